From an optimization exercise on the open Yosys and OpenROAD flow, aimed at small area, a short achievable clock period and few clock cycles per item; shortcuts taken in it are not production practice. Only simulation tests tie the RTL to the original design; equivalence was not proved. Runs are listed by start time; runs that overlapped did not see each other's results, and the first one shown may already differ from the original design. The series may have gaps, and a smaller design here may also do less where the tests do not look.

==> design/flow/run.sh <==
#!/bin/bash
# synth_recipe.tcl (not shown) runs the flow's synth.tcl, then flattens the netlist and writes it again
# the make line also repeats each setting of config.mk as NAME=value (left out here)
make -C /OpenROAD-flow-scripts/flow DESIGN_CONFIG=/design/flow/config.mk WORK_HOME=/design/flow/orfs CLKGATE_MAP_FILE= SYNTH_SCRIPT=/design/flow/synth_recipe.tcl finish
==> design/flow/config.mk <==
export PLATFORM = sky130hd
export DESIGN_NAME = avalon_accel
export DESIGN_NICKNAME = avalon_accel
export VERILOG_FILES = /design/flow/design.v
export SDC_FILE = /design/flow/constraint.sdc
export NUM_CORES = 4
export LEC_CHECK = 0
export CAP_MARGIN = 20
export CORE_MARGIN = 2
export CORE_UTILIZATION = 40
export PLACE_DENSITY = 0.6
export SLEW_MARGIN = 20
==> design/flow/constraint.sdc <==
create_clock -name core_clock -period 7.0 [get_ports {clk}]
set_input_delay 1.4000 -clock core_clock [delete_from_list [all_inputs] [get_ports {clk}]]
set_output_delay 1.4000 -clock core_clock [all_outputs]
set_load 0.01 [all_outputs]
==> design/flow/design.v <==
package present_pkg;
localparam N_ROUNDS = 32;
localparam ROUNDS_PER_CYCLE = 2;
endpackage
import present_pkg::*;
module present_dp (
                    clk,
                    nrst,
                    ld,
                    plaintext,
                    key,
                    round,
                    ciphertext
                  );
input  clk;
input  nrst;
input  ld;
input  [63:0] plaintext;
input  [127:0] key;
input  [4:0]  round ;
output logic [63:0] ciphertext;
function [63:0] P (input [63:0] D);
    P = {
             D[63],D[59],D[55],D[51],D[47],D[43],D[39],D[35],D[31],D[27],D[23],D[19],D[15],D[11],D[ 7],D[ 3],
             D[62],D[58],D[54],D[50],D[46],D[42],D[38],D[34],D[30],D[26],D[22],D[18],D[14],D[10],D[ 6],D[ 2],
             D[61],D[57],D[53],D[49],D[45],D[41],D[37],D[33],D[29],D[25],D[21],D[17],D[13],D[ 9],D[ 5],D[ 1],
             D[60],D[56],D[52],D[48],D[44],D[40],D[36],D[32],D[28],D[24],D[20],D[16],D[12],D[ 8],D[ 4],D[ 0]
           };
endfunction
function [127:0] SK (input [127:0] K);
    SK = { K[66:0] , K[127:67] };
endfunction
function [3:0] fSBox ( input [3:0] i );
case (i)
  4'h0: fSBox = 4'hC ; 4'h1: fSBox = 4'h5 ; 4'h2: fSBox = 4'h6 ; 4'h3: fSBox = 4'hB ;
  4'h4: fSBox = 4'h9 ; 4'h5: fSBox = 4'h0 ; 4'h6: fSBox = 4'hA ; 4'h7: fSBox = 4'hD ;
  4'h8: fSBox = 4'h3 ; 4'h9: fSBox = 4'hE ; 4'hA: fSBox = 4'hF ; 4'hB: fSBox = 4'h8 ;
  4'hC: fSBox = 4'h4 ; 4'hD: fSBox = 4'h7 ; 4'hE: fSBox = 4'h1 ; 4'hF: fSBox = 4'h2 ;
endcase
endfunction
logic [63:0] Dreg,Dnext;
logic [127:0] Kreg,Knext;
always_ff @(posedge clk or negedge nrst)
if(!nrst)
begin
    Dreg <= '0;
    Kreg <= '0;
end
else
begin
    Dreg <= Dnext;
    Kreg <= Knext;
end
always_comb
begin: combi
int sb;
int rd;
logic [63:0]  D;
logic [128:0] K;
logic [63:0] DxorK;
logic [4:0] un_round, KxorR_66_62;
logic [3:0] Ksbox127_124, Ksbox123_120;
   D = Dreg;
   K = Kreg;
   for (rd=0; rd<ROUNDS_PER_CYCLE; rd++)
   begin
      un_round = ((round-1)*ROUNDS_PER_CYCLE + (rd+1));
      DxorK  =  D ^ K[127-:64];
      for (sb=0; sb< 16; sb++)
         D[3+4*sb-:4] = fSBox(DxorK[3+4*sb-:4]);
      D = P(D);
      K = SK(K);
      KxorR_66_62 = K[66-:5] ^ un_round;
      Ksbox127_124 = fSBox(K[127-:4]);
      Ksbox123_120 = fSBox(K[123-:4]);
      K = {Ksbox127_124,Ksbox123_120,K[119:67],KxorR_66_62,K[61:0]};
   end
   if (ld)
   begin
      Dnext = plaintext;
      Knext = key ;
   end
   else
   begin
      Dnext = D;
      Knext = K;
   end
   ciphertext = DxorK;
end
endmodule
import present_pkg::N_ROUNDS;
import present_pkg::ROUNDS_PER_CYCLE;
module present_ctrl  (
                       clk,
                       nrst,
                       start,
                       eoc,
                       round 
                      );
input        clk;
input        nrst;
input        start;
output       eoc;
output [4:0] round ;
logic [4:0] round ;
logic eoc;
logic computing;
always_ff @(posedge clk or negedge nrst)
if(!nrst)
begin
    round <= 5'd1;;
    eoc <= 1'b0;
    computing <= 1'b0;
end
else
begin
  eoc <= 1'b0;
  if (start)
  begin
    round <= 5'b1;
    computing <= 1'b1;
  end
  if(computing)
  begin
    round <= round + 1'b1;
    if(round == N_ROUNDS/ROUNDS_PER_CYCLE -1)
    begin
      eoc <= 1'b1;
      computing <= 1'b0;
    end
  end
end
endmodule
module present(
                 clk,
                 nrst,
                 start,
                 eoc,
                 plaintext,
                 key,
                 ciphertext
                );
input  clk;
input  nrst;
input  start;
output eoc;
input  [63:0] plaintext;
input  [127:0] key;
output [63:0] ciphertext;
wire   [4:0] round;
wire ld = start;
present_dp dp_i(
                    .clk(clk),
                    .nrst(nrst),
                    .ld(ld),
                    .plaintext(plaintext),
                    .key(key),
                    .round(round),
                    .ciphertext(ciphertext)
                  );
present_ctrl  ctrl_i (
                       .clk(clk),
                       .nrst(nrst),
                       .start(start),
                       .eoc(eoc),
                       .round(round ) 
                      );
endmodule
module avalon_accel(
  input  clk,
  input  reset_n,
  input         avs_write,
  input  [31:0] avs_writedata,
  output [31:0] avs_readdata,
  input  [4:0]  avs_address,
  output logic avm_write,
  output logic avm_read,
  input         avm_waitrequest,
  output logic [31:0] avm_writedata,
  input  [31:0] avm_readdata,
  output logic [31:0] avm_address,
  output logic irq
);
logic[31:0] R[0:7];
wire[3:0][31:0] key_reg  = {R[3],R[2],R[1],R[0]};
wire[31:0]      src_addr_reg = R[4];
wire[31:0]     dest_addr_reg = R[5];
wire[31:0]       num_blk_reg = R[6];
wire[31:0]          ctrl_reg = R[7];
wire start_dma = ctrl_reg;
always_ff@(posedge clk or negedge reset_n)
  if(!reset_n)
    for(int i=0; i<8; i++)
      R[i] <= '0;
  else
    if(avs_write) 
      R[avs_address[4:2]] <= avs_writedata;
enum logic [3:0] {wait_for_crtl, read_frst_word, read_scd_word, start_encr, wait_end_encry, write_frst_word, write_scd_word, gen_irq} state; 
assign avs_readdata = (avs_address == 5'h1c) ? !(state == wait_for_crtl) : R[avs_address[4:2]];
logic [63:0] ct;
logic [63:0] ct_sauv;
logic [63:0] pt;
logic eoc;
logic[31:0] read_addr_reg;
logic[31:0] write_addr_reg;
logic[31:0] blk_reg;
always_ff@(posedge clk or negedge reset_n)
  if(!reset_n)begin
    read_addr_reg <= '0;
  end
  else
  begin
     if (state == read_frst_word && !avm_waitrequest) begin
          read_addr_reg <= read_addr_reg + 4;
          pt[63:32] <= avm_readdata;
     end
     if (state == read_scd_word  && !avm_waitrequest) begin 
        read_addr_reg <= read_addr_reg + 4;
        pt[31:0] <= avm_readdata;
      end
    if (state == write_frst_word && !avm_waitrequest) begin
      write_addr_reg <= write_addr_reg + 4;
     end
     if (state == write_scd_word  && !avm_waitrequest) begin
      write_addr_reg <= write_addr_reg + 4;
     end
     if (state == wait_for_crtl) begin 
        write_addr_reg <= dest_addr_reg;
        read_addr_reg <= src_addr_reg;
      end
  end
always_comb begin
  avm_read      = (state == read_frst_word)  || (state == read_scd_word);
  avm_write     = (state == write_frst_word) || (state == write_scd_word);
  avm_address   = avm_write ? write_addr_reg : read_addr_reg;
  avm_writedata = (state == write_frst_word) ? ct_sauv[63:32] : ct_sauv[31:0];
end
always_ff@(posedge clk or negedge reset_n)
  if(!reset_n)
    blk_reg <= '0;
  else
    begin
      if (state == start_encr) blk_reg <= blk_reg - 1;
      if (state == wait_for_crtl)  blk_reg <= num_blk_reg;
    end
wire start_present = (state == start_encr);
always_ff@(posedge clk or negedge reset_n)
  if(!reset_n)
    state <= wait_for_crtl;
  else
    case(state)
      wait_for_crtl :
        if(start_dma) state <= read_frst_word;
      read_frst_word :
	      if(!avm_waitrequest) state <= read_scd_word;
      read_scd_word :
	      if(!avm_waitrequest) state <= start_encr;
      start_encr :
      	state <= wait_end_encry;
      wait_end_encry :
	      if (eoc)begin
          state <= write_frst_word;
          ct_sauv <= ct;
        end
      write_frst_word :
        if(!avm_waitrequest) begin 
          state <= write_scd_word;
        end
      write_scd_word :
        if(!avm_waitrequest) if(blk_reg) state <= read_frst_word;
                              else state <= gen_irq;
      gen_irq :
      	if (!start_dma) state <= wait_for_crtl;
    endcase 
always_ff @(posedge clk or negedge reset_n)
  if(!reset_n)
    irq <= 0;
  else begin
    if(state == gen_irq) irq <= 1;
    else if(irq)  irq <= 0;
  end
present my_inst (
                 .clk(clk),
                 .nrst(reset_n),
                 .start(start_present),
                 .eoc(eoc),
                 .plaintext(pt),
                 .key(key_reg),
                 .ciphertext(ct)
                );
endmodule
==> summary.txt, run 1 <==
Placement
  • Post-place setup slack: 1370 ps
  • IO Port Bufs: 171
  • DP Area: around 40000 µm²
  • Routability congestion estimate: between 0.9 and 1
  • Hpwl dp: around 83000 µm

Job
  • Max Cap Viol: 0

Status
  • Status: no timing/DRC/antenna violations

Global route
  • Total GRT Usage: a little under a quarter
  • First-pass GRT wire length: between 150000 and 200000 µm
  • Initial antenna violation count: 3
  • Number of global-route vias before repair: ~25000
  • Remaining Overflow, GRT: 0
  • Largest net degree at the start of global routing: 160

Layout
  • Net count, final: 3643
  • Syn-to-layout area delta: 14.8%
  • Share of cells above drive strength 1: 18.7%
  • Top reg by flops: R
  • Design area: ~42000 µm²
  • Commonest non-fill, non-tap cell in the layout: dfrtp_1
  • Most frequent cells in the layout: dfrtp_1, nand2_1, mux2_2
  • Largest register FFs: approximately 260
  • Top Registers: R: 256 flops, my_inst.dp_i.Kreg: 128 flops

STA
  • Final TNS setup: 0 ps
  • Clock skew: roughly 34 ps
  • Setup repair after global routing missed its margin: false
  • Hold_ws: 446 ps
  • Max Slew Vio Count: 0
  • Final Hold Viols: 0
  • Setup slack after layout: 1380 ps
  • Post-layout min period: approximately 5600 ps
  • Worst Max-Slew Pin Slew: roughly 1100 ps
  • Period utilisation layout: about four fifths
  • Fmax: 178 MHz
  • Final Setup Violations: 0
  • Max transition margin: 29.2%

Synthesis
  • Commonest register cell after synthesis: dfrtp_1
  • Synth unique cells: 76
  • Post-Syn Instances: around 3300
  • Seq/Total Area, Yosys: approximately half
  • Mapped Area: about 37000 µm²
  • Async set-reset flop share out of synthesis: between 70% and 80%
  • Synth warn: 4
  • Mean Syn Cell Area: approximately 11 µm²
  • Synth Register Bits: 683
  • Number of synthesized flops with an enable pin: 160

Floorplanning
  • Die extent in y: between 300 and 400 µm
  • Die width: approximately 310 µm
  • Die area: 94700 µm²
  • Ports: 172
  • FP Rows: between 100 and 150
  • Core ar.: around 92000 µm²
  • Initial core utilization: between 40% and 50%

CTS
  • Clock slew seen by the registers of the worst setup and hold paths: roughly 60 ps
  • Root Buffer: clkbuf_16
  • CTS Buf Count: 76
  • Longest Clk Path Bufs: 3
  • # hold bufs at CTS: 0
  • Worst skew pair latency: around 630 ps
  • Post-CTS Setup Inserts: 0
  • CTS sink cnt: 683
  • CTS tree: built
  • H-Tree Level Count: 3
  • Post-cts sizing count: 0

Routing
  • Total Wirelength: about 110000 µm
  • Vias: about 26000
  • Initial DRC count: about 2100
  • DRC viols: 0
  • Drt via density: between 5 and 6
  • Per-cell routed wire length: 24.2 µm
  • Initial DRT Pass Iterations: 5
  • Antenna viol nets, final: 0

Worst setup path
  • Crit path kind: input pin to primary output
  • Worst EP required: approximately 5600 ps
  • Worst setup SP type: input pin
  • Arr. time, crit path: about 4200 ps
  • Crit end category: primary output
  • Critical path fanouts, max: 41

Min path
  • HP Class: flip-flop to flip-flop
-- final cells by class --
cell class	count	area [µm²]
Multi-Input combinational cell	2263	17800
Antenna cell	1	2.50
Clock inverter	29	320
Clock buffer	109	2160
Fill cell	8369	49200
Timing Repair Buffer	205	2020
Sequential cell	683	17900
Inverter	173	649
Tap cell	1186	1480
-- metrics by stage --
step,util [%],instances
5_1_grt,46.3,4648
2_1_floorplan,-,3274
3_3_place_gp,43.5,4509
4_1_cts,46.2,4647
6_report,46.3,4649
3_5_place_dp,43.5,4509
-- critical path: stages --
cell	delay, ps
buf_4	520
inv_1	390
nor2_1	440
nand2_1	100
o21ai_0	90
a221oi_1	140
nor3_1	490
clkdlybuf4s50_1	640
-- per-layer routing --
metal / track usage [%] / wire [µm]
met5: 0 / 13
met4: 8.61 / 4070
met3: 3.19 / 6380
met2: 36.5 / 50800
met1: 34.4 / 51200
-- cell usage after synthesis (15+ instances only) --
library cell	number	area [µm²]
o22a_1	18	158
o21ai_0	129	646
clkbuf_1	104	390
a31oi_1	20	125
edfxtp_1	160	4800
ha_1	168	2100
nor2_1	227	852
mux2i_1	89	891
nand3_1	45	225
nor3_1	46	230
inv_1	171	642
mux4_2	105	2360
xor2_2	17	277
nand2_1	517	1940
dfrtp_1	522	13100
xor2_1	104	911
buf_1	33	124
a21oi_1	121	606
a211oi_1	25	188
xnor2_1	96	841
xnor2_2	15	244
mux2_2	327	3680
-- path summary, 6_finish.rpt --
kind | slack (ps) | endpoint | start | cells past startpoint
min in group asynchronous | 690 | R[0][7] | reset_n | 1
setup reg to reg | 3080 | my_inst.dp_i.Dreg[6] | my_inst.dp_i.Dreg[44] | 9
hold / removal | 450 | my_inst.dp_i.Dreg[11] | pt[11] | 1
max in group asynchronous | 4300 | R[7][20] | reset_n | 3
hold reg to reg | 450 | my_inst.dp_i.Dreg[11] | pt[11] | 1
setup / recovery | 1380 | avs_readdata[6] | avs_address[2] | 8
-- kinds of logic after synthesis --
group | count (synthesis) | synth area share, %
muxes | 524 | 19.0
adders and majority gates | 168 | 5.70
xor gates and xnor gates | 232 | 6.16
buffers and inverters | 328 | 3.49
AOI/OAI and AO/OA | 405 | 6.61
DFF | 683 | 48.5
and+or+nand+nor | 934 | 10.6
Testbench counts, summed over its fixed seeds: cycles 42,283, blocks 1,681.
Power of run 1 is not shown: default switching activity piles up to over one toggle a cycle in this logic, so the estimate is an artifact.
==> run 2: changes to the inputs <==
==> design/flow/design.v (replaced) <==
package present_pkg;
localparam N_ROUNDS = 32;
localparam ROUNDS_PER_CYCLE = 4;
localparam N_CYCLES = N_ROUNDS / ROUNDS_PER_CYCLE;
endpackage
import present_pkg::*;
module present_dp (
  input  [63:0]  d,
  input  [127:0] k,
  input  [2:0]   cyc,
  output logic [63:0]  d_next,
  output logic [127:0] k_next,
  output logic [63:0]  ct
);
function [3:0] fSBox (input [3:0] i);
case (i)
  4'h0: fSBox = 4'hC ; 4'h1: fSBox = 4'h5 ; 4'h2: fSBox = 4'h6 ; 4'h3: fSBox = 4'hB ;
  4'h4: fSBox = 4'h9 ; 4'h5: fSBox = 4'h0 ; 4'h6: fSBox = 4'hA ; 4'h7: fSBox = 4'hD ;
  4'h8: fSBox = 4'h3 ; 4'h9: fSBox = 4'hE ; 4'hA: fSBox = 4'hF ; 4'hB: fSBox = 4'h8 ;
  4'hC: fSBox = 4'h4 ; 4'hD: fSBox = 4'h7 ; 4'hE: fSBox = 4'h1 ; 4'hF: fSBox = 4'h2 ;
endcase
endfunction
function [63:0] P (input [63:0] x);
integer b;
begin
  for (b = 0; b < 63; b = b + 1)
    P[(16*b) % 63] = x[b];
  P[63] = x[63];
end
endfunction
always_comb begin : rounds
  integer j, sb;
  logic [63:0]  dd, ax;
  logic [127:0] kk;
  logic [4:0]   rc;
  dd = d;
  kk = k;
  ax = '0;
  for (j = 0; j < ROUNDS_PER_CYCLE; j = j + 1) begin
    rc = 5'({cyc, 2'b00} + j + 1);
    ax = dd ^ kk[127:64];
    for (sb = 0; sb < 16; sb = sb + 1)
      dd[4*sb+3 -: 4] = fSBox(ax[4*sb+3 -: 4]);
    dd = P(dd);
    kk = {kk[66:0], kk[127:67]};
    kk = {fSBox(kk[127:124]), fSBox(kk[123:120]), kk[119:67], kk[66:62] ^ rc, kk[61:0]};
  end
  d_next = dd;
  k_next = kk;
  ct = ax;
end
endmodule
import present_pkg::*;
module present_ctrl (
  input            clk,
  input            nrst,
  input            ld,      
  input            run,     
  output           last,    
  output logic [2:0] cyc
);
assign last = (cyc == 3'(N_CYCLES-1));
always_ff @(posedge clk)
  if (ld)
    cyc <= 3'd0;
  else if (run && !last)
    cyc <= cyc + 3'd1;
endmodule
import present_pkg::*;
module present (
  input          clk,
  input          nrst,
  input          ld,
  input          busy,       
  input  [63:0]  plaintext,
  input  [127:0] key,
  output         ready,      
  output [63:0]  ciphertext
);
logic [63:0]  dreg;
logic [127:0] kreg;
wire  [63:0]  d_next;
wire  [127:0] k_next;
wire  [2:0]   cyc;
wire          last;
present_ctrl ctrl_i (
  .clk (clk),
  .nrst(nrst),
  .ld  (ld),
  .run (busy),
  .last(last),
  .cyc (cyc)
);
present_dp dp_i (
  .d     (dreg),
  .k     (kreg),
  .cyc   (cyc),
  .d_next(d_next),
  .k_next(k_next),
  .ct    (ciphertext)
);
always_ff @(posedge clk)
  if (ld) begin
    dreg <= plaintext;
    kreg <= key;
  end else if (!last) begin
    dreg <= d_next;
    kreg <= k_next;
  end
assign ready = !busy || last;
endmodule
module avalon_accel(
  input  clk,
  input  reset_n,
  input         avs_write,
  input  [31:0] avs_writedata,
  output [31:0] avs_readdata,
  input  [4:0]  avs_address,
  output logic avm_write,
  output logic avm_read,
  input         avm_waitrequest,
  output logic [31:0] avm_writedata,
  input  [31:0] avm_readdata,
  output logic [31:0] avm_address,
  output logic irq
);
logic [31:0] R [0:7];
wire [127:0] key_reg = {R[3], R[2], R[1], R[0]};
always_ff @(posedge clk or negedge reset_n)
  if (!reset_n)
    for (int i = 0; i < 8; i++)
      R[i] <= '0;
  else if (avs_write)
    R[avs_address[4:2]] <= avs_writedata;
logic act;
wire  run = act && !irq;
assign avs_readdata = (avs_address == 5'h1c) ? {31'b0, act} : R[avs_address[4:2]];
wire ctrl_wr = avs_write && (avs_address[4:2] == 3'd7);
localparam [1:0] WH = 2'd0, WL = 2'd1, RH = 2'd2, RL = 2'd3;
logic [1:0]  ph;
logic        breq;           
logic        bpt;            
logic        comp;           
logic [63:0] buff;           
logic [31:3] rd_ptr, wr_ptr;
logic [31:0] rem;            
wire acc    = breq && !avm_waitrequest;
wire more   = (rem != 32'd0);
wire bdone  = (acc && (ph == RL || (ph == WL && !more))) || (run && !breq);
wire finish = acc && ph == WL && !more && !comp;
wire        ready;
wire [63:0] ct;
wire        swap = run && bdone && ready && !finish;
wire        newpt = (acc && ph == RL) || bpt;
wire [63:0] pt = {buff[63:32], breq ? avm_readdata : buff[31:0]};
assign avm_read      = breq && ph[1];
assign avm_write     = breq && !ph[1];
assign avm_address   = {ph[1] ? rd_ptr : wr_ptr, ph[0], 2'b00};
assign avm_writedata = ph[0] ? buff[31:0] : buff[63:32];
always_ff @(posedge clk or negedge reset_n)
  if (!reset_n) begin
    act  <= 1'b0;
    irq  <= 1'b0;
    breq <= 1'b0;
    bpt  <= 1'b0;
    comp <= 1'b0;
    ph   <= RH;
  end else begin
    if (!act) begin
      if (ctrl_wr && avs_writedata[0]) begin
        act  <= 1'b1;
        breq <= 1'b1;
        ph   <= RH;
        bpt  <= 1'b0;
        comp <= 1'b0;
      end
    end else if (irq) begin
      if (ctrl_wr && !avs_writedata[0]) begin
        act <= 1'b0;
        irq <= 1'b0;
      end
    end else begin
      if (finish) begin
        irq  <= 1'b1;
        breq <= 1'b0;
      end else if (swap) begin
        comp <= newpt;
        bpt  <= 1'b0;
        breq <= comp || more;
        ph   <= comp ? WH : RH;
      end else if (acc) begin
        case (ph)
          WH: ph <= WL;
          WL: if (more) ph <= RH; else breq <= 1'b0;
          RH: ph <= RL;
          RL: begin breq <= 1'b0; bpt <= 1'b1; end
        endcase
      end
    end
  end
always_ff @(posedge clk) begin
  if (!act) begin
    rd_ptr <= R[4][31:3];
    wr_ptr <= R[5][31:3];
    rem    <= R[6];
  end else begin
    if (acc && ph == RH) rem <= rem - 32'd1;
    if (acc && ph == RL) rd_ptr <= rd_ptr + 29'd1;
    if (acc && ph == WL) wr_ptr <= wr_ptr + 29'd1;
  end
  if (swap)
    buff <= ct;
  else if (acc && ph == RH)
    buff[63:32] <= avm_readdata;
  else if (acc && ph == RL)
    buff[31:0] <= avm_readdata;
end
present core (
  .clk       (clk),
  .nrst      (reset_n),
  .ld        (swap),
  .busy      (comp),
  .plaintext (pt),
  .key       (key_reg),
  .ready     (ready),
  .ciphertext(ct)
);
endmodule
==> run 2 against run 1 <==
Sequential share of layout area shrank 9.3 points. Count of clock-buffer cells in the layout shrank 12. Highest routed layer unchanged. Worst hold slack better by 28 ps. Still clean. Die area is 24% higher. Clock skew about the same. Setup slack worse by 1000 ps. Area after synthesis rose by 24%. Critical path depth increased by 10. Synthesized cell count is 39% higher. Routed wire length up 49%. Core utilization shrank 0.50 points. First-iteration DRC count rose by 87%.
==> summary.txt, run 2 <==
STA
  • Fmax: 150 MHz (-16%)
  • Final TNS setup: 0 ps (unchanged)
  • Clock skew: 33.3 ps (-0.336 ps)
  • Worst Max-Slew Pin Slew: 1150 ps (+91.2 ps)
  • Final Setup Violations: 0 (unchanged)
  • Max Slew Vio Count: 0 (unchanged)
  • Setup repair after global routing missed its margin: false
  • Final Hold Viols: 0 (unchanged)
  • Post-layout min period: 6660 ps (+1040 ps)
  • Period utilisation layout: 95.1% (+15 points)
  • Max transition margin: 23.1% (-6.1 points)

CTS
  • CTS tree: built
  • CTS Buf Count: 75 (-1.3%)
  • Clock slew seen by the registers of the worst setup and hold paths: 60 ps (about the same)
  • Worst skew pair latency: 670 ps (+40 ps)
  • # hold bufs at CTS: 0 (unchanged)
  • H-Tree Level Count: 3 (unchanged)
  • CTS sink cnt: 620 (-9.2%)
  • Root Buffer: clkbuf_16
  • Longest Clk Path Bufs: 3 (unchanged)

Routing
  • Initial DRT Pass Iterations: 5 (unchanged)
  • Initial DRC count: 3944 (+87%)
  • Drt via density: 5.79 (+4.7%)
  • DRC viols: 0 (unchanged)
  • Total Wirelength: 168000 µm (+49%)
  • Vias: 36400 (+42%)
  • Per-cell routed wire length: 26.7 µm (+10%)
  • Antenna viol nets, final: 0 (unchanged)

Synthesis
  • Mean Syn Cell Area: 10.1 µm² (-11%)
  • Async set-reset flop share out of synthesis: 42.4% (-34 points)
  • Yosys top cell by area: edfxtp_1
  • Count leader, synth: nand2_1
  • Post-synth top area share: 22.6% (-13 points)
  • Post-Syn Instances: 4561 (+39%)
  • Top post-synthesis cells by area: edfxtp_1, dfrtp_1, ha_1
  • Mapped Area: 45900 µm² (+24%)
  • Number of synthesized flops with an enable pin: 346 (+120%)
  • Synth unique cells: 103 (+36%)
  • Synth Register Bits: 620 (-9.2%)
  • Seq/Total Area, Yosys: 37.4% (-11 points)
  • Commonest register cell after synthesis: edfxtp_1
  • Synth warn: 5 (+1)
  • Top post-synthesis cells by count: nand2_1, edfxtp_1, mux2_2

Worst setup path
  • Crit end category: flip-flop
  • Critical path fanouts, max: 6 (-85%)
  • Worst EP required: 7310 ps (+1710 ps)
  • Worst setup SP type: flip-flop
  • R2R Path Start: core.dreg[52]
  • Reg2reg path depth: 18 (+9)
  • Crit path kind: flip-flop to flip-flop
  • Arr. time, crit path: 6970 ps (+2750 ps)
  • Setup crit start: core.dreg[52]

Layout
  • Net count, final: 5136 (+41%)
  • Register area: 17200 µm² (-3.9%)
  • Syn-to-layout area delta: 13.8%
  • Share of cells above drive strength 1: 15.7% (-3.0 points)
  • Multi-input gate area: 27000 µm² (+52%)
  • Most frequent cells in the layout: nand2_1, edfxtp_1, mux2_2
  • Top Registers: R: 256 flops, core.kreg: 128 flops
  • Top reg by flops: R
  • FILL cells: 10900 (+30%)
  • Commonest non-fill, non-tap cell in the layout: nand2_1
  • Largest register FFs: 256 (unchanged)

Min path
  • HP Class: flip-flop to flip-flop
  • Hold Crit Start: R[7][23]
  • Hold Path Depth: 2 (+1)

Global route
  • First-pass GRT wire length: 241000 µm (+43%)
  • Remaining Overflow, GRT: 0 (unchanged)
  • Number of global-route vias before repair: 34500 (+37%)
  • Initial antenna violation count: 5 (+2)
  • Met3 usage in global routing: 4.02% (+0.84 points)
  • GR peak layer: met2
  • GR Layer Usage met2: 44.4% (+7.9 points)
  • Largest net degree at the start of global routing: 167 (+4.4%)
  • Met1 usage: 37.6% (+3.2 points)
  • Total GRT Usage: 28.1% (+4.3 points)

Floorplanning
  • Ports: 172 (unchanged)
  • Die extent in y: 343 µm (+11%)
  • Initial core utilization: 40.2% (-0.099 points)
  • FP Rows: 124 (+12%)
  • Core ar.: 114000 µm² (+25%)
  • Die width: 343 µm (+11%)
  • Die area: 118000 µm² (+24%)

Placement
  • IO Port Bufs: 169 (-1.2%)
  • Routability congestion estimate: 1.01 (+9.3%)
  • Hpwl dp: 131000 µm (+57%)

Job
  • Max Cap Viol: 0 (unchanged)

Status
  • Status: no timing/DRC/antenna violations
[run 2: cell types whose count changed after synthesis, moves of 36 or more]
cell      delta
nand2_1    +103
dfrtp_1    -260
inv_1       +95
xor2_1      +54
mux2i_1    +175
nand3_1     +36
o21ai_0     +67
a21oi_1     +73
xnor2_1    +109
nor2_1     +112
edfxtp_1   +186
clkbuf_1    +48
o22ai_1     +37
ha_1       +168
[run 2: logic make-up (layout without fill, tap and decap cells)]
group,Yosys count,count (layout),synth area share [%]
simple gates,1303,1303,12.4
compound gates,728,728,10.0
mux,682,682,17.8
flops,620,620,37.4
buf+inv,469,692,4.01
xor+xnor,422,422,9.20
fa+ha+maj,336,336,9.15
other cells,1,3,0.00816
[run 2: what timing repair did]
action / 4_1_cts / 5_1_grt
setup buffers: 0 / 0
setup endpoints to repair: 1 / 1
gates resized for setup: 1 / 3
[run 2: critical path, stage by stage (launching register included)]
cell,delay [ps]
edfxtp_1,640
xor2_1,390
inv_1,130
ha_1,220
mux4_2,500
xnor2_1,400
inv_1,160
ha_1,360
xor2_1,170
mux2i_1,670
xor2_2,460
o21ai_0,170
o22ai_1,220
xor2_2,430
inv_1,170
ha_1,340
and2_1,150
o32a_1,330
o21ai_0,410
[run 2: final cells by class]
type	count	share of cell area, %
Timing Repair Buffer	282	5.13
Inverter	275	1.97
Sequential cell	620	32.9
Multi-Input combinational cell	3473	51.7
Antenna cell	1	0.00479
Clock buffer	97	3.93
Clock inverter	38	0.742
Tap cell	1512	3.62
[run 2: final timing paths]
check	slack [ps]	end
hold reg to reg	470	R[7][23]
max in group asynchronous	4770	R[3][1]
hold / removal	470	R[7][23]
min in group asynchronous	760	R[5][29]
setup reg to reg	340	core.dreg[4]
setup / recovery	340	core.dreg[4]
[run 2: stage by stage]
stage | util (%) | std cells | setup WS, ps | instance area, µm² | hold slack, ps
floorplan | - | 4562 | 966 | 45900 | 440
global placement | 43.6 | 6160 | -84.2 | 49700 | 453
detailed placement | 43.6 | 6161 | -7.25 | 49800 | 458
CTS | 45.7 | 6296 | 155 | 52200 | 473
global route | 45.8 | 6298 | 50.3 | 52300 | 485
finish | 45.8 | 6298 | 343 | 52300 | 474
[run 2: metal layers]
layer / up-vias / share of wire (%)
met2: 1491 / 46
met3: 280 / 7.3
li1: 16500 / -
met4: 2 / 5.5
met1: 18200 / 42
met5: - / 0.0077
Testbench counts for the RTL of run 2, summed over its fixed seeds: cycles 15,956, blocks 1,681.
Power of run 2 is left out for the same reason.
==> run 3: changes to the inputs <==
--- a/design/flow/design.v
+++ b/design/flow/design.v
@@ -3,3 +3,5 @@
 localparam ROUNDS_PER_CYCLE = 4;
-localparam N_CYCLES = N_ROUNDS / ROUNDS_PER_CYCLE;
+localparam N_CYCLES = (N_ROUNDS + ROUNDS_PER_CYCLE - 1) / ROUNDS_PER_CYCLE;
+localparam CT_STAGE = N_ROUNDS - (N_CYCLES - 1) * ROUNDS_PER_CYCLE - 1;
+localparam CW = (N_CYCLES <= 2) ? 1 : (N_CYCLES <= 4) ? 2 : (N_CYCLES <= 8) ? 3 : (N_CYCLES <= 16) ? 4 : 5;
 endpackage
@@ -9,3 +11,3 @@
   input  [127:0] k,
-  input  [2:0]   cyc,
+  input  [CW-1:0] cyc,
   output logic [63:0]  d_next,
@@ -14,9 +16,10 @@
 );
-function [3:0] fSBox (input [3:0] i);
-case (i)
-  4'h0: fSBox = 4'hC ; 4'h1: fSBox = 4'h5 ; 4'h2: fSBox = 4'h6 ; 4'h3: fSBox = 4'hB ;
-  4'h4: fSBox = 4'h9 ; 4'h5: fSBox = 4'h0 ; 4'h6: fSBox = 4'hA ; 4'h7: fSBox = 4'hD ;
-  4'h8: fSBox = 4'h3 ; 4'h9: fSBox = 4'hE ; 4'hA: fSBox = 4'hF ; 4'hB: fSBox = 4'h8 ;
-  4'hC: fSBox = 4'h4 ; 4'hD: fSBox = 4'h7 ; 4'hE: fSBox = 4'h1 ; 4'hF: fSBox = 4'h2 ;
-endcase
+function [3:0] fSBox (input [3:0] x);
+  fSBox[0] = (x[1]&x[2]) ^ x[2] ^ x[3] ^ x[0];
+  fSBox[1] = (x[1]&x[3]) ^ (x[0]&x[1]&x[2]) ^ (x[0]&x[2]&x[3]) ^ (x[2]&x[3]) ^
+             (x[0]&x[1]&x[3]) ^ x[3] ^ x[1];
+  fSBox[2] = ~((x[0]&x[3]) ^ (x[0]&x[1]) ^ (x[0]&x[2]&x[3]) ^ (x[1]&x[3]) ^
+               (x[0]&x[1]&x[3]) ^ x[3] ^ x[2]);
+  fSBox[3] = ~((x[0]&x[1]&x[3]) ^ (x[1]&x[2]) ^ (x[0]&x[1]&x[2]) ^ (x[0]&x[2]&x[3]) ^
+               x[3] ^ x[1] ^ x[0]);
 endfunction
@@ -38,5 +41,7 @@
   ax = '0;
+  ct = '0;
   for (j = 0; j < ROUNDS_PER_CYCLE; j = j + 1) begin
-    rc = 5'({cyc, 2'b00} + j + 1);
+    rc = 5'(cyc * ROUNDS_PER_CYCLE + j + 1);
     ax = dd ^ kk[127:64];
+    if (j == CT_STAGE) ct = ax;
     for (sb = 0; sb < 16; sb = sb + 1)
@@ -49,3 +54,2 @@
   k_next = kk;
-  ct = ax;
 end
@@ -59,10 +63,10 @@
   output           last,    
-  output logic [2:0] cyc
-);
-assign last = (cyc == 3'(N_CYCLES-1));
+  output logic [CW-1:0] cyc
+);
+assign last = (cyc == CW'(N_CYCLES-1));
 always_ff @(posedge clk)
   if (ld)
-    cyc <= 3'd0;
+    cyc <= '0;
   else if (run && !last)
-    cyc <= cyc + 3'd1;
+    cyc <= cyc + 1'b1;
 endmodule
@@ -83,3 +87,3 @@
 wire  [127:0] k_next;
-wire  [2:0]   cyc;
+wire  [CW-1:0] cyc;
 wire          last;
@@ -146,4 +150,4 @@
 logic [31:0] rem;            
+logic        more;           
 wire acc    = breq && !avm_waitrequest;
-wire more   = (rem != 32'd0);
 wire bdone  = (acc && (ph == RL || (ph == WL && !more))) || (run && !breq);
@@ -205,4 +209,8 @@
     rem    <= R[6];
+    more   <= 1'b1;
   end else begin
-    if (acc && ph == RH) rem <= rem - 32'd1;
+    if (acc && ph == RH) begin
+      rem  <= rem - 32'd1;
+      more <= (rem != 32'd1);
+    end
     if (acc && ph == RL) rd_ptr <= rd_ptr + 29'd1;
==> run 3 against run 2 <==
Core utilization is 0.075 points lower. Non-clock buffer count is 50 lower. Synthesized cell count is 8.9% lower. Count of clock-buffer cells in the layout stayed put. Global-route usage is 2.5 points higher. Sequential cell count is 7 lower. Largest cell class unchanged. Maximum frequency is 16% higher. Area after synthesis is 11% lower. Worst hold slack worse by 3.0 ps. Final cell count is 9.8% lower.
==> summary.txt, run 3 <==
Status
  • Status: no timing/DRC/antenna violations

CTS
  • Longest Clk Path Bufs: 3 (unchanged)
  • H-Tree Level Count: 3 (unchanged)
  • CTS tree: built
  • Post-cts sizing count: 0 (-1)
  • CTS sink cnt: 613 (-1.1%)
  • Root Buffer: clkbuf_16
  • Worst skew pair latency: 650 ps (-20 ps)
  • CTS Buf Count: 69 (-8.0%)
  • Clock slew seen by the registers of the worst setup and hold paths: 60 ps (about the same)
  • Post-CTS Setup Inserts: 0 (unchanged)
  • # hold bufs at CTS: 0 (unchanged)

Floorplanning
  • FP Rows: 117 (-5.6%)
  • Ports: 172 (unchanged)
  • Core ar.: 101000 µm² (-11%)
  • Die area: 105000 µm² (-11%)
  • Initial core utilization: 40.2% (about the same)
  • Die width: 323 µm (-5.7%)
  • Die extent in y: 323 µm (-5.7%)

Worst setup path
  • Crit path kind: flip-flop to flip-flop
  • Critical path fanouts, max: 9 (+3)
  • Most common cell on crit path: xor2_1
  • Worst EP required: 7390 ps (+80 ps)
  • Worst path max stage delay: 790 ps (+120 ps)
  • Critical Path, Cell by Cell: xor2_1 -> nor3_1 -> o32ai_2 -> xnor2_1 -> xnor3_1 -> a221oi_1 -> xnor2_1 -> xnor3_1 -> a221oi_1 -> xor2_1 -> nand2_1 -> xor2_1 -> a21oi_1
  • Crit end category: flip-flop
  • Slowest cell on crit path: xor2_1
  • Arr. time, crit path: 6140 ps (-830 ps)
  • Worst setup SP type: flip-flop

Layout
  • Most frequent cells in the layout: nand2_1, nor2_1, edfxtp_1
  • Top Registers: R: 256 flops, core.kreg: 128 flops
  • Non-Filler Instances: 5679 (-9.8%)
  • Largest register FFs: 256 (unchanged)
  • Commonest non-fill, non-tap cell in the layout: nand2_1
  • Syn-to-layout area delta: 13.6%
  • Net count, final: 4335 (-16%)
  • Top reg by flops: R
  • Post-layout util: 45.7% (-0.075 points)
  • FILL cells: 9570 (-12%)
  • Share of cells above drive strength 1: 13.9% (-1.8 points)

Synthesis
  • Seq/Total Area, Yosys: 41.8% (+4.3 points)
  • Top post-synthesis cells by count: nand2_1, nor2_1, edfxtp_1
  • Synth unique cells: 110 (+6.8%)
  • Simple-gate area share of the yosys netlist: 16.9% (+4.5 points)
  • Top post-synthesis cells by area: edfxtp_1, dfrtp_1, mux2_2
  • Mapped Area: 40800 µm² (-11%)
  • Mean Syn Cell Area: 9.82 µm² (-2.5%)
  • Async set-reset flop share out of synthesis: 42.9% (+0.48 points)
  • Synth Register Bits: 613 (-1.1%)
  • Post-synthesis xor/xnor area fraction: 13.9% (+4.7 points)
  • Largest family of logic cells by synthesized area: simple AND/OR/NAND/NOR gates
  • Synth warn: 5 (unchanged)
  • Yosys top cell by area: edfxtp_1
  • Compound-cell area share of the yosys netlist: 13.8% (+3.8 points)
  • Post-synthesis mux area share: 10.8% (-7.0 points)
  • Count leader, synth: nand2_1
  • Post-synthesis adder-cell area fraction: 0.306% (-8.8 points)
  • Post-Syn Instances: 4157 (-8.9%)
  • Commonest register cell after synthesis: edfxtp_1
  • Number of synthesized flops with an enable pin: 346 (unchanged)
  • Post-synth top area share: 25.4% (+2.8 points)

Placement
  • Hpwl dp: 125000 µm (-4.9%)
  • IO Port Bufs: 169 (unchanged)
  • Routability congestion estimate: 1.04 (+2.4%)
  • Post-place setup slack: 1390 ps (+1390 ps)
  • Dpl cells: 5547 (-10%)

Global route
  • Remaining Overflow, GRT: 0 (unchanged)
  • Total GRT Usage: 30.5% (+2.5 points)
  • GR Layer Usage met2: 44.8% (+0.40 points)
  • First-pass GRT wire length: 229000 µm (-5.0%)
  • Met1 usage: 43.6% (+5.9 points)
  • Initial antenna violation count: 8 (+3)
  • Met3 usage in global routing: 5.82% (+1.8 points)
  • Largest net degree at the start of global routing: 162 (-3.0%)
  • GR peak layer: met2
  • Number of global-route vias before repair: 31200 (-9.6%)

Routing
  • Per-cell routed wire length: 28.6 µm (+7.2%)
  • Total Wirelength: 162000 µm (-3.3%)
  • Initial DRT Pass Iterations: 6 (+1)
  • Initial DRC count: 4954 (+26%)
  • Drt via density: 6.11 (+5.6%)
  • Vias: 34700 (-4.8%)
  • DRC viols: 0 (unchanged)
  • Antenna viol nets, final: 0 (unchanged)

STA
  • Setup repair after global routing missed its margin: false
  • Post-layout min period: 5750 ps (-906 ps)
  • Worst Max-Slew Pin Slew: 1270 ps (+124 ps)
  • Clock skew: 24.4 ps (-8.87 ps)
  • Max transition margin: 14.9% (-8.2 points)
  • Max Slew Vio Count: 0 (unchanged)
  • Final TNS setup: 0 ps (unchanged)
  • Setup slack after layout: 1250 ps (+906 ps)
  • Fmax: 174 MHz (+16%)
  • Period utilisation layout: 82.2% (-13 points)
  • Final Setup Violations: 0 (unchanged)
  • Final Hold Viols: 0 (unchanged)

Job
  • Max Cap Viol: 0 (unchanged)

Min path
  • HP Class: flip-flop to flip-flop
-- run 3: changes by cell type after synthesis, moves of 51 or more --
cell	change
xnor2_1	+57
a21oi_1	+74
mux4_2	-51
mux2i_1	-201
inv_1	-228
ha_1	-326
nor2_1	+61
-- run 3: final cells by class --
class | instances | area, µm² | area share (%)
Sequential cell | 613 | 17100 | 36.8
Multi-Input combinational cell | 3298 | 22900 | 49.4
Clock buffer | 97 | 2030 | 4.37
Clock inverter | 29 | 259 | 0.559
Timing Repair Buffer | 232 | 2250 | 4.86
Antenna cell | 4 | 10.0 | 0.0216
Tap cell | 1368 | 1710 | 3.69
Inverter | 38 | 143 | 0.308
-- run 3: metal layers --
layer / routed length [µm] / up-vias
met2: 69700 / 1862
met4: 7720 / 2
met1: 68900 / 17200
met5: 13 / -
met3: 16000 / 298
li1: - / 15300
-- run 3: final timing paths --
check                           depth (start not counted)  slack (ps)             to     startpoint
worst min-delay path                                    2         470       R[7][29]       R[7][29]
min in group asynchronous                               1         770       R[4][20]        reset_n
max in group asynchronous                               2        4750       R[3][27]        reset_n
worst min register to register                          2         470       R[7][29]       R[7][29]
worst max-delay path                                   13        1250  core.dreg[13]  core.dreg[15]
worst max register to register                         13        1250  core.dreg[13]  core.dreg[15]
-- run 3: kinds of logic (layout without fill, tap and decap cells) --
| logic type | Yosys count | count (layout) |
|---|---|---|
| AOI/OAI and AO/OA | 856 | 856 |
| xor gates and xnor gates | 543 | 543 |
| adders and majority gates | 10 | 10 |
| buffers and inverters | 247 | 396 |
| DFF | 613 | 613 |
| muxes | 380 | 380 |
| other | 1 | 6 |
| and+or+nand+nor | 1507 | 1507 |
-- run 3: stage by stage --
stage                     cell area, µm²  hold WS [ps]
after detailed placement           44000           457
after CTS                          46300           472
after global routing               46400           486
final                              46400           471
after floorplan                    40800           440
after global placement             44000           452
-- run 3: worst max-delay path, delay by kind of cell, from the launching register on --
family | cells | cell delay, ps
AO/OA/AOI/OAI | 4 | 1690
XOR/XNOR | 7 | 2900
flip-flops | 1 | 610
AND/OR/NAND/NOR | 2 | 300
Testbench counts for the RTL of run 3, summed over its fixed seeds: cycles 15,956, blocks 1,681.
Power of run 3 is left out for the same reason.
==> run 4: changes to the inputs <==
--- a/design/flow/design.v
+++ b/design/flow/design.v
@@ -2,3 +2,3 @@
 localparam N_ROUNDS = 32;
-localparam ROUNDS_PER_CYCLE = 4;
+localparam ROUNDS_PER_CYCLE = 3;
 localparam N_CYCLES = (N_ROUNDS + ROUNDS_PER_CYCLE - 1) / ROUNDS_PER_CYCLE;
==> run 4 against run 3 <==
Area after synthesis decreased by 5.9%. Die area decreased by 5.8%. Sequential cell count increased by 1. Clock skew increased by 13 ps. Critical path type is now input pin to primary output. Via count decreased by 13%. Design area decreased by 5.5%. Synthesized cell count decreased by 10%. Maximum frequency about the same. Non-clock buffer count decreased by 22. Still clean. First-iteration DRC count decreased by 34%.
==> summary.txt, run 4 <==
Global route
  • Met3 usage in global routing: 3.75% (-2.1 points)
  • GR Layer Usage met2: 40.3% (-4.5 points)
  • Initial antenna violation count: 3 (-5)
  • Remaining Overflow, GRT: 0 (unchanged)
  • Largest net degree at the start of global routing: 148 (-8.6%)
  • GR peak layer: met2
  • Total GRT Usage: 26.6% (-3.9 points)
  • Number of global-route vias before repair: 27800 (-11%)
  • First-pass GRT wire length: 193000 µm (-16%)
  • Met1 usage: 37.7% (-5.9 points)

CTS
  • CTS sink cnt: 614 (+0.16%)
  • Clock slew seen by the registers of the worst setup and hold paths: 60 ps (about the same)
  • CTS Buf Count: 72 (+4.3%)
  • Longest Clk Path Bufs: 3 (unchanged)
  • Post-CTS Setup Inserts: 0 (unchanged)
  • H-Tree Level Count: 3 (unchanged)
  • Worst skew pair latency: 660 ps (about the same)
  • Root Buffer: clkbuf_16
  • Post-cts sizing count: 0 (unchanged)
  • CTS tree: built
  • # hold bufs at CTS: 0 (unchanged)

Layout
  • Net count, final: 3908 (-9.9%)
  • Largest register FFs: 256 (unchanged)
  • Share of cells above drive strength 1: 16.4% (+2.5 points)
  • Non-Filler Instances: 5142 (-9.5%)
  • Ant diodes: 0 (-4)
  • Syn-to-layout area delta: 14.0%
  • Top Registers: R: 256 flops, core.kreg: 128 flops
  • Top reg by flops: R
  • FILL cells: 8947 (-6.5%)
  • Multi-input gate area: 20500 µm² (-10%)
  • Register area: 17100 µm² (+0.12%)
  • Most frequent cells in the layout: nand2_1, edfxtp_1, nor2_1
  • Commonest non-fill, non-tap cell in the layout: nand2_1

Worst setup path
  • Crit path kind: input pin to primary output
  • Crit end category: primary output
  • Critical path fanouts, max: 44 (+35)
  • Worst setup SP type: input pin
  • Worst EP required: 5600 ps (-1790 ps)
  • Arr. time, crit path: 4350 ps (-1790 ps)

Job
  • Max Cap Viol: 0 (unchanged)

Floorplanning
  • FP Rows: 113 (-3.4%)
  • Ports: 172 (unchanged)
  • Core ar.: 95200 µm² (-6.2%)
  • Initial core utilization: 40.4% (+0.15 points)
  • Die extent in y: 314 µm (-2.9%)
  • Die width: 314 µm (-2.9%)
  • Die area: 98600 µm² (-5.8%)

STA
  • Max transition margin: 22.2% (+7.3 points)
  • Post-layout min period: 5750 ps (+2.61 ps)
  • Clock skew: 37.1 ps (+12.8 ps)
  • Max Slew Vio Count: 0 (unchanged)
  • Period utilisation layout: 82.2% (about the same)
  • Fmax: 174 MHz (about the same)
  • Final Setup Violations: 0 (unchanged)
  • Final TNS setup: 0 ps (unchanged)
  • Worst Max-Slew Pin Slew: 1170 ps (-107 ps)
  • Setup repair after global routing missed its margin: false
  • Final Hold Viols: 0 (unchanged)

Synthesis
  • Synth Register Bits: 614 (+0.16%)
  • Number of synthesized flops with an enable pin: 346 (unchanged)
  • Mapped Area: 38400 µm² (-5.9%)
  • Synth unique cells: 106 (-3.6%)
  • Count leader, synth: nand2_1
  • Top post-synthesis cells by area: edfxtp_1, dfrtp_1, mux2_2
  • Yosys top cell by area: edfxtp_1
  • Seq/Total Area, Yosys: 44.4% (+2.7 points)
  • Top post-synthesis cells by count: nand2_1, edfxtp_1, nor2_1
  • Synth warn: 5 (unchanged)
  • Post-Syn Instances: 3721 (-10%)
  • Async set-reset flop share out of synthesis: 42.8% (-0.070 points)
  • Commonest register cell after synthesis: edfxtp_1
  • Mean Syn Cell Area: 10.3 µm² (+5.2%)
  • Post-synth top area share: 27.0% (+1.6 points)

Routing
  • Antenna viol nets, final: 0 (unchanged)
  • Initial DRT Pass Iterations: 7 (+1)
  • Vias: 30100 (-13%)
  • Per-cell routed wire length: 25.8 µm (-9.6%)
  • Drt via density: 5.86 (-4.1%)
  • Initial DRC count: 3287 (-34%)
  • Total Wirelength: 133000 µm (-18%)
  • DRC viols: 0 (unchanged)

Placement
  • Hpwl dp: 102000 µm (-18%)
  • IO Port Bufs: 169 (unchanged)
  • Dpl cells: 5009 (-9.7%)
  • Routability congestion estimate: 0.992 (-4.4%)

Min path
  • HP Class: flip-flop to flip-flop

Status
  • Status: no timing/DRC/antenna violations
==> run 4: cell types whose count changed after synthesis, moves of 11 or more <==
cell / delta
nor4_1: -17
nor2_1: -66
a211oi_1: -35
xor2_2: +15
mux2_2: +33
xnor2_1: -66
a221oi_1: -14
o21ai_0: -19
nand2_1: -118
xnor3_1: -11
nor2b_1: -11
xor2_1: -40
mux2i_1: -12
==> run 4: cells by family (layout without fill, tap and decap cells) <==
family	Yosys count	in the layout	synth area share [%]
XOR/XNOR	455	455	13.1
AO/OA/AOI/OAI	751	751	12.7
buffers and inverters	233	388	2.39
adder cells (fa/ha/maj)	16	16	0.540
AND/OR/NAND/NOR	1249	1249	14.6
other	1	2	0.00976
flip-flops	614	614	44.4
multiplexers	402	402	12.2
==> run 4: worst max-delay path: stages <==
cell             delay, ps
buf_2                  660
buf_4                  540
mux2_2                 240
a221oi_1                90
nor2_1                 130
nor2_1                  50
a211oi_1               560
clkdlybuf4s50_1        660
==> run 4: layout make-up <==
type                    instances  area share (%)
repair buffers                210            4.66
clock inverters                39           0.974
clock buffers                  93            4.55
inverters                      46           0.394
multi-input cells            2875            46.8
flip-flops and latches        614            39.0
well taps                    1265            3.61
==> run 4: final timing paths <==
kind                                startpoint                to  slack [ps]  depth (start not counted)
worst max-delay path            avs_address[3]  avs_readdata[28]        1250                          8
worst min-delay path                   R[5][0]           R[5][0]         490                          2
worst max register to register           ph[1]     core.kreg[60]        1870                         10
worst min register to register         R[5][0]           R[5][0]         490                          2
max in group asynchronous              reset_n               act        5020                          2
min in group asynchronous              reset_n          R[5][25]         690                          1
==> run 4: per-layer routing <==
metal  part of all wire (%)  wire, µm
met5                  0.023        30
met4                    5.1      6820
met3                    7.6     10100
met2                     44     58800
met1                     43     57200
==> run 4: metrics by stage <==
| step | hold slack (ps) | utilization [%] | area (µm²) | setup slack [ps] |
|---|---|---|---|---|
| after detailed placement | 479 | 43.5 | 41400 | 1290 |
| after global placement | 464 | 43.5 | 41400 | 1320 |
| after floorplan | 445 | - | 38400 | 520 |
| after global routing | 512 | 46.1 | 43800 | 1130 |
| after CTS | 492 | 46.0 | 43800 | 1270 |
| final | 490 | 46.1 | 43800 | 1250 |
Testbench counts for the RTL of run 4, summed over its fixed seeds: cycles 20,158, blocks 1,681.
Power of run 4 is left out for the same reason.
==> run 5: changes to the inputs <==
--- a/design/flow/design.v
+++ b/design/flow/design.v
@@ -2,3 +2,3 @@
 localparam N_ROUNDS = 32;
-localparam ROUNDS_PER_CYCLE = 3;
+localparam ROUNDS_PER_CYCLE = 4;
 localparam N_CYCLES = (N_ROUNDS + ROUNDS_PER_CYCLE - 1) / ROUNDS_PER_CYCLE;
--- a/design/flow/config.mk
+++ b/design/flow/config.mk
@@ -11,2 +11,3 @@
 export PLACE_DENSITY = 0.6
+export SETUP_SLACK_MARGIN = 1.5
 export SLEW_MARGIN = 20
==> run 5 against run 4 <==
Register-to-register slack worse by 390 ps. Non-clock buffer count rose by 24. Setup slack gained 230 ps. Synthesized cell count is 12% higher. Critical endpoint is now core.dreg[13].
==> summary.txt, run 5 <==
Status
  • Status: no timing/DRC/antenna violations

Floorplanning
  • Initial core utilization: 40.2% (-0.15 points)
  • Core ar.: 101000 µm² (+6.6%)
  • FP Rows: 117 (+3.5%)
  • Die width: 323 µm (+3.0%)
  • Die area: 105000 µm² (+6.1%)
  • Ports: 172 (unchanged)
  • Die extent in y: 323 µm (+3.0%)

STA
  • Period utilisation layout: 78.9% (-3.3 points)
  • Post-layout min period: 5520 ps (-231 ps)
  • Final Setup Violations: 0 (unchanged)
  • Fmax: 181 MHz (+4.2%)
  • Final Hold Viols: 0 (unchanged)
  • Setup repair after global routing missed its margin: true
  • Max transition margin: 15.6% (-6.6 points)
  • Final TNS setup: 0 ps (unchanged)
  • Worst Max-Slew Pin Slew: 1260 ps (+95.8 ps)
  • Clock skew: 25.2 ps (-11.9 ps)
  • Max Slew Vio Count: 0 (unchanged)

Layout
  • Net count, final: 4337 (+11%)
  • Top reg by flops: R
  • Top Registers: R: 256 flops, core.kreg: 128 flops
  • FILL cells: 9571 (+7.0%)
  • Syn-to-layout area delta: 13.7%
  • Most frequent cells in the layout: nand2_1, nor2_1, edfxtp_1
  • Non-Filler Instances: 5680 (+10%)
  • Commonest non-fill, non-tap cell in the layout: nand2_1
  • Largest register FFs: 256 (unchanged)
  • Share of cells above drive strength 1: 14.2% (-2.3 points)

Placement
  • Routability congestion estimate: 1.04 (+4.6%)
  • Hpwl dp: 125000 µm (+22%)
  • IO Port Bufs: 169 (unchanged)
  • Dpl cells: 5547 (+11%)

Routing
  • Drt via density: 6.10 (+4.2%)
  • Antenna viol nets, final: 0 (unchanged)
  • Initial DRC count: 4772 (+45%)
  • Total Wirelength: 162000 µm (+22%)
  • Initial DRT Pass Iterations: 6 (-1)
  • Per-cell routed wire length: 28.6 µm (+10%)
  • Vias: 34700 (+15%)
  • DRC viols: 0 (unchanged)

Worst setup path
  • Worst EP required: 7390 ps (+1790 ps)
  • Crit path kind: flip-flop to flip-flop
  • Critical path fanouts, max: 8 (-82%)
  • Arr. time, crit path: 5910 ps (+1560 ps)
  • Critical Path, Cell by Cell: xnor2_1 -> xnor2_1 -> xnor3_1 -> xnor2_1 -> o221ai_1 -> xor2_1 -> or3b_2 -> a31oi_1 -> xnor2_1 -> xnor2_1 -> xor2_1 -> a21oi_1
  • Crit end category: flip-flop
  • Slowest cell on crit path: xnor2_1
  • Worst setup SP type: flip-flop
  • Most common cell on crit path: xnor2_1
  • Worst path max stage delay: 980 ps (+320 ps)

Synthesis
  • Top post-synthesis cells by count: nand2_1, nor2_1, edfxtp_1
  • Yosys top cell by area: edfxtp_1
  • Top post-synthesis cells by area: edfxtp_1, dfrtp_1, mux2_2
  • Synth Register Bits: 613 (-0.16%)
  • Mapped Area: 40800 µm² (+6.2%)
  • Synth warn: 5 (unchanged)
  • Seq/Total Area, Yosys: 41.8% (-2.7 points)
  • Synth unique cells: 110 (+3.8%)
  • Post-synth top area share: 25.4% (-1.6 points)
  • Async set-reset flop share out of synthesis: 42.9% (+0.070 points)
  • Number of synthesized flops with an enable pin: 346 (unchanged)
  • Mean Syn Cell Area: 9.82 µm² (-4.9%)
  • Commonest register cell after synthesis: edfxtp_1
  • Count leader, synth: nand2_1
  • Post-Syn Instances: 4157 (+12%)

CTS
  • H-Tree Level Count: 3 (unchanged)
  • Longest Clk Path Bufs: 3 (unchanged)
  • CTS sink cnt: 613 (-0.16%)
  • CTS Buf Count: 69 (-4.2%)
  • Worst skew pair latency: 650 ps (about the same)
  • # hold bufs at CTS: 0 (unchanged)
  • Root Buffer: clkbuf_16
  • CTS tree: built
  • Clock slew seen by the registers of the worst setup and hold paths: 70 ps (about the same)

Global route
  • Remaining Overflow, GRT: 0 (unchanged)
  • Largest net degree at the start of global routing: 162 (+9.5%)
  • First-pass GRT wire length: 229000 µm (+19%)
  • Initial antenna violation count: 8 (+5)
  • Total GRT Usage: 30.5% (+4.0 points)
  • Number of global-route vias before repair: 31200 (+12%)

Job
  • Max Cap Viol: 0 (unchanged)

Min path
  • HP Class: flip-flop to flip-flop
[run 5: repair_timing]
| action | in CTS | in global routing |
|---|---|---|
| cloned | 0 | 0 |
| endpoints found under the hold margin | 0 | 0 |
| pin swaps | 0 | 2 |
| gates resized for setup | 2 | 8 |
| setup buffers | 0 | 3 |
| setup endpoints to repair | 9 | 30 |
[run 5: layout make-up]
type	instances	area, µm²	share of cell area (%)
Antenna cell	3	7.51	0.0162
Clock buffer	97	2030	4.37
Clock inverter	29	259	0.558
Inverter	38	143	0.307
Multi-Input combinational cell	3298	23000	49.5
Sequential cell	613	17100	36.7
Tap cell	1368	1710	3.69
Timing Repair Buffer	234	2260	4.86
[run 5: final timing paths]
path / slack (ps) / from / cells after the start / to
max: 1480 / core.kreg[83] / 12 / core.dreg[13]
min: 470 / R[7][8] / 2 / R[7][8]
max reg2reg: 1480 / core.kreg[83] / 12 / core.dreg[13]
min reg2reg: 470 / R[7][8] / 2 / R[7][8]
max in group asynchronous: 4760 / reset_n / 2 / R[2][26]
min in group asynchronous: 770 / reset_n / 1 / R[4][20]
[run 5: critical path: cells and delay by family (launching register included)]
kind	cells	cell delay, ps
xor gates and xnor gates	8	3630
and+or+nand+nor	1	230
DFF	1	550
AOI/OAI and AO/OA	3	820
[run 5: kinds of logic (layout without fill, tap and decap cells)]
group | after synthesis | count (layout) | share of synthesized area [%]
DFF | 613 | 613 | 41.8
muxes | 380 | 380 | 10.8
adders and majority gates | 10 | 10 | 0.306
other | 1 | 5 | 0.00919
buffers and inverters | 247 | 398 | 2.51
xor gates and xnor gates | 543 | 543 | 13.9
AOI/OAI and AO/OA | 856 | 856 | 13.8
and+or+nand+nor | 1507 | 1507 | 16.9
[run 5: through the flow]
step | hold WS [ps] | setup slack (ps) | instance area [µm²] | util [%]
6_report | 470 | 1480 | 46400 | 45.8
2_1_floorplan | 440 | 1650 | 40800 | -
4_1_cts | 472 | 1500 | 46300 | 45.6
3_3_place_gp | 452 | 1390 | 44000 | 43.3
3_5_place_dp | 457 | 1390 | 44000 | 43.4
5_1_grt | 486 | 1490 | 46400 | 45.8
[run 5: routing by layer]
| layer | vias up | part of all wire [%] | GRT usage (%) |
|---|---|---|---|
| met4 | 2 | 4.9 | 13.7 |
| met3 | 300 | 9.8 | 5.94 |
| met5 | - | 0.0080 | 0 |
| met1 | 17200 | 42 | 43.5 |
| met2 | 1826 | 43 | 44.8 |
| li1 | 15300 | - | - |
Testbench counts for the RTL of run 5, summed over its fixed seeds: cycles 15,956, blocks 1,681.
Power of run 5 is left out for the same reason.
==> run 6: changes to the inputs <==
--- a/design/flow/config.mk
+++ b/design/flow/config.mk
@@ -11,3 +11,3 @@
 export PLACE_DENSITY = 0.6
-export SETUP_SLACK_MARGIN = 1.5
+export SETUP_SLACK_MARGIN = 2.5
 export SLEW_MARGIN = 20
==> run 6 against run 5 <==
Via count increased by 3.9%. Setup slack improved by 970 ps. Sequential cell count unchanged. Count of clock-buffer cells in the layout decreased by 3. Still clean on timing, DRC and antenna. Design area increased by 10%. Clock skew decreased by 2.3 ps. Worst hold slack improved by 2.7 ps.
==> summary.txt, run 6 <==
Routing
  • Per-cell routed wire length: 28.8 µm (+1.0%)
  • Total Wirelength: 170000 µm (+4.7%)
  • DRC viols: 0 (unchanged)
  • Initial DRC count: 4842 (+1.5%)
  • Antenna viol nets, final: 0 (unchanged)
  • Vias: 36000 (+3.9%)
  • Drt via density: 6.12 (+0.23%)
  • Initial DRT Pass Iterations: 10 (+4)

STA
  • Setup repair after global routing missed its margin: true
  • Post-layout min period: 4550 ps (-971 ps)
  • Worst Max-Slew Pin Slew: 1180 ps (-86.7 ps)
  • Hold_ws: 473 ps (+2.73 ps)
  • Final TNS setup: 0 ps (unchanged)
  • Period utilisation layout: 65.0% (-14 points)
  • Max Slew Vio Count: 0 (unchanged)
  • Clock skew: 22.9 ps (-2.32 ps)
  • Final Hold Viols: 0 (unchanged)
  • Final Setup Violations: 0 (unchanged)
  • Max transition margin: 21.0% (+5.4 points)
  • Fmax: 220 MHz (+21%)

Floorplanning
  • Ports: 172 (unchanged)
  • Die area: 105000 µm² (unchanged)
  • FP Rows: 117 (unchanged)
  • Core ar.: 101000 µm² (unchanged)
  • Initial core utilization: 40.2% (unchanged)
  • Die extent in y: 323 µm (unchanged)
  • Die width: 323 µm (unchanged)

CTS
  • H-Tree Level Count: 3 (unchanged)
  • CTS tree: built
  • Root Buffer: clkbuf_16
  • Worst skew pair latency: 650 ps (about the same)
  • # hold bufs at CTS: 0 (unchanged)
  • CTS Buf Count: 70 (+1.4%)
  • Longest Clk Path Bufs: 3 (unchanged)
  • CTS sink cnt: 613 (unchanged)
  • Clock slew seen by the registers of the worst setup and hold paths: 60 ps (about the same)

Min path
  • Hold Crit Start: R[7][28]
  • HP Class: flip-flop to flip-flop

Layout
  • Design area: 51200 µm² (+10%)
  • Share of cells above drive strength 1: 25.4% (+11 points)
  • FILL cells: 9212 (-3.8%)
  • Largest register FFs: 256 (unchanged)
  • Most frequent cells in the layout: nand2_1, nor2_1, edfxtp_1
  • Syn-to-layout area delta: 25.5%
  • Top reg by flops: R
  • Commonest non-fill, non-tap cell in the layout: nand2_1
  • Top Registers: R: 256 flops, core.kreg: 128 flops
  • Net count, final: 4543 (+4.7%)
  • Non-Filler Instances: 5886 (+3.6%)

Synthesis
  • Post-Syn Instances: 4157 (unchanged)
  • Seq/Total Area, Yosys: 41.8% (unchanged)
  • Mean Syn Cell Area: 9.82 µm² (unchanged)
  • Post-synth top area share: 25.4% (unchanged)
  • Commonest register cell after synthesis: edfxtp_1
  • Number of synthesized flops with an enable pin: 346 (unchanged)
  • Count leader, synth: nand2_1
  • Top post-synthesis cells by count: nand2_1, nor2_1, edfxtp_1
  • Mapped Area: 40800 µm² (unchanged)
  • Async set-reset flop share out of synthesis: 42.9% (unchanged)
  • Top post-synthesis cells by area: edfxtp_1, dfrtp_1, mux2_2
  • Synth unique cells: 110 (unchanged)
  • Synth warn: 5 (unchanged)
  • Yosys top cell by area: edfxtp_1
  • Synth Register Bits: 613 (unchanged)

Worst setup path
  • Worst setup SP type: input pin
  • Crit path kind: input pin to primary output
  • Critical path fanouts, max: 19 (+11)
  • RR Endpoint: core.dreg[4]
  • Reg2reg path depth: 15 (+3)
  • Setup crit start: avs_address[3]
  • Worst EP required: 5600 ps (-1790 ps)
  • Critical Path End: avs_readdata[5]
  • Arr. time, crit path: 3150 ps (-2760 ps)
  • FF-to-FF setup slack: 2490 ps (+1010 ps)
  • R2R Path Start: core.dreg[34]
  • Crit end category: primary output

Global route
  • Initial antenna violation count: 9 (+1)
  • Number of global-route vias before repair: 32300 (+3.8%)
  • First-pass GRT wire length: 235000 µm (+2.9%)
  • Remaining Overflow, GRT: 0 (unchanged)
  • Total GRT Usage: 31.5% (+0.98 points)
  • Largest net degree at the start of global routing: 169 (+4.3%)

Placement
  • Dpl cells: 5553 (+0.11%)
  • IO Port Bufs: 169 (unchanged)
  • Routability congestion estimate: 1.03 (-0.35%)
  • DP Area: 44000 µm² (+0.12%)
  • Hpwl dp: 124000 µm (-0.19%)

Job
  • Max Cap Viol: 0 (unchanged)

Status
  • Status: no timing/DRC/antenna violations
[run 6: cell count changes in the layout (fill, tap and decap cells not counted), moves of 17 or more]
cell / before / now
xnor2_1: 255 / 163
xor2_2: 11 / 77
buf_4: 61 / 232
a21oi_1: 267 / 248
xnor2_4: 1 / 42
dlygate4sd2_1: 0 / 21
nor2_1: 397 / 380
clkdlybuf4s50_1: 165 / 139
xnor2_2: 35 / 88
xor2_1: 197 / 120
a211oi_1: 74 / 56
a211oi_2: 0 / 18
[run 6: logic make-up after synthesis]
logic type	Yosys count	synth area share, %
adders and majority gates	10	0.306
xor gates and xnor gates	543	13.9
other	1	0.00919
muxes	380	10.8
buffers and inverters	247	2.51
DFF	613	41.8
and+or+nand+nor	1507	16.9
AOI/OAI and AO/OA	856	13.8
[run 6: timing repair]
| action | CTS | global route |
|---|---|---|
| setup buffers | 92 | 98 |
| resized for setup | 288 | 232 |
| setup endpoints to repair | 130 | 78 |
| pin swaps | 34 | 61 |
| cloned | 7 | 4 |
[run 6: final cells by class]
| type | count | area, µm² | share of cell area [%] |
|---|---|---|---|
| clock inverter | 33 | 244 | 0.476 |
| tap | 1368 | 1710 | 3.34 |
| timing repair buffer | 436 | 4250 | 8.29 |
| sequential | 613 | 17100 | 33.3 |
| multi-input combinational | 3301 | 25800 | 50.4 |
| inverter | 38 | 150 | 0.293 |
| antenna | 3 | 7.51 | 0.0147 |
| clock buffer | 94 | 1970 | 3.84 |
[run 6: critical path, stage by stage]
cell           delay (ps)
buf_16                170
clkinvlp_4            210
nand2_8               170
buf_4                 210
nor2_1                 60
a211oi_1              220
a21oi_1                80
nor2_2                290
dlygate4sd2_1         310
[run 6: stage by stage]
stage          setup WS, ps  util (%)
2_1_floorplan          2500         -
3_3_place_gp           1420      43.4
3_5_place_dp           1410      43.4
4_1_cts                2490      48.1
5_1_grt                2420      50.5
6_report               2450      50.5
[run 6: worst min path at each step]
stage	endpoint	slack, ps	cells past startpoint
4_1_cts	R[7][21]	470	2
6_report	R[7][28]	470	2
2_1_floorplan	R[7][15]	440	2
3_3_place_gp	R[7][29]	450	2
3_5_place_dp	R[7][21]	460	2
5_1_grt	R[7][28]	490	2
[run 6: routing by layer]
metal  global-route usage (%)  vias up  wire length (µm)
li1                         -    15700                 -
met1                     43.9    17900             68800
met2                     45.6     2046             72200
met3                     7.55      391             18900
met4                     15.8        4              9880
met5                        0        -                34
Power of run 6 is left out for the same reason.
==> run 7: changes to the inputs <==
--- a/design/flow/config.mk
+++ b/design/flow/config.mk
@@ -11,3 +11,3 @@
 export PLACE_DENSITY = 0.6
-export SETUP_SLACK_MARGIN = 2.5
+export SETUP_SLACK_MARGIN = 3.0
 export SLEW_MARGIN = 20
==> run 7 against run 6 <==
Core utilization grew 7.0 points. Global-route usage grew 2.2 points. Clock skew grew 2.6 ps. Critical path depth grew 10. Worst hold slack gained 1.2 ps. Die area is the same. First-iteration DRC count grew 6.4%. Via count grew 8.1%. Final cell count grew 6.5%. Non-clock buffer count grew 377. Still clean on timing, DRC and antenna. Sequential share of layout area shrank 4.1 points.
==> summary.txt, run 7 <==
Status
  • Status: no timing/DRC/antenna violations

Floorplanning
  • FP Rows: 117 (unchanged)
  • Die extent in y: 323 µm (unchanged)
  • Die width: 323 µm (unchanged)
  • Ports: 172 (unchanged)
  • Die area: 105000 µm² (unchanged)
  • Core ar.: 101000 µm² (unchanged)
  • Initial core utilization: 40.2% (unchanged)

Routing
  • Initial DRT Pass Iterations: 9 (-1)
  • M1 WL: 68400 µm (-0.52%)
  • Total Wirelength: 184000 µm (+8.3%)
  • Initial DRC count: 5153 (+6.4%)
  • DRC viols: 0 (unchanged)
  • Antenna viol nets, final: 0 (unchanged)
  • Top Layer Used: met5
  • Drt via density: 6.21 (+1.5%)
  • Vias: 38900 (+8.1%)
  • Met2 wire len: 78900 µm (+9.3%)
  • Met3 routed WL: 23000 µm (+22%)
  • Per-cell routed wire length: 29.3 µm (+1.7%)

Synthesis
  • Yosys top cell by area: edfxtp_1
  • Post-synth top area share: 25.4% (unchanged)
  • Synth Register Bits: 613 (unchanged)
  • Top post-synthesis cells by area: edfxtp_1, dfrtp_1, mux2_2
  • Mapped Area: 40800 µm² (unchanged)
  • Synth warn: 5 (unchanged)
  • Synth unique cells: 110 (unchanged)
  • Top post-synthesis cells by count: nand2_1, nor2_1, edfxtp_1
  • Post-Syn Instances: 4157 (unchanged)
  • Async set-reset flop share out of synthesis: 42.9% (unchanged)
  • Count leader, synth: nand2_1
  • Commonest register cell after synthesis: edfxtp_1
  • Number of synthesized flops with an enable pin: 346 (unchanged)
  • Mean Syn Cell Area: 9.82 µm² (unchanged)
  • Seq/Total Area, Yosys: 41.8% (unchanged)

STA
  • Final Hold Viols: 0 (unchanged)
  • Setup repair after global routing missed its margin: true
  • Hold_ws: 474 ps (+1.18 ps)
  • Clock skew: 25.5 ps (+2.65 ps)
  • Fmax: 224 MHz (+1.9%)
  • Final Setup Violations: 0 (unchanged)
  • Final TNS setup: 0 ps (unchanged)
  • Worst Max-Slew Pin Slew: 1230 ps (+51.9 ps)
  • Max transition margin: 17.2% (-3.8 points)
  • Post-layout min period: 4470 ps (-85.5 ps)
  • Period utilisation layout: 63.8% (-1.2 points)
  • Max Slew Vio Count: 0 (unchanged)

Global route
  • Largest net degree at the start of global routing: 136 (-20%)
  • Remaining Overflow, GRT: 0 (unchanged)
  • Number of global-route vias before repair: 35900 (+11%)
  • Total GRT Usage: 33.7% (+2.2 points)
  • First-pass GRT wire length: 254000 µm (+7.8%)
  • Initial antenna violation count: 10 (+1)

Layout
  • Syn-to-layout area delta: 43.0%
  • Commonest non-fill, non-tap cell in the layout: nand2_1
  • Post-layout util: 57.5% (+7.0 points)
  • Top reg by flops: R
  • Share of cells above drive strength 1: 39.8% (+14 points)
  • FILL cells: 8166 (-11%)
  • Largest register FFs: 256 (unchanged)
  • Net count, final: 4921 (+8.3%)
  • Top Registers: R: 256 flops, core.kreg: 128 flops
  • Most frequent cells in the layout: nand2_1, buf_4, nor2_1

CTS
  • H-Tree Level Count: 3 (unchanged)
  • Worst skew pair latency: 650 ps (about the same)
  • # hold bufs at CTS: 0 (unchanged)
  • CTS tree: built
  • Clock slew seen by the registers of the worst setup and hold paths: 70 ps (about the same)
  • CTS sink cnt: 613 (unchanged)
  • Root Buffer: clkbuf_16
  • CTS Buf Count: 69 (-1.4%)
  • Longest Clk Path Bufs: 3 (unchanged)

Worst setup path
  • Crit end category: flip-flop
  • Arr. time, crit path: 4840 ps (+1690 ps)
  • Crit path kind: flip-flop to flip-flop
  • Worst setup SP type: flip-flop
  • Worst EP required: 7370 ps (+1770 ps)
  • Critical path fanouts, max: 7 (-12)

Placement
  • Routability congestion estimate: 0.993 (-3.9%)
  • IO Port Bufs: 169 (unchanged)
  • Hpwl dp: 124000 µm (-0.44%)

Job
  • Max Cap Viol: 0 (unchanged)

Min path
  • HP Class: flip-flop to flip-flop
## run 7: cell counts after synthesis
No cell type changed its count.
## run 7: cell families (layout without fill, tap and decap cells)
family	after synthesis	count (layout)	synth area share, %
compound gates	856	856	13.8
xor+xnor	543	544	13.9
fa+ha+maj	10	10	0.306
buf+inv	247	978	2.51
flops	613	613	41.8
mux	380	380	10.8
other cells	1	6	0.00919
simple gates	1507	1511	16.9
## run 7: final cells by class
class	count	area (µm²)	share of cell area [%]
Clock inverter	40	415	0.712
Antenna cell	4	10.0	0.0171
Clock buffer	87	1870	3.20
Timing Repair Buffer	813	7750	13.3
Inverter	38	150	0.257
Sequential cell	613	17100	29.2
Tap cell	1368	1710	2.93
Multi-Input combinational cell	3303	29400	50.4
## run 7: per-layer routing
metal | global-route usage, % | vias up
li1 | - | 16400
met1 | 44.9 | 19400
met2 | 49.8 | 2409
met3 | 9.02 | 636
met4 | 18.1 | 8
met5 | 0 | -
## run 7: timing repair
item	4_1_cts	5_1_grt
pin swaps	288	213
cloned	18	4
resized for setup	1005	342
setup endpoints to repair	578	195
setup buffers	435	122
## run 7: final timing paths
kind	start	depth (start not counted)	to	slack [ps]
max	core.kreg[127]	19	core.dreg[41]	2530
min	R[7][5]	2	R[7][5]	470
max reg2reg	core.kreg[127]	19	core.dreg[41]	2530
min reg2reg	R[7][5]	2	R[7][5]	470
max in group asynchronous	reset_n	2	R[6][11]	4620
min in group asynchronous	reset_n	1	R[5][14]	770
## run 7: critical path: stages (launching register included)
cell and delay (ps):
edfxtp_1 420, buf_12 170, xnor2_4 320, buf_6 160, nand4_1 150, o221ai_4 120
buf_12 160, xor2_4 300, xnor2_4 130, buf_4 160, a221oi_4 460, xnor2_4 210
or2_4 300, a211oi_2 280, nor4_4 80, buf_6 150, buf_6 140, nor4_2 280
a21o_1 140, a211oi_2 70
## run 7: metrics by stage
stage / worst slack, ps / std cells / area, µm²
2_1_floorplan: 2980 / 4158 / 41000
3_3_place_gp: 1200 / 5553 / 44100
3_5_place_dp: 1190 / 5554 / 44200
4_1_cts: 2760 / 6134 / 55300
5_1_grt: 2440 / 6263 / 58400
6_report: 2530 / 6266 / 58400
Power of run 7 is left out for the same reason.
==> run 8: changes to the inputs <==
--- a/design/flow/config.mk
+++ b/design/flow/config.mk
@@ -9,4 +9,4 @@
 export CORE_MARGIN = 2
-export CORE_UTILIZATION = 40
-export PLACE_DENSITY = 0.6
+export CORE_UTILIZATION = 55
+export PLACE_DENSITY = 0.7
 export SETUP_SLACK_MARGIN = 3.0
==> run 8 against run 7 <==
Final cell count fell by 5.4%. Global-route usage rose by 9.4 points. Design area rose by 1.2%. Die area fell by 27%. Count of clock-buffer cells in the layout rose by 9. Non-clock buffer count rose by 62. The layout now fails its checks (capacitance limit, slew limit). First-iteration DRC count rose by 24%. Maximum frequency fell by 7.4%. Routed wire length rose by 4.5%. Critical path depth fell by 3. Worst hold slack got worse by 1.8 ps.
==> summary.txt, run 8 <==
Status
  • Status: complete, but fails checks
  • SO Viols: capacitance limit, slew limit

Placement
  • Routability congestion estimate: 1.08 (+8.4%)
  • Hpwl dp: 116000 µm (-6.0%)
  • IO Port Bufs: 169 (unchanged)

Layout
  • Commonest non-fill, non-tap cell in the layout: nand2_1
  • Most frequent cells in the layout: nand2_1, buf_4, edfxtp_1
  • Net count, final: 4990 (+1.4%)
  • Syn-to-layout area delta: 44.6%
  • FILL cells: 4066 (-50%)
  • Largest register FFs: 256 (unchanged)
  • Register area: 17100 µm² (about the same)
  • Share of cells above drive strength 1: 41.1% (+1.4 points)
  • Multi-input gate area: 29900 µm² (+1.7%)
  • Top Registers: R: 256 flops, core.kreg: 128 flops
  • Top reg by flops: R

STA
  • Setup repair after global routing missed its margin: true
  • Period utilisation layout: 69.0% (+5.1 points)
  • Clock skew: 48.7 ps (+23.1 ps)
  • Max Slew Vio Count: 4 (+4)
  • Final TNS setup: 0 ps (unchanged)
  • Fmax: 207 MHz (-7.4%)
  • Final Setup Violations: 0 (unchanged)
  • Post-layout min period: 4830 ps (+359 ps)
  • Final Hold Viols: 0 (unchanged)
  • Worst Max-Slew Pin Slew: 1670 ps (+437 ps)
  • Max transition margin: -11.0% (-28 points)

Min path
  • HP Class: flip-flop to flip-flop

Floorplanning
  • FP Rows: 99 (-15%)
  • Ports: 172 (unchanged)
  • Initial core utilization: 55.8% (+16 points)
  • Die extent in y: 276 µm (-15%)
  • Core ar.: 73200 µm² (-28%)
  • Die area: 76400 µm² (-27%)
  • Die width: 276 µm (-15%)

Routing
  • Drt via density: 6.98 (+12%)
  • Per-cell routed wire length: 32.4 µm (+10%)
  • Antenna viol nets, final: 0 (unchanged)
  • Vias: 41400 (+6.4%)
  • Initial DRC count: 6381 (+24%)
  • DRC viols: 0 (unchanged)
  • Initial DRT Pass Iterations: 8 (-1)
  • Total Wirelength: 192000 µm (+4.5%)

Global route
  • Remaining Overflow, GRT: 0 (unchanged)
  • Largest net degree at the start of global routing: 128 (-5.9%)
  • Total GRT Usage: 43.1% (+9.4 points)
  • Initial antenna violation count: 12 (+2)
  • Number of global-route vias before repair: 35300 (-1.6%)
  • First-pass GRT wire length: 241000 µm (-5.2%)

CTS
  • Worst skew pair latency: 680 ps (+30 ps)
  • Root Buffer: clkbuf_16
  • CTS Buf Count: 70 (+1.4%)
  • Longest Clk Path Bufs: 3 (unchanged)
  • CTS sink cnt: 613 (unchanged)
  • CTS tree: built
  • H-Tree Level Count: 3 (unchanged)
  • # hold bufs at CTS: 0 (unchanged)
  • Clock slew seen by the registers of the worst setup and hold paths: 80 ps (about the same)

Worst setup path
  • Critical path fanouts, max: 8 (+1)
  • Crit path kind: flip-flop to flip-flop
  • Arr. time, crit path: 5190 ps (+350 ps)
  • Delay-heaviest family, CP: XOR/XNOR gates
  • Worst path max stage delay: 810 ps (+350 ps)
  • Crit end category: flip-flop
  • Slowest cell on crit path: edfxtp_1
  • Worst EP required: 7360 ps (about the same)
  • Worst setup SP type: flip-flop
  • CP Buf/Inv Count: 3 (-3)
  • Critical Path, Cell by Cell: xnor2_4 -> buf_4 -> nand4_1 -> nor4b_4 -> buf_6 -> xor2_4 -> xnor2_4 -> xnor3_2 -> nor2b_1 -> a211oi_1 -> a21oi_2 -> xnor2_1 -> buf_4 -> nand2b_1 -> o211ai_1 -> a22oi_2

Synthesis
  • Commonest register cell after synthesis: edfxtp_1
  • Yosys top cell by area: edfxtp_1
  • Post-Syn Instances: 4157 (unchanged)
  • Synth Register Bits: 613 (unchanged)
  • Top post-synthesis cells by count: nand2_1, nor2_1, edfxtp_1
  • Synth warn: 5 (unchanged)
  • Async set-reset flop share out of synthesis: 42.9% (unchanged)
  • Mapped Area: 40800 µm² (unchanged)
  • Mean Syn Cell Area: 9.82 µm² (unchanged)
  • Number of synthesized flops with an enable pin: 346 (unchanged)
  • Synth unique cells: 110 (unchanged)
  • Count leader, synth: nand2_1
  • Seq/Total Area, Yosys: 41.8% (unchanged)
  • Post-synth top area share: 25.4% (unchanged)
  • Top post-synthesis cells by area: edfxtp_1, dfrtp_1, mux2_2

Job
  • Max Cap Viol: 1 (+1)
==> run 8: cell count changes in the layout (fill, tap and decap cells not counted), moves of 15 or more <==
cell,change
a21oi_4,-15
buf_4,+32
buf_6,+23
nor2_2,+16
xnor2_2,-20
xnor2_4,+27
==> run 8: area by class of cell <==
cell class,count,share of cell area (%)
multi-input combinational,3308,50.6
sequential,613,28.9
timing repair buffer,875,14.1
clock buffer,96,3.29
tap,959,2.03
clock inverter,33,0.761
inverter,38,0.254
antenna,6,0.0254
timing repair inverter,1,0.0127
==> run 8: repair_timing <==
| action | 4_1_cts | 5_1_grt |
|---|---|---|
| endpoints found under the setup margin | 383 | 349 |
| cloned | 21 | 10 |
| gates resized for setup | 746 | 677 |
| pin swaps | 185 | 305 |
| buffers inserted | 334 | 283 |
==> run 8: final timing paths <==
kind	start	endpoint	slack (ps)	cells after the start
min in group asynchronous	reset_n	R[2][20]	720	1
worst min-delay path	R[7][8]	R[7][8]	470	2
worst max-delay path	core.dreg[30]	core.dreg[24]	2170	16
worst max register to register	core.dreg[30]	core.dreg[24]	2170	16
worst min register to register	R[7][8]	R[7][8]	470	2
max in group asynchronous	reset_n	R[6][3]	4990	2
==> run 8: logic make-up (layout without fill, tap and decap cells) <==
logic type,after synthesis,in the layout,synth area share (%)
other cells,1,8,0.00919
fa+ha+maj,10,10,0.306
mux,380,380,10.8
compound gates,856,856,13.8
flops,613,613,41.8
simple gates,1507,1513,16.9
xor+xnor,543,547,13.9
buf+inv,247,1043,2.51
==> run 8: tightest hold or removal path, stage by stage, from the launching register on <==
cell and delay, ps:
dfrtp_1 340, nand2_1 50, nand2_1 60
==> run 8: metal layers <==
metal	track usage, %	part of all wire [%]	wire, µm	vias to the layer above
met3	13.5	17	33300	1048
li1	-	-	-	16600
met4	22.5	7.9	15300	8
met2	60.3	41	77900	3624
met1	59.8	34	65700	20100
met5	0	0.026	50	-
==> run 8: stage by stage <==
stage,hold slack (ps),util [%],setup WS (ps),cells,cell area [µm²]
2_1_floorplan,440,-,2980,4158,41000
3_3_place_gp,453,59.6,1480,5143,43600
3_5_place_dp,458,59.7,1550,5144,43700
4_1_cts,473,72.0,2520,5628,52700
5_1_grt,503,80.6,2280,5923,59000
6_report,472,80.7,2170,5929,59000
Power of run 8 is left out for the same reason.
==> run 9: changes to the inputs <==
--- a/design/flow/config.mk
+++ b/design/flow/config.mk
@@ -7,7 +7,8 @@
 export LEC_CHECK = 0
+export ABC_CLOCK_PERIOD_IN_PS = 4500
 export CAP_MARGIN = 20
 export CORE_MARGIN = 2
-export CORE_UTILIZATION = 55
-export PLACE_DENSITY = 0.7
-export SETUP_SLACK_MARGIN = 3.0
+export CORE_UTILIZATION = 40
+export PLACE_DENSITY = 0.6
+export SETUP_SLACK_MARGIN = 2.5
 export SLEW_MARGIN = 20
==> run 9 against run 8 <==
Now clean on timing, DRC and antenna. Routed wire length fell by 12%. Critical path depth fell by 7. Worst hold slack improved by 0.59 ps. Area after synthesis did not move. Critical endpoint is now avs_readdata[5]. Highest routed layer unchanged.
==> summary.txt, run 9 <==
Floorplanning
  • Initial core utilization: 40.2% (-16 points)
  • Die width: 323 µm (+17%)
  • Ports: 172 (unchanged)
  • Core ar.: 101000 µm² (+39%)
  • FP Rows: 117 (+18%)
  • Die area: 105000 µm² (+37%)
  • Die extent in y: 323 µm (+17%)

Layout
  • Non-Filler Instances: 5886 (-0.73%)
  • Largest register FFs: 256 (unchanged)
  • Most frequent cells in the layout: nand2_1, nor2_1, edfxtp_1
  • Syn-to-layout area delta: 25.5%
  • Share of cells above drive strength 1: 25.4% (-16 points)
  • Register area: 17100 µm² (about the same)
  • Multi-input gate area: 25800 µm² (-14%)
  • Top reg by flops: R
  • FILL cells: 9212 (+130%)
  • Commonest non-fill, non-tap cell in the layout: nand2_1
  • Top Registers: R: 256 flops, core.kreg: 128 flops
  • Net count, final: 4543 (-9.0%)

Synthesis
  • Yosys top cell by area: edfxtp_1
  • Count leader, synth: nand2_1
  • Number of synthesized flops with an enable pin: 346 (unchanged)
  • Synth Register Bits: 613 (unchanged)
  • Mapped Area: 40800 µm² (unchanged)
  • Synth unique cells: 110 (unchanged)
  • Commonest register cell after synthesis: edfxtp_1
  • Mean Syn Cell Area: 9.82 µm² (unchanged)
  • Async set-reset flop share out of synthesis: 42.9% (unchanged)
  • Post-Syn Instances: 4157 (unchanged)
  • Top post-synthesis cells by area: edfxtp_1, dfrtp_1, mux2_2
  • Post-synth top area share: 25.4% (unchanged)
  • Top post-synthesis cells by count: nand2_1, nor2_1, edfxtp_1
  • Synth warn: 5 (unchanged)
  • Seq/Total Area, Yosys: 41.8% (unchanged)

CTS
  • Longest Clk Path Bufs: 3 (unchanged)
  • Clock slew seen by the registers of the worst setup and hold paths: 60 ps (-20 ps)
  • Root Buffer: clkbuf_16
  • H-Tree Level Count: 3 (unchanged)
  • CTS sink cnt: 613 (unchanged)
  • Worst skew pair latency: 650 ps (-30 ps)
  • CTS Buf Count: 70 (unchanged)
  • CTS tree: built

STA
  • Final Setup Violations: 0 (unchanged)
  • Max transition margin: 21.0% (+32 points)
  • Clock skew: 22.9 ps (-25.8 ps)
  • Final TNS setup: 0 ps (unchanged)
  • Post-layout min period: 4550 ps (-274 ps)
  • Final Hold Viols: 0 (unchanged)
  • Setup repair after global routing missed its margin: true
  • Worst Max-Slew Pin Slew: 1180 ps (-489 ps)
  • Period utilisation layout: 65.0% (-3.9 points)
  • Max Slew Vio Count: 0 (-4)
  • Fmax: 220 MHz (+6.0%)

Worst setup path
  • WP depth: 9 (-7)
  • Crit end category: primary output
  • Arr. time, crit path: 3150 ps (-2040 ps)
  • Reg2reg path depth: 15 (-1)
  • Critical path fanouts, max: 19 (+11)
  • Slowest cell on crit path: dlygate4sd2_1
  • Delay-heaviest family, CP: buffers and inverters
  • Crit path kind: input pin to primary output
  • FF-to-FF setup slack: 2490 ps (+320 ps)
  • R2R Path Start: core.dreg[34]
  • Setup crit start: avs_address[3]
  • Worst EP required: 5600 ps (-1760 ps)
  • RR Endpoint: core.dreg[4]
  • Worst setup SP type: input pin
  • Critical Path End: avs_readdata[5]
  • Worst path max stage delay: 310 ps (-500 ps)
  • Critical Path, Cell by Cell: buf_16 -> clkinvlp_4 -> nand2_8 -> buf_4 -> nor2_1 -> a211oi_1 -> a21oi_1 -> nor2_2 -> dlygate4sd2_1
  • CP Buf/Inv Count: 4 (+1)

Global route
  • Remaining Overflow, GRT: 0 (unchanged)
  • First-pass GRT wire length: 235000 µm (-2.2%)
  • Number of global-route vias before repair: 32300 (-8.4%)
  • Largest net degree at the start of global routing: 169 (+32%)
  • Total GRT Usage: 31.5% (-12 points)
  • Initial antenna violation count: 9 (-3)

Routing
  • Total Wirelength: 170000 µm (-12%)
  • Initial DRT Pass Iterations: 10 (+2)
  • Initial DRC count: 4842 (-24%)
  • Drt via density: 6.12 (-12%)
  • DRC viols: 0 (unchanged)
  • Per-cell routed wire length: 28.8 µm (-11%)
  • Antenna viol nets, final: 0 (unchanged)
  • Vias: 36000 (-13%)

Min path
  • Hold Crit Start: R[7][28]
  • Hold Path Depth: 2 (unchanged)
  • HP Class: flip-flop to flip-flop

Placement
  • IO Port Bufs: 169 (unchanged)
  • Dpl cells: 5553 (+8.0%)
  • Routability congestion estimate: 1.03 (-4.0%)
  • Hpwl dp: 124000 µm (+6.9%)

Status
  • Status: no timing/DRC/antenna violations

Job
  • Max Cap Viol: 0 (-1)
run 9: cell count changes in the layout (fill, tap and decap cells not counted), moves of 24 or more:
cell	previous run	this run
buf_4	510	232
buf_6	130	2
xnor2_4	107	42
xnor2_1	109	163
nor2_1	337	380
o21ai_0	110	150
a21oi_1	213	248
xor2_4	48	13
xor2_1	86	120
buf_2	33	0
a21oi_2	49	18
nor3_1	44	74
a211oi_1	29	56
nor2_2	38	14
run 9: worst min path at each step:
stage,end
after detailed placement,R[7][21]
after CTS,R[7][21]
after global routing,R[7][28]
final,R[7][28]
after global placement,R[7][29]
after floorplan,R[7][15]
run 9: final cells by class:
| cell class | count | share of cell area, % |
|---|---|---|
| inverter | 38 | 0.293 |
| timing repair buffer | 436 | 8.29 |
| multi-input combinational | 3301 | 50.4 |
| antenna | 3 | 0.0147 |
| clock buffer | 94 | 3.84 |
| clock inverter | 33 | 0.476 |
| sequential | 613 | 33.3 |
| tap | 1368 | 3.34 |
run 9: cell families after synthesis:
| family | Yosys count | synth area share, % |
|---|---|---|
| adders and majority gates | 10 | 0.306 |
| AOI/OAI and AO/OA | 856 | 13.8 |
| muxes | 380 | 10.8 |
| other | 1 | 0.00919 |
| DFF | 613 | 41.8 |
| buffers and inverters | 247 | 2.51 |
| and+or+nand+nor | 1507 | 16.9 |
| xor gates and xnor gates | 543 | 13.9 |
run 9: per-stage QoR:
step / setup WS [ps] / instance area, µm² / hold WS [ps] / utilization, %
2_1_floorplan: 2500 / 40800 / 440 / -
3_3_place_gp: 1420 / 44000 / 452 / 43.4
3_5_place_dp: 1410 / 44000 / 457 / 43.4
4_1_cts: 2490 / 48800 / 473 / 48.1
5_1_grt: 2420 / 51200 / 487 / 50.5
6_report: 2450 / 51200 / 473 / 50.5
run 9: worst reg2reg max path, delay by kind of cell (launching register included):
family,cells,cell delay [ps]
DFF,1,520
xor gates and xnor gates,6,1840
AOI/OAI and AO/OA,3,560
buffers and inverters,2,440
and+or+nand+nor,4,900
run 9: timing repair:
action / 4_1_cts / 5_1_grt
setup buffers: 92 / 98
endpoints found under the setup margin: 130 / 78
pin swaps: 34 / 61
gates resized for setup: 288 / 232
gates cloned: 7 / 4
hold buffers: 0 / 0
run 9: routing by layer:
layer | global-route usage, % | up-vias | share of wire, %
met5 | 0 | - | 0.020
met4 | 15.8 | 4 | 5.8
met3 | 7.55 | 391 | 11
met2 | 45.6 | 2046 | 43
met1 | 43.9 | 17900 | 40
li1 | - | 15700 | -
Power of run 9 is left out for the same reason.
==> run 10: changes to the inputs <==
--- a/design/flow/config.mk
+++ b/design/flow/config.mk
@@ -7,3 +7,2 @@
 export LEC_CHECK = 0
-export ABC_CLOCK_PERIOD_IN_PS = 4500
 export CAP_MARGIN = 20
@@ -11,2 +10,3 @@
 export CORE_UTILIZATION = 40
+export CTS_BUF_LIST = sky130_fd_sc_hd__clkbuf_4 sky130_fd_sc_hd__clkbuf_8
 export PLACE_DENSITY = 0.6
==> run 10 against run 9 <==
Still clean on timing, DRC and antenna. Core utilization rose by 0.48 points. Maximum frequency fell by 0.13%. Final cell count rose by 1.8%. Global-route usage rose by 0.12 points. First-iteration DRC count rose by 4.5%. Sequential cell count did not move. Critical path type is now flip-flop to flip-flop. Critical endpoint is now core.dreg[47]. Largest cell class unchanged. Highest routed layer unchanged.
==> summary.txt, run 10 <==
Status
  • Status: no timing/DRC/antenna violations

Floorplanning
  • Die extent in y: 323 µm (unchanged)
  • Initial core utilization: 40.2% (unchanged)
  • Die width: 323 µm (unchanged)
  • Ports: 172 (unchanged)
  • Core ar.: 101000 µm² (unchanged)
  • Die area: 105000 µm² (unchanged)
  • FP Rows: 117 (unchanged)

Layout
  • Syn-to-layout area delta: 26.7%
  • Top reg by flops: R
  • Net count, final: 4610 (+1.5%)
  • Share of cells above drive strength 1: 27.9% (+2.4 points)
  • Largest register FFs: 256 (unchanged)
  • Design area: 51700 µm² (+0.95%)
  • Post-layout util: 51.0% (+0.48 points)
  • Commonest non-fill, non-tap cell in the layout: nand2_1
  • Top Registers: R: 256 flops, core.kreg: 128 flops
  • Most frequent cells in the layout: nand2_1, nor2_1, edfxtp_1

CTS
  • CTS tree: built
  • Worst skew pair latency: 810 ps (+160 ps)
  • # hold bufs at CTS: 0 (unchanged)
  • Clock slew seen by the registers of the worst setup and hold paths: 60 ps (about the same)
  • CTS Buf Count: 105 (+50%)
  • CTS sink cnt: 613 (unchanged)
  • H-Tree Level Count: 3 (unchanged)
  • Root Buffer: clkbuf_8
  • Longest Clk Path Bufs: 3 (unchanged)

Worst setup path
  • Worst setup SP type: flip-flop
  • FF-to-FF setup slack: 2440 ps (-50 ps)
  • Crit end category: flip-flop
  • Critical Path, Cell by Cell: xnor2_2 -> nor3_1 -> o32ai_2 -> xnor2_2 -> xnor3_2 -> a221oi_4 -> xor2_2 -> xor3_1 -> a222oi_1 -> xnor2_1 -> buf_4 -> and3b_1 -> a21o_1 -> o31a_1
  • Most common cell on crit path: xnor2_2
  • Critical path fanouts, max: 10 (-9)
  • CP Buf/Inv Count: 1 (-3)
  • Crit path kind: flip-flop to flip-flop
  • Worst path max stage delay: 540 ps (+230 ps)
  • Slowest cell on crit path: edfxtp_1
  • Delay-heaviest family, CP: XOR/XNOR gates
  • Arr. time, crit path: 5050 ps (+1900 ps)
  • RR Endpoint: core.dreg[47]
  • Worst EP required: 7490 ps (+1890 ps)
  • Reg2reg path depth: 14 (-1)
  • R2R Path Start: core.dreg[13]

STA
  • Hold_ws: 471 ps (-2.13 ps)
  • Setup repair after global routing missed its margin: true
  • Worst Max-Slew Pin Slew: 1270 ps (+90.2 ps)
  • Fmax: 219 MHz (-0.13%)
  • Final Setup Violations: 0 (unchanged)
  • Max transition margin: 15.5% (-5.5 points)
  • Clock skew: 65.4 ps (+42.5 ps)
  • Post-layout min period: 4560 ps (+6.08 ps)
  • Final Hold Viols: 0 (unchanged)
  • Max Slew Vio Count: 0 (unchanged)
  • Final TNS setup: 0 ps (unchanged)
  • Period utilisation layout: 65.1% (+0.087 points)

Synthesis
  • Yosys top cell by area: edfxtp_1
  • Mapped Area: 40800 µm² (unchanged)
  • Number of synthesized flops with an enable pin: 346 (unchanged)
  • Top post-synthesis cells by count: nand2_1, nor2_1, edfxtp_1
  • Seq/Total Area, Yosys: 41.8% (unchanged)
  • Synth warn: 5 (unchanged)
  • Synth Register Bits: 613 (unchanged)
  • Commonest register cell after synthesis: edfxtp_1
  • Synth unique cells: 110 (unchanged)
  • Mean Syn Cell Area: 9.82 µm² (unchanged)
  • Post-Syn Instances: 4157 (unchanged)
  • Async set-reset flop share out of synthesis: 42.9% (unchanged)
  • Top post-synthesis cells by area: edfxtp_1, dfrtp_1, mux2_2
  • Count leader, synth: nand2_1
  • Post-synth top area share: 25.4% (unchanged)

Min path
  • Hold Crit Start: R[7][28]
  • Hold-critical path endpoint: R[7][28]
  • HP Class: flip-flop to flip-flop
  • Hold Path Depth: 2 (unchanged)

Routing
  • DRC viols: 0 (unchanged)
  • Initial DRC count: 5059 (+4.5%)
  • Per-cell routed wire length: 28.5 µm (-1.0%)
  • Drt via density: 6.12 (about the same)
  • Total Wirelength: 171000 µm (+0.72%)
  • Antenna viol nets, final: 0 (unchanged)
  • Initial DRT Pass Iterations: 6 (-4)
  • Vias: 36600 (+1.8%)

Placement
  • Routability congestion estimate: 1.03 (unchanged)
  • DP Area: 44000 µm² (unchanged)
  • IO Port Bufs: 169 (unchanged)
  • Hpwl dp: 124000 µm (unchanged)

Global route
  • First-pass GRT wire length: 237000 µm (+0.73%)
  • Largest net degree at the start of global routing: 169 (unchanged)
  • Number of global-route vias before repair: 32900 (+1.8%)
  • Initial antenna violation count: 11 (+2)
  • Remaining Overflow, GRT: 0 (unchanged)
  • Total GRT Usage: 31.6% (+0.12 points)

Job
  • Max Cap Viol: 0 (unchanged)
==> run 10: changes by cell type in the layout (fill, tap and decap cells not counted), sizes merged, moves of 5 or more <==
cell	change
clkinv	-6
buf	+34
bufinv	+5
clkbuf	+71
==> run 10: per-stage QoR <==
step / cells / setup WS [ps]
finish: 5991 / 2440
global route: 5990 / 2330
detailed placement: 5553 / 1410
floorplan: 4158 / 2500
global placement: 5552 / 1420
CTS: 5869 / 2400
==> run 10: cell type report <==
type	count	area (µm²)
sequential	613	17100
multi-input combinational	3300	25900
antenna	5	12.5
fill	9158	49700
clock inverter	32	349
inverter	38	150
tap	1368	1710
clock buffer	166	2050
timing repair buffer	469	4480
==> run 10: cells by family (layout without fill, tap and decap cells) <==
family,Yosys count,count (layout),share of synthesized area (%)
mux,380,380,10.8
buf+inv,247,705,2.51
other cells,1,7,0.00919
fa+ha+maj,10,10,0.306
compound gates,856,856,13.8
simple gates,1507,1507,16.9
flops,613,613,41.8
xor+xnor,543,545,13.9
==> run 10: routing by layer <==
metal  track usage, %  share of wire (%)  wire length [µm]
met5                0              0.011                19
met4             16.5                6.3             10900
met1             43.9                 40             68500
met3             7.41                 11             19600
met2             45.8                 42             72000
==> run 10: what timing repair did <==
item	CTS	global route
pin swaps	36	57
endpoints found under the setup margin	131	77
endpoints found under the hold margin	0	0
buffers inserted	112	112
gates cloned	6	3
resized for setup	312	224
==> run 10: how the worst max path moves through the flow <==
stage | startpoint | endpoint | cells past startpoint
CTS | avs_address[2] | avs_readdata[11] | 8
global placement | core.kreg[123] | core.dreg[12] | 13
finish | core.dreg[13] | core.dreg[47] | 14
floorplan | avs_address[2] | avs_readdata[13] | 7
global route | core.dreg[46] | core.dreg[31] | 16
detailed placement | core.kreg[123] | core.dreg[12] | 13
==> run 10: worst reg2reg max path, stage by stage, from the launching register on <==
cell      delay (ps)
edfxtp_1         540
xnor2_2          220
nor3_1           310
o32ai_2          180
xnor2_2          270
xnor3_2          380
a221oi_4         480
xor2_2           220
xor3_1           320
a222oi_1         330
xnor2_1          180
buf_4            230
and3b_1          210
a21o_1           150
o31a_1           250
Power of run 10 is left out for the same reason.
==> run 11: changes to the inputs <==
--- a/design/flow/config.mk
+++ b/design/flow/config.mk
@@ -10,5 +10,4 @@
 export CORE_UTILIZATION = 40
-export CTS_BUF_LIST = sky130_fd_sc_hd__clkbuf_4 sky130_fd_sc_hd__clkbuf_8
 export PLACE_DENSITY = 0.6
-export SETUP_SLACK_MARGIN = 2.5
+export SETUP_SLACK_MARGIN = 2.0
 export SLEW_MARGIN = 20
==> run 11 against run 10 <==
Still clean. Sequential cell count did not move. Register-to-register slack worse by 340 ps. Core utilization fell by 4.2 points. Sequential share of layout area up 3.0 points. Setup slack worse by 440 ps. Critical path depth fell by 7. Final cell count is 4.7% lower. Design area shrank 8.3%. Highest routed layer unchanged.
==> summary.txt, run 11 <==
Status
  • Status: no timing/DRC/antenna violations

Worst setup path
  • Crit path kind: input pin to primary output
  • Slowest cell on crit path: mux2i_1
  • Arr. time, crit path: 3600 ps (-1450 ps)
  • Setup crit start: avs_address[2]
  • CP Buf/Inv Count: 3 (+2)
  • Worst setup SP type: input pin
  • Critical path fanouts, max: 29 (+19)
  • Critical Path End: avs_readdata[24]
  • Worst path max stage delay: 670 ps (+130 ps)
  • Worst EP required: 5600 ps (-1890 ps)
  • Delay-heaviest family, CP: buffers and inverters
  • Critical Path, Cell by Cell: buf_8 -> buf_8 -> mux2i_1 -> a211oi_1 -> a21oi_1 -> nor2_1 -> clkdlybuf4s50_1
  • WP depth: 7 (-7)
  • RR Endpoint: core.dreg[0]
  • R2R Path Start: core.kreg[124]
  • Most common cell on crit path: buf_8
  • Crit end category: primary output
  • FF-to-FF setup slack: 2100 ps (-340 ps)
  • Reg2reg path depth: 14 (unchanged)

STA
  • Final TNS setup: 0 ps (unchanged)
  • Worst Max-Slew Pin Slew: 1180 ps (-90.4 ps)
  • Setup repair after global routing missed its margin: true
  • Final Setup Violations: 0 (unchanged)
  • Final Hold Viols: 0 (unchanged)
  • Max Slew Vio Count: 0 (unchanged)
  • Max transition margin: 21.6% (+6.0 points)
  • Period utilisation layout: 71.4% (+6.3 points)
  • Fmax: 200 MHz (-8.8%)
  • Clock skew: 21.3 ps (-44.0 ps)
  • Post-layout min period: 5000 ps (+442 ps)

Routing
  • Per-cell routed wire length: 28.7 µm (+0.57%)
  • Total Wirelength: 164000 µm (-4.1%)
  • Antenna viol nets, final: 0 (unchanged)
  • Drt via density: 6.12 (+0.10%)
  • Initial DRT Pass Iterations: 7 (+1)
  • DRC viols: 0 (unchanged)
  • Vias: 35000 (-4.6%)
  • Initial DRC count: 4614 (-8.8%)

Global route
  • Remaining Overflow, GRT: 0 (unchanged)
  • First-pass GRT wire length: 229000 µm (-3.5%)
  • Largest net degree at the start of global routing: 169 (unchanged)
  • Initial antenna violation count: 6 (-5)
  • Number of global-route vias before repair: 31500 (-4.4%)
  • Total GRT Usage: 30.6% (-1.1 points)

Job
  • Max Cap Viol: 0 (unchanged)

CTS
  • CTS tree: built
  • Root Buffer: clkbuf_16
  • Worst skew pair latency: 650 ps (-160 ps)
  • CTS Buf Count: 70 (-33%)
  • Clock slew seen by the registers of the worst setup and hold paths: 60 ps (about the same)
  • # hold bufs at CTS: 0 (unchanged)
  • Longest Clk Path Bufs: 3 (unchanged)
  • H-Tree Level Count: 3 (unchanged)
  • CTS sink cnt: 613 (unchanged)

Synthesis
  • Post-synthesis xor/xnor area fraction: 13.9% (unchanged)
  • Top post-synthesis cells by count: nand2_1, nor2_1, edfxtp_1
  • Async set-reset flop share out of synthesis: 42.9% (unchanged)
  • Mapped Area: 40800 µm² (unchanged)
  • Seq/Total Area, Yosys: 41.8% (unchanged)
  • Compound-cell area share of the yosys netlist: 13.8% (unchanged)
  • Synth unique cells: 110 (unchanged)
  • Largest family of logic cells by synthesized area: simple AND/OR/NAND/NOR gates
  • Synth Register Bits: 613 (unchanged)
  • Mean Syn Cell Area: 9.82 µm² (unchanged)
  • Simple-gate area share of the yosys netlist: 16.9% (unchanged)
  • Count leader, synth: nand2_1
  • Yosys top cell by area: edfxtp_1
  • Synth warn: 5 (unchanged)
  • Post-synth top area share: 25.4% (unchanged)
  • Commonest register cell after synthesis: edfxtp_1
  • Post-Syn Instances: 4157 (unchanged)
  • Number of synthesized flops with an enable pin: 346 (unchanged)
  • Post-synthesis adder-cell area fraction: 0.306% (unchanged)
  • Top post-synthesis cells by area: edfxtp_1, dfrtp_1, mux2_2
  • Post-synthesis mux area share: 10.8% (unchanged)

Layout
  • Top Registers: R: 256 flops, core.kreg: 128 flops
  • Commonest non-fill, non-tap cell in the layout: nand2_1
  • Most frequent cells in the layout: nand2_1, nor2_1, edfxtp_1
  • Largest register FFs: 256 (unchanged)
  • FILL cells: 9551 (+4.3%)
  • Syn-to-layout area delta: 16.2%
  • Net count, final: 4369 (-5.2%)
  • Share of cells above drive strength 1: 16.9% (-11 points)
  • Top reg by flops: R

Floorplanning
  • Die extent in y: 323 µm (unchanged)
  • Ports: 172 (unchanged)
  • Die area: 105000 µm² (unchanged)
  • Initial core utilization: 40.2% (unchanged)
  • Core ar.: 101000 µm² (unchanged)
  • Die width: 323 µm (unchanged)
  • FP Rows: 117 (unchanged)

Min path
  • HP Class: flip-flop to flip-flop

Placement
  • Routability congestion estimate: 1.03 (unchanged)
  • Hpwl dp: 124000 µm (unchanged)
  • IO Port Bufs: 169 (unchanged)
## run 11: cell counts after synthesis
No cell type changed its count.
## run 11: layout make-up
| class | instances | area, µm² | share of cell area [%] |
|---|---|---|---|
| multi-input cells | 3298 | 23700 | 49.9 |
| flip-flops and latches | 613 | 17100 | 36.0 |
| repair buffers | 265 | 2620 | 5.51 |
| clock buffers | 94 | 1970 | 4.15 |
| well taps | 1368 | 1710 | 3.61 |
| clock inverters | 33 | 244 | 0.514 |
| inverters | 38 | 150 | 0.317 |
| diodes | 3 | 7.51 | 0.0158 |
## run 11: kinds of logic (layout without fill, tap and decap cells)
group | count (synthesis) | count (layout)
AOI/OAI and AO/OA | 856 | 856
xor gates and xnor gates | 543 | 543
adders and majority gates | 10 | 10
buffers and inverters | 247 | 430
DFF | 613 | 613
muxes | 380 | 380
other | 1 | 5
and+or+nand+nor | 1507 | 1507
## run 11: stage by stage
stage                     worst slack (ps)  area [µm²]  utilization, %  hold slack [ps]  cells
after floorplan                       2500       40800               -              440   4158
after global placement                1420       44000            43.4              452   5552
after detailed placement              1410       44000            43.4              457   5553
after CTS                             1940       46600            45.9              473   5691
after global routing                  1970       47400            46.8              487   5710
final                                 2000       47400            46.8              471   5712
## run 11: worst reg2reg max path, delay by kind of cell, from the launching register on
kind	cells	cell delay, ps
and+or+nand+nor	1	60
buffers and inverters	1	220
DFF	1	600
xor gates and xnor gates	11	3250
AOI/OAI and AO/OA	1	450
## run 11: worst min path at each step
stage / to / startpoint / depth (start not counted) / slack, ps
after global routing: R[7][28] / R[7][28] / 2 / 490
after floorplan: R[7][15] / R[7][15] / 2 / 440
after CTS: R[7][21] / R[7][21] / 2 / 470
after global placement: R[7][29] / R[7][29] / 2 / 450
final: R[7][28] / R[7][28] / 2 / 470
after detailed placement: R[7][21] / R[7][21] / 2 / 460
## run 11: metal layers
metal / vias up / GRT usage (%) / routed length [µm]
li1: 15400 / - / -
met5: - / 0 / 46
met4: 6 / 14.2 / 8260
met2: 1915 / 44.4 / 70000
met3: 322 / 7.26 / 17700
met1: 17400 / 42.9 / 68000
## run 11: timing repair
action,CTS,global route
setup endpoints to repair,79,88
cloned,0,1
setup buffers,11,15
pin swaps,4,3
gates resized for setup,45,95
Power of run 11 is left out for the same reason.
==> run 12: changes to the inputs <==
--- a/design/flow/design.v
+++ b/design/flow/design.v
@@ -149,4 +149,5 @@
 logic [31:3] rd_ptr, wr_ptr;
-logic [31:0] rem;            
 logic        more;           
+wire  [31:3] end_ptr = R[4][31:3] + R[6][28:0];
+wire  [31:3] rd_ptr_inc = rd_ptr + 29'd1;
 wire acc    = breq && !avm_waitrequest;
@@ -208,10 +209,6 @@
     wr_ptr <= R[5][31:3];
-    rem    <= R[6];
     more   <= 1'b1;
   end else begin
-    if (acc && ph == RH) begin
-      rem  <= rem - 32'd1;
-      more <= (rem != 32'd1);
-    end
-    if (acc && ph == RL) rd_ptr <= rd_ptr + 29'd1;
+    if (acc && ph == RH) more <= (rd_ptr_inc != end_ptr);
+    if (acc && ph == RL) rd_ptr <= rd_ptr_inc;
     if (acc && ph == WL) wr_ptr <= wr_ptr + 29'd1;
--- a/design/flow/config.mk
+++ b/design/flow/config.mk
@@ -11,3 +11,3 @@
 export PLACE_DENSITY = 0.6
-export SETUP_SLACK_MARGIN = 2.0
+export SETUP_SLACK_MARGIN = 2.5
 export SLEW_MARGIN = 20
==> run 12 against run 11 <==
Still clean on timing, DRC and antenna. Area after synthesis increased by 1.3%. Final cell count rose by 6.5%. Via count increased by 8.4%. Setup slack better by 340 ps. Maximum frequency increased by 7.2%. Die area grew 1.3%. Core utilization grew 5.0 points. Critical path depth grew 6.
==> summary.txt, run 12 <==
Status
  • Status: no timing/DRC/antenna violations

Synthesis
  • Post-synth top area share: 22.8% (-2.6 points)
  • Synth Register Bits: 581 (-5.2%)
  • Synth unique cells: 113 (+2.7%)
  • Number of synthesized flops with an enable pin: 314 (-9.2%)
  • Count leader, synth: nand2_1
  • Top post-synthesis cells by area: edfxtp_1, dfrtp_1, mux2_2
  • Mapped Area: 41400 µm² (+1.3%)
  • Commonest register cell after synthesis: edfxtp_1
  • Mean Syn Cell Area: 9.62 µm² (-2.0%)
  • Yosys top cell by area: edfxtp_1
  • Seq/Total Area, Yosys: 38.9% (-2.9 points)
  • Post-Syn Instances: 4297 (+3.4%)
  • Synth warn: 5 (unchanged)
  • Async set-reset flop share out of synthesis: 45.3% (+2.4 points)
  • Top post-synthesis cells by count: nand2_1, nor2_1, edfxtp_1

CTS
  • CTS Buf Count: 73 (+4.3%)
  • CTS tree: built
  • CTS sink cnt: 581 (-5.2%)
  • Root Buffer: clkbuf_16
  • Clock slew seen by the registers of the worst setup and hold paths: 60 ps (about the same)
  • # hold bufs at CTS: 0 (unchanged)
  • Longest Clk Path Bufs: 3 (unchanged)
  • Worst skew pair latency: 670 ps (+20 ps)
  • H-Tree Level Count: 3 (unchanged)

Placement
  • Hpwl dp: 129000 µm (+3.6%)
  • Routability congestion estimate: 1.03 (-0.29%)
  • Post-place setup slack: 1340 ps (-71.7 ps)
  • IO Port Bufs: 169 (unchanged)

Global route
  • Total GRT Usage: 31.6% (+1.0 points)
  • Largest net degree at the start of global routing: 154 (-8.9%)
  • Met3 usage in global routing: 5.89% (-1.4 points)
  • Met1 usage: 41.6% (-1.3 points)
  • Number of global-route vias before repair: 34400 (+9.4%)
  • GR Layer Usage met2: 48.8% (+4.4 points)
  • GR peak layer: met2
  • Remaining Overflow, GRT: 0 (unchanged)
  • First-pass GRT wire length: 245000 µm (+7.1%)
  • Initial antenna violation count: 11 (+5)

Floorplanning
  • Die extent in y: 326 µm (+0.64%)
  • Ports: 172 (unchanged)
  • FP Rows: 117 (unchanged)
  • Die width: 326 µm (+0.64%)
  • Core ar.: 102000 µm² (+0.72%)
  • Die area: 106000 µm² (+1.3%)
  • Initial core utilization: 40.5% (+0.23 points)

STA
  • Post-layout min period: 4670 ps (-335 ps)
  • Max transition margin: 14.3% (-7.3 points)
  • Period utilisation layout: 66.7% (-4.8 points)
  • Final Hold Viols: 0 (unchanged)
  • Setup slack after layout: 2330 ps (+335 ps)
  • Worst Max-Slew Pin Slew: 1250 ps (+74.0 ps)
  • Max Slew Vio Count: 0 (unchanged)
  • Setup repair after global routing missed its margin: true
  • Final TNS setup: 0 ps (unchanged)
  • Clock skew: 45.6 ps (+24.3 ps)
  • Final Setup Violations: 0 (unchanged)
  • Fmax: 214 MHz (+7.2%)

Worst setup path
  • RR Endpoint: core.dreg[47]
  • Worst setup SP type: flip-flop
  • Crit end category: flip-flop
  • Reg2reg path depth: 13 (-1)
  • Critical path fanouts, max: 9 (-69%)
  • Arr. time, crit path: 5070 ps (+1470 ps)
  • FF-to-FF setup slack: 2330 ps (+230 ps)
  • R2R Path Start: core.dreg[6]
  • Crit path kind: flip-flop to flip-flop
  • Worst EP required: 7410 ps (+1810 ps)
  • Setup crit start: core.dreg[6]
  • Critical Path End: core.dreg[47]

Routing
  • DRC viols: 0 (unchanged)
  • Per-cell routed wire length: 28.9 µm (+0.78%)
  • Antenna viol nets, final: 0 (unchanged)
  • Initial DRT Pass Iterations: 7 (unchanged)
  • Total Wirelength: 176000 µm (+7.3%)
  • Initial DRC count: 4484 (-2.8%)
  • Vias: 37900 (+8.4%)
  • Drt via density: 6.23 (+1.8%)

Layout
  • Top Registers: R: 256 flops, core.kreg: 128 flops
  • Top reg by flops: R
  • Syn-to-layout area delta: 27.9%
  • Most frequent cells in the layout: nand2_1, nor2_1, edfxtp_1
  • Net count, final: 4761 (+9.0%)
  • Share of cells above drive strength 1: 26.8% (+9.8 points)
  • Largest register FFs: 256 (unchanged)
  • Commonest non-fill, non-tap cell in the layout: nand2_1

Min path
  • HP Class: flip-flop to flip-flop
  • Hold Path Depth: 2 (unchanged)

Job
  • Max Cap Viol: 0 (unchanged)
==> run 12: cell count changes after synthesis, sizes merged, moves of 13 or more <==
cell    delta
a21boi    +13
edfxtp    -32
o21ai     +59
nand3     +25
ha        +26
o211ai    +21
a21o      +28
xor2      -22
o22ai     +13
nor2      -66
a21oi     -15
inv       +15
==> run 12: routing by layer <==
metal	up-vias	wire length (µm)
li1	16500	-
met1	18800	68500
met2	2112	77500
met3	484	17200
met4	8	12800
met5	-	55
==> run 12: worst min path at each step <==
stage               endpoint      from
floorplan           R[7][12]  R[7][12]
global placement    R[7][29]  R[7][29]
CTS                 R[7][12]  R[7][12]
global route        R[7][12]  R[7][12]
finish              R[7][22]  R[7][22]
detailed placement  R[7][12]  R[7][12]
==> run 12: logic make-up (layout without fill, tap and decap cells) <==
family | after synthesis | in the layout | synth area share (%)
compound gates | 1043 | 1043 | 16.8
buf+inv | 264 | 671 | 2.57
fa+ha+maj | 37 | 37 | 1.14
xor+xnor | 543 | 544 | 14.0
flops | 581 | 581 | 38.9
mux | 382 | 382 | 10.7
other cells | 1 | 7 | 0.00907
simple gates | 1446 | 1450 | 15.9
==> run 12: critical path: stages, from the launching register on <==
cell and delay [ps]:
edfxtp_1 560, xnor2_2 290, nand3_1 180, and4_2 280, xor2_4 200, and3_4 250, or4_4 600, xnor2_4 240
xnor3_2 320, o221ai_4 430, xor2_4 230, nand2b_1 270, o211a_1 230, o31ai_2 340
==> run 12: what timing repair did <==
action,in CTS,in global routing
pin swaps,29,104
gates resized for setup,336,301
cloned,11,2
buffers inserted,99,140
endpoints found under the setup margin,123,170
endpoints found under the hold margin,0,0
==> run 12: area by class of cell <==
class / count / area [µm²]
tap: 1368 / 1710
timing repair buffer: 483 / 4680
clock inverter: 42 / 387
multi-input combinational: 3458 / 27700
clock buffer: 92 / 2050
sequential: 581 / 16100
antenna: 5 / 12.5
fill: 9295 / 49300
inverter: 54 / 219
==> run 12: per-stage QoR <==
step / cell area, µm² / hold slack, ps / utilization, % / instances
finish: 52900 / 478 / 51.7 / 6083
global route: 52900 / 487 / 51.7 / 6078
CTS: 49900 / 472 / 48.8 / 5935
detailed placement: 44600 / 458 / 43.6 / 5691
global placement: 44500 / 453 / 43.6 / 5687
floorplan: 41400 / 440 / - / 4298
Testbench counts for the RTL of run 12, summed over its fixed seeds: cycles 15,956, blocks 1,681.
Power of run 12 is left out for the same reason.
==> run 13: changes to the inputs <==
--- a/design/flow/design.v
+++ b/design/flow/design.v
@@ -149,5 +149,4 @@
 logic [31:3] rd_ptr, wr_ptr;
+logic [31:0] rem;            
 logic        more;           
-wire  [31:3] end_ptr = R[4][31:3] + R[6][28:0];
-wire  [31:3] rd_ptr_inc = rd_ptr + 29'd1;
 wire acc    = breq && !avm_waitrequest;
@@ -209,6 +208,10 @@
     wr_ptr <= R[5][31:3];
+    rem    <= R[6];
     more   <= 1'b1;
   end else begin
-    if (acc && ph == RH) more <= (rd_ptr_inc != end_ptr);
-    if (acc && ph == RL) rd_ptr <= rd_ptr_inc;
+    if (acc && ph == RH) begin
+      rem  <= rem - 32'd1;
+      more <= (rem != 32'd1);
+    end
+    if (acc && ph == RL) rd_ptr <= rd_ptr + 29'd1;
     if (acc && ph == WL) wr_ptr <= wr_ptr + 29'd1;
--- a/design/flow/config.mk
+++ b/design/flow/config.mk
@@ -9,4 +9,4 @@
 export CORE_MARGIN = 2
-export CORE_UTILIZATION = 40
-export PLACE_DENSITY = 0.6
+export CORE_UTILIZATION = 50
+export PLACE_DENSITY = 0.65
 export SETUP_SLACK_MARGIN = 2.5
==> run 13 against run 12 <==
Register-to-register slack improved by 100 ps. Synthesized cell count decreased by 3.3%. Critical path depth increased by 1. Area after synthesis decreased by 1.3%. Final cell count decreased by 7.3%.
==> summary.txt, run 13 <==
Status
  • Status: no timing/DRC/antenna violations

Global route
  • Met1 usage: 54.3% (+13 points)
  • Largest net degree at the start of global routing: 154 (unchanged)
  • Total GRT Usage: 38.0% (+6.4 points)
  • GR peak layer: met2
  • Initial antenna violation count: 6 (-5)
  • Remaining Overflow, GRT: 0 (unchanged)
  • GR Layer Usage met2: 54.5% (+5.7 points)
  • Met3 usage in global routing: 10.1% (+4.2 points)
  • Number of global-route vias before repair: 32800 (-4.9%)
  • First-pass GRT wire length: 228000 µm (-6.7%)

Synthesis
  • Seq/Total Area, Yosys: 41.8% (+2.9 points)
  • Count leader, synth: nand2_1
  • Top post-synthesis cells by area: edfxtp_1, dfrtp_1, mux2_2
  • Mapped Area: 40800 µm² (-1.3%)
  • Synth Register Bits: 613 (+5.5%)
  • Synth warn: 5 (unchanged)
  • Number of synthesized flops with an enable pin: 346 (+10%)
  • Mean Syn Cell Area: 9.82 µm² (+2.0%)
  • Post-Syn Instances: 4157 (-3.3%)
  • Synth unique cells: 110 (-2.7%)
  • Commonest register cell after synthesis: edfxtp_1
  • Post-synth top area share: 25.4% (+2.6 points)
  • Yosys top cell by area: edfxtp_1
  • Top post-synthesis cells by count: nand2_1, nor2_1, edfxtp_1
  • Async set-reset flop share out of synthesis: 42.9% (-2.4 points)

Worst setup path
  • FF-to-FF setup slack: 2440 ps (+100 ps)
  • RR Endpoint: core.dreg[35]
  • Crit path kind: flip-flop to flip-flop
  • Worst path max stage delay: 610 ps (about the same)
  • Reg2reg path depth: 14 (+1)
  • Crit end category: flip-flop
  • Most common cell on crit path: xnor2_2
  • Critical path fanouts, max: 6 (-3)
  • Slowest cell on crit path: xnor2_2
  • Worst EP required: 7370 ps (-40 ps)
  • Critical Path, Cell by Cell: xnor2_2 -> xnor2_2 -> o221ai_2 -> xnor2_2 -> or4_1 -> nand4b_1 -> buf_4 -> xor2_4 -> nand2_1 -> xor2_1 -> xnor2_2 -> mux2_2 -> mux2i_1 -> o21ai_1
  • Arr. time, crit path: 4930 ps (-140 ps)
  • Worst setup SP type: flip-flop
  • R2R Path Start: core.kreg[95]

Layout
  • Share of cells above drive strength 1: 27.5% (+0.72 points)
  • Top reg by flops: R
  • Largest register FFs: 256 (unchanged)
  • Syn-to-layout area delta: 27.5%
  • Most frequent cells in the layout: nand2_1, nor2_1, edfxtp_1
  • Net count, final: 4603 (-3.3%)
  • FILL cells: 6460 (-31%)
  • Post-layout util: 64.5% (+13 points)
  • Top Registers: R: 256 flops, core.kreg: 128 flops
  • Commonest non-fill, non-tap cell in the layout: nand2_1
  • Non-Filler Instances: 5636 (-7.3%)

Job
  • Max Cap Viol: 0 (unchanged)

STA
  • Fmax: 219 MHz (+2.3%)
  • Post-layout min period: 4560 ps (-103 ps)
  • Max Slew Vio Count: 0 (unchanged)
  • Worst Max-Slew Pin Slew: 1310 ps (+57.4 ps)
  • Final TNS setup: 0 ps (unchanged)
  • Final Setup Violations: 0 (unchanged)
  • Setup repair after global routing missed its margin: true
  • Final Hold Viols: 0 (unchanged)
  • Clock skew: 32.3 ps (-13.3 ps)
  • Period utilisation layout: 65.2% (-1.5 points)
  • Max transition margin: 10.3% (-3.9 points)

Routing
  • Initial DRC count: 5092 (+14%)
  • Antenna viol nets, final: 0 (unchanged)
  • Vias: 36500 (-3.7%)
  • Drt via density: 6.48 (+3.9%)
  • Total Wirelength: 165000 µm (-6.4%)
  • Per-cell routed wire length: 29.2 µm (+1.0%)
  • Initial DRT Pass Iterations: 8 (+1)
  • DRC viols: 0 (unchanged)

Placement
  • IO Port Bufs: 169 (unchanged)
  • Dpl cells: 5243 (-7.9%)
  • Routability congestion estimate: 1.05 (+1.9%)
  • Hpwl dp: 119000 µm (-7.7%)

Floorplanning
  • FP Rows: 104 (-11%)
  • Ports: 172 (unchanged)
  • Core ar.: 80700 µm² (-21%)
  • Die extent in y: 290 µm (-11%)
  • Die area: 84000 µm² (-21%)
  • Die width: 290 µm (-11%)
  • Initial core utilization: 50.6% (+10 points)

CTS
  • Clock slew seen by the registers of the worst setup and hold paths: 60 ps (about the same)
  • CTS tree: built
  • H-Tree Level Count: 3 (unchanged)
  • Root Buffer: clkbuf_16
  • CTS Buf Count: 71 (-2.7%)
  • Worst skew pair latency: 650 ps (-20 ps)
  • Longest Clk Path Bufs: 3 (unchanged)
  • CTS sink cnt: 613 (+5.5%)
  • # hold bufs at CTS: 0 (unchanged)

Min path
  • HP Class: flip-flop to flip-flop
  • Hold Crit Start: R[7][5]
  • Hold-critical path endpoint: R[7][5]
  • Hold Path Depth: 2 (unchanged)
## run 13: changes by cell type after synthesis, moves of 14 or more
cell / previous run / this run
nand3_1: 100 / 75
xnor2_1: 279 / 262
inv_1: 52 / 38
ha_1: 36 / 10
nor2_1: 334 / 400
o211ai_1: 52 / 31
o21ai_0: 226 / 164
edfxtp_1: 314 / 346
xor2_1: 181 / 200
a21o_1: 43 / 15
a21oi_1: 254 / 268
## run 13: per-stage QoR
step	area, µm²	setup slack, ps	hold WS [ps]
final	52100	2440	474
after global routing	52000	2270	502
after CTS	48900	2410	472
after detailed placement	43600	1210	458
after global placement	43600	1200	453
after floorplan	40800	2500	440
## run 13: layer usage
| layer | share of wire (%) | wire [µm] |
|---|---|---|
| met5 | 0.028 | 46 |
| met4 | 5.0 | 8310 |
| met3 | 13 | 21600 |
| met2 | 42 | 69600 |
| met1 | 40 | 65200 |
## run 13: worst max-delay path by stage
stage / startpoint / end / slack (ps)
floorplan: avs_address[2] / avs_readdata[13] / 2500
global placement: core.kreg[80] / core.dreg[22] / 1200
detailed placement: core.kreg[80] / core.dreg[22] / 1210
CTS: core.kreg[70] / core.dreg[6] / 2410
global route: core.kreg[62] / core.dreg[11] / 2270
finish: core.kreg[95] / core.dreg[35] / 2440
## run 13: critical path, delay by kind of cell (launching register included)
family	cells	cell delay [ps]
compound gates	2	450
buf+inv	1	180
flops	1	560
simple gates	3	830
mux	2	580
xor+xnor	6	1680
## run 13: kinds of logic after synthesis
logic type      Yosys count  synth area share [%]
compound gates          856                  13.8
xor+xnor                543                  13.9
fa+ha+maj                10                 0.306
buf+inv                 247                  2.51
flops                   613                  41.8
mux                     380                  10.8
other cells               1               0.00919
simple gates           1507                  16.9
## run 13: what timing repair did
item                                    in CTS  in global routing
resized for setup                          306                290
endpoints found under the setup margin     136                189
pin swaps                                   38                 94
buffers inserted                           104                147
gates cloned                                 9                  3
## run 13: area by class of cell
class                   count  area [µm²]  share of cell area (%)
diodes                      1        2.50                 0.00481
clock buffers             106        2060                    3.96
clock inverters            22         342                   0.656
inverters                  38         150                   0.288
multi-input cells        3300       26400                    50.8
flip-flops and latches    613       17100                    32.8
well taps                1060        1330                    2.55
repair buffers            496        4690                    9.01
Testbench counts for the RTL of run 13, summed over its fixed seeds: cycles 15,956, blocks 1,681.
Power of run 13 is left out for the same reason.
==> run 14: changes to the inputs <==
--- a/design/flow/config.mk
+++ b/design/flow/config.mk
@@ -9,5 +9,5 @@
 export CORE_MARGIN = 2
-export CORE_UTILIZATION = 50
-export PLACE_DENSITY = 0.65
-export SETUP_SLACK_MARGIN = 2.5
+export CORE_UTILIZATION = 40
+export PLACE_DENSITY = 0.6
+export SETUP_SLACK_MARGIN = 2.75
 export SLEW_MARGIN = 20
==> run 14 against run 13 <==
Sequential cell count did not move. Die area increased by 25%. Maximum frequency increased by 1.9%. Clock skew fell by 12 ps. Area after synthesis did not move. Register-to-register slack better by 80 ps. Setup slack better by 83 ps. Design area increased by 6.4%. Still clean on timing, DRC and antenna. Critical path type unchanged. Non-clock buffer count is 160 higher.
==> summary.txt, run 14 <==
Worst setup path
  • FF-to-FF setup slack: 2520 ps (+80 ps)
  • CP Buf/Inv Count: 6 (+5)
  • Critical Path End: core.dreg[42]
  • Arr. time, crit path: 4860 ps (-70 ps)
  • Worst EP required: 7380 ps (about the same)
  • Crit end category: flip-flop
  • Crit path kind: flip-flop to flip-flop
  • R2R Path Start: core.kreg[123]
  • Reg2reg path depth: 17 (+3)
  • RR Endpoint: core.dreg[42]
  • Worst setup SP type: flip-flop
  • Critical path fanouts, max: 6 (unchanged)
  • WP depth: 17 (+3)
  • Worst path max stage delay: 590 ps (-20 ps)
  • Slowest cell on crit path: edfxtp_1
  • Delay-heaviest family, CP: compound AO/OA/AOI/OAI gates
  • Critical Path, Cell by Cell: buf_6 -> xnor2_4 -> a21oi_2 -> a2bb2oi_4 -> buf_12 -> xor2_4 -> o211ai_1 -> buf_4 -> buf_4 -> a21o_1 -> a221o_1 -> a32oi_2 -> xor2_2 -> buf_4 -> buf_4 -> a2111oi_1 -> a311oi_1
  • Setup crit start: core.kreg[123]
  • Most common cell on crit path: buf_4

STA
  • Period utilisation layout: 64.0% (-1.2 points)
  • Worst Max-Slew Pin Slew: 1280 ps (-31.2 ps)
  • Final Hold Viols: 0 (unchanged)
  • Clock skew: 19.9 ps (-12.3 ps)
  • Fmax: 223 MHz (+1.9%)
  • Max transition margin: 14.3% (+4.0 points)
  • Final Setup Violations: 0 (unchanged)
  • Setup repair after global routing missed its margin: true
  • Post-layout min period: 4480 ps (-82.9 ps)
  • Max Slew Vio Count: 0 (unchanged)
  • Final TNS setup: 0 ps (unchanged)

Placement
  • IO Port Bufs: 169 (unchanged)
  • Routability congestion estimate: 0.999 (-4.8%)
  • Hpwl dp: 126000 µm (+5.6%)

Global route
  • Initial antenna violation count: 10 (+4)
  • First-pass GRT wire length: 246000 µm (+7.7%)
  • Number of global-route vias before repair: 34200 (+4.4%)
  • Met3 usage in global routing: 9.28% (-0.82 points)
  • Remaining Overflow, GRT: 0 (unchanged)
  • Largest net degree at the start of global routing: 159 (+3.2%)
  • GR Layer Usage met2: 47.4% (-7.1 points)
  • Met1 usage: 45.0% (-9.3 points)
  • Total GRT Usage: 32.9% (-5.0 points)
  • GR peak layer: met2

Synthesis
  • Post-synth top area share: 25.4% (unchanged)
  • Synth warn: 5 (unchanged)
  • Seq/Total Area, Yosys: 41.8% (unchanged)
  • Mapped Area: 40800 µm² (unchanged)
  • Commonest register cell after synthesis: edfxtp_1
  • Top post-synthesis cells by count: nand2_1, nor2_1, edfxtp_1
  • Top post-synthesis cells by area: edfxtp_1, dfrtp_1, mux2_2
  • Mean Syn Cell Area: 9.82 µm² (unchanged)
  • Async set-reset flop share out of synthesis: 42.9% (unchanged)
  • Yosys top cell by area: edfxtp_1
  • Number of synthesized flops with an enable pin: 346 (unchanged)
  • Post-Syn Instances: 4157 (unchanged)
  • Count leader, synth: nand2_1
  • Synth unique cells: 110 (unchanged)
  • Synth Register Bits: 613 (unchanged)

Floorplanning
  • Core ar.: 101000 µm² (+26%)
  • Die area: 105000 µm² (+25%)
  • Ports: 172 (unchanged)
  • FP Rows: 117 (+13%)
  • Die width: 323 µm (+12%)
  • Initial core utilization: 40.2% (-10 points)
  • Die extent in y: 323 µm (+12%)

CTS
  • CTS sink cnt: 613 (unchanged)
  • Worst skew pair latency: 660 ps (about the same)
  • H-Tree Level Count: 3 (unchanged)
  • CTS Buf Count: 70 (-1.4%)
  • CTS tree: built
  • Clock slew seen by the registers of the worst setup and hold paths: 60 ps (about the same)
  • Longest Clk Path Bufs: 3 (unchanged)
  • Root Buffer: clkbuf_16

Layout
  • Top reg by flops: R
  • Most frequent cells in the layout: nand2_1, buf_4, nor2_1
  • Largest register FFs: 256 (unchanged)
  • Syn-to-layout area delta: 35.7%
  • Share of cells above drive strength 1: 34.2% (+6.7 points)
  • Net count, final: 4768 (+3.6%)
  • Top Registers: R: 256 flops, core.kreg: 128 flops
  • Commonest non-fill, non-tap cell in the layout: nand2_1

Job
  • Max Cap Viol: 0 (unchanged)

Routing
  • Antenna viol nets, final: 0 (unchanged)
  • Drt via density: 6.19 (-4.4%)
  • Vias: 37900 (+3.8%)
  • Initial DRC count: 5153 (+1.2%)
  • Initial DRT Pass Iterations: 5 (-3)
  • Per-cell routed wire length: 29.4 µm (+0.64%)
  • DRC viols: 0 (unchanged)
  • Total Wirelength: 180000 µm (+9.2%)

Status
  • Status: no timing/DRC/antenna violations

Min path
  • HP Class: flip-flop to flip-flop
run 14: cell type report:
cell class | count | area (µm²)
clock buffers | 99 | 2020
flip-flops and latches | 613 | 17100
multi-input cells | 3306 | 28000
diodes | 9 | 22.5
fillers | 8596 | 46100
repair buffers | 656 | 6070
inverters | 38 | 150
clock inverters | 28 | 304
well taps | 1368 | 1710
run 14: cells by family (layout without fill, tap and decap cells):
group,count (synthesis),count (layout),synth area share (%)
AOI/OAI and AO/OA,856,856,13.8
xor gates and xnor gates,543,546,13.9
adders and majority gates,10,10,0.306
buffers and inverters,247,821,2.51
DFF,613,613,41.8
muxes,380,380,10.8
other,1,11,0.00919
and+or+nand+nor,1507,1512,16.9
run 14: per-layer routing:
| layer | part of all wire [%] | wire, µm | vias to the layer above |
|---|---|---|---|
| li1 | - | - | 16200 |
| met3 | 13 | 23900 | 508 |
| met2 | 42 | 75700 | 2409 |
| met5 | 0.023 | 41 | - |
| met1 | 38 | 68400 | 18800 |
| met4 | 6.6 | 11800 | 6 |
run 14: through the flow:
step / hold slack (ps) / utilization [%] / std cells / setup slack, ps / area, µm²
5_1_grt: 490 / 54.6 / 6110 / 2390 / 55400
2_1_floorplan: 440 / - / 4158 / 2760 / 40900
3_3_place_gp: 453 / 43.3 / 5544 / 1350 / 43900
3_5_place_dp: 458 / 43.4 / 5546 / 1320 / 44000
4_1_cts: 473 / 50.9 / 5944 / 2650 / 51700
6_report: 472 / 54.6 / 6117 / 2520 / 55400
run 14: what timing repair did:
| action | CTS | global route |
|---|---|---|
| pin swaps | 121 | 140 |
| hold buffers | 0 | 0 |
| cloned | 15 | 4 |
| buffers inserted | 256 | 158 |
| setup endpoints to repair | 306 | 201 |
| gates resized for setup | 547 | 390 |
run 14: worst min path at each step:
stage / start / endpoint / slack, ps / depth (start not counted)
4_1_cts: R[7][17] / R[7][17] / 470 / 2
3_5_place_dp: R[7][25] / R[7][25] / 460 / 2
3_3_place_gp: R[7][21] / R[7][21] / 450 / 2
2_1_floorplan: R[7][15] / R[7][15] / 440 / 2
6_report: R[7][24] / R[7][24] / 470 / 2
5_1_grt: R[7][24] / R[7][24] / 490 / 2
run 14: tightest hold or removal path: cells and delay by family (launching register included):
| kind | cells | cell delay [ps] |
|---|---|---|
| DFF | 1 | 340 |
| and+or+nand+nor | 2 | 100 |
Power of run 14 is left out for the same reason.
==> run 15: changes to the inputs <==
--- a/design/flow/config.mk
+++ b/design/flow/config.mk
@@ -11,3 +11,4 @@
 export PLACE_DENSITY = 0.6
-export SETUP_SLACK_MARGIN = 2.75
+export SETUP_SLACK_MARGIN = 2.5
 export SLEW_MARGIN = 20
+export TNS_END_PERCENT = 30
==> run 15 against run 14 <==
Core utilization shrank 4.2 points. Setup slack worse by 240 ps. Worst hold slack improved by 1.5 ps. Still clean. Final cell count decreased by 3.5%. Synthesized cell count unchanged. Sequential share of layout area rose by 2.5 points. Clock skew up 7.8 ps. Sequential cell count stayed put. Register-to-register slack worse by 130 ps. Die area stayed put. First-iteration DRC count fell by 7.1%.
==> summary.txt, run 15 <==
Status
  • Status: no timing/DRC/antenna violations

Job
  • Max Cap Viol: 0 (unchanged)

Synthesis
  • Post-Syn Instances: 4157 (unchanged)
  • Async set-reset flop share out of synthesis: 42.9% (unchanged)
  • Mean Syn Cell Area: 9.82 µm² (unchanged)
  • Synth unique cells: 110 (unchanged)
  • Top post-synthesis cells by count: nand2_1, nor2_1, edfxtp_1
  • Count leader, synth: nand2_1
  • Yosys top cell by area: edfxtp_1
  • Synth warn: 5 (unchanged)
  • Top post-synthesis cells by area: edfxtp_1, dfrtp_1, mux2_2
  • Commonest register cell after synthesis: edfxtp_1
  • Post-synth top area share: 25.4% (unchanged)
  • Seq/Total Area, Yosys: 41.8% (unchanged)
  • Mapped Area: 40800 µm² (unchanged)
  • Synth Register Bits: 613 (unchanged)
  • Number of synthesized flops with an enable pin: 346 (unchanged)

Worst setup path
  • Worst EP required: 5600 ps (-1780 ps)
  • Setup crit start: avs_address[3]
  • R2R Path Start: core.kreg[116]
  • Worst path max stage delay: 600 ps (about the same)
  • Critical Path, Cell by Cell: buf_16 -> clkinvlp_4 -> nand2_8 -> nor2_1 -> a211oi_1 -> a21oi_1 -> nor2_1 -> clkdlybuf4s50_1
  • Arr. time, crit path: 3320 ps (-1540 ps)
  • Most common cell on crit path: nor2_1
  • Crit end category: primary output
  • Critical path fanouts, max: 19 (+13)
  • Worst setup SP type: input pin
  • Crit path kind: input pin to primary output
  • Slowest cell on crit path: clkdlybuf4s50_1

Layout
  • Most frequent cells in the layout: nand2_1, nor2_1, edfxtp_1
  • Share of cells above drive strength 1: 25.4% (-8.7 points)
  • Top Registers: R: 256 flops, core.kreg: 128 flops
  • Syn-to-layout area delta: 25.3%
  • FILL cells: 9204 (+7.1%)
  • Commonest non-fill, non-tap cell in the layout: nand2_1
  • Design area: 51200 µm² (-7.6%)
  • Non-Filler Instances: 5900 (-3.5%)
  • Net count, final: 4556 (-4.4%)
  • Largest register FFs: 256 (unchanged)
  • Top reg by flops: R

Global route
  • Largest net degree at the start of global routing: 169 (+6.3%)
  • Total GRT Usage: 31.4% (-1.5 points)
  • Remaining Overflow, GRT: 0 (unchanged)
  • Initial antenna violation count: 8 (-2)
  • First-pass GRT wire length: 235000 µm (-4.7%)
  • Number of global-route vias before repair: 32200 (-5.7%)

Floorplanning
  • Ports: 172 (unchanged)
  • Initial core utilization: 40.2% (unchanged)
  • FP Rows: 117 (unchanged)
  • Die width: 323 µm (unchanged)
  • Die area: 105000 µm² (unchanged)
  • Core ar.: 101000 µm² (unchanged)
  • Die extent in y: 323 µm (unchanged)

CTS
  • Worst skew pair latency: 660 ps (about the same)
  • CTS tree: built
  • Longest Clk Path Bufs: 3 (unchanged)
  • CTS sink cnt: 613 (unchanged)
  • CTS Buf Count: 70 (unchanged)
  • Clock slew seen by the registers of the worst setup and hold paths: 60 ps (about the same)
  • Root Buffer: clkbuf_16
  • H-Tree Level Count: 3 (unchanged)

Routing
  • Per-cell routed wire length: 28.7 µm (-2.3%)
  • Antenna viol nets, final: 0 (unchanged)
  • Initial DRT Pass Iterations: 8 (+3)
  • Drt via density: 6.11 (-1.3%)
  • Initial DRC count: 4785 (-7.1%)
  • Vias: 36000 (-4.8%)
  • Total Wirelength: 169000 µm (-5.8%)
  • DRC viols: 0 (unchanged)

STA
  • Period utilisation layout: 67.4% (+3.4 points)
  • Fmax: 212 MHz (-5.1%)
  • Max Slew Vio Count: 0 (unchanged)
  • Max transition margin: 18.5% (+4.2 points)
  • Setup repair after global routing missed its margin: true
  • Clock skew: 27.7 ps (+7.77 ps)
  • Worst Max-Slew Pin Slew: 1220 ps (-54.2 ps)
  • Post-layout min period: 4720 ps (+239 ps)
  • Final Setup Violations: 0 (unchanged)
  • Final TNS setup: 0 ps (unchanged)
  • Final Hold Viols: 0 (unchanged)

Placement
  • Hpwl dp: 124000 µm (-0.98%)
  • IO Port Bufs: 169 (unchanged)
  • Dpl cells: 5553 (+0.13%)
  • DP Area: 44000 µm² (+0.13%)
  • Routability congestion estimate: 1.03 (+3.4%)

Min path
  • Hold Crit Start: R[7][21]
  • HP Class: flip-flop to flip-flop
[run 15: per-layer routing]
layer	vias up	wire length, µm	part of all wire [%]	GRT usage (%)
met4	4	9670	5.7	15.1
li1	15700	-	-	-
met2	1983	72400	43	45.6
met1	18000	68500	40	43.7
met5	-	27	0.016	0
met3	392	18900	11	7.71
[run 15: timing repair]
action                     CTS  global route
cloned                       7             1
hold buffers                 0             0
resized for setup          248           238
setup endpoints to repair  130            99
buffers inserted            74           132
pin swaps                   25            50
hold endpoints to repair     0             0
[run 15: cells by family (layout without fill, tap and decap cells)]
group	Yosys count	count (layout)	share of synthesized area, %
compound gates	856	856	13.8
xor+xnor	543	544	13.9
fa+ha+maj	10	10	0.306
buf+inv	247	616	2.51
flops	613	613	41.8
mux	380	380	10.8
other cells	1	6	0.00919
simple gates	1507	1507	16.9
[run 15: final cells by class]
| class | count | area [µm²] | share of cell area [%] |
|---|---|---|---|
| multi-input cells | 3299 | 25700 | 50.3 |
| flip-flops and latches | 613 | 17100 | 33.4 |
| repair buffers | 451 | 4290 | 8.39 |
| clock buffers | 94 | 1970 | 3.84 |
| well taps | 1368 | 1710 | 3.35 |
| clock inverters | 33 | 244 | 0.477 |
| inverters | 38 | 150 | 0.293 |
| diodes | 4 | 10.0 | 0.0196 |
[run 15: final timing paths]
kind,endpoint,slack [ps],cells past startpoint
worst max register to register,core.dreg[62],2390,13
worst max-delay path,avs_readdata[6],2280,8
worst min register to register,R[7][21],470,2
max in group asynchronous,R[3][14],4890,3
min in group asynchronous,R[4][24],650,1
worst min-delay path,R[7][21],470,2
[run 15: worst max-delay path: cells and delay by family]
| family | cells | cell delay [ps] |
|---|---|---|
| AOI/OAI and AO/OA | 2 | 410 |
| and+or+nand+nor | 3 | 500 |
| buffers and inverters | 3 | 980 |
[run 15: per-stage QoR]
stage	setup WS, ps	hold slack [ps]	util [%]
floorplan	2500	440	-
global placement	1420	452	43.4
detailed placement	1410	457	43.4
CTS	2350	473	47.8
global route	2240	487	50.4
finish	2280	473	50.4
Power of run 15 is left out for the same reason.
==> run 16: changes to the inputs <==
--- a/design/flow/config.mk
+++ b/design/flow/config.mk
@@ -11,4 +11,3 @@
 export PLACE_DENSITY = 0.6
-export SETUP_SLACK_MARGIN = 2.5
+export SETUP_SLACK_MARGIN = 2.25
 export SLEW_MARGIN = 20
-export TNS_END_PERCENT = 30
==> run 16 against run 15 <==
Design area is 4.4% lower. Non-clock buffer count down 126. Final cell count shrank 2.2%.
==> summary.txt, run 16 <==
Worst setup path
  • Critical Path, Cell by Cell: buf_16 -> buf_16 -> mux2i_1 -> a211oi_1 -> a21oi_1 -> nor2_1 -> clkdlybuf4s50_1
  • R2R Path Start: core.kreg[104]
  • WP depth: 7 (-1)
  • Arr. time, crit path: 3390 ps (+70 ps)
  • FF-to-FF setup slack: 2270 ps (-120 ps)
  • RR Endpoint: core.dreg[12]
  • Crit path kind: input pin to primary output
  • Setup crit start: avs_address[2]
  • Delay-heaviest family, CP: buffers and inverters
  • CP Buf/Inv Count: 3 (unchanged)
  • Most common cell on crit path: buf_16
  • Critical Path End: avs_readdata[19]
  • Reg2reg path depth: 12 (-1)
  • Worst path max stage delay: 610 ps (about the same)
  • Crit end category: primary output
  • Slowest cell on crit path: mux2i_1
  • Critical path fanouts, max: 29 (+10)
  • Worst EP required: 5600 ps (about the same)
  • Worst setup SP type: input pin

Synthesis
  • Synth Register Bits: 613 (unchanged)
  • Commonest register cell after synthesis: edfxtp_1
  • Mapped Area: 40800 µm² (unchanged)
  • Seq/Total Area, Yosys: 41.8% (unchanged)
  • Top post-synthesis cells by area: edfxtp_1, dfrtp_1, mux2_2
  • Post-synth top area share: 25.4% (unchanged)
  • Synth warn: 5 (unchanged)
  • Synth unique cells: 110 (unchanged)
  • Mean Syn Cell Area: 9.82 µm² (unchanged)
  • Async set-reset flop share out of synthesis: 42.9% (unchanged)
  • Count leader, synth: nand2_1
  • Number of synthesized flops with an enable pin: 346 (unchanged)
  • Yosys top cell by area: edfxtp_1
  • Top post-synthesis cells by count: nand2_1, nor2_1, edfxtp_1
  • Post-Syn Instances: 4157 (unchanged)

Routing
  • Total Wirelength: 165000 µm (-2.3%)
  • Vias: 35300 (-2.1%)
  • Drt via density: 6.11 (about the same)
  • DRC viols: 0 (unchanged)
  • Initial DRC count: 4710 (-1.6%)
  • Antenna viol nets, final: 0 (unchanged)
  • Initial DRT Pass Iterations: 6 (-2)
  • Per-cell routed wire length: 28.7 µm (-0.20%)

Floorplanning
  • FP Rows: 117 (unchanged)
  • Ports: 172 (unchanged)
  • Die width: 323 µm (unchanged)
  • Die area: 105000 µm² (unchanged)
  • Die extent in y: 323 µm (unchanged)
  • Initial core utilization: 40.2% (unchanged)
  • Core ar.: 101000 µm² (unchanged)

Layout
  • Syn-to-layout area delta: 19.8%
  • Most frequent cells in the layout: nand2_1, nor2_1, edfxtp_1
  • Share of cells above drive strength 1: 20.5% (-4.9 points)
  • Commonest non-fill, non-tap cell in the layout: nand2_1
  • Net count, final: 4429 (-2.8%)
  • Largest register FFs: 256 (unchanged)
  • FILL cells: 9393 (+2.1%)
  • Top Registers: R: 256 flops, core.kreg: 128 flops
  • Top reg by flops: R

Global route
  • Total GRT Usage: 30.9% (-0.52 points)
  • Remaining Overflow, GRT: 0 (unchanged)
  • First-pass GRT wire length: 231000 µm (-1.5%)
  • Largest net degree at the start of global routing: 169 (unchanged)
  • Initial antenna violation count: 7 (-1)
  • Number of global-route vias before repair: 31700 (-1.7%)

CTS
  • Clock slew seen by the registers of the worst setup and hold paths: 60 ps (about the same)
  • H-Tree Level Count: 3 (unchanged)
  • CTS tree: built
  • # hold bufs at CTS: 0 (unchanged)
  • CTS sink cnt: 613 (unchanged)
  • Root Buffer: clkbuf_16
  • Worst skew pair latency: 650 ps (about the same)
  • Longest Clk Path Bufs: 3 (unchanged)
  • CTS Buf Count: 70 (unchanged)

STA
  • Max Slew Vio Count: 0 (unchanged)
  • Final Setup Violations: 0 (unchanged)
  • Max transition margin: 21.7% (+3.2 points)
  • Fmax: 209 MHz (-1.5%)
  • Clock skew: 27.3 ps (-0.368 ps)
  • Setup repair after global routing missed its margin: true
  • Final TNS setup: 0 ps (unchanged)
  • Hold_ws: 471 ps (-2.31 ps)
  • Period utilisation layout: 68.5% (+1.1 points)
  • Post-layout min period: 4790 ps (+74.1 ps)
  • Worst Max-Slew Pin Slew: 1170 ps (-47.5 ps)
  • Final Hold Viols: 0 (unchanged)

Placement
  • Routability congestion estimate: 1.03 (unchanged)
  • IO Port Bufs: 169 (unchanged)
  • Hpwl dp: 124000 µm (unchanged)

Min path
  • HP Class: flip-flop to flip-flop

Status
  • Status: no timing/DRC/antenna violations

Job
  • Max Cap Viol: 0 (unchanged)
## run 16: cell counts after synthesis
Identical to the previous run, type by type.
## run 16: metal layers
| metal | up-vias | wire length, µm | track usage (%) |
|---|---|---|---|
| met3 | 356 | 18500 | 7.95 |
| met2 | 1846 | 70500 | 44.7 |
| met1 | 17600 | 67700 | 42.9 |
| li1 | 15500 | - | - |
| met4 | 8 | 8640 | 14.5 |
| met5 | - | 83 | 0 |
## run 16: area by class of cell
class                   count  area (µm²)  area share (%)
flip-flops and latches    613       17100            34.9
clock inverters            33         244           0.499
inverters                  38         150           0.307
repair buffers            325        3240            6.62
diodes                      4        10.0          0.0205
multi-input cells        3298       24500            50.1
clock buffers              94        1970            4.02
well taps                1368        1710            3.50
## run 16: metrics by stage
stage | util (%) | worst slack [ps] | instances | cell area (µm²)
6_report | 48.2 | 2210 | 5773 | 48900
5_1_grt | 48.2 | 2170 | 5770 | 48900
4_1_cts | 46.6 | 2200 | 5706 | 47300
3_5_place_dp | 43.4 | 1410 | 5553 | 44000
3_3_place_gp | 43.4 | 1420 | 5552 | 44000
2_1_floorplan | - | 2500 | 4158 | 40800
## run 16: worst min path at each step
stage          cells after the start  startpoint  endpoint
2_1_floorplan                      2    R[7][15]  R[7][15]
3_3_place_gp                       2    R[7][29]  R[7][29]
3_5_place_dp                       2    R[7][21]  R[7][21]
4_1_cts                            2    R[7][21]  R[7][21]
5_1_grt                            2    R[7][28]  R[7][28]
6_report                           2    R[7][28]  R[7][28]
## run 16: what timing repair did
| action | in CTS | in global routing |
|---|---|---|
| resized for setup | 126 | 162 |
| endpoints found under the setup margin | 101 | 94 |
| pin swaps | 8 | 20 |
| endpoints found under the hold margin | 0 | 0 |
| gates cloned | 2 | 0 |
| setup buffers | 24 | 61 |
## run 16: cells by family (layout without fill, tap and decap cells)
| family | after synthesis | in the layout | share of synthesized area (%) |
|---|---|---|---|
| compound gates | 856 | 856 | 13.8 |
| xor+xnor | 543 | 543 | 13.9 |
| fa+ha+maj | 10 | 10 | 0.306 |
| buf+inv | 247 | 490 | 2.51 |
| flops | 613 | 613 | 41.8 |
| mux | 380 | 380 | 10.8 |
| other cells | 1 | 6 | 0.00919 |
| simple gates | 1507 | 1507 | 16.9 |
## run 16: worst reg2reg max path: cells and delay by family, from the launching register on
kind | cells | cell delay (ps)
compound gates | 3 | 950
flops | 1 | 560
simple gates | 2 | 700
xor+xnor | 7 | 2290
Power of run 16 is left out for the same reason.

-- port drivers added, routing unchanged --
Ports are ideal in the flow. The routed layouts listed here were re-timed in OpenROAD.
Step 1 (the two cells are an assumption about what drives the block):
set clk [get_ports {clk}]
set_driving_cell -lib_cell sky130_fd_sc_hd__clkbuf_16 $clk
set_driving_cell -lib_cell sky130_fd_sc_hd__buf_2 [delete_from_list [all_inputs] $clk]
Step 2 adds t to the input delays and takes it off the output delays; t is the mean of the earliest and latest rising clock arrival at the registers after step 1. Input paths then give back, and output paths get back, about the clock's delay inside the block.
Slacks: ideal ports / drivers / drivers and shift; pairs: ideal ports / drivers.
| run | t (ns) | setup slack, ns | slew at the worst register clock pin (ns) | pins driven straight from the clock port |
|---|---|---|---|---|
| run 1 | 0.678 | 1.378 / 1.325 / 1.325 | 0.06 / 0.06 | 1 |
| run 2 | 0.724 | 0.343 / 0.343 / 0.343 | 0.07 / 0.07 | 1 |
| run 3 | 0.704 | 1.248 / 1.248 / 1.248 | 0.07 / 0.07 | 1 |
| run 4 | 0.706 | 1.245 / 1.187 / 1.187 | 0.07 / 0.07 | 1 |
| run 5 | 0.702 | 1.477 / 1.477 / 1.477 | 0.07 / 0.07 | 1 |
| run 6 | 0.706 | 2.447 / 2.357 / 2.169 | 0.07 / 0.07 | 1 |
| run 7 | 0.703 | 2.533 / 2.533 / 2.338 | 0.08 / 0.08 | 1 |
| run 8 | 0.726 | 2.173 / 2.173 / 2.173 | 0.08 / 0.08 | 1 |
| run 9 | 0.706 | 2.447 / 2.357 / 2.169 | 0.07 / 0.07 | 1 |
| run 10 | 0.836 | 2.441 / 2.390 / 2.033 | 0.08 / 0.08 | 1 |
| run 11 | 0.703 | 1.999 / 1.949 / 1.949 | 0.07 / 0.07 | 1 |
| run 12 | 0.728 | 2.334 / 2.334 / 2.264 | 0.07 / 0.07 | 1 |
| run 13 | 0.708 | 2.438 / 2.314 / 2.185 | 0.07 / 0.07 | 1 |
| run 14 | 0.718 | 2.521 / 2.521 / 2.187 | 0.07 / 0.07 | 1 |
| run 15 | 0.709 | 2.282 / 2.193 / 1.988 | 0.07 / 0.07 | 1 |
| run 16 | 0.712 | 2.208 / 2.122 / 2.122 | 0.07 / 0.07 | 1 |
For run 10, which loses most, drivers alone change the setup slack by -0.051 ns; drivers and shift together by -0.408 ns.
